Context: an optimization exercise on an open-source flow, tuned for small area, a short achievable clock period and few clock cycles. The choices shown serve that exercise and are no tape-out recipe.
At most, simulation tests tie the RTL to the original design; equivalence was not proved.
Order is by start time. A run may have started before the one above it ended, and the first run may already hold edits.
The series may have gaps, and a smaller design here may also do less where the tests do not look.
The RTL of runs 2 to 5, 9, 10, 15 and 21 was laid out without a check of its function.
Power is estimated from default activity; no workload was simulated.

**flow/run.sh**
```bash
#!/bin/bash
# synth_recipe.tcl (not shown) runs the flow's synth.tcl, then flattens the netlist and writes it again
# the make line also repeats each setting of config.mk as NAME=value (left out here)
make -C /OpenROAD-flow-scripts/flow DESIGN_CONFIG=/design/flow/config.mk WORK_HOME=/design/flow/orfs CLKGATE_MAP_FILE= SYNTH_SCRIPT=/design/flow/synth_recipe.tcl finish
```
**flow/config.mk**
```make
export PLATFORM = sky130hd
export DESIGN_NAME = pipeline_top
export DESIGN_NICKNAME = pipeline_top
export VERILOG_FILES = /design/flow/design.v
export SDC_FILE = /design/flow/constraint.sdc
export NUM_CORES = 8
export LEC_CHECK = 0
export CAP_MARGIN = 20
export CORE_MARGIN = 2
export CORE_UTILIZATION = 40
export SLEW_MARGIN = 20
```
**flow/constraint.sdc**
```tcl
create_clock -name core_clock -period 8.0 [get_ports {clk}]
set_input_delay 1.6000 -clock core_clock [delete_from_list [all_inputs] [get_ports {clk}]]
set_output_delay 1.6000 -clock core_clock [all_outputs]
set_load 0.01 [all_outputs]
```
**flow/design.v**
```verilog
module alu (
    A, B, aluControl, result, Z, V, N, C
);
    input [31:0] A, B;
    input [2:0] aluControl;
    output [31:0] result;
    output Z, V, N, C;
    wire [31:0] a_and_b, a_or_b, not_b, mux_1, sum, mux_2, slt;
    wire carry_out;
    assign a_and_b = A & B;           
    assign a_or_b = A | B;            
    assign not_b = ~B;                
    assign mux_1 = (aluControl[0] == 1'b0) ? B : not_b;
    assign {carry_out, sum} = A + mux_1 + aluControl[0];           
    assign slt = {{31{1'b0}}, sum[31]};   
    assign mux_2 = (aluControl[2:0] == 3'b000) ? sum :
                   (aluControl[2:0] == 3'b001) ? sum :
                   (aluControl[2:0] == 3'b010) ? a_and_b :
                   (aluControl[2:0] == 3'b011) ? a_or_b :
                   (aluControl[2:0] == 3'b101) ? slt : 32'h00000000;
    assign result = mux_2;
    assign Z = &(~result);                
    assign N = result[31];                
    assign C = carry_out & ~aluControl[1]; 
    assign V = (~aluControl[1]) & (A[31] ^ sum[31]) & (~(aluControl[0] ^ A[31] ^ B[31]));  
endmodule
module alu_decoder(ALUOp, op5, funct7_5, funct3, aluControl);
    input [1:0] ALUOp;
    input op5;                
    input funct7_5;          
    input [2:0] funct3;      
    output [2:0] aluControl;
    wire [1:0] op5_funct7_5;
    assign op5_funct7_5 = {op5, funct7_5};
    assign aluControl = (ALUOp == 2'b00) ? 3'b000 :                      
                        (ALUOp == 2'b01) ? 3'b001 :                      
                        (ALUOp == 2'b10 && funct3 == 3'b010) ? 3'b101 :  
                        (ALUOp == 2'b10 && funct3 == 3'b110) ? 3'b011 :  
                        (ALUOp == 2'b10 && funct3 == 3'b111) ? 3'b010 :  
                        (ALUOp == 2'b10 && funct3 == 3'b000 && op5_funct7_5 == 2'b11) ? 3'b001 :  
                        (ALUOp == 2'b10 && funct3 == 3'b000 && op5_funct7_5 != 2'b11) ? 3'b000 :  
                        3'b000;  
endmodule                            
module main_decoder(op, RegWrite, MemWrite, ResultSrc, ALUSrc, ImmSrc, ALUOp, Branch);
    input  [6:0] op;
    output       RegWrite, MemWrite, ResultSrc, ALUSrc, Branch;
    output [1:0] ImmSrc, ALUOp;
    wire is_r   = (op == 7'b0110011);
    wire is_lw  = (op == 7'b0000011);
    wire is_sw  = (op == 7'b0100011);
    wire is_beq = (op == 7'b1100011);
    assign RegWrite  = is_r | is_lw;
    assign MemWrite  = is_sw;
    assign ResultSrc = is_lw;
    assign ALUSrc    = is_lw | is_sw;
    assign Branch    = is_beq;
    assign ImmSrc = is_sw ? 2'b01 :
                    is_beq ? 2'b10 :
                             2'b00;
    assign ALUOp = is_beq ? 2'b01 :
                   is_r   ? 2'b10 :
                            2'b00;
endmodule
module Control_Unit_Top (
    input  [6:0] opcode, funct7,
    input  [2:0] funct3,
    output       RegWrite, MemWrite, Branch, ALUSrc, ResultSrc,
    output [1:0] ImmSrc,
    output [2:0] ALUControl
);
    wire [1:0] ALUOp;
    wire       op5      = opcode[5];
    wire       funct7_5 = funct7[5];
    main_decoder u_main_decoder (
        .op(opcode),
        .RegWrite(RegWrite),
        .MemWrite(MemWrite),
        .ResultSrc(ResultSrc),
        .ALUSrc(ALUSrc),
        .ImmSrc(ImmSrc),
        .ALUOp(ALUOp),
        .Branch(Branch)
    );
    alu_decoder u_alu_decoder (
        .ALUOp(ALUOp),
        .op5(op5),
        .funct7_5(funct7_5),
        .funct3(funct3),
        .aluControl(ALUControl)
    );
endmodule
module Mux (a,b,s,c);
    input [31:0] a, b;
    input s;
    output [31:0] c;
    assign c = (~s) ? a : b;
endmodule
module PC_Adder(c, a, b);
    input [31:0] a, b;           
    output [31:0] c;             
    assign c = a + b;            
endmodule
module P_C(clk, rst, EN, PC, PC_NEXT);
    input clk, rst, EN;
    input [31:0] PC_NEXT;
    output reg [31:0] PC;
    always @(posedge clk or negedge rst) begin
        if (!rst) begin
            PC <= 32'h00000000;  
        end else if (!EN) begin  
            PC <= PC_NEXT;       
        end
    end
endmodule
module register_file(clk, rst, WE3, A1, A2, A3, WD3, RD1, RD2);
    input clk, rst;                
    input WE3;                     
    input [4:0] A1, A2, A3;       
    input [31:0] WD3;             
    output [31:0] RD1, RD2;       
    reg [31:0] reg_file [31:0];
    assign RD1 = (!rst) ? 32'b0 :
                 (WE3 && (A1 == A3) && (A3 != 5'd0)) ? WD3 : reg_file[A1];
    assign RD2 = (!rst) ? 32'b0 :
                 (WE3 && (A2 == A3) && (A3 != 5'd0)) ? WD3 : reg_file[A2];
    always @(posedge clk or negedge rst) begin
        if (!rst) begin
            integer i;
            for (i = 0; i < 32; i = i + 1) begin
                reg_file[i] <= 32'b0;
            end
        end else if (WE3 && A3 != 5'd0) begin
            reg_file[A3] <= WD3;  
        end
    end
endmodule
module sign_extend(In, ImmExt, ImmSrc);
    input [31:0] In;
    input [1:0] ImmSrc;
    output reg [31:0] ImmExt;
    always @(*) begin
        case (ImmSrc)
            2'b00: ImmExt = {{20{In[31]}}, In[31:20]};                
            2'b01: ImmExt = {{20{In[31]}}, In[31:25], In[11:7]};     
            2'b10: ImmExt = {{19{In[31]}}, In[31], In[7], In[30:25], In[11:8], 1'b0};  
            default: ImmExt = 32'b0;  
        endcase
    end
endmodule
module hazard_unit (
    output reg stallF, stallD, flushD, flushE,
    output reg [1:0] ForwardAE, ForwardBE,
    input [4:0] RS1D, RS2D, RS1E, RS2E, RDE, RDM, RDW,
    input PCSrcE, ResultSrcE,
    input RegWriteM, RegWriteW
);
    reg lwStall;
    always @(*) begin
        ForwardAE = 2'b00;
        ForwardBE = 2'b00;
        stallF    = 1'b0;
        stallD    = 1'b0;
        flushD    = 1'b0;
        flushE    = 1'b0;
        lwStall   = 1'b0;
        if ((RS1E == RDM) && RegWriteM && (RS1E != 5'b0))
            ForwardAE = 2'b10;
        else if ((RS1E == RDW) && RegWriteW && (RS1E != 5'b0))
            ForwardAE = 2'b01;
        if ((RS2E == RDM) && RegWriteM && (RS2E != 5'b0))
            ForwardBE = 2'b10;
        else if ((RS2E == RDW) && RegWriteW && (RS2E != 5'b0))
            ForwardBE = 2'b01;
        lwStall = ResultSrcE && ((RS1D == RDE) || (RS2D == RDE));
        stallF = lwStall;
        stallD = lwStall;
        flushD = PCSrcE;
        flushE = lwStall | PCSrcE;
    end
endmodule 
module fetch_cycle (clk, rst, stallF, EN, flushD, InstrD, PCPlus4D, PCD, PCSrcE, PCTargetE, PCF, InstrF);
    input clk, rst;
    input stallF, EN, flushD;
    input PCSrcE;
    input [31:0] PCTargetE;
    output [31:0] InstrD, PCPlus4D, PCD;
    output [31:0] PCF;            
    input  [31:0] InstrF;         
    wire [31:0] PCNextF, PCPlus4_F;
    reg  [31:0] InstrF_reg, PCF_reg, PCPlus4F_reg;
    Mux PC_Mux (
        .a(PCPlus4_F),
        .b(PCTargetE),
        .s(PCSrcE),
        .c(PCNextF)
    );
    P_C Program_Counter (
        .clk(clk),
        .rst(rst),
        .EN(stallF),
        .PC(PCF),
        .PC_NEXT(PCNextF)
    );
    PC_Adder PCadder_F (
        .c(PCPlus4_F),
        .a(PCF),
        .b(32'd4)
    );
    always @(posedge clk or negedge rst) begin
        if(!rst) begin
            InstrF_reg    <= 32'b0;
            PCF_reg       <= 32'b0;
            PCPlus4F_reg  <= 32'b0;
        end else if (flushD) begin
            InstrF_reg    <= 32'b0;
            PCF_reg       <= 32'b0;
            PCPlus4F_reg  <= 32'b0;
        end else if (!EN) begin
            InstrF_reg    <= InstrF;
            PCF_reg       <= PCF;
            PCPlus4F_reg  <= PCPlus4_F;
        end
    end
    assign InstrD    = InstrF_reg;
    assign PCD       = PCF_reg;
    assign PCPlus4D  = PCPlus4F_reg;
endmodule
module decode_cycle(clk, rst, flushE,
                    InstrD, PCD, PCPlus4D, RS1D, RS2D,
                    RegWriteW, RDW, ResultW, RS1E, RS2E, RD1E, RD2E, ImmExtE, PCPlus4E, RDE, PCE,
                    RegWriteE, ResultSrcE, MemWriteE, BranchE, ALUControlE, ALUSrcE);
    input clk, rst;
    input [31:0] InstrD, PCD, PCPlus4D;
    input RegWriteW;
    input [4:0] RDW;
    input [31:0] ResultW;
    input flushE;
    output [4:0] RS1D, RS2D;
    output [4:0] RS1E, RS2E;
    output [31:0] RD1E, RD2E, ImmExtE, PCPlus4E;
    output [4:0] RDE;
    output [31:0] PCE;
    output RegWriteE, ResultSrcE, MemWriteE, BranchE;
    output [2:0] ALUControlE;
    output ALUSrcE;
    wire RegWriteD, ResultSrcD, MemWriteD, BranchD, ALUSrcD;
    wire [2:0] ALUControlD;
    wire [31:0] RD1D, RD2D, ImmExtD;
    wire [1:0]  ImmSrcD;
    assign RS1D = InstrD[19:15];
    assign RS2D = InstrD[24:20];
    reg RegWriteE_r, ResultSrcE_r, MemWriteE_r, BranchE_r, ALUSrcE_r;
    reg [2:0] ALUControlE_r;
    reg [31:0] RD1E_r, RD2E_r, ImmExtE_r, PCPlus4E_r, PCE_r;
    reg [4:0] RDE_r, RS1E_r, RS2E_r;
    register_file u_register_file (
        .clk(clk),
        .rst(rst),
        .WE3(RegWriteW),
        .A1(InstrD[19:15]),
        .A2(InstrD[24:20]),
        .A3(RDW),
        .WD3(ResultW),
        .RD1(RD1D),
        .RD2(RD2D)
    );
    sign_extend u_sign_extend (
        .In(InstrD),
        .ImmExt(ImmExtD),
        .ImmSrc(ImmSrcD)
    );
    Control_Unit_Top u_cut (
        .opcode(InstrD[6:0]),
        .funct7(InstrD[31:25]),
        .funct3(InstrD[14:12]),
        .RegWrite(RegWriteD),
        .MemWrite(MemWriteD),
        .Branch(BranchD),
        .ALUSrc(ALUSrcD),
        .ResultSrc(ResultSrcD),
        .ImmSrc(ImmSrcD),
        .ALUControl(ALUControlD)
    );
    always @(posedge clk or negedge rst) begin
        if (!rst) begin
            RegWriteE_r   <= 1'b0;
            ResultSrcE_r  <= 1'b0;
            MemWriteE_r   <= 1'b0;
            BranchE_r     <= 1'b0;
            ALUSrcE_r     <= 1'b0;
            ALUControlE_r <= 3'b0;
            RD1E_r        <= 32'b0;
            RD2E_r        <= 32'b0;
            ImmExtE_r     <= 32'b0;
            PCPlus4E_r    <= 32'b0;
            PCE_r         <= 32'b0;
            RDE_r         <= 5'b0;
            RS1E_r        <= 5'b0;
            RS2E_r        <= 5'b0;
        end else if (flushE) begin
            RegWriteE_r   <= 1'b0;
            ResultSrcE_r  <= 1'b0;
            MemWriteE_r   <= 1'b0;
            BranchE_r     <= 1'b0;
            ALUSrcE_r     <= 1'b0;
            ALUControlE_r <= 3'b0;
            RD1E_r        <= 32'b0;
            RD2E_r        <= 32'b0;
            ImmExtE_r     <= 32'b0;
            PCPlus4E_r    <= 32'b0;
            PCE_r         <= 32'b0;
            RDE_r         <= 5'b0;
            RS1E_r        <= 5'b0;
            RS2E_r        <= 5'b0;
        end else begin
            RegWriteE_r   <= RegWriteD;
            ResultSrcE_r  <= ResultSrcD;
            MemWriteE_r   <= MemWriteD;
            BranchE_r     <= BranchD;
            ALUSrcE_r     <= ALUSrcD;
            ALUControlE_r <= ALUControlD;
            RD1E_r        <= RD1D;
            RD2E_r        <= RD2D;
            ImmExtE_r     <= ImmExtD;
            PCPlus4E_r    <= PCPlus4D;
            PCE_r         <= PCD;
            RDE_r         <= InstrD[11:7];
            RS1E_r        <= RS1D;
            RS2E_r        <= RS2D;
        end
    end
    assign RS1E       = RS1E_r;
    assign RS2E       = RS2E_r;
    assign RD1E       = RD1E_r;
    assign RD2E       = RD2E_r;
    assign ImmExtE    = ImmExtE_r;
    assign PCPlus4E   = PCPlus4E_r;
    assign PCE        = PCE_r;
    assign RDE        = RDE_r;
    assign RegWriteE  = RegWriteE_r;
    assign ResultSrcE = ResultSrcE_r;
    assign MemWriteE  = MemWriteE_r;
    assign BranchE    = BranchE_r;
    assign ALUControlE= ALUControlE_r;
    assign ALUSrcE    = ALUSrcE_r;
endmodule
module execute_cycle(clk, rst,
                    RD1E, RD2E, ImmExtE, PCPlus4E, RDE, PCE, ForwardAE, ForwardBE, ResultW,
                    RegWriteE, ResultSrcE, MemWriteE, BranchE, ALUControlE, ALUSrcE,
                    RegWriteM, ResultSrcM, MemWriteM, ALUResultM, WriteDataM, RDM, PCPlus4M, PCTargetE, PCSrcE);
        input clk, rst;
        input [31:0] RD1E, RD2E, ImmExtE, PCPlus4E, PCE, ResultW;
        input [4:0] RDE;
        input RegWriteE, ResultSrcE, MemWriteE, BranchE;
        input [1:0] ForwardAE, ForwardBE;
        input [2:0] ALUControlE;
        input ALUSrcE;
        output RegWriteM, ResultSrcM, MemWriteM;
        output [31:0] ALUResultM, WriteDataM, PCPlus4M;
        output [4:0] RDM;
        output [31:0] PCTargetE;
        output PCSrcE;
        wire [31:0] SrcBE, SrcAE, ALUResultE, SrcB_mux;
        wire zeroE;
        reg RegWriteE_r, ResultSrcE_r, MemWriteE_r;
        reg [31:0] ALUResultE_r, WriteDataE_r, PCPlus4E_r;
        reg [4:0] RDE_r;
        assign SrcAE = (ForwardAE == 2'b00) ? RD1E :
                        (ForwardAE == 2'b01) ? ResultW :
                        (ForwardAE == 2'b10) ? ALUResultM : 32'b0;
        assign SrcB_mux = (ForwardBE == 2'b00) ? RD2E :
                            (ForwardBE == 2'b01) ? ResultW :
                            (ForwardBE == 2'b10) ? ALUResultM : 32'b0;
        Mux u_alu_src_mux (
            .a(SrcB_mux),
            .b(ImmExtE),
            .s(ALUSrcE),
            .c(SrcBE)
        );
        alu u_alu (
            .A(SrcAE), .B(SrcBE), .aluControl(ALUControlE), .result(ALUResultE), .Z(zeroE), .V(), .N(), .C()
        );
        PC_Adder u_pc_adder (
            .c(PCTargetE), .a(PCE), .b(ImmExtE)
        );
        always @(posedge clk or negedge rst) begin
            if(!rst) begin
                RegWriteE_r   <= 1'b0;
                ResultSrcE_r  <= 1'b0;
                MemWriteE_r   <= 1'b0;
                ALUResultE_r  <= 32'b0;
                WriteDataE_r  <= 32'b0;
                PCPlus4E_r    <= 32'b0;
                RDE_r         <= 5'b0;
            end else begin
                RegWriteE_r   <= RegWriteE;
                ResultSrcE_r  <= ResultSrcE;
                MemWriteE_r   <= MemWriteE;
                ALUResultE_r  <= ALUResultE;
                WriteDataE_r  <= SrcB_mux;    
                PCPlus4E_r    <= PCPlus4E;
                RDE_r         <= RDE;
            end
        end
        assign PCSrcE = BranchE & zeroE;
        assign RegWriteM = RegWriteE_r;
        assign ResultSrcM = ResultSrcE_r;
        assign MemWriteM = MemWriteE_r;
        assign ALUResultM = ALUResultE_r;
        assign WriteDataM = WriteDataE_r;
        assign PCPlus4M = PCPlus4E_r;
        assign RDM = RDE_r;
endmodule
module writeback_cycle(clk, rst, ResultSrcW, ReadDataW, ALUResultW, ResultW);
    input clk, rst;
    input ResultSrcW;
    input [31:0] ReadDataW, ALUResultW;
    output [31:0] ResultW;
    Mux result_mux (.a(ALUResultW), .b(ReadDataW), .s(ResultSrcW), .c(ResultW));
endmodule
module datamem_cycle (clk, rst, RegWriteM, ResultSrcM, MemWriteM, ALUResultM, WriteDataM, RDM, PCPlus4M, ReadDataM,
                    RegWriteW, ResultSrcW, ReadDataW, RDW, PCPlus4W, ALUResultW);
    input clk, rst;
    input RegWriteM, ResultSrcM, MemWriteM;
    input [31:0] ALUResultM, WriteDataM, PCPlus4M;
    input [4:0] RDM;
    output RegWriteW, ResultSrcW;
    output [31:0] ReadDataW, PCPlus4W, ALUResultW;
    output [4:0] RDW;
    input [31:0] ReadDataM;       
    reg RegWriteM_r, ResultSrcM_r;
    reg [31:0] ALUResultM_r, ReadDataM_r, PCPlus4M_r;
    reg [4:0] RDM_r;
    always @(posedge clk or negedge rst) begin
        if(!rst) begin
            RegWriteM_r    <= 1'b0;
            ResultSrcM_r   <= 1'b0;
            ALUResultM_r   <= 32'b0;
            ReadDataM_r    <= 32'b0;
            PCPlus4M_r     <= 32'b0;
            RDM_r          <= 5'b0;
        end else begin
            RegWriteM_r    <= RegWriteM;
            ResultSrcM_r   <= ResultSrcM;
            ALUResultM_r   <= ALUResultM;
            ReadDataM_r    <= ReadDataM;
            PCPlus4M_r     <= PCPlus4M;
            RDM_r          <= RDM;
        end
    end
    assign RegWriteW = RegWriteM_r;
    assign ResultSrcW = ResultSrcM_r;
    assign ReadDataW = ReadDataM_r;
    assign PCPlus4W = PCPlus4M_r;
    assign RDW = RDM_r;
    assign ALUResultW = ALUResultM_r;
endmodule
module pipeline_top (clk, rst, imem_addr, imem_rdata, dmem_addr, dmem_wdata, dmem_we, dmem_rdata);
    input clk, rst;
    output [31:0] imem_addr;
    input  [31:0] imem_rdata;
    output [31:0] dmem_addr;
    output [31:0] dmem_wdata;
    output        dmem_we;
    input  [31:0] dmem_rdata;
    wire stallF, stallD, flushD, PCSrcE, flushE, RegWriteW, RegWriteE, ResultSrcE, MemWriteE, BranchE, ALUSrcE, RegWriteM, ResultSrcM, MemWriteM, ResultSrcW;
    wire [31:0] PCTargetE, InstrD, PCPlus4D, PCD, RD1E, RD2E, ImmExtE, PCPlus4E, ResultW, PCE, ALUResultM, WriteDataM, PCPlus4M, ReadDataW, PCPlus4W, ALUResultW;
    wire [4:0] RDW, RS1E, RS2E, RDE, RS1D, RS2D, RDM;
    wire [2:0] ALUControlE;
    wire [1:0] ForwardAE, ForwardBE;
    fetch_cycle FETCH (
        .clk(clk),
        .rst(rst),
        .EN(stallD),
        .flushD(flushD),
        .stallF(stallF),
        .InstrD(InstrD),
        .PCPlus4D(PCPlus4D),
        .PCD(PCD),
        .PCSrcE(PCSrcE),
        .PCTargetE(PCTargetE),
        .PCF(imem_addr),
        .InstrF(imem_rdata)
    );
    decode_cycle DECODE (
        .clk(clk), .rst(rst), .flushE(flushE),
        .InstrD(InstrD), .PCD(PCD), .PCPlus4D(PCPlus4D), .RS1D(RS1D), .RS2D(RS2D),
        .RegWriteW(RegWriteW), .RDW(RDW), .ResultW(ResultW), .RS1E(RS1E), .RS2E(RS2E), .RD1E(RD1E), .RD2E(RD2E), .ImmExtE(ImmExtE), .PCPlus4E(PCPlus4E), .RDE(RDE), .PCE(PCE),
        .RegWriteE(RegWriteE), .ResultSrcE(ResultSrcE), .MemWriteE(MemWriteE), .BranchE(BranchE), .ALUControlE(ALUControlE), .ALUSrcE(ALUSrcE)
    );
    execute_cycle EXECUTE (
        .clk(clk), .rst(rst),
        .RD1E(RD1E), .RD2E(RD2E), .ImmExtE(ImmExtE), .PCPlus4E(PCPlus4E), .RDE(RDE), .PCE(PCE), .ForwardAE(ForwardAE), .ForwardBE(ForwardBE), .ResultW(ResultW),
        .RegWriteE(RegWriteE), .ResultSrcE(ResultSrcE), .MemWriteE(MemWriteE), .BranchE(BranchE), .ALUControlE(ALUControlE), .ALUSrcE(ALUSrcE),
        .RegWriteM(RegWriteM), .ResultSrcM(ResultSrcM), .MemWriteM(MemWriteM), .ALUResultM(ALUResultM), .WriteDataM(WriteDataM), .RDM(RDM), .PCPlus4M(PCPlus4M), .PCTargetE(PCTargetE), .PCSrcE(PCSrcE)
    );
    datamem_cycle MEM (
        .clk(clk), .rst(rst), .RegWriteM(RegWriteM), .ResultSrcM(ResultSrcM), .MemWriteM(MemWriteM), .ALUResultM(ALUResultM), .WriteDataM(WriteDataM), .RDM(RDM), .PCPlus4M(PCPlus4M), .ReadDataM(dmem_rdata),
        .RegWriteW(RegWriteW), .ResultSrcW(ResultSrcW), .ReadDataW(ReadDataW), .RDW(RDW), .PCPlus4W(PCPlus4W), .ALUResultW(ALUResultW)
    );
    writeback_cycle WB(
        .clk(clk), .rst(rst), .ResultSrcW(ResultSrcW), .ReadDataW(ReadDataW), .ALUResultW(ALUResultW), .ResultW(ResultW)
    );
    assign dmem_addr  = ALUResultM;
    assign dmem_wdata = WriteDataM;
    assign dmem_we    = MemWriteM;
    hazard_unit HAZARD (
        .stallF(stallF), .stallD(stallD), .flushD(flushD), .flushE(flushE),
        .ForwardAE(ForwardAE), .ForwardBE(ForwardBE),
        .RS1D(RS1D), .RS2D(RS2D), .RS1E(RS1E), .RS2E(RS2E), .RDE(RDE), .RDM(RDM), .RDW(RDW),
        .PCSrcE(PCSrcE), .ResultSrcE(ResultSrcE),
        .RegWriteM(RegWriteM), .RegWriteW(RegWriteW)
    );
endmodule
```
==> impl_metrics.csv, run 1 <==
group,metric,value,unit
clock_tree,numCtsBuffers,154,
logic_synthesis,synthDistinctLibCells,87,
sta,setup_viol,0,
logic_synthesis,synthMostInstantiatedCell,"dfrtp_1",
clock_tree,post-cts-setup-buffer-count,0,
sta,drv_slew,0,
setup_path,end_kind,"flip-flop",
clock_tree,clkTransAtPathRegs,0.06,ns
sta,relSlewSlack,8.18,%
worst_hold_path,holdCritStartpoint,"DECODE.RegWriteE_r",
sta,tightestPinTransition,1.37,ns
setup_path,r2r.worst_path.cells,22,
clock_tree,insertion_delay,0.82,ns
global_route,antenna_found_initial,22,
placement,placed_cell_area,72200,um^2
setup_path,worst-endpoint-arrival,8.17,ns
final_layout,multiInputGateArea,30800,um^2
routing,drtAntennaViolNets,0,
sta,fin_crit_sh,93.6,%
final_layout,layout.nets,7221,
setup_path,worstReg2RegEnd,"FETCH.Program_Counter.PC[1]",
final_layout,fin_util,46.4,%
final_layout,fillers,15694,
sta,fmax,134,MHz
final_layout,syn2layout_area_growth,15.0,%
logic_synthesis,synthCells,7210,
logic_synthesis,yosysWarnings,9,
setup_path,start_kind,"flip-flop",
power_and_ir_drop,irDropWorstVdd,0.176,mV
global_route,grt_overflow,0,
setup_path,reg2reg_from,"DECODE.RS1E_r[1]",
logic_synthesis,ys_seq_elements,1395,
floorplanning,row_count,150,
placement,hpwl,194000,um
sta,fin_skew,0.0294,ns
floorplanning,num_io_pins,163,
placement,dp_cells,9131,
global_route,grt_pass1_vias,61362,
setup_path,r2r_slack,0.51,ns
logic_synthesis,synth_commonest_cells,"1395 x dfrtp_1, 862 x a21oi_1, 827 x nor2_1, 738 x nand2_1, 612 x clkbuf_1",
worst_hold_path,whs_endpoint,"EXECUTE.RegWriteE_r",
clock_tree,cts_tree,"yes",
placement,dp_slack,0.492,ns
final_layout,design_area,77700,um^2
power_and_ir_drop,p_leak,33.6,nW
floorplanning,core_area,167000,um^2
floorplanning,die_h,415,um
routing,drt-pass1-iter-count,12,
global_route,grt_max_degree,161,
floorplanning,dieArea,172000,um^2
clock_tree,cts.sinks,1395,
sta,post-route-min-period,7.49,ns
worst_hold_path,holdPathStages,0,
final_layout,layout-drive-gt1-share,9.87,%
final_layout,final_cells,9431,
clock_tree,cts_buffer_depth,3,
setup_path,path_max_fanout,84,
global_route,grt_usage,37.6,%
logic_synthesis,synth_edf_count,0,
placement,gp_congestion,0.967,
logic_synthesis,yosysTopAreaCellShare,51.7,%
logic_synthesis,async_flop_share,100,%
logic_synthesis,synth.top_cells.by_area,"dfrtp_1 52%, a21oi_1 6.4%, nor2_1 4.6%, a221oi_1 4.2%, a22o_1 4.2%",
floorplanning,initial_core_util,40.4,%
global_route,grt_pass1_wl,466000,um
logic_synthesis,syn_area,67600,um^2
logic_synthesis,synth-main-ff-cell,"dfrtp_1",
routing,vias_per_cell,6.85,
final_layout,regArea,34900,um^2
setup_path,required,8.68,ns
clock_tree,root_buffer,"clkbuf_16",
setup_path,crit_type,"flip-flop to flip-flop",
sta,hold_viol,0,
status,status,"timing/DRC/antenna clean",
routing,drtIter0Drc,11025,
floorplanning,fp.dieW,415,um
logic_synthesis,yosysSeqAreaShare,51.7,%
final_layout,regMostFlops,"DECODE.u_register_file.reg_file",
power_and_ir_drop,powerDensity,211,nW/um^2
routing,wl_per_cell,35.1,um
sta,tns,0,ns
flow_run,max-cap-violations,0,
routing,drc,0,
worst_hold_path,holdCritPathClass,"flip-flop to flip-flop",
routing,routed_wl,331000,um
sta,rsz0062_at_grt,"no",
clock_tree,htree_levels,4,
final_layout,largest_reg_flops,1024,
placement,port_buffers,162,
routing,routed-via-count,64638,
logic_synthesis,yosys.area.top_type,"dfrtp_1",
sta,fin_ws,0.510,ns
logic_synthesis,syn_avg_cell_area,9.37,um^2
## critical path, cell delays in order (launching register included)
cell,delay (ns)
dfrtp_1,0.41
or4_1,0.58
o211a_1,0.34
and2_2,0.24
o31ai_1,0.54
o21ba_4,0.26
or2_2,0.29
fa_1,0.44
nand2b_1,0.22
a21oi_1,0.31
o211ai_1,0.27
nand3_1,0.21
nand3_1,0.17
a211oi_2,0.45
o211ai_1,0.17
a211o_1,0.30
nand3b_1,0.17
nor4_1,0.43
nand4_4,0.32
nor2_4,0.26
buf_12,0.36
nand2_1,0.22
mux2_2,0.34
## routing by layer
| layer | global-route usage [%] | wire, um |
|---|---|---|
| met1 | 48.6 | 123000 |
| met3 | 15.5 | 48400 |
| met5 | 0.556 | 327 |
| met4 | 24.0 | 26600 |
| met2 | 51.6 | 132000 |
## logic make-up after synthesis
logic type                 share of synthesized area (%)
AOI/OAI and AO/OA                                   25.9
DFF                                                 51.7
xor gates and xnor gates                            1.46
buffers and inverters                               4.19
and+or+nand+nor                                     13.6
adders and majority gates                           1.47
muxes                                               1.68
## worst max path at each step
stage | start | to | slack (ns) | cells after the start
floorplan | DECODE.RS2E_r[1] | FETCH.Program_Counter.PC[15] | 1.92 | 27
finish | DECODE.RS1E_r[1] | FETCH.Program_Counter.PC[1] | 0.51 | 22
global route | DECODE.RS2E_r[1] | FETCH.Program_Counter.PC[0] | 0.01 | 22
global placement | DECODE.RS1E_r[1] | FETCH.Program_Counter.PC[1] | 0.57 | 22
CTS | DECODE.RS1E_r[1] | FETCH.Program_Counter.PC[0] | 0.45 | 22
detailed placement | DECODE.RS1E_r[1] | FETCH.Program_Counter.PC[0] | 0.49 | 22
## where the power goes
part	leakage (nW)	switching (W)	internal [W]
registers	19.1	0.000244	0.00729
clock network	2.57	0.00311	0.00433
logic	11.9	0.000909	0.000471
## cell type report
class / instances / share of cell area, %
Clock inverter: 44 / 0.673
Sequential cell: 1395 / 45.0
Tap cell: 2204 / 3.55
Inverter: 54 / 0.261
Clock buffer: 232 / 6.03
Timing Repair Buffer: 402 / 4.76
Multi-Input combinational cell: 5084 / 39.7
Antenna cell: 16 / 0.0516
## stage by stage
step,power (W),hold WS [ns]
floorplan,0.00824,0.331
global placement,0.00896,0.332
detailed placement,0.00898,0.339
CTS,0.0163,0.352
global route,0.0168,0.362
finish,0.0163,0.339
## placed cells by master, fill, tap and decap left out, types with 21 or more instances in the layout
cell	Yosys	routed
mux2i_1	57	25
nand4_1	147	147
a21o_1	29	29
dfrtp_1	1395	1393
mux2_2	50	50
buf_4	1	222
a221oi_1	325	325
clkbuf_1	612	32
nand3_1	126	126
and2_1	63	61
clkbuf_8	0	39
clkdlybuf4s50_1	0	161
a22o_1	323	323
inv_1	53	53
ha_1	62	62
nor3_1	65	59
a21oi_1	862	862
o21ai_0	550	549
o31ai_1	30	30
o21a_1	24	23
clkinv_2	0	23
xor2_1	32	32
clkbuf_16	0	161
nor2_4	1	76
or3_1	21	21
nor2_1	827	750
and3_1	39	39
o32ai_1	58	53
nand2_1	738	727
a22oi_1	337	337
xnor2_1	81	81
## what timing repair did
item                                   CTS  global route
hold buffers                             0             0
setup endpoints to repair                0             5
gates resized for setup                  0             2
endpoints found under the hold margin    0             0
Testbench counts, summed over its fixed seeds: cycles 17,570.
==> inputs of run 2 (changes only) <==
==> flow/design.v (replaced) <==
module register_file (clk, rst, we, wa, wd, ra1, ra2, rd1, rd2);
    input clk, rst;
    input we;                    
    input [4:0] wa, ra1, ra2;
    input [31:0] wd;
    output [31:0] rd1, rd2;
    reg  [31:1] vld;
    wire [32*32-1:0] q;          
    assign q[31:0] = 32'b0;
    genvar i;
    generate
        for (i = 1; i < 32; i = i + 1) begin : g_reg
            reg [31:0] r;
            wire wsel = we & (wa == i);
            always @(posedge clk or negedge rst) begin
                if (!rst)
                    vld[i] <= 1'b0;
                else if (wsel)
                    vld[i] <= 1'b1;
            end
            always @(posedge clk) begin
                if (wsel)
                    r <= wd;
            end
            assign q[32*i +: 32] = r;
        end
    endgenerate
    reg [31:0] o1, o2;
    integer k;
    always @(*) begin
        o1 = 32'b0;
        o2 = 32'b0;
        for (k = 1; k < 32; k = k + 1) begin
            o1 = o1 | ({32{vld[k] & (ra1 == k)}} & q[32*k +: 32]);
            o2 = o2 | ({32{vld[k] & (ra2 == k)}} & q[32*k +: 32]);
        end
    end
    assign rd1 = o1;
    assign rd2 = o2;
endmodule
module pipeline_top (clk, rst, imem_addr, imem_rdata, dmem_addr, dmem_wdata, dmem_we, dmem_rdata);
    input clk, rst;
    output [31:0] imem_addr;
    input  [31:0] imem_rdata;
    output [31:0] dmem_addr;
    output [31:0] dmem_wdata;
    output        dmem_we;
    input  [31:0] dmem_rdata;
    reg [31:0] pc;
    reg        e_wen, e_st, e_br;    
    reg        e_ld, e_sub;
    reg [1:0]  e_fn;                 
    reg [4:0]  e_rd;
    reg        e_fa, e_fb, e_ft;     
    reg [31:0] e_a, e_b, e_t;        
    reg        w_wen, w_st;          
    reg        w_ld;
    reg [4:0]  w_rd;
    reg [31:0] w_res, w_wd;          
    wire [31:0] res = w_ld ? dmem_rdata : w_res;
    assign dmem_addr  = w_res;
    assign dmem_wdata = w_wd;
    assign dmem_we    = w_st;
    wire [31:0] a = e_fa ? res : e_a;
    wire [31:0] b = e_fb ? (res ^ {32{e_sub}}) : e_b;
    wire [31:0] t = e_ft ? res : e_t;
    wire [32:0] sum_x = {a, e_sub} + {b, e_sub};
    wire [31:0] sum   = sum_x[32:1];
    reg  [31:0] alu;
    always @(*) begin
        case (e_fn)
            2'd0: alu = sum;
            2'd1: alu = {31'b0, sum[31]};
            2'd2: alu = a | b;
            default: alu = a & b;
        endcase
    end
    wire taken = e_br & (a == b);
    wire [31:0] ins = imem_rdata;
    wire [6:0]  op  = ins[6:0];
    wire [2:0]  f3  = ins[14:12];
    wire [4:0]  rs1 = ins[19:15];
    wire [4:0]  rs2 = ins[24:20];
    wire [4:0]  rd  = ins[11:7];
    wire is_r  = (op == 7'b0110011);
    wire is_lw = (op == 7'b0000011);
    wire is_sw = (op == 7'b0100011);
    wire is_br = (op == 7'b1100011);
    wire jmp   = is_br & (rs1 == rs2);      
    wire [31:0] immI = {{20{ins[31]}}, ins[31:20]};
    wire [31:0] immS = {{20{ins[31]}}, ins[31:25], ins[11:7]};
    wire [31:0] immB = {{20{ins[31]}}, ins[7], ins[30:25], ins[11:8], 1'b0};
    wire [31:0] pc_br = pc + immB;
    wire [31:0] pc_4  = pc + 32'd4;
    wire [31:0] rf1, rf2;
    register_file u_rf (
        .clk(clk), .rst(rst),
        .we(w_wen), .wa(w_rd), .wd(res),
        .ra1(rs1), .ra2(rs2), .rd1(rf1), .rd2(rf2)
    );
    wire [31:0] v1 = (w_wen && w_rd == rs1) ? res : rf1;
    wire [31:0] v2 = (w_wen && w_rd == rs2) ? res : rf2;
    wire m1 = e_wen && (e_rd == rs1);
    wire m2 = e_wen && (e_rd == rs2);
    wire sub = is_r & (((f3 == 3'b000) & ins[30]) | (f3 == 3'b010));
    wire [1:0] fn = !is_r          ? 2'd0 :
                    (f3 == 3'b010) ? 2'd1 :
                    (f3 == 3'b110) ? 2'd2 :
                    (f3 == 3'b111) ? 2'd3 : 2'd0;
    wire [31:0] b_next = is_lw ? immI :
                         is_sw ? immS :
                         sub   ? ~v2  : v2;
    wire [31:0] t_next = is_br ? pc_br : v2;
    always @(posedge clk or negedge rst) begin
        if (!rst) begin
            pc    <= 32'b0;
            e_wen <= 1'b0;
            e_st  <= 1'b0;
            e_br  <= 1'b0;
            w_wen <= 1'b0;
            w_st  <= 1'b0;
        end else begin
            pc    <= taken ? e_t : (jmp ? pc_br : pc_4);
            e_wen <= ~taken & (is_r | is_lw) & (rd != 5'd0);
            e_st  <= ~taken & is_sw;
            e_br  <= ~taken & is_br & ~jmp;
            w_wen <= e_wen;
            w_st  <= e_st;
        end
    end
    always @(posedge clk) begin
        e_ld  <= is_lw;
        e_sub <= sub;
        e_fn  <= fn;
        e_rd  <= rd;
        e_fa  <= m1;
        e_fb  <= m2 & ~(is_lw | is_sw);
        e_ft  <= m2 & is_sw;
        e_a   <= v1;
        e_b   <= b_next;
        e_t   <= t_next;
        w_ld  <= e_ld;
        w_rd  <= e_rd;
        w_res <= alu;
        w_wd  <= t;
    end
    assign imem_addr = pc;
endmodule
--- a/flow/config.mk
+++ b/flow/config.mk
@@ -8,4 +8,5 @@
 export CAP_MARGIN = 20
 export CORE_MARGIN = 2
 export CORE_UTILIZATION = 40
+export SETUP_SLACK_MARGIN = 4.5
 export SLEW_MARGIN = 20
==> impl_metrics.csv, run 2 <==
group,metric,value,unit
global_route,grt_pass1_vias,44972,
setup_path,path_max_fanout,3,
final_layout,regMostFlops,"u_rf.g.r",
sta,fmax,241,MHz
final_layout,largest_reg_flops,992,
final_layout,syn2layout_area_growth,22.7,%
routing,wl_met3,47300,um
sta,post-route-min-period,4.15,ns
floorplanning,die_h,378,um
logic_synthesis,synth_edf_count,992,
logic_synthesis,synthCells,4368,
global_route,grt_overflow,0,
logic_synthesis,synthMostInstantiatedCell,"edfxtp_1",
flow_run,max-cap-violations,0,
setup_path,worstReg2RegEnd,"w_res[0]",
worst_hold_path,holdCritPathClass,"flip-flop to flip-flop",
logic_synthesis,yosysTopAreaCellShare,53.3,%
final_layout,layout-drive-gt1-share,21.6,%
placement,dp_cells,6210,
routing,routed_wl,267000,um
logic_synthesis,yosysWarnings,2,
logic_synthesis,async_flop_share,5.49,%
setup_path,end_kind,"flip-flop",
logic_synthesis,yosysSeqAreaShare,62.7,%
setup_path,worst-endpoint-arrival,4.81,ns
clock_tree,htree_levels,4,
setup_path,required,8.66,ns
clock_tree,clkTransAtPathRegs,0.06,ns
final_layout,layout_common_cells,"992 x edfxtp_1, 338 x a22oi_1, 282 x a22o_1",
placement,gp_congestion,0.992,
setup_path,start_kind,"primary input",
setup_path,reg2reg_from,"e_sub",
logic_synthesis,syn_avg_cell_area,12.8,um^2
routing,routed-via-count,48262,
routing,drtIter0Drc,12111,
sta,relSlewSlack,17.2,%
setup_path,path_cells,"buf_6 > mux2i_4 > xnor2_1 > mux2_4 > inv_4 > fa_2 > nand2b_4 > a21o_1 > a21oi_4 > a31o_4 > a31oi_4 > or3_4 > a31oi_4 > xor2_2 > mux4_2",
clock_tree,cts.sinks,1238,
logic_synthesis,synth-main-ff-cell,"edfxtp_1",
setup_path,cp_slowest_stage_delay,0.45,ns
sta,drv_slew,0,
final_layout,layout.nets,4806,
routing,wl_met2,108000,um
sta,hold_viol,0,
worst_hold_path,holdCritStartpoint,"e_ld",
power_and_ir_drop,irDropWorstVdd,0.202,mV
final_layout,layout_commonest_cell,"edfxtp_1",
placement,port_buffers,162,
floorplanning,row_count,137,
routing,drtAntennaViolNets,0,
global_route,grt_max_degree,65,
setup_path,r2r.worst_path.cells,13,
clock_tree,ctsHoldBuffers,0,
global_route,antenna_found_initial,15,
floorplanning,fp.dieW,378,um
routing,wl_per_cell,40.3,um
clock_tree,numCtsBuffers,131,
sta,rsz0062_at_grt,"yes",
placement,hpwl,148000,um
routing,highest_layer,"met5",
sta,fin_skew,0.0301,ns
setup_path,critPathSlowestCell,"mux4_2",
floorplanning,dieArea,143000,um^2
sta,tns,0,ns
power_and_ir_drop,p_leak,24.3,nW
sta,hold_slack,0.338,ns
clock_tree,cts_buffer_depth,3,
sta,fin_crit_sh,51.9,%
clock_tree,insertion_delay,0.80,ns
floorplanning,num_io_pins,163,
floorplanning,initial_core_util,40.2,%
logic_synthesis,yosys.area.top_type,"edfxtp_1",
worst_hold_path,whs_endpoint,"w_ld",
global_route,grt_pass1_wl,358000,um
global_route,grt_usage,36.1,%
floorplanning,core_area,139000,um^2
setup_path,cpMostUsedCell,"a31oi_4",
logic_synthesis,synthDistinctLibCells,75,
setup_path,crit_type,"primary input to flip-flop",
logic_synthesis,ys_seq_elements,1238,
power_and_ir_drop,powerDensity,215,nW/um^2
routing,drc,0,
logic_synthesis,synth.top_cells.by_area,"edfxtp_1 53%, dfxtp_1 6.4%, a22oi_1 4.5%, a22o_1 4.4%, a221oi_1 4.4%",
routing,wl_met1,87100,um
routing,vias_per_cell,7.27,
worst_hold_path,holdPathStages,0,
logic_synthesis,synth_commonest_cells,"992 x edfxtp_1, 338 x a22oi_1, 283 x a22o_1, 282 x a221oi_1, 232 x nor2_1",
status,status,"timing/DRC/antenna clean",
routing,drt-pass1-iter-count,12,
clock_tree,root_buffer,"clkbuf_16",
sta,setup_viol,0,
logic_synthesis,syn_area,55900,um^2
clock_tree,cts_tree,"yes",
final_layout,final_cells,6637,
sta,tightestPinTransition,1.24,ns
setup_path,r2r_slack,4.03,ns
[run 2: final cells by class]
class / instances / area (um^2)
Fill cell: 11886 / 70400
Inverter: 124 / 474
Multi-Input combinational cell: 2664 / 21700
Clock buffer: 157 / 3500
Timing Repair Buffer: 484 / 4620
Tap cell: 1876 / 2350
Clock inverter: 81 / 856
Sequential cell: 1238 / 35100
Antenna cell: 13 / 32.5
[run 2: how the worst max path moves through the flow]
stage / from / to / slack (ns) / depth (start not counted)
final: dmem_rdata[0] / w_res[0] / 3.85 / 15
after global routing: dmem_rdata[9] / w_res[0] / 3.77 / 14
after CTS: dmem_rdata[0] / w_res[0] / 3.93 / 15
after detailed placement: dmem_rdata[23] / pc[16] / 1.86 / 11
after global placement: dmem_rdata[23] / pc[23] / 1.93 / 11
after floorplan: dmem_rdata[0] / w_res[0] / 3.63 / 14
[run 2: report_power, final]
group | internal, W | switching [W]
Clock | 0.00362 | 0.00268
Sequential | 0.00703 | 0.000133
Combinational | 0.000584 | 0.000727
[run 2: cell families (layout without fill, tap and decap cells)]
family | Yosys count | in the layout | share of synthesized area [%]
compound gates | 1400 | 1400 | 19.1
xor+xnor | 171 | 171 | 2.68
fa+ha+maj | 97 | 97 | 2.20
buf+inv | 472 | 846 | 3.55
flops | 1238 | 1238 | 62.7
mux | 95 | 95 | 1.83
other cells | 0 | 13 | 0
simple gates | 895 | 901 | 7.92
[run 2: critical path, delay by kind of cell]
kind / cells / cell delay [ns]
AO/OA/AOI/OAI: 5 / 1.06
adder cells (fa/ha/maj): 1 / 0.38
XOR/XNOR: 2 / 0.28
multiplexers: 3 / 0.84
buffers and inverters: 2 / 0.14
AND/OR/NAND/NOR: 2 / 0.51
[run 2: routing by layer]
layer | GRT usage [%] | up-vias
li1 | - | 18004
met1 | 43.4 | 22878
met4 | 23.3 | 18
met3 | 16.7 | 1795
met5 | 0.858 | -
met2 | 51.8 | 5567
[run 2: repair_timing]
action	4_1_cts	5_1_grt
setup endpoints to repair	172	161
pin swaps	75	89
buffers inserted	110	54
gates resized for setup	401	163
cloned	2	4
[run 2: per-stage QoR]
stage | utilization (%) | worst slack (ns) | power (W) | cell area (um^2)
floorplan | - | 3.63 | 0.00791 | 56700
global placement | 43.6 | 1.93 | 0.00834 | 60600
detailed placement | 43.6 | 1.86 | 0.00835 | 60600
CTS | 48.4 | 3.93 | 0.0146 | 67200
global route | 49.3 | 3.77 | 0.0151 | 68600
finish | 49.4 | 3.85 | 0.0148 | 68600
==> inputs of run 3 (changes only) <==
--- a/flow/design.v
+++ b/flow/design.v
@@ -1,3 +1,27 @@
+module alu (e_a, e_b, res, fa, fb, sub, fn, y, eq);
+    input  [31:0] e_a, e_b;      
+    input  [31:0] res;           
+    input         fa, fb;        
+    input         sub;           
+    input  [1:0]  fn;            
+    output [31:0] y;
+    output        eq;            
+    wire [31:0] a = fa ? res : e_a;
+    wire [31:0] b = fb ? (res ^ {32{sub}}) : e_b;
+    wire [32:0] sum_x = {a, sub} + {b, sub};
+    wire [31:0] sum   = sum_x[32:1];
+    reg [31:0] r;
+    always @(*) begin
+        case (fn)
+            2'd0: r = sum;
+            2'd1: r = {31'b0, sum[31]};
+            2'd2: r = a | b;
+            default: r = a & b;
+        endcase
+    end
+    assign y  = r;
+    assign eq = (a == b);
+endmodule
 module register_file (clk, rst, we, wa, wd, ra1, ra2, rd1, rd2);
     input clk, rst;
     input we;                    
@@ -25,18 +49,29 @@
             assign q[32*i +: 32] = r;
         end
     endgenerate
-    reg [31:0] o1, o2;
-    integer k;
-    always @(*) begin
-        o1 = 32'b0;
-        o2 = 32'b0;
-        for (k = 1; k < 32; k = k + 1) begin
-            o1 = o1 | ({32{vld[k] & (ra1 == k)}} & q[32*k +: 32]);
-            o2 = o2 | ({32{vld[k] & (ra2 == k)}} & q[32*k +: 32]);
+    wire [31:1] s1, s2;
+    generate
+        for (i = 1; i < 32; i = i + 1) begin : g_sel
+            assign s1[i] = vld[i] & (ra1 == i);
+            assign s2[i] = vld[i] & (ra2 == i);
         end
-    end
-    assign rd1 = o1;
-    assign rd2 = o2;
+    endgenerate
+    genvar b;
+    generate
+        for (b = 0; b < 32; b = b + 1) begin : g_rd
+            wire [31:1] d;
+            for (i = 1; i < 32; i = i + 1) begin : g_d
+                assign d[i] = q[32*i + b];
+            end
+            rf_read_bit u_rd1 (.s(s1), .d(d), .o(rd1[b]));
+            rf_read_bit u_rd2 (.s(s2), .d(d), .o(rd2[b]));
+        end
+    endgenerate
+endmodule
+module rf_read_bit (s, d, o);
+    input  [31:1] s, d;
+    output o;
+    assign o = |(s & d);
 endmodule
 module pipeline_top (clk, rst, imem_addr, imem_rdata, dmem_addr, dmem_wdata, dmem_we, dmem_rdata);
     input clk, rst;
@@ -61,21 +96,14 @@
     assign dmem_addr  = w_res;
     assign dmem_wdata = w_wd;
     assign dmem_we    = w_st;
-    wire [31:0] a = e_fa ? res : e_a;
-    wire [31:0] b = e_fb ? (res ^ {32{e_sub}}) : e_b;
+    wire [31:0] alu;
+    wire        eq;
+    alu u_alu (
+        .e_a(e_a), .e_b(e_b), .res(res), .fa(e_fa), .fb(e_fb),
+        .sub(e_sub), .fn(e_fn), .y(alu), .eq(eq)
+    );
     wire [31:0] t = e_ft ? res : e_t;
-    wire [32:0] sum_x = {a, e_sub} + {b, e_sub};
-    wire [31:0] sum   = sum_x[32:1];
-    reg  [31:0] alu;
-    always @(*) begin
-        case (e_fn)
-            2'd0: alu = sum;
-            2'd1: alu = {31'b0, sum[31]};
-            2'd2: alu = a | b;
-            default: alu = a & b;
-        endcase
-    end
-    wire taken = e_br & (a == b);
+    wire taken = e_br & eq;
     wire [31:0] ins = imem_rdata;
     wire [6:0]  op  = ins[6:0];
     wire [2:0]  f3  = ins[14:12];
==> flow/flow/run.sh (new file) <==
#!/bin/bash
# Layout flow: the standard flow, except that synthesis maps the ALU
# module with a delay-driven ABC script and without ORFS's full-adder
# extraction (see synth_custom.tcl). Everything after synthesis is
# standard.sh unchanged. Each step's output goes to a log file here.
set -euo pipefail
W=$PWD
export FAST_MODULES=alu
make -C "$FLOW_HOME" DESIGN_CONFIG="$FLOW_CONFIG" WORK_HOME="$W/orfs" CLKGATE_MAP_FILE= \
    SYNTH_SCRIPT="$W/flow/synth_custom.tcl" ADDER_MAP_FILE= FAST_MODULES=alu synth \
    > "$W/run_synth.log" 2>&1
bash "$W/standard.sh" finish > "$W/run_layout.log" 2>&1
==> flow/flow/abc_fast.script (new file) <==
strash
dch
map -D 500
topo
buffer -c
upsize -c -D 500
dnsize -c -D 500
==> flow/flow/synth_custom.tcl (new file) <==
set ::custom_synth_file [info script]
# The standard flow's synthesis (synth_recipe.tcl), except that ABC maps the modules named
# in FAST_MODULES with a delay-driven script (abc_fast.script beside this file).
proc synth {args} { yosys synth -nofsm -noshare {*}$args }

proc abc {args} {
  set here [file dirname $::custom_synth_file]
  set fast_script [file join $here abc_fast.script]
  set i [lsearch -exact $args -script]
  set fast_args [lreplace $args [expr {$i + 1}] [expr {$i + 1}] $fast_script]
  set sel "*"
  foreach m $::env(FAST_MODULES) {
    puts "custom abc: fast mapping of module $m"
    yosys abc {*}$fast_args $m
    append sel " $m %d"
  }
  yosys abc {*}$args {*}$sel
}
source $::env(SCRIPTS_DIR)/synth.tcl
# left out here: clear keep_hierarchy, flatten, clean up, hide names made inside functions, write 1_2_yosys.v
==> flow/standard.sh (new file) <==
#!/bin/bash
# synth_recipe.tcl (not shown) runs the flow's synth.tcl, then flattens the netlist and writes it again
# the make line also repeats each setting of config.mk as NAME=value (left out here)
make -C /OpenROAD-flow-scripts/flow DESIGN_CONFIG=/design/flow/config.mk WORK_HOME=/design/flow/orfs CLKGATE_MAP_FILE= SYNTH_SCRIPT=/design/flow/synth_recipe.tcl "${@:-finish}"
--- a/flow/config.mk
+++ b/flow/config.mk
@@ -10,3 +10,4 @@
 export CORE_UTILIZATION = 40
 export SETUP_SLACK_MARGIN = 4.5
 export SLEW_MARGIN = 20
+export SYNTH_HIERARCHICAL = 1
removed: flow/run.sh
==> impl_metrics.csv, run 3 <==
group,metric,value,unit
status,status,"timing/DRC/antenna clean",
clock_tree,numCtsBuffers,136,
placement,gp_congestion,1.02,
final_layout,layout_commonest_cell,"edfxtp_1",
clock_tree,root_buffer,"clkbuf_16",
final_layout,syn2layout_area_growth,31.8,%
global_route,grt_usage,36.3,%
sta,fmax,256,MHz
logic_synthesis,syn_avg_cell_area,12.3,um^2
logic_synthesis,yosys.area.top_type,"edfxtp_1",
routing,drt-pass1-iter-count,10,
sta,drv_slew,0,
setup_path,path_max_fanout,5,
sta,fin_crit_sh,48.8,%
final_layout,fillers,11885,
final_layout,regMostFlops,"u_rf.g.r",
clock_tree,cts_tree,"yes",
floorplanning,initial_core_util,40.3,%
final_layout,fin_util,53.1,%
final_layout,largest_reg_flops,992,
logic_synthesis,synth-main-ff-cell,"edfxtp_1",
clock_tree,cts.sinks,1238,
floorplanning,fp.dieW,382,um
power_and_ir_drop,p_comb_share,11.2,%
floorplanning,row_count,138,
sta,hold_viol,0,
sta,rsz0062_at_grt,"yes",
setup_path,cp_slowest_stage_delay,0.60,ns
logic_synthesis,synth_edf_count,992,
final_layout,regArea,35100,um^2
sta,tightestPinTransition,1.05,ns
floorplanning,die_h,382,um
setup_path,critPathTopFamily,"simple AND/OR/NAND/NOR gates",
global_route,grt_pass1_wl,372000,um
power_and_ir_drop,switching_power,0.00382,W
final_layout,multiInputGateArea,25200,um^2
floorplanning,core_area,142000,um^2
sta,post-route-min-period,3.90,ns
setup_path,start_kind,"primary input",
routing,wl_per_cell,37.3,um
setup_path,required,8.68,ns
routing,drtAntennaViolNets,0,
setup_path,path_cells,"buf_6 > mux2i_4 > buf_12 > inv_16 > and2_4 > o21ai_4 > nand3_4 > nand2_4 > nand4_1 > or4_4 > nor4_4 > buf_6 > and2_4 > buf_12 > buf_4 > nor3b_1 > or3_1",
routing,drc,0,
setup_path,critPathSlowestCell,"or4_4",
sta,relSlewSlack,30.3,%
logic_synthesis,synthDistinctLibCells,118,
clock_tree,htree_levels,4,
global_route,grt_overflow,0,
routing,routed-via-count,51553,
final_layout,layout-drive-gt1-share,30.4,%
worst_hold_path,holdCritPathClass,"flip-flop to flip-flop",
final_layout,layout_common_cells,"992 x edfxtp_1, 752 x a22oi_1, 438 x buf_4",
logic_synthesis,yosysTopAreaCellShare,52.1,%
sta,setup_viol,0,
logic_synthesis,syn_area,57200,um^2
power_and_ir_drop,clkPwrFrac,40.8,%
clock_tree,cts_buffer_depth,3,
clock_tree,insertion_delay,0.83,ns
power_and_ir_drop,p_sw_share,25.7,%
logic_synthesis,yosysSeqAreaShare,61.3,%
global_route,grt_max_degree,69,
setup_path,end_kind,"flip-flop",
logic_synthesis,synth_commonest_cells,"992 x edfxtp_1, 773 x a22oi_1, 321 x nand2_1, 284 x nor2_1, 242 x nand3_1",
routing,vias_per_cell,6.91,
global_route,antenna_found_initial,16,
power_and_ir_drop,p_total,0.0149,W
logic_synthesis,ys_seq_elements,1238,
routing,drtIter0Drc,9254,
sta,tns,0,ns
power_and_ir_drop,powerDensity,197,nW/um^2
setup_path,worst-endpoint-arrival,4.58,ns
power_and_ir_drop,irDropWorstVdd,0.248,mV
sta,hold_slack,0.324,ns
power_and_ir_drop,cell_internal_pwr,0.0110,W
setup_path,critPathBufInv,6,
power_and_ir_drop,p_leak,26.5,nW
placement,hpwl,157000,um
clock_tree,clkTransAtPathRegs,0.06,ns
logic_synthesis,async_flop_share,5.49,%
final_layout,layout.nets,5526,
setup_path,crit_type,"primary input to flip-flop",
global_route,grt_pass1_vias,47594,
logic_synthesis,synthCells,4659,
floorplanning,num_io_pins,163,
sta,fin_skew,0.0365,ns
flow_run,max-cap-violations,0,
logic_synthesis,synth.top_cells.by_area,"edfxtp_1 52%, a22oi_1 10%, dfxtp_1 6.2%, dfrtp_1 3.0%, nand4_1 2.2%",
routing,routed_wl,278000,um
placement,port_buffers,162,
floorplanning,dieArea,146000,um^2
power_and_ir_drop,power.share.sequential,48.0,%
logic_synthesis,synthMostInstantiatedCell,"edfxtp_1",
logic_synthesis,yosysWarnings,9,
-- run 3: cell count changes after synthesis, moves of 64 or more --
cell      before  now
a22oi_1      338  773
a221oi_1     282    6
a22o_1       283   64
nand2_1      146  321
clkbuf_1     227   74
nand4_1       86  200
ha_1          95    0
nand3_1      161  242
or4_1          3   75
a221oi_2       0   64
-- run 3: logic make-up (layout without fill, tap and decap cells) --
group,count (synthesis),in the layout,share of synthesized area (%)
buffers and inverters,241,1125,1.99
muxes,55,55,0.969
other,0,2,0
xor gates and xnor gates,112,112,1.73
AOI/OAI and AO/OA,1564,1564,20.7
and+or+nand+nor,1445,1469,13.2
DFF,1238,1238,61.3
adders and majority gates,4,4,0.0766
-- run 3: layer usage --
metal  up-vias  GRT usage (%)  part of all wire, %
met5         -          0.827                0.025
met4        12           20.2                  7.0
met3       949           13.6                   14
met2      4169           54.5                   44
met1     25675           44.9                   35
li1      20748              -                    -
-- run 3: stage by stage --
step	worst slack [ns]	cell area [um^2]	std cells
2_1_floorplan	3.69	58100	4659
3_3_place_gp	1.47	62500	6701
3_5_place_dp	1.47	62500	6701
4_1_cts	4.11	72800	7328
5_1_grt	4.03	75300	7457
6_report	4.10	75300	7459
-- run 3: power groups by stage --
stage | sequential, W | clock, W | combinational, W
floorplan | 0.00723 | 0 | 0.000728
global placement | 0.00733 | 0 | 0.00108
detailed placement | 0.00733 | 0 | 0.00109
CTS | 0.00715 | 0.00607 | 0.00147
global route | 0.00714 | 0.00634 | 0.00173
finish | 0.00714 | 0.00607 | 0.00166
-- run 3: worst paths after layout --
path                           to  slack, ns  depth (start not counted)           start
max                        pc[29]       4.10                         17  dmem_rdata[10]
min                          w_ld       0.32                          0            e_ld
max reg2reg                pc[29]       4.20                         17            w_ld
min reg2reg                  w_ld       0.32                          0            e_ld
max in group asynchronous  pc[11]       6.24                          1             rst
min in group asynchronous  pc[29]       0.95                          1             rst
-- run 3: repair_timing --
action,4_1_cts,5_1_grt
setup endpoints to repair,193,133
setup buffers,328,115
hold buffers,0,0
resized for setup,775,310
cloned,54,14
pin swaps,205,227
-- run 3: Yosys stat by module (local to each module, per instance) --
module         cell area, um^2  cells
rf_read_bit                154     20
register_file            31700   1202
alu                       4980    925
pipeline_top             10700   1252
-- run 3: worst register-to-register path: stages, from the launching register on --
cell and delay (ns):
dfxtp_4 0.38, buf_12 0.25, mux2i_4 0.32, buf_12 0.17, inv_16 0.04, and2_4 0.15
o21bai_4 0.20, nand3_4 0.12, nand2_4 0.07, nand4_1 0.12, or4_4 0.60, nor4_4 0.18
buf_6 0.22, and2_4 0.25, buf_12 0.12, buf_4 0.10, nor3b_1 0.04, or3_1 0.34
-- run 3: layout make-up --
| class | instances | area share [%] |
|---|---|---|
| sequential | 1238 | 46.6 |
| multi-input combinational | 3204 | 33.4 |
| timing repair buffer | 750 | 9.96 |
| tap | 1890 | 3.14 |
| inverter | 100 | 1.03 |
| clock buffer | 181 | 4.93 |
| antenna | 2 | 0.00664 |
| clock inverter | 64 | 0.644 |
| timing repair inverter | 30 | 0.306 |
==> inputs of run 4 (changes only) <==
--- a/flow/design.v
+++ b/flow/design.v
@@ -1,14 +1,30 @@
-module alu (e_a, e_b, res, fa, fb, sub, fn, y, eq);
+module opsel (e_a, e_b, e_t, w_res, x_res, res,
+              a_w, a_x, a_e, b_w, b_wi, b_x, b_xi, b_e, b_ei, b_t, c_w, c_x, c_e,
+              a, b, c, sd);
     input  [31:0] e_a, e_b;      
+    input  [31:0] e_t;           
+    input  [31:0] w_res;         
+    input  [31:0] x_res;         
     input  [31:0] res;           
-    input         fa, fb;        
-    input         sub;           
+    input         a_w, a_x, a_e;                        
+    input         b_w, b_wi, b_x, b_xi, b_e, b_ei, b_t;  
+    input         c_w, c_x, c_e;                        
+    output [31:0] a, b;          
+    output [31:0] c;             
+    output [31:0] sd;            
+    assign a  = ({32{a_w}} & w_res) | ({32{a_x}} & x_res) | ({32{a_e}} & e_a);
+    assign b  = ({32{b_w}} & w_res) | ({32{b_wi}} & ~w_res) |
+                ({32{b_x}} & x_res) | ({32{b_xi}} & ~x_res) |
+                ({32{b_e}} & e_b)   | ({32{b_ei}} & ~e_b)   | ({32{b_t}} & e_t);
+    assign c  = ({32{c_w}} & w_res) | ({32{c_x}} & x_res) | ({32{c_e}} & e_b);
+    assign sd = ({32{c_w}} & res)   | ({32{c_x}} & x_res) | ({32{c_e}} & e_b);
+endmodule
+module alu (a, b, cin, fn, y);
+    input  [31:0] a, b;          
+    input         cin;           
     input  [1:0]  fn;            
     output [31:0] y;
-    output        eq;            
-    wire [31:0] a = fa ? res : e_a;
-    wire [31:0] b = fb ? (res ^ {32{sub}}) : e_b;
-    wire [32:0] sum_x = {a, sub} + {b, sub};
+    wire [32:0] sum_x = {a, cin} + {b, cin};
     wire [31:0] sum   = sum_x[32:1];
     reg [31:0] r;
     always @(*) begin
@@ -19,8 +35,26 @@
             default: r = a & b;
         endcase
     end
-    assign y  = r;
-    assign eq = (a == b);
+    assign y = r;
+endmodule
+module cmp (a, c, eq);
+    input  [31:0] a, c;
+    output        eq;
+    assign eq = (a == c);
+endmodule
+module PC_Adder (pc, imm, pc_br, pc_4);
+    input  [31:0] pc;
+    input  [12:0] imm;           
+    output [31:0] pc_br, pc_4;
+    wire [18:0] hi     = pc[31:13];
+    wire [18:0] hi_inc = hi + 19'd1;
+    wire [18:0] hi_dec = hi - 19'd1;
+    wire [13:0] lo = {1'b0, pc[12:0]} + {1'b0, imm};
+    wire        c  = lo[13];
+    wire        s  = imm[12];
+    assign pc_br = {(c & ~s) ? hi_inc : (~c & s) ? hi_dec : hi, lo[12:0]};
+    wire [11:0] lo4 = {1'b0, pc[12:2]} + 12'd1;
+    assign pc_4 = {lo4[11] ? hi_inc : hi, lo4[10:0], pc[1:0]};
 endmodule
 module register_file (clk, rst, we, wa, wd, ra1, ra2, rd1, rd2);
     input clk, rst;
@@ -83,27 +117,36 @@
     input  [31:0] dmem_rdata;
     reg [31:0] pc;
     reg        e_wen, e_st, e_br;    
+    reg        e_hz;                 
+    reg        a_w, a_x, a_e;        
+    reg        b_w, b_wi, b_x, b_xi, b_e, b_ei, b_t;
+    reg        c_w, c_x, c_e;
     reg        e_ld, e_sub;
     reg [1:0]  e_fn;                 
     reg [4:0]  e_rd;
-    reg        e_fa, e_fb, e_ft;     
-    reg [31:0] e_a, e_b, e_t;        
-    reg        w_wen, w_st;          
-    reg        w_ld;
+    reg [31:0] e_a, e_b;             
+    reg [31:0] e_t;                  
+    reg        w_wen, w_st, w_ld;    
     reg [4:0]  w_rd;
     reg [31:0] w_res, w_wd;          
+    reg [31:0] x_res;
     wire [31:0] res = w_ld ? dmem_rdata : w_res;
     assign dmem_addr  = w_res;
     assign dmem_wdata = w_wd;
     assign dmem_we    = w_st;
-    wire [31:0] alu;
+    wire stall = w_ld & e_hz;
+    wire [31:0] a, b, c, sd, alu;
     wire        eq;
-    alu u_alu (
-        .e_a(e_a), .e_b(e_b), .res(res), .fa(e_fa), .fb(e_fb),
-        .sub(e_sub), .fn(e_fn), .y(alu), .eq(eq)
+    opsel u_opsel (
+        .e_a(e_a), .e_b(e_b), .e_t(e_t), .w_res(w_res), .x_res(x_res), .res(res),
+        .a_w(a_w), .a_x(a_x), .a_e(a_e),
+        .b_w(b_w), .b_wi(b_wi), .b_x(b_x), .b_xi(b_xi), .b_e(b_e), .b_ei(b_ei), .b_t(b_t),
+        .c_w(c_w), .c_x(c_x), .c_e(c_e),
+        .a(a), .b(b), .c(c), .sd(sd)
     );
-    wire [31:0] t = e_ft ? res : e_t;
-    wire taken = e_br & eq;
+    alu u_alu (.a(a), .b(b), .cin(e_sub), .fn(e_fn), .y(alu));
+    cmp u_cmp (.a(a), .c(c), .eq(eq));
+    wire taken = e_br & eq & ~stall;
     wire [31:0] ins = imem_rdata;
     wire [6:0]  op  = ins[6:0];
     wire [2:0]  f3  = ins[14:12];
@@ -117,60 +160,83 @@
     wire jmp   = is_br & (rs1 == rs2);      
     wire [31:0] immI = {{20{ins[31]}}, ins[31:20]};
     wire [31:0] immS = {{20{ins[31]}}, ins[31:25], ins[11:7]};
-    wire [31:0] immB = {{20{ins[31]}}, ins[7], ins[30:25], ins[11:8], 1'b0};
-    wire [31:0] pc_br = pc + immB;
-    wire [31:0] pc_4  = pc + 32'd4;
+    wire [12:0] immB = {ins[31], ins[7], ins[30:25], ins[11:8], 1'b0};
+    wire [31:0] pc_br, pc_4;
+    PC_Adder u_pc_add (.pc(pc), .imm(immB), .pc_br(pc_br), .pc_4(pc_4));
     wire [31:0] rf1, rf2;
     register_file u_rf (
         .clk(clk), .rst(rst),
         .we(w_wen), .wa(w_rd), .wd(res),
         .ra1(rs1), .ra2(rs2), .rd1(rf1), .rd2(rf2)
     );
-    wire [31:0] v1 = (w_wen && w_rd == rs1) ? res : rf1;
-    wire [31:0] v2 = (w_wen && w_rd == rs2) ? res : rf2;
     wire m1 = e_wen && (e_rd == rs1);
     wire m2 = e_wen && (e_rd == rs2);
+    wire n1 = w_wen && (w_rd == rs1);
+    wire n2 = w_wen && (w_rd == rs2);
     wire sub = is_r & (((f3 == 3'b000) & ins[30]) | (f3 == 3'b010));
     wire [1:0] fn = !is_r          ? 2'd0 :
                     (f3 == 3'b010) ? 2'd1 :
                     (f3 == 3'b110) ? 2'd2 :
                     (f3 == 3'b111) ? 2'd3 : 2'd0;
-    wire [31:0] b_next = is_lw ? immI :
-                         is_sw ? immS :
-                         sub   ? ~v2  : v2;
-    wire [31:0] t_next = is_br ? pc_br : v2;
+    wire [31:0] t_next = is_br ? pc_br : is_sw ? immS : immI;
+    wire br   = is_br & ~jmp;               
+    wire use1 = is_r | is_lw | is_sw | br;
+    wire sa_w = m1;
+    wire sa_x = ~m1 & n1;
+    wire sa_e = ~m1 & ~n1;
+    wire sb_w = m2;
+    wire sb_x = ~m2 & n2;
+    wire sb_e = ~m2 & ~n2;
     always @(posedge clk or negedge rst) begin
         if (!rst) begin
             pc    <= 32'b0;
             e_wen <= 1'b0;
             e_st  <= 1'b0;
             e_br  <= 1'b0;
+            e_hz  <= 1'b0;
             w_wen <= 1'b0;
             w_st  <= 1'b0;
+            w_ld  <= 1'b0;
         end else begin
-            pc    <= taken ? e_t : (jmp ? pc_br : pc_4);
-            e_wen <= ~taken & (is_r | is_lw) & (rd != 5'd0);
-            e_st  <= ~taken & is_sw;
-            e_br  <= ~taken & is_br & ~jmp;
-            w_wen <= e_wen;
-            w_st  <= e_st;
+            if (!stall) begin
+                pc    <= taken ? e_t : (jmp ? pc_br : pc_4);
+                e_wen <= ~taken & (is_r | is_lw) & (rd != 5'd0);
+                e_st  <= ~taken & is_sw;
+                e_br  <= ~taken & br;
+                e_hz  <= ~taken & ((m1 & use1) | (m2 & (is_r | br)));
+            end
+            w_wen <= e_wen & ~stall;
+            w_st  <= e_st & ~stall;
+            w_ld  <= e_ld & ~stall;
         end
     end
     always @(posedge clk) begin
-        e_ld  <= is_lw;
-        e_sub <= sub;
-        e_fn  <= fn;
-        e_rd  <= rd;
-        e_fa  <= m1;
-        e_fb  <= m2 & ~(is_lw | is_sw);
-        e_ft  <= m2 & is_sw;
-        e_a   <= v1;
-        e_b   <= b_next;
-        e_t   <= t_next;
-        w_ld  <= e_ld;
+        if (!stall) begin
+            a_w   <= sa_w;
+            a_x   <= sa_x;
+            a_e   <= sa_e;
+            b_w   <= is_r & sb_w & ~sub;
+            b_wi  <= is_r & sb_w & sub;
+            b_x   <= is_r & sb_x & ~sub;
+            b_xi  <= is_r & sb_x & sub;
+            b_e   <= is_r & sb_e & ~sub;
+            b_ei  <= is_r & sb_e & sub;
+            b_t   <= ~is_r;
+            c_w   <= sb_w;
+            c_x   <= sb_x;
+            c_e   <= sb_e;
+            e_ld  <= is_lw;
+            e_sub <= sub;
+            e_fn  <= fn;
+            e_rd  <= rd;
+            e_a   <= rf1;
+            e_b   <= rf2;
+            e_t   <= t_next;
+            x_res <= res;
+        end
+        w_res <= stall ? dmem_rdata : alu;
         w_rd  <= e_rd;
-        w_res <= alu;
-        w_wd  <= t;
+        w_wd  <= sd;
     end
     assign imem_addr = pc;
 endmodule
==> flow/flow/run.sh (replaced) <==
#!/bin/bash
# Layout flow: the standard flow, except for synthesis, where ABC maps
# the operand selection, the ALU, the branch comparison, the register-file
# read slices and the fetch-address adders each
# on its own with a delay-driven script, and ORFS's full-adder extraction is
# off (see synth_custom.tcl). Everything after synthesis is standard.sh
# unchanged. Each step's output goes to a log file here.
set -euo pipefail
W=$PWD
export FAST_MODULES="opsel:400 alu:1200 cmp:500 rf_read_bit:600 PC_Adder:1000"
make -C "$FLOW_HOME" DESIGN_CONFIG="$FLOW_CONFIG" WORK_HOME="$W/orfs" CLKGATE_MAP_FILE= \
    SYNTH_SCRIPT="$W/flow/synth_custom.tcl" ADDER_MAP_FILE= synth \
    > "$W/run_synth.log" 2>&1
bash "$W/standard.sh" finish > "$W/run_layout.log" 2>&1
==> flow/flow/synth_custom.tcl (replaced) <==
set ::custom_synth_file [info script]
# The standard flow's synthesis (synth_recipe.tcl), except that ABC maps each module named
# in FAST_MODULES (entries NAME:DELAY_PS) with a delay-driven script aiming at
# that delay; the rest of the design is mapped as ORFS does.
proc synth {args} { yosys synth -nofsm -noshare {*}$args }

proc abc {args} {
  set i [lsearch -exact $args -script]
  set sel "*"
  foreach entry $::env(FAST_MODULES) {
    lassign [split $entry :] m d
    set script [file join $::env(OBJECTS_DIR) abc_fast_$m.script]
    set fp [open $script w]
    puts $fp "strash\ndch\nmap -D $d\ntopo\nbuffer -c\nupsize -c -D $d\ndnsize -c -D $d"
    close $fp
    puts "custom abc: module $m mapped for a delay of $d ps"
    yosys abc {*}[lreplace $args [expr {$i + 1}] [expr {$i + 1}] $script] $m
    append sel " $m %d"
  }
  yosys abc {*}$args {*}$sel
}
source $::env(SCRIPTS_DIR)/synth.tcl
# left out here: clear keep_hierarchy, flatten, clean up, hide names made inside functions, write 1_2_yosys.v
--- a/flow/config.mk
+++ b/flow/config.mk
@@ -8,6 +8,6 @@
 export CAP_MARGIN = 20
 export CORE_MARGIN = 2
 export CORE_UTILIZATION = 40
-export SETUP_SLACK_MARGIN = 4.5
+export SETUP_SLACK_MARGIN = 4.8
 export SLEW_MARGIN = 20
 export SYNTH_HIERARCHICAL = 1
removed: flow/flow/abc_fast.script
==> impl_metrics.csv, run 4 <==
group,metric,value,unit
status,status,"timing/DRC/antenna clean",
clock_tree,insertion_delay,0.79,ns
logic_synthesis,syn_avg_cell_area,12.2,um^2
floorplanning,die_h,389,um
power_and_ir_drop,power.share.sequential,48.2,%
placement,port_buffers,162,
power_and_ir_drop,switching_power,0.00397,W
logic_synthesis,synth_top_family_by_area,"compound AO/OA/AOI/OAI gates",
setup_path,start_kind,"primary input",
logic_synthesis,synth-compound-area-share,19.4,%
logic_synthesis,async_flop_share,5.46,%
final_layout,syn2layout_area_growth,18.0,%
floorplanning,core_area,147000,um^2
power_and_ir_drop,p_sw_share,25.1,%
setup_path,critPathSlowestCell,"nand4_1",
logic_synthesis,synthDistinctLibCells,93,
logic_synthesis,synth-main-ff-cell,"edfxtp_1",
final_layout,design_area,70000,um^2
sta,drv_slew,0,
sta,fmax,308,MHz
global_route,grt_pass1_wl,327000,um
final_layout,regMostFlops,"u_rf.g.r",
sta,hold_viol,0,
logic_synthesis,syn_area,59300,um^2
clock_tree,numCtsBuffers,142,
sta,relSlewSlack,23.9,%
floorplanning,initial_core_util,40.2,%
placement,placed_cell_area,63900,um^2
setup_path,end_kind,"flip-flop",
logic_synthesis,ys_seq_elements,1281,
logic_synthesis,yosysTopAreaCellShare,57.8,%
clock_tree,cts_buffer_depth,3,
global_route,antenna_found_initial,6,
setup_path,crit_type,"primary input to flip-flop",
floorplanning,dieArea,151000,um^2
clock_tree,root_buffer,"clkbuf_16",
placement,dp_cells,6962,
logic_synthesis,synth-xor-area-share,0.909,%
sta,setup_viol,0,
floorplanning,num_io_pins,163,
logic_synthesis,synthAdderAreaFrac,0,%
logic_synthesis,synthMostInstantiatedCell,"edfxtp_1",
setup_path,path_max_fanout,32,
routing,wl_per_cell,32.3,um
logic_synthesis,synth_edf_count,1142,
logic_synthesis,yosysWarnings,9,
power_and_ir_drop,cell_internal_pwr,0.0118,W
final_layout,layout.nets,5291,
final_layout,layout-drive-gt1-share,14.7,%
global_route,grt_pass1_vias,45171,
setup_path,path_cells,"clkdlybuf4s18_2 > nor3b_1 > and3_1 > buf_4 > a22o_1 > a211oi_1 > nand4_1",
logic_synthesis,yosys.area.top_type,"edfxtp_1",
sta,fin_crit_sh,40.6,%
power_and_ir_drop,irDropWorstVdd,0.235,mV
global_route,grt_max_degree,76,
power_and_ir_drop,powerDensity,226,nW/um^2
power_and_ir_drop,p_comb_share,9.8,%
floorplanning,fp.dieW,389,um
routing,drtAntennaViolNets,0,
clock_tree,clkTransAtPathRegs,0.06,ns
clock_tree,ctsHoldBuffers,0,
sta,rsz0062_at_grt,"yes",
clock_tree,cts_tree,"yes",
routing,routed_wl,235000,um
power_and_ir_drop,p_leak,24.8,nW
routing,drtIter0Drc,7440,
final_layout,final_cells,7277,
flow_run,max-cap-violations,0,
final_layout,largest_reg_flops,992,
logic_synthesis,yosysSeqAreaShare,63.1,%
routing,routed-via-count,48560,
power_and_ir_drop,clkPwrFrac,41.9,%
final_layout,fin_util,47.4,%
floorplanning,row_count,141,
sta,tns,0,ns
logic_synthesis,muxShareOfSynthArea,1.35,%
routing,drt-pass1-iter-count,6,
final_layout,layout_commonest_cell,"edfxtp_1",
routing,vias_per_cell,6.67,
placement,gp_congestion,0.949,
global_route,grt_usage,29.8,%
placement,hpwl,143000,um
setup_path,worst-endpoint-arrival,3.65,ns
clock_tree,cts.sinks,1281,
sta,fin_skew,0.0294,ns
logic_synthesis,synth-simple-area-share,12.7,%
clock_tree,htree_levels,4,
global_route,grt_overflow,0,
routing,drc,0,
logic_synthesis,synth.top_cells.by_area,"edfxtp_1 58%, a22oi_1 9.0%, nand2_1 4.2%, dfrtp_1 3.0%, a22o_1 2.8%",
worst_hold_path,holdCritPathClass,"flip-flop to flip-flop",
logic_synthesis,synth_commonest_cells,"1142 x edfxtp_1, 711 x a22oi_1, 668 x nand2_1, 299 x nor2_1, 259 x nand4_1",
sta,tightestPinTransition,1.14,ns
sta,post-route-min-period,3.25,ns
logic_synthesis,synthCells,4864,
final_layout,layout_common_cells,"1142 x edfxtp_1, 708 x a22oi_1, 655 x nand2_1",
setup_path,cp_slowest_stage_delay,0.36,ns
setup_path,required,8.40,ns
run 4: cell count changes in the layout (fill, tap and decap cells not counted), moves of 59 or more:
cell and change:
nand3_2 -62, edfxtp_1 +150, buf_4 -317, a221oi_1 +118
a222oi_1 -64, nand2_1 +369, a22o_1 +128, buf_12 -72
dfxtp_1 -129, clkdlybuf4s50_1 -60, nand4_1 +59, dlygate4sd2_1 +78
inv_1 +145
run 4: path summary, 6_finish.rpt:
| kind | endpoint | slack [ns] | cells after the start | startpoint |
|---|---|---|---|---|
| min in group asynchronous | w_st | 0.71 | 1 | rst |
| worst max-delay path | e_a[30] | 4.75 | 7 | imem_rdata[15] |
| worst max register to register | w_res[0] | 4.84 | 16 | b_ei |
| worst min-delay path | w_ld | 0.45 | 1 | e_ld |
| worst min register to register | w_ld | 0.45 | 1 | e_ld |
| max in group asynchronous | pc[27] | 6.13 | 2 | rst |
run 4: critical path, delay by kind of cell:
| family | cells | cell delay (ns) |
|---|---|---|
| simple gates | 3 | 0.82 |
| compound gates | 2 | 0.57 |
| buf+inv | 2 | 0.64 |
run 4: power groups by stage:
stage / sequential [W] / combinational, W / clock, W
after CTS: 0.00762 / 0.00145 / 0.00669
final: 0.00763 / 0.00156 / 0.00663
after global routing: 0.00763 / 0.00166 / 0.00696
after global placement: 0.00779 / 0.00132 / 0
after detailed placement: 0.00779 / 0.00133 / 0
after floorplan: 0.00773 / 0.000820 / 0
run 4: cell type report:
class | instances | area, um^2
antenna | 5 | 12.5
inverter | 215 | 875
timing repair inverter | 2 | 32.5
multi-input combinational | 3260 | 21500
clock inverter | 77 | 863
clock buffer | 184 | 3820
fill | 13119 | 77500
timing repair buffer | 323 | 2920
sequential | 1281 | 37500
tap | 1930 | 2410
run 4: metal layers:
layer  up-vias  share of wire [%]  global-route usage, %
li1      20194                  -                      -
met1     24143                 38                   40.6
met2      3615                 43                   44.4
met3       604                 13                   7.42
met4         4                5.4                   14.7
met5         -              0.011                      0
run 4: cell families after synthesis:
family,Yosys count
flops,1281
mux,75
other cells,1
xor+xnor,60
compound gates,1539
simple gates,1578
buf+inv,330
run 4: metrics by stage:
stage / hold slack (ns) / worst slack, ns / power, W
6_report: 0.452 / 4.75 / 0.0158
5_1_grt: 0.472 / 4.71 / 0.0163
4_1_cts: 0.453 / 4.79 / 0.0158
3_5_place_dp: 0.435 / 3.01 / 0.00912
3_3_place_gp: 0.433 / 3.05 / 0.00910
2_1_floorplan: 0.407 / 4.77 / 0.00855
run 4: repair_timing:
item	in CTS	in global routing
setup endpoints to repair	331	170
setup buffers	25	16
pin swaps	12	26
resized for setup	336	147
cloned	4	4
run 4: modules after synthesis (local to each module, per instance):
module,cells inside,area (um^2),flip-flops and latches
register_file,1202,31700,1023
pipeline_top,676,9490,258
alu,545,2920,0
opsel,589,2790,0
PC_Adder,368,2050,0
cmp,140,614,0
rf_read_bit,21,153,0
==> inputs of run 5 (changes only) <==
==> flow/flow/run.sh (replaced) <==
#!/bin/bash
# Layout flow: the standard flow, except for synthesis, where ABC maps
# the operand selection, the ALU, the branch comparison, the register-file
# read slices and the fetch-address adders each
# on its own with a delay-driven script, and ORFS's full-adder extraction is
# off (see synth_custom.tcl); and the ports are buffered with buf_2 cells
# (the standard flow picks a delay cell). Everything else is standard.sh
# unchanged. Each step's output goes to a log file here.
set -euo pipefail
W=$PWD
export FAST_MODULES="opsel:400 alu:1200 cmp:500 rf_read_bit:600 PC_Adder:1000"
make -C "$FLOW_HOME" DESIGN_CONFIG="$FLOW_CONFIG" WORK_HOME="$W/orfs" CLKGATE_MAP_FILE= \
    SYNTH_SCRIPT="$W/flow/synth_custom.tcl" ADDER_MAP_FILE= synth \
    > "$W/run_synth.log" 2>&1
bash "$W/standard.sh" BUFFER_PORTS_ARGS="-buffer_cell sky130_fd_sc_hd__buf_2" finish > "$W/run_layout.log" 2>&1
--- a/flow/config.mk
+++ b/flow/config.mk
@@ -8,6 +8,8 @@
 export CAP_MARGIN = 20
 export CORE_MARGIN = 2
 export CORE_UTILIZATION = 40
+export CTS_CLUSTER_DIAMETER = 80
+export CTS_CLUSTER_SIZE = 30
 export SETUP_SLACK_MARGIN = 4.8
 export SLEW_MARGIN = 20
 export SYNTH_HIERARCHICAL = 1
==> impl_metrics.csv, run 5 <==
group,metric,value,unit
power_and_ir_drop,clkPwrFrac,32.9,%
power_and_ir_drop,irDropWorstVdd,0.149,mV
setup_path,crit_type,"primary input to flip-flop",
logic_synthesis,synth_commonest_cells,"1142 x edfxtp_1, 711 x a22oi_1, 668 x nand2_1, 299 x nor2_1, 259 x nand4_1",
setup_path,start_kind,"primary input",
final_layout,layout.nets,5202,
logic_synthesis,yosysTopAreaCellShare,57.8,%
logic_synthesis,synthCells,4864,
floorplanning,dieArea,151000,um^2
setup_path,required,8.46,ns
logic_synthesis,synthMostInstantiatedCell,"edfxtp_1",
global_route,antenna_found_initial,15,
power_and_ir_drop,p_sw_share,27.1,%
worst_hold_path,holdCritPathClass,"flip-flop to flip-flop",
clock_tree,root_buffer,"clkbuf_16",
routing,routed-via-count,48138,
power_and_ir_drop,power.share.sequential,56.9,%
power_and_ir_drop,powerDensity,201,nW/um^2
routing,drtIter0Drc,7360,
logic_synthesis,syn_area,59300,um^2
routing,wl_per_cell,33.3,um
final_layout,layout_commonest_cell,"edfxtp_1",
final_layout,layout_common_cells,"1142 x edfxtp_1, 711 x a22oi_1, 641 x nand2_1",
final_layout,largest_reg_flops,992,
final_layout,regMostFlops,"u_rf.g.r",
placement,port_buffers,162,
sta,fin_crit_sh,40.5,%
clock_tree,cts_buffer_depth,3,
sta,relSlewSlack,19.9,%
placement,dp_cells,6958,
final_layout,layout-drive-gt1-share,15.0,%
floorplanning,core_area,147000,um^2
floorplanning,row_count,141,
global_route,grt_usage,30.1,%
floorplanning,num_io_pins,163,
setup_path,path_max_fanout,32,
logic_synthesis,synth_edf_count,1142,
logic_synthesis,async_flop_share,5.46,%
floorplanning,fp.dieW,389,um
global_route,grt_pass1_vias,44981,
sta,fin_skew,0.0686,ns
placement,gp_congestion,0.936,
logic_synthesis,yosysSeqAreaShare,63.1,%
logic_synthesis,yosys.area.top_type,"edfxtp_1",
logic_synthesis,synthDistinctLibCells,93,
placement,placed_cell_area,63000,um^2
power_and_ir_drop,p_comb_share,10.1,%
logic_synthesis,synth.top_cells.by_area,"edfxtp_1 58%, a22oi_1 9.0%, nand2_1 4.2%, dfrtp_1 3.0%, a22o_1 2.8%",
logic_synthesis,yosysWarnings,9,
clock_tree,insertion_delay,0.75,ns
logic_synthesis,ys_seq_elements,1281,
floorplanning,initial_core_util,40.2,%
routing,routed_wl,237000,um
sta,rsz0062_at_grt,"yes",
final_layout,syn2layout_area_growth,12.5,%
routing,vias_per_cell,6.76,
final_layout,design_area,66700,um^2
final_layout,fin_util,45.3,%
routing,drc,0,
routing,drt-pass1-iter-count,8,
power_and_ir_drop,cell_internal_pwr,0.00979,W
routing,drtAntennaViolNets,0,
final_layout,final_cells,7123,
status,status,"timing/DRC/antenna clean",
power_and_ir_drop,p_leak,23.4,nW
sta,hold_viol,0,
logic_synthesis,syn_avg_cell_area,12.2,um^2
sta,post-route-min-period,3.24,ns
clock_tree,cts.sinks,1281,
setup_path,end_kind,"flip-flop",
clock_tree,htree_levels,3,
clock_tree,clkTransAtPathRegs,0.10,ns
power_and_ir_drop,switching_power,0.00364,W
sta,tns,0,ns
sta,tightestPinTransition,1.20,ns
clock_tree,cts_tree,"yes",
global_route,grt_max_degree,99,
sta,drv_slew,0,
power_and_ir_drop,p_total,0.0134,W
clock_tree,numCtsBuffers,71,
floorplanning,die_h,389,um
global_route,grt_overflow,0,
global_route,grt_pass1_wl,329000,um
logic_synthesis,synth-main-ff-cell,"edfxtp_1",
sta,setup_viol,0,
setup_path,worst-endpoint-arrival,3.71,ns
placement,hpwl,143000,um
flow_run,max-cap-violations,0,
sta,fmax,308,MHz
[run 5: final cells by class]
type | count | area [um^2]
diodes | 5 | 12.5
clock buffers | 77 | 1840
clock inverters | 48 | 683
fillers | 13309 | 80700
inverters | 215 | 870
multi-input cells | 3259 | 21400
flip-flops and latches | 1281 | 37400
well taps | 1930 | 2410
repair buffers | 305 | 2040
repair inverters | 3 | 41.3
[run 5: logic make-up after synthesis]
| kind of cell | after synthesis | share of synthesized area [%] |
|---|---|---|
| buffers and inverters | 330 | 2.45 |
| flip-flops | 1281 | 63.1 |
| multiplexers | 75 | 1.35 |
| AO/OA/AOI/OAI | 1539 | 19.4 |
| XOR/XNOR | 60 | 0.909 |
| AND/OR/NAND/NOR | 1578 | 12.7 |
| other | 1 | 0.00632 |
[run 5: power groups by stage]
stage / Clock (W) / Combinational (W) / Sequential [W]
floorplan: 0 / 0.000820 / 0.00773
global placement: 0 / 0.00123 / 0.00779
detailed placement: 0 / 0.00124 / 0.00779
CTS: 0.00446 / 0.00126 / 0.00764
global route: 0.00468 / 0.00147 / 0.00766
finish: 0.00442 / 0.00136 / 0.00765
[run 5: metal layers]
layer | part of all wire, % | wire, um | global-route usage [%] | vias to the layer above
li1 | - | - | - | 19932
met1 | 38 | 89700 | 40.5 | 24037
met2 | 45 | 106000 | 46.4 | 3576
met3 | 12 | 28700 | 6.67 | 589
met4 | 5.5 | 13000 | 14.2 | 4
met5 | 0.011 | 27 | 0 | -
[run 5: metrics by stage]
step,worst slack (ns),hold slack [ns]
global route,4.66,0.507
finish,4.76,0.466
floorplan,4.77,0.407
detailed placement,3.59,0.448
CTS,4.81,0.472
global placement,3.65,0.442
[run 5: timing repair]
| action | CTS | global route |
|---|---|---|
| pin swaps | 4 | 32 |
| gates resized for setup | 55 | 162 |
| buffers inserted | 4 | 23 |
| gates cloned | 2 | 6 |
| hold buffers | 0 | 0 |
| setup endpoints to repair | 133 | 122 |
| hold endpoints to repair | 0 | 0 |
[run 5: worst max-delay path: stages]
cell and delay (ns):
buf_2 0.27, and3b_1 0.27, and3_1 0.20, buf_4 0.31
a22o_1 0.29, a221oi_1 0.53, nand4_1 0.19
[run 5: worst paths after layout]
path                                     start   endpoint  slack (ns)  cells past startpoint
worst max-delay path            imem_rdata[23]     e_b[0]        4.76                      7
worst min-delay path                      e_ld       w_ld        0.47                      1
worst max register to register            b_xi  w_res[21]        4.78                     18
worst min register to register            e_ld       w_ld        0.47                      1
max in group asynchronous                  rst     pc[23]        6.51                      1
min in group asynchronous                  rst       e_st        0.95                      1
[run 5: modules after synthesis, one instance, submodules excluded]
module,copies in the design,cells inside
cmp,1,140
rf_read_bit,64,21
register_file,1,1202
pipeline_top,1,676
opsel,1,589
PC_Adder,1,368
alu,1,545
==> inputs of run 6 (changes only) <==
--- a/flow/design.v
+++ b/flow/design.v
@@ -117,7 +117,6 @@
     input  [31:0] dmem_rdata;
     reg [31:0] pc;
     reg        e_wen, e_st, e_br;    
-    reg        e_hz;                 
     reg        a_w, a_x, a_e;        
     reg        b_w, b_wi, b_x, b_xi, b_e, b_ei, b_t;
     reg        c_w, c_x, c_e;
@@ -126,7 +125,8 @@
     reg [4:0]  e_rd;
     reg [31:0] e_a, e_b;             
     reg [31:0] e_t;                  
-    reg        w_wen, w_st, w_ld;    
+    reg        w_wen, w_st;          
+    reg        w_ld;
     reg [4:0]  w_rd;
     reg [31:0] w_res, w_wd;          
     reg [31:0] x_res;
@@ -134,7 +134,6 @@
     assign dmem_addr  = w_res;
     assign dmem_wdata = w_wd;
     assign dmem_we    = w_st;
-    wire stall = w_ld & e_hz;
     wire [31:0] a, b, c, sd, alu;
     wire        eq;
     opsel u_opsel (
@@ -146,7 +145,7 @@
     );
     alu u_alu (.a(a), .b(b), .cin(e_sub), .fn(e_fn), .y(alu));
     cmp u_cmp (.a(a), .c(c), .eq(eq));
-    wire taken = e_br & eq & ~stall;
+    wire taken = e_br & eq;
     wire [31:0] ins = imem_rdata;
     wire [6:0]  op  = ins[6:0];
     wire [2:0]  f3  = ins[14:12];
@@ -187,54 +186,49 @@
     wire sb_w = m2;
     wire sb_x = ~m2 & n2;
     wire sb_e = ~m2 & ~n2;
+    wire stall = e_ld & ((m1 & use1) | (m2 & (is_r | br)));
     always @(posedge clk or negedge rst) begin
         if (!rst) begin
             pc    <= 32'b0;
             e_wen <= 1'b0;
             e_st  <= 1'b0;
             e_br  <= 1'b0;
-            e_hz  <= 1'b0;
             w_wen <= 1'b0;
             w_st  <= 1'b0;
-            w_ld  <= 1'b0;
         end else begin
-            if (!stall) begin
-                pc    <= taken ? e_t : (jmp ? pc_br : pc_4);
-                e_wen <= ~taken & (is_r | is_lw) & (rd != 5'd0);
-                e_st  <= ~taken & is_sw;
-                e_br  <= ~taken & br;
-                e_hz  <= ~taken & ((m1 & use1) | (m2 & (is_r | br)));
-            end
-            w_wen <= e_wen & ~stall;
-            w_st  <= e_st & ~stall;
-            w_ld  <= e_ld & ~stall;
+            if (!stall)
+                pc <= taken ? e_t : (jmp ? pc_br : pc_4);
+            e_wen <= ~taken & ~stall & (is_r | is_lw) & (rd != 5'd0);
+            e_st  <= ~taken & ~stall & is_sw;
+            e_br  <= ~taken & ~stall & br;
+            w_wen <= e_wen;
+            w_st  <= e_st;
         end
     end
     always @(posedge clk) begin
-        if (!stall) begin
-            a_w   <= sa_w;
-            a_x   <= sa_x;
-            a_e   <= sa_e;
-            b_w   <= is_r & sb_w & ~sub;
-            b_wi  <= is_r & sb_w & sub;
-            b_x   <= is_r & sb_x & ~sub;
-            b_xi  <= is_r & sb_x & sub;
-            b_e   <= is_r & sb_e & ~sub;
-            b_ei  <= is_r & sb_e & sub;
-            b_t   <= ~is_r;
-            c_w   <= sb_w;
-            c_x   <= sb_x;
-            c_e   <= sb_e;
-            e_ld  <= is_lw;
-            e_sub <= sub;
-            e_fn  <= fn;
-            e_rd  <= rd;
-            e_a   <= rf1;
-            e_b   <= rf2;
-            e_t   <= t_next;
-            x_res <= res;
-        end
-        w_res <= stall ? dmem_rdata : alu;
+        a_w   <= sa_w;
+        a_x   <= sa_x;
+        a_e   <= sa_e;
+        b_w   <= is_r & sb_w & ~sub;
+        b_wi  <= is_r & sb_w & sub;
+        b_x   <= is_r & sb_x & ~sub;
+        b_xi  <= is_r & sb_x & sub;
+        b_e   <= is_r & sb_e & ~sub;
+        b_ei  <= is_r & sb_e & sub;
+        b_t   <= ~is_r;
+        c_w   <= sb_w;
+        c_x   <= sb_x;
+        c_e   <= sb_e;
+        e_ld  <= is_lw & ~stall;
+        e_sub <= sub;
+        e_fn  <= fn;
+        e_rd  <= rd;
+        e_a   <= rf1;
+        e_b   <= rf2;
+        e_t   <= t_next;
+        x_res <= res;
+        w_ld  <= e_ld;
+        w_res <= alu;
         w_rd  <= e_rd;
         w_wd  <= sd;
     end
==> impl_metrics.csv, run 6 <==
group,metric,value,unit
clock_tree,cts_buffer_depth,3,
logic_synthesis,ys_seq_elements,1280,
setup_path,startpoint,"w_res[27]",
logic_synthesis,yosysWarnings,9,
final_layout,largest_reg_flops,992,
routing,drtAntennaViolNets,0,
power_and_ir_drop,irDropWorstVdd,0.199,mV
routing,drc,0,
final_layout,layout.nets,5099,
logic_synthesis,synthMostInstantiatedCell,"edfxtp_1",
power_and_ir_drop,p_sw_share,26.8,%
routing,routed_wl,218000,um
routing,wl_per_cell,31.1,um
setup_path,crit_type,"flip-flop to output port",
logic_synthesis,synth.top_cells.by_area,"edfxtp_1 52%, a22oi_1 9.2%, dfxtp_1 7.7%, nand2_1 3.7%, dfrtp_1 3.0%",
sta,fin_skew,0.0482,ns
setup_path,critPathBufInv,1,
final_layout,layout_common_cells,"992 x edfxtp_1, 705 x a22oi_1, 559 x nand2_1",
final_layout,layout_commonest_cell,"edfxtp_1",
setup_path,critPathSlowestCell,"dfxtp_1",
clock_tree,htree_levels,3,
setup_path,cp_slowest_stage_delay,0.67,ns
power_and_ir_drop,p_comb_share,10.2,%
sta,hold_slack,0.366,ns
logic_synthesis,yosysSeqAreaShare,62.4,%
worst_hold_path,holdCritStartpoint,"e_st",
placement,hpwl,136000,um
final_layout,multiInputGateArea,20900,um^2
final_layout,syn2layout_area_growth,12.1,%
clock_tree,insertion_delay,0.73,ns
routing,drtIter0Drc,6977,
global_route,grt_overflow,0,
logic_synthesis,syn_area,57500,um^2
floorplanning,die_h,383,um
sta,relSlewSlack,29.4,%
logic_synthesis,yosys.area.top_type,"edfxtp_1",
power_and_ir_drop,powerDensity,202,nW/um^2
setup_path,path_max_fanout,6,
setup_path,end_kind,"output port",
floorplanning,num_io_pins,163,
setup_path,path_cells,"buf_2",
final_layout,regArea,35900,um^2
sta,fin_crit_sh,40.3,%
setup_path,r2r.worst_path.cells,13,
floorplanning,fp.dieW,383,um
power_and_ir_drop,switching_power,0.00348,W
logic_synthesis,yosysTopAreaCellShare,51.8,%
placement,gp_congestion,0.985,
logic_synthesis,synthCells,4755,
power_and_ir_drop,clkPwrFrac,32.5,%
sta,hold_viol,0,
sta,post-route-min-period,3.22,ns
worst_hold_path,holdPathStages,0,
routing,routed-via-count,45552,
global_route,grt_max_degree,69,
sta,tns,0,ns
setup_path,reg2reg_from,"b_x",
floorplanning,core_area,143000,um^2
power_and_ir_drop,cell_internal_pwr,0.00954,W
logic_synthesis,synth_edf_count,992,
clock_tree,numCtsBuffers,67,
floorplanning,initial_core_util,40.2,%
clock_tree,root_buffer,"clkbuf_16",
logic_synthesis,synth_commonest_cells,"992 x edfxtp_1, 705 x a22oi_1, 569 x nand2_1, 332 x nor2_1, 259 x nand4_1",
logic_synthesis,async_flop_share,5.31,%
status,status,"timing/DRC/antenna clean",
flow_run,max-cap-violations,0,
setup_path,worst-endpoint-arrival,1.62,ns
final_layout,layout-drive-gt1-share,14.8,%
setup_path,start_kind,"flip-flop",
sta,fmax,310,MHz
global_route,antenna_found_initial,6,
logic_synthesis,synthDistinctLibCells,93,
floorplanning,row_count,139,
clock_tree,cts_tree,"yes",
logic_synthesis,synth-main-ff-cell,"edfxtp_1",
routing,vias_per_cell,6.52,
power_and_ir_drop,power.share.sequential,57.3,%
worst_hold_path,holdCritPathClass,"flip-flop to flip-flop",
setup_path,critPathTopFamily,"flip-flops",
sta,tightestPinTransition,1.06,ns
placement,port_buffers,162,
floorplanning,dieArea,147000,um^2
final_layout,fillers,12866,
power_and_ir_drop,p_leak,22.6,nW
clock_tree,cts.sinks,1280,
setup_path,cp.depth,1,
sta,drv_slew,0,
setup_path,required,6.40,ns
sta,setup_viol,0,
sta,rsz0062_at_grt,"yes",
logic_synthesis,syn_avg_cell_area,12.1,um^2
global_route,grt_pass1_wl,306000,um
final_layout,regMostFlops,"u_rf.g.r",
global_route,grt_usage,28.7,%
routing,drt-pass1-iter-count,8,
clock_tree,clkTransAtPathRegs,0.09,ns
global_route,grt_pass1_vias,42985,
## run 6: cell count changes after synthesis, sizes merged, moves of 8 or more
cell	delta
dfxtp	+151
edfxtp	-150
nand2	-99
mux2	+32
nor2	+32
o22ai	-26
a21oi	-20
clkbuf	-8
## run 6: timing repair
action,CTS,global route
endpoints found under the setup margin,101,94
endpoints found under the hold margin,0,0
gates resized for setup,47,71
cloned,1,1
hold buffers,0,0
setup buffers,2,21
pin swaps,2,14
## run 6: metal layers
layer	global-route usage [%]	wire length, um	share of wire [%]
met1	37.7	82700	38
met2	44.4	96600	44
met3	5.49	24600	11
met4	16.5	13800	6.4
met5	0	13	0.0060
## run 6: cell families (layout without fill, tap and decap cells)
logic type	count (synthesis)	after routing	synth area share (%)
AO/OA/AOI/OAI	1480	1480	19.5
XOR/XNOR	57	57	0.892
buffers and inverters	319	648	2.47
flip-flops	1280	1280	62.4
multiplexers	107	107	2.02
other	1	4	0.00652
AND/OR/NAND/NOR	1511	1512	12.7
## run 6: power groups by stage
stage | clock network [W] | logic, W | registers (W)
2_1_floorplan | 0 | 0.000808 | 0.00755
4_1_cts | 0.00427 | 0.00123 | 0.00746
3_3_place_gp | 0 | 0.00117 | 0.00760
6_report | 0.00423 | 0.00132 | 0.00747
3_5_place_dp | 0 | 0.00118 | 0.00761
5_1_grt | 0.00450 | 0.00143 | 0.00748
## run 6: per-stage QoR
stage	util [%]	instance area (um^2)	total power [W]	cells	setup WS, ns
floorplan	-	57700	0.00836	4756	4.60
global placement	42.9	61400	0.00877	6841	3.53
detailed placement	42.9	61400	0.00878	6841	3.53
CTS	44.7	64000	0.0130	6966	4.79
global route	45.0	64400	0.0134	6989	4.72
finish	45.0	64400	0.0130	6991	4.78
## run 6: path summary, 6_finish.rpt
path	endpoint	slack, ns
worst max-delay path	dmem_addr[27]	4.78
worst min-delay path	w_st	0.37
worst max register to register	w_res[21]	4.94
worst min register to register	w_st	0.37
max in group asynchronous	pc[31]	6.51
min in group asynchronous	w_st	0.87
## run 6: modules after synthesis (local to each module, per instance)
| module | cells inside | area (um^2) |
|---|---|---|
| register_file | 1202 | 31700 |
| pipeline_top | 567 | 7680 |
| alu | 545 | 2920 |
| opsel | 589 | 2790 |
| PC_Adder | 368 | 2050 |
| cmp | 140 | 614 |
| rf_read_bit | 21 | 153 |
## run 6: cell type report
| cell class | instances | area share, % |
|---|---|---|
| flip-flops and latches | 1280 | 55.7 |
| multi-input cells | 3158 | 32.4 |
| well taps | 1903 | 3.69 |
| repair buffers | 311 | 3.24 |
| clock buffers | 80 | 2.78 |
| inverters | 215 | 1.28 |
| clock inverters | 42 | 0.918 |
| diodes | 2 | 0.00777 |
Testbench counts for the RTL of run 6, summed over its fixed seeds: cycles 15,181.
==> inputs of run 7 (changes only) <==
==> flow/flow/run.sh (replaced) <==
#!/bin/bash
# Layout flow: the standard flow, except for synthesis, where ABC maps
# the operand selection, the ALU, the branch comparison, the register-file
# read slices and the fetch-address adders each
# on its own with a delay-driven script, ORFS's full-adder extraction is off,
# and the register-file read slice is the gate-level netlist in
# rf_read_bit_cells.v (see synth_custom.tcl); and the ports are buffered with buf_2 cells
# (the standard flow picks a delay cell). Everything else is standard.sh
# unchanged. Each step's output goes to a log file here.
set -euo pipefail
W=$PWD
export FAST_MODULES="opsel:400 alu:1200 cmp:500 rf_read_bit:600 PC_Adder:1000"
export GATE_MODULES="rf_read_bit:rf_read_bit_cells.v"
make -C "$FLOW_HOME" DESIGN_CONFIG="$FLOW_CONFIG" WORK_HOME="$W/orfs" CLKGATE_MAP_FILE= \
    SYNTH_SCRIPT="$W/flow/synth_custom.tcl" ADDER_MAP_FILE= synth \
    > "$W/run_synth.log" 2>&1
bash "$W/standard.sh" BUFFER_PORTS_ARGS="-buffer_cell sky130_fd_sc_hd__buf_2" finish > "$W/run_layout.log" 2>&1
==> flow/flow/rf_read_bit_cells.v (new file) <==
// Gate-level rf_read_bit (o = |(s & d)) used by the layout flow in place of
// ABC's mapping: ten a222oi and a nand2 for the 31 select/data pairs, then
// a nand4-nand4-nand3 / nor3 / inverter tree.
module rf_read_bit (s, d, o);
    input  [31:1] s, d;
    output o;
    wire [10:0] t;
    wire [2:0] u;
    wire on;
    sky130_fd_sc_hd__a222oi_1 g_t0 (.A1(s[1]), .A2(d[1]), .B1(s[2]), .B2(d[2]), .C1(s[3]), .C2(d[3]), .Y(t[0]));
    sky130_fd_sc_hd__a222oi_1 g_t1 (.A1(s[4]), .A2(d[4]), .B1(s[5]), .B2(d[5]), .C1(s[6]), .C2(d[6]), .Y(t[1]));
    sky130_fd_sc_hd__a222oi_1 g_t2 (.A1(s[7]), .A2(d[7]), .B1(s[8]), .B2(d[8]), .C1(s[9]), .C2(d[9]), .Y(t[2]));
    sky130_fd_sc_hd__a222oi_1 g_t3 (.A1(s[10]), .A2(d[10]), .B1(s[11]), .B2(d[11]), .C1(s[12]), .C2(d[12]), .Y(t[3]));
    sky130_fd_sc_hd__a222oi_1 g_t4 (.A1(s[13]), .A2(d[13]), .B1(s[14]), .B2(d[14]), .C1(s[15]), .C2(d[15]), .Y(t[4]));
    sky130_fd_sc_hd__a222oi_1 g_t5 (.A1(s[16]), .A2(d[16]), .B1(s[17]), .B2(d[17]), .C1(s[18]), .C2(d[18]), .Y(t[5]));
    sky130_fd_sc_hd__a222oi_1 g_t6 (.A1(s[19]), .A2(d[19]), .B1(s[20]), .B2(d[20]), .C1(s[21]), .C2(d[21]), .Y(t[6]));
    sky130_fd_sc_hd__a222oi_1 g_t7 (.A1(s[22]), .A2(d[22]), .B1(s[23]), .B2(d[23]), .C1(s[24]), .C2(d[24]), .Y(t[7]));
    sky130_fd_sc_hd__a222oi_1 g_t8 (.A1(s[25]), .A2(d[25]), .B1(s[26]), .B2(d[26]), .C1(s[27]), .C2(d[27]), .Y(t[8]));
    sky130_fd_sc_hd__a222oi_1 g_t9 (.A1(s[28]), .A2(d[28]), .B1(s[29]), .B2(d[29]), .C1(s[30]), .C2(d[30]), .Y(t[9]));
    sky130_fd_sc_hd__nand2_1 g_t10 (.A(s[31]), .B(d[31]), .Y(t[10]));
    sky130_fd_sc_hd__nand4_1 g_u0 (.A(t[0]), .B(t[1]), .C(t[2]), .D(t[3]), .Y(u[0]));
    sky130_fd_sc_hd__nand4_1 g_u1 (.A(t[4]), .B(t[5]), .C(t[6]), .D(t[7]), .Y(u[1]));
    sky130_fd_sc_hd__nand3_1 g_u2 (.A(t[8]), .B(t[9]), .C(t[10]), .Y(u[2]));
    sky130_fd_sc_hd__nor3_1 g_on (.A(u[0]), .B(u[1]), .C(u[2]), .Y(on));
    sky130_fd_sc_hd__inv_1 g_o (.A(on), .Y(o));
endmodule
--- a/flow/flow/synth_custom.tcl
+++ b/flow/flow/synth_custom.tcl
@@ -1,7 +1,9 @@
 set ::custom_synth_file [info script]
 # The standard flow's synthesis (synth_recipe.tcl), except that ABC maps each module named
 # in FAST_MODULES (entries NAME:DELAY_PS) with a delay-driven script aiming at
-# that delay; the rest of the design is mapped as ORFS does.
+# that delay, the rest of the design is mapped as ORFS does, and each module
+# named in GATE_MODULES (entries NAME:FILE, FILE beside this script) is then
+# replaced by the gate-level netlist in FILE.
 proc synth {args} { yosys synth -nofsm -noshare {*}$args }
 
 proc abc {args} {
@@ -20,4 +22,13 @@
   yosys abc {*}$args {*}$sel
 }
 source $::env(SCRIPTS_DIR)/synth.tcl
+if { [info exists ::env(GATE_MODULES)] } {
+  foreach entry $::env(GATE_MODULES) {
+    lassign [split $entry :] m f
+    puts "custom synthesis: module $m from $f"
+    yosys read_verilog -overwrite [file join [file dirname $::custom_synth_file] $f]
+  }
+  yosys hierarchy -check -top $::env(DESIGN_NAME)
+  yosys tee -o $::env(REPORTS_DIR)/synth_stat_gates.txt stat {*}$lib_args
+}
 # left out here: clear keep_hierarchy, flatten, clean up, hide names made inside functions, write 1_2_yosys.v
==> impl_metrics.csv, run 7 <==
group,metric,value,unit
setup_path,r2r_slack,4.95,ns
clock_tree,insertion_delay,0.78,ns
sta,fmax,300,MHz
power_and_ir_drop,powerDensity,205,nW/um^2
logic_synthesis,syn_avg_cell_area,12.6,um^2
sta,fin_crit_sh,41.7,%
clock_tree,root_buffer,"clkbuf_16",
flow_run,max-cap-violations,0,
setup_path,required,8.65,ns
routing,routed_wl,207000,um
setup_path,cp_slowest_stage_delay,0.50,ns
sta,tns,0,ns
placement,dp_cells,6487,
floorplanning,core_area,139000,um^2
clock_tree,numCtsBuffers,61,
final_layout,layout_common_cells,"992 x edfxtp_1, 640 x a222oi_1, 563 x nand2_1",
sta,drv_slew,0,
routing,drtIter0Drc,9702,
global_route,grt_usage,27.7,%
final_layout,final_cells,6636,
floorplanning,die_h,378,um
power_and_ir_drop,power.share.sequential,57.6,%
final_layout,largest_reg_flops,992,
floorplanning,row_count,137,
final_layout,layout_commonest_cell,"edfxtp_1",
final_layout,layout.nets,4768,
setup_path,start_kind,"primary input",
clock_tree,clkTransAtPathRegs,0.12,ns
final_layout,layout-drive-gt1-share,15.2,%
routing,wl_per_cell,31.2,um
worst_hold_path,holdCritPathClass,"flip-flop to flip-flop",
setup_path,path_cells,"buf_4 > and3b_2 > and3_1 > buf_12 > a222oi_1 > nand4_1 > nor3_2 > inv_1",
power_and_ir_drop,clkPwrFrac,32.0,%
sta,setup_viol,0,
power_and_ir_drop,p_comb_share,10.4,%
setup_path,worst-endpoint-arrival,3.99,ns
placement,placed_cell_area,59900,um^2
clock_tree,cts.sinks,1280,
setup_path,crit_type,"primary input to flip-flop",
final_layout,syn2layout_area_growth,12.6,%
logic_synthesis,yosysWarnings,9,
global_route,grt_pass1_vias,41631,
global_route,grt_pass1_wl,290000,um
power_and_ir_drop,switching_power,0.00341,W
power_and_ir_drop,p_sw_share,26.3,%
power_and_ir_drop,p_total,0.0130,W
routing,drt-pass1-iter-count,17,
setup_path,end_kind,"flip-flop",
sta,relSlewSlack,31.8,%
final_layout,fillers,12563,
placement,hpwl,128000,um
clock_tree,htree_levels,2,
final_layout,fin_util,45.3,%
floorplanning,dieArea,143000,um^2
sta,hold_viol,0,
placement,port_buffers,162,
power_and_ir_drop,p_leak,22.8,nW
routing,drtAntennaViolNets,0,
routing,drc,0,
logic_synthesis,synthCells,4435,
final_layout,regMostFlops,"u_rf.g.r",
routing,routed-via-count,44299,
setup_path,critPathSlowestCell,"a222oi_1",
floorplanning,num_io_pins,163,
clock_tree,ctsHoldBuffers,0,
clock_tree,cts_buffer_depth,3,
power_and_ir_drop,cell_internal_pwr,0.00954,W
status,status,"timing/DRC/antenna clean",
sta,fin_skew,0.0589,ns
placement,gp_congestion,0.991,
final_layout,design_area,63100,um^2
power_and_ir_drop,irDropWorstVdd,0.219,mV
global_route,antenna_found_initial,8,
global_route,grt_max_degree,65,
sta,rsz0062_at_grt,"yes",
sta,tightestPinTransition,1.02,ns
setup_path,path_max_fanout,32,
global_route,grt_overflow,0,
floorplanning,initial_core_util,40.2,%
routing,vias_per_cell,6.68,
floorplanning,fp.dieW,378,um
sta,post-route-min-period,3.34,ns
clock_tree,cts_tree,"yes",
logic_synthesis,syn_area,56100,um^2
run 7: layout make-up:
class / count / area, um^2 / share of cell area (%)
diodes: 5 / 12.5 / 0.0198
clock buffers: 81 / 1610 / 2.55
clock inverters: 35 / 684 / 1.08
inverters: 279 / 1070 / 1.69
multi-input cells: 2775 / 19300 / 30.6
flip-flops and latches: 1280 / 35900 / 56.9
well taps: 1876 / 2350 / 3.72
repair buffers: 305 / 2200 / 3.48
run 7: power groups by stage:
stage | Clock (W) | Combinational [W] | Sequential, W
global placement | 0 | 0.00116 | 0.00759
global route | 0.00440 | 0.00147 | 0.00747
floorplan | 0 | 0.000808 | 0.00755
detailed placement | 0 | 0.00117 | 0.00760
CTS | 0.00419 | 0.00122 | 0.00745
finish | 0.00414 | 0.00135 | 0.00746
run 7: critical path: cells and delay by family:
family	cells	cell delay, ns
and+or+nand+nor	4	1.37
AOI/OAI and AO/OA	1	0.50
buffers and inverters	3	0.45
run 7: stage by stage:
stage	setup WS, ns	hold slack [ns]
finish	4.66	0.367
detailed placement	3.53	0.350
global placement	3.55	0.349
CTS	4.80	0.365
global route	4.65	0.371
floorplan	4.60	0.331
run 7: what timing repair did:
action / 4_1_cts / 5_1_grt
endpoints found under the setup margin: 71 / 92
gates resized for setup: 41 / 115
setup buffers: 3 / 21
cloned: 1 / 3
pin swaps: 9 / 56
run 7: final timing paths:
| path | cells past startpoint | end | startpoint |
|---|---|---|---|
| setup / recovery | 8 | e_b[18] | imem_rdata[24] |
| hold / removal | 0 | w_ld | e_ld |
| setup reg to reg | 13 | pc[15] | e_b[21] |
| hold reg to reg | 0 | w_ld | e_ld |
| max in group asynchronous | 2 | u_rf.vld[20] | rst |
| min in group asynchronous | 1 | pc[30] | rst |
run 7: layer usage:
| layer | up-vias | routed length (um) | GRT usage, % | share of wire [%] |
|---|---|---|---|---|
| met4 | 10 | 7640 | 10.1 | 3.7 |
| met3 | 473 | 26700 | 7.15 | 13 |
| met2 | 3120 | 95300 | 44.6 | 46 |
| li1 | 18732 | - | - | - |
| met1 | 21964 | 77400 | 35.9 | 37 |
| met5 | - | 51 | 0 | 0.025 |
==> inputs of run 8 (changes only) <==
--- a/flow/config.mk
+++ b/flow/config.mk
@@ -7,7 +7,7 @@
 export LEC_CHECK = 0
 export CAP_MARGIN = 20
 export CORE_MARGIN = 2
-export CORE_UTILIZATION = 40
+export CORE_UTILIZATION = 55
 export CTS_CLUSTER_DIAMETER = 80
 export CTS_CLUSTER_SIZE = 30
 export SETUP_SLACK_MARGIN = 4.8
==> impl_metrics.csv, run 8 <==
group,metric,value,unit
status,status,"timing/DRC/antenna clean",
global_route,grt_usage,39.9,%
floorplanning,core_area,101000,um^2
global_route,grt_pass1_wl,297000,um
routing,vias_per_cell,7.40,
routing,drc,0,
floorplanning,row_count,117,
sta,setup_viol,0,
placement,hpwl,136000,um
setup_path,critPathSlowestCell,"nand4_1",
routing,drtAntennaViolNets,0,
clock_tree,cts_tree,"yes",
final_layout,layout_commonest_cell,"edfxtp_1",
setup_path,reg2reg_from,"a_x",
floorplanning,die_h,323,um
global_route,grt_pass1_vias,41326,
routing,drt-pass1-iter-count,15,
floorplanning,initial_core_util,55.3,%
final_layout,regMostFlops,"u_rf.g.r",
sta,hold_viol,0,
sta,tightestPinTransition,1.09,ns
sta,rsz0062_at_grt,"yes",
routing,drtIter0Drc,10234,
sta,relSlewSlack,26.8,%
power_and_ir_drop,irDropWorstVdd,0.243,mV
clock_tree,root_buffer,"clkbuf_16",
logic_synthesis,syn_area,56100,um^2
clock_tree,htree_levels,2,
final_layout,syn2layout_area_growth,11.0,%
worst_hold_path,holdCritPathClass,"flip-flop to flip-flop",
worst_hold_path,whs_endpoint,"w_ld",
setup_path,worst-endpoint-arrival,3.94,ns
setup_path,crit_type,"primary input to flip-flop",
routing,routed_wl,217000,um
setup_path,worstReg2RegEnd,"pc[10]",
final_layout,layout-drive-gt1-share,15.3,%
final_layout,multiInputGateArea,19300,um^2
logic_synthesis,yosysWarnings,9,
sta,tns,0,ns
final_layout,fillers,8070,
setup_path,r2r_slack,4.91,ns
clock_tree,numCtsBuffers,57,
sta,fin_crit_sh,41.1,%
final_layout,final_cells,6126,
floorplanning,fp.dieW,323,um
global_route,grt_max_degree,65,
placement,dp_cells,5970,
clock_tree,cts_buffer_depth,3,
power_and_ir_drop,powerDensity,201,nW/um^2
routing,wl_per_cell,35.5,um
global_route,grt_overflow,0,
placement,port_buffers,162,
floorplanning,dieArea,104000,um^2
setup_path,path_cells,"buf_6 > and3b_2 > buf_6 > and3_4 > buf_12 > buf_12 > a222oi_1 > nand4_1 > nor3_1 > inv_1",
sta,fin_skew,0.0442,ns
power_and_ir_drop,p_leak,22.6,nW
floorplanning,num_io_pins,163,
clock_tree,cts.sinks,1280,
setup_path,required,8.65,ns
worst_hold_path,holdCritStartpoint,"e_ld",
final_layout,layout.nets,4772,
flow_run,max-cap-violations,0,
final_layout,regArea,35900,um^2
clock_tree,ctsHoldBuffers,0,
placement,gp_congestion,0.957,
routing,routed-via-count,45358,
sta,drv_slew,0,
setup_path,path_max_fanout,13,
final_layout,largest_reg_flops,992,
sta,fmax,304,MHz
setup_path,cp_slowest_stage_delay,0.44,ns
clock_tree,clkTransAtPathRegs,0.11,ns
logic_synthesis,synthCells,4435,
setup_path,start_kind,"primary input",
setup_path,r2r.worst_path.cells,14,
final_layout,layout_common_cells,"992 x edfxtp_1, 640 x a222oi_1, 563 x nand2_1",
global_route,antenna_found_initial,12,
sta,post-route-min-period,3.29,ns
setup_path,end_kind,"flip-flop",
worst_hold_path,holdPathStages,0,
logic_synthesis,syn_avg_cell_area,12.6,um^2
clock_tree,insertion_delay,0.75,ns
==> run 8: layer usage <==
layer  part of all wire [%]  track usage [%]  vias up
met1                     35             52.1    22149
met2                     44             60.9     3731
met5                  0.046                0        -
met3                     15             11.5      713
met4                    6.0             20.5       14
li1                       -                -    18751
==> run 8: per-stage QoR <==
step / util (%) / hold WS [ns] / total power [W] / area [um^2] / setup WS [ns]
floorplan: - / 0.331 / 0.00836 / 56200 / 4.60
global placement: 58.3 / 0.348 / 0.00879 / 59200 / 3.50
detailed placement: 58.3 / 0.345 / 0.00880 / 59200 / 3.45
CTS: 60.6 / 0.368 / 0.0124 / 61500 / 4.69
global route: 61.3 / 0.375 / 0.0128 / 62200 / 4.79
finish: 61.3 / 0.370 / 0.0125 / 62200 / 4.71
==> run 8: final cells by class <==
type                    instances  area share [%]
clock inverters                25           0.601
repair buffers                311            3.72
inverters                     279            1.71
diodes                          5          0.0201
flip-flops and latches       1280            57.7
multi-input cells            2777            31.0
well taps                    1368            2.75
clock buffers                  81            2.45
==> run 8: how the worst max path moves through the flow <==
stage | start | endpoint | cells after the start
floorplan | imem_rdata[27] | pc[20] | 14
global placement | imem_rdata[22] | e_b[22] | 7
detailed placement | imem_rdata[22] | e_b[22] | 7
CTS | imem_rdata[22] | e_b[22] | 8
global route | imem_rdata[27] | pc[31] | 15
finish | imem_rdata[23] | e_b[5] | 10
==> run 8: where the power goes <==
part	internal [W]	switching, W
registers	0.00727	0.000214
clock network	0.00145	0.00225
logic	0.000464	0.000827
==> run 8: critical path, delay by kind of cell <==
family | cells | cell delay (ns)
buffers and inverters | 5 | 0.63
and+or+nand+nor | 4 | 1.26
AOI/OAI and AO/OA | 1 | 0.40
==> run 8: repair_timing <==
item                                    4_1_cts  5_1_grt
pin swaps                                    25       49
gates resized for setup                      68      118
hold endpoints to repair                      0        0
setup buffers                                 7       28
endpoints found under the setup margin      108      100
gates cloned                                  1        9
==> inputs of run 9 (changes only) <==
--- a/flow/design.v
+++ b/flow/design.v
@@ -42,10 +42,13 @@
     output        eq;
     assign eq = (a == c);
 endmodule
-module PC_Adder (pc, imm, pc_br, pc_4);
+module PC_Adder (pc, imm, e_t, taken, stall, jmp, pc_br, pc_next);
     input  [31:0] pc;
     input  [12:0] imm;           
-    output [31:0] pc_br, pc_4;
+    input  [31:0] e_t;
+    input         taken, stall, jmp;
+    output [31:0] pc_br, pc_next;
+    wire   [31:0] pc_4;
     wire [18:0] hi     = pc[31:13];
     wire [18:0] hi_inc = hi + 19'd1;
     wire [18:0] hi_dec = hi - 19'd1;
@@ -55,6 +58,11 @@
     assign pc_br = {(c & ~s) ? hi_inc : (~c & s) ? hi_dec : hi, lo[12:0]};
     wire [11:0] lo4 = {1'b0, pc[12:2]} + 12'd1;
     assign pc_4 = {lo4[11] ? hi_inc : hi, lo4[10:0], pc[1:0]};
+    wire s_t  = taken;
+    wire s_h  = ~taken & stall;
+    wire s_br = ~taken & ~stall & jmp;
+    wire s_4  = ~taken & ~stall & ~jmp;
+    assign pc_next = ({32{s_t}} & e_t) | ({32{s_h}} & pc) | ({32{s_br}} & pc_br) | ({32{s_4}} & pc_4);
 endmodule
 module register_file (clk, rst, we, wa, wd, ra1, ra2, rd1, rd2);
     input clk, rst;
@@ -84,12 +92,8 @@
         end
     endgenerate
     wire [31:1] s1, s2;
-    generate
-        for (i = 1; i < 32; i = i + 1) begin : g_sel
-            assign s1[i] = vld[i] & (ra1 == i);
-            assign s2[i] = vld[i] & (ra2 == i);
-        end
-    endgenerate
+    rf_dec u_dec1 (.vld(vld), .ra(ra1), .s(s1));
+    rf_dec u_dec2 (.vld(vld), .ra(ra2), .s(s2));
     genvar b;
     generate
         for (b = 0; b < 32; b = b + 1) begin : g_rd
@@ -106,6 +110,32 @@
     input  [31:1] s, d;
     output o;
     assign o = |(s & d);
+endmodule
+module rf_dec (vld, ra, s);
+    input  [31:1] vld;
+    input  [4:0]  ra;
+    output [31:1] s;
+    genvar i;
+    generate
+        for (i = 1; i < 32; i = i + 1) begin : g_s
+            assign s[i] = vld[i] & (ra == i);
+        end
+    endgenerate
+endmodule
+module hazard_unit (ins, e_rd, e_ldw, stall);
+    input  [31:0] ins;           
+    input  [4:0]  e_rd;          
+    input         e_ldw;         
+    output        stall;
+    wire [6:0] op   = ins[6:0];
+    wire is_r  = (op == 7'b0110011);
+    wire is_lw = (op == 7'b0000011);
+    wire is_sw = (op == 7'b0100011);
+    wire is_br = (op == 7'b1100011);
+    wire br    = is_br & (ins[19:15] != ins[24:20]);    
+    wire use1  = is_r | is_lw | is_sw | br;
+    wire use2  = is_r | br;
+    assign stall = e_ldw & (((ins[19:15] == e_rd) & use1) | ((ins[24:20] == e_rd) & use2));
 endmodule
 module pipeline_top (clk, rst, imem_addr, imem_rdata, dmem_addr, dmem_wdata, dmem_we, dmem_rdata);
     input clk, rst;
@@ -117,6 +147,7 @@
     input  [31:0] dmem_rdata;
     reg [31:0] pc;
     reg        e_wen, e_st, e_br;    
+    reg        e_ldw;                
     reg        a_w, a_x, a_e;        
     reg        b_w, b_wi, b_x, b_xi, b_e, b_ei, b_t;
     reg        c_w, c_x, c_e;
@@ -160,8 +191,7 @@
     wire [31:0] immI = {{20{ins[31]}}, ins[31:20]};
     wire [31:0] immS = {{20{ins[31]}}, ins[31:25], ins[11:7]};
     wire [12:0] immB = {ins[31], ins[7], ins[30:25], ins[11:8], 1'b0};
-    wire [31:0] pc_br, pc_4;
-    PC_Adder u_pc_add (.pc(pc), .imm(immB), .pc_br(pc_br), .pc_4(pc_4));
+    wire [31:0] pc_br, pc_next;
     wire [31:0] rf1, rf2;
     register_file u_rf (
         .clk(clk), .rst(rst),
@@ -186,21 +216,29 @@
     wire sb_w = m2;
     wire sb_x = ~m2 & n2;
     wire sb_e = ~m2 & ~n2;
-    wire stall = e_ld & ((m1 & use1) | (m2 & (is_r | br)));
+    wire stall;
+    hazard_unit u_hz (
+        .ins(ins), .e_rd(e_rd), .e_ldw(e_ldw), .stall(stall)
+    );
+    PC_Adder u_pc_add (
+        .pc(pc), .imm(immB), .e_t(e_t), .taken(taken), .stall(stall), .jmp(jmp),
+        .pc_br(pc_br), .pc_next(pc_next)
+    );
     always @(posedge clk or negedge rst) begin
         if (!rst) begin
             pc    <= 32'b0;
             e_wen <= 1'b0;
             e_st  <= 1'b0;
             e_br  <= 1'b0;
+            e_ldw <= 1'b0;
             w_wen <= 1'b0;
             w_st  <= 1'b0;
         end else begin
-            if (!stall)
-                pc <= taken ? e_t : (jmp ? pc_br : pc_4);
+            pc    <= pc_next;
             e_wen <= ~taken & ~stall & (is_r | is_lw) & (rd != 5'd0);
             e_st  <= ~taken & ~stall & is_sw;
             e_br  <= ~taken & ~stall & br;
+            e_ldw <= ~taken & ~stall & is_lw & (rd != 5'd0);
             w_wen <= e_wen;
             w_st  <= e_st;
         end
--- a/flow/flow/run.sh
+++ b/flow/flow/run.sh
@@ -1,6 +1,7 @@
 #!/bin/bash
 # Layout flow: the standard flow, except for synthesis, where ABC maps
 # the operand selection, the ALU, the branch comparison, the register-file
+# read decoders, the load-use hazard check,
 # read slices and the fetch-address adders each
 # on its own with a delay-driven script, ORFS's full-adder extraction is off,
 # and the register-file read slice is the gate-level netlist in
@@ -9,7 +10,7 @@
 # unchanged. Each step's output goes to a log file here.
 set -euo pipefail
 W=$PWD
-export FAST_MODULES="opsel:400 alu:1200 cmp:500 rf_read_bit:600 PC_Adder:1000"
+export FAST_MODULES="opsel:400 alu:1200 cmp:500 rf_read_bit:600 PC_Adder:1000 rf_dec:300 hazard_unit:400"
 export GATE_MODULES="rf_read_bit:rf_read_bit_cells.v"
 make -C "$FLOW_HOME" DESIGN_CONFIG="$FLOW_CONFIG" WORK_HOME="$W/orfs" CLKGATE_MAP_FILE= \
     SYNTH_SCRIPT="$W/flow/synth_custom.tcl" ADDER_MAP_FILE= synth \
--- a/flow/config.mk
+++ b/flow/config.mk
@@ -7,9 +7,9 @@
 export LEC_CHECK = 0
 export CAP_MARGIN = 20
 export CORE_MARGIN = 2
-export CORE_UTILIZATION = 55
+export CORE_UTILIZATION = 40
 export CTS_CLUSTER_DIAMETER = 80
 export CTS_CLUSTER_SIZE = 30
-export SETUP_SLACK_MARGIN = 4.8
+export SETUP_SLACK_MARGIN = 4.95
 export SLEW_MARGIN = 20
 export SYNTH_HIERARCHICAL = 1
==> impl_metrics.csv, run 9 <==
group,metric,value,unit
final_layout,layout.nets,4943,
final_layout,layout-drive-gt1-share,19.0,%
setup_path,path_max_fanout,8,
final_layout,syn2layout_area_growth,15.1,%
global_route,grt_max_degree,70,
setup_path,worst-endpoint-arrival,3.79,ns
logic_synthesis,syn_area,56300,um^2
routing,wl_per_cell,32.8,um
clock_tree,cts_tree,"yes",
routing,vias_per_cell,6.78,
sta,rsz0062_at_grt,"yes",
floorplanning,core_area,140000,um^2
power_and_ir_drop,powerDensity,193,nW/um^2
placement,port_buffers,162,
final_layout,fin_util,46.4,%
routing,drc,0,
power_and_ir_drop,p_leak,22.7,nW
global_route,grt_usage,29.7,%
placement,gp_congestion,0.920,
setup_path,cp_slowest_stage_delay,0.38,ns
global_route,antenna_found_initial,13,
clock_tree,numCtsBuffers,58,
power_and_ir_drop,p_total,0.0125,W
setup_path,critPathTopFamily,"simple AND/OR/NAND/NOR gates",
logic_synthesis,syn_avg_cell_area,12.4,um^2
final_layout,layout_common_cells,"992 x edfxtp_1, 640 x a222oi_1, 629 x nand2_1",
routing,drt-pass1-iter-count,14,
clock_tree,insertion_delay,0.74,ns
sta,setup_viol,0,
routing,routed-via-count,46083,
sta,drv_slew,0,
setup_path,end_kind,"flip-flop",
clock_tree,ctsHoldBuffers,0,
final_layout,largest_reg_flops,992,
setup_path,critPathBufInv,5,
setup_path,start_kind,"flip-flop",
final_layout,regMostFlops,"u_rf.g.r",
routing,drtIter0Drc,10273,
sta,hold_viol,0,
clock_tree,cts_buffer_depth,3,
floorplanning,initial_core_util,40.3,%
placement,dp_cells,6605,
placement,hpwl,132000,um
floorplanning,die_h,379,um
setup_path,required,8.61,ns
floorplanning,row_count,137,
final_layout,layout_commonest_cell,"edfxtp_1",
floorplanning,fp.dieW,379,um
floorplanning,dieArea,144000,um^2
global_route,grt_overflow,0,
sta,fin_crit_sh,39.8,%
global_route,grt_pass1_vias,43382,
sta,tightestPinTransition,1.05,ns
flow_run,max-cap-violations,0,
sta,fmax,314,MHz
setup_path,critPathSlowestCell,"dfxtp_4",
routing,drtAntennaViolNets,0,
sta,fin_ws,4.82,ns
placement,dp_slack,3.12,ns
logic_synthesis,synthCells,4558,
clock_tree,clkTransAtPathRegs,0.10,ns
sta,post-route-min-period,3.18,ns
setup_path,crit_type,"flip-flop to flip-flop",
logic_synthesis,yosysWarnings,9,
sta,relSlewSlack,30.1,%
global_route,grt_pass1_wl,309000,um
sta,tns,0,ns
status,status,"timing/DRC/antenna clean",
worst_hold_path,holdCritPathClass,"flip-flop to flip-flop",
clock_tree,cts.sinks,1281,
setup_path,path_cells,"buf_12 > buf_16 > a22oi_2 > nand2_2 > xor2_2 > nor3_4 > nand4_1 > nor2_2 > and2_4 > buf_12 > nor2_4 > nand2_4 > inv_6 > a21oi_4 > buf_12 > nor2_4 > a221oi_2 > nand2_1",
power_and_ir_drop,irDropWorstVdd,0.218,mV
sta,fin_skew,0.0407,ns
final_layout,final_cells,6799,
clock_tree,root_buffer,"clkbuf_16",
routing,routed_wl,223000,um
floorplanning,num_io_pins,163,
setup_path,cpMostUsedCell,"buf_12",
clock_tree,htree_levels,2,
## run 9: metrics by stage
stage	hold WS, ns	cell area (um^2)
final	0.332	64800
after global placement	0.314	60400
after floorplan	0.310	56600
after detailed placement	0.315	60400
after global routing	0.347	64800
after CTS	0.334	63500
## run 9: area by class of cell
| type | instances | area, um^2 |
|---|---|---|
| clock buffer | 76 | 1560 |
| antenna | 2 | 5.00 |
| inverter | 300 | 1170 |
| multi-input combinational | 2865 | 20100 |
| clock inverter | 28 | 434 |
| tap | 1876 | 2350 |
| fill | 12616 | 74700 |
| timing repair buffer | 371 | 3210 |
| sequential | 1281 | 36000 |
## run 9: path summary, 6_finish.rpt
kind / start / to / slack, ns / cells past startpoint
worst max register to register: a_w / pc[22] / 4.82 / 18
min in group asynchronous: rst / pc[2] / 0.91 / 1
worst min register to register: e_ld / w_ld / 0.33 / 0
worst max-delay path: a_w / pc[22] / 4.82 / 18
max in group asynchronous: rst / pc[30] / 6.52 / 1
worst min-delay path: e_ld / w_ld / 0.33 / 0
## run 9: worst register-to-register path: cells and delay by family (launching register included)
family          cells  cell delay, ns
xor+xnor            1            0.20
buf+inv             5            0.67
flops               1            0.38
simple gates        9            1.20
compound gates      3            0.64
## run 9: metal layers
metal / wire length, um / vias to the layer above / GRT usage [%] / share of wire (%)
met5: 13 / - / 0 / 0.0058
met4: 12000 / 2 / 14.6 / 5.4
met3: 29400 / 615 / 7.88 / 13
met2: 101000 / 3382 / 47.2 / 45
met1: 80700 / 22870 / 37.6 / 36
li1: - / 19214 / - / -
## run 9: report_power, final
group          internal, W  switching (W)  leakage [nW]
Sequential         0.00728       0.000181          11.6
Clock              0.00152        0.00231         0.953
Combinational     0.000405       0.000828          10.2
Total              0.00920        0.00332          22.7
## run 9: timing repair
action	CTS	global route
endpoints found under the setup margin	149	111
buffers inserted	31	43
pin swaps	67	122
cloned	5	9
gates resized for setup	190	197
==> inputs of run 10 (changes only) <==
--- a/flow/design.v
+++ b/flow/design.v
@@ -42,12 +42,11 @@
     output        eq;
     assign eq = (a == c);
 endmodule
-module PC_Adder (pc, imm, e_t, taken, stall, jmp, pc_br, pc_next);
+module PC_Adder (pc, imm, stall, jmp, pc_br, pc_seq);
     input  [31:0] pc;
     input  [12:0] imm;           
-    input  [31:0] e_t;
-    input         taken, stall, jmp;
-    output [31:0] pc_br, pc_next;
+    input         stall, jmp;
+    output [31:0] pc_br, pc_seq;
     wire   [31:0] pc_4;
     wire [18:0] hi     = pc[31:13];
     wire [18:0] hi_inc = hi + 19'd1;
@@ -58,11 +57,10 @@
     assign pc_br = {(c & ~s) ? hi_inc : (~c & s) ? hi_dec : hi, lo[12:0]};
     wire [11:0] lo4 = {1'b0, pc[12:2]} + 12'd1;
     assign pc_4 = {lo4[11] ? hi_inc : hi, lo4[10:0], pc[1:0]};
-    wire s_t  = taken;
-    wire s_h  = ~taken & stall;
-    wire s_br = ~taken & ~stall & jmp;
-    wire s_4  = ~taken & ~stall & ~jmp;
-    assign pc_next = ({32{s_t}} & e_t) | ({32{s_h}} & pc) | ({32{s_br}} & pc_br) | ({32{s_4}} & pc_4);
+    wire s_h  = stall;
+    wire s_br = ~stall & jmp;
+    wire s_4  = ~stall & ~jmp;
+    assign pc_seq = ({32{s_h}} & pc) | ({32{s_br}} & pc_br) | ({32{s_4}} & pc_4);
 endmodule
 module register_file (clk, rst, we, wa, wd, ra1, ra2, rd1, rd2);
     input clk, rst;
@@ -191,7 +189,7 @@
     wire [31:0] immI = {{20{ins[31]}}, ins[31:20]};
     wire [31:0] immS = {{20{ins[31]}}, ins[31:25], ins[11:7]};
     wire [12:0] immB = {ins[31], ins[7], ins[30:25], ins[11:8], 1'b0};
-    wire [31:0] pc_br, pc_next;
+    wire [31:0] pc_br, pc_seq;
     wire [31:0] rf1, rf2;
     register_file u_rf (
         .clk(clk), .rst(rst),
@@ -221,8 +219,8 @@
         .ins(ins), .e_rd(e_rd), .e_ldw(e_ldw), .stall(stall)
     );
     PC_Adder u_pc_add (
-        .pc(pc), .imm(immB), .e_t(e_t), .taken(taken), .stall(stall), .jmp(jmp),
-        .pc_br(pc_br), .pc_next(pc_next)
+        .pc(pc), .imm(immB), .stall(stall), .jmp(jmp),
+        .pc_br(pc_br), .pc_seq(pc_seq)
     );
     always @(posedge clk or negedge rst) begin
         if (!rst) begin
@@ -234,7 +232,7 @@
             w_wen <= 1'b0;
             w_st  <= 1'b0;
         end else begin
-            pc    <= pc_next;
+            pc    <= taken ? e_t : pc_seq;
             e_wen <= ~taken & ~stall & (is_r | is_lw) & (rd != 5'd0);
             e_st  <= ~taken & ~stall & is_sw;
             e_br  <= ~taken & ~stall & br;
==> impl_metrics.csv, run 10 <==
group,metric,value,unit
global_route,grt_pass1_vias,43937,
routing,drtAntennaViolNets,0,
final_layout,regMostFlops,"u_rf.g.r",
setup_path,required,8.60,ns
sta,hold_slack,0.330,ns
clock_tree,clkTransAtPathRegs,0.11,ns
logic_synthesis,yosysWarnings,9,
setup_path,critPathTopFamily,"simple AND/OR/NAND/NOR gates",
final_layout,syn2layout_area_growth,13.7,%
sta,rsz0062_at_grt,"yes",
global_route,grt_usage,29.1,%
setup_path,end_kind,"flip-flop",
routing,vias_per_cell,6.86,
sta,relSlewSlack,23.6,%
clock_tree,numCtsBuffers,57,
setup_path,crit_type,"primary input to flip-flop",
placement,port_buffers,162,
final_layout,layout.nets,4926,
placement,placed_cell_area,61000,um^2
global_route,grt_overflow,0,
setup_path,critPathBufInv,5,
floorplanning,core_area,141000,um^2
logic_synthesis,synthCells,4594,
sta,fin_skew,0.0539,ns
worst_hold_path,holdCritPathClass,"flip-flop to flip-flop",
setup_path,path_max_fanout,32,
final_layout,layout-drive-gt1-share,19.0,%
power_and_ir_drop,p_leak,22.7,nW
final_layout,largest_reg_flops,992,
power_and_ir_drop,powerDensity,195,nW/um^2
clock_tree,cts_tree,"yes",
floorplanning,fp.dieW,381,um
placement,hpwl,133000,um
final_layout,layout_common_cells,"992 x edfxtp_1, 640 x a222oi_1, 622 x nand2_1",
logic_synthesis,syn_avg_cell_area,12.4,um^2
clock_tree,cts_buffer_depth,3,
sta,post-route-min-period,3.16,ns
setup_path,reg2reg_from,"a_x",
global_route,grt_max_degree,70,
sta,drv_slew,0,
sta,tns,0,ns
routing,drt-pass1-iter-count,11,
status,status,"timing/DRC/antenna clean",
final_layout,final_cells,6800,
power_and_ir_drop,irDropWorstVdd,0.185,mV
final_layout,layout_commonest_cell,"edfxtp_1",
logic_synthesis,syn_area,57000,um^2
floorplanning,die_h,381,um
sta,fmax,316,MHz
setup_path,startpoint,"imem_rdata[21]",
routing,routed-via-count,46674,
placement,gp_congestion,0.969,
routing,drtIter0Drc,10495,
setup_path,cp_slowest_stage_delay,0.43,ns
global_route,antenna_found_initial,7,
clock_tree,insertion_delay,0.74,ns
setup_path,worst-endpoint-arrival,3.76,ns
setup_path,critPathSlowestCell,"nand4_1",
clock_tree,ctsHoldBuffers,0,
routing,drc,0,
sta,hold_viol,0,
floorplanning,initial_core_util,40.3,%
sta,tightestPinTransition,1.14,ns
placement,dp_cells,6642,
sta,fin_crit_sh,39.5,%
clock_tree,root_buffer,"clkbuf_16",
worst_hold_path,holdCritStartpoint,"e_ld",
sta,setup_viol,0,
final_layout,design_area,64800,um^2
floorplanning,dieArea,145000,um^2
setup_path,start_kind,"primary input",
setup_path,path_cells,"buf_8 > inv_1 > nand4_1 > buf_4 > nor2_4 > buf_12 > a222oi_1 > nand4_1 > nor3_4 > inv_1",
floorplanning,num_io_pins,163,
routing,wl_per_cell,32.9,um
clock_tree,htree_levels,2,
global_route,grt_pass1_wl,310000,um
routing,routed_wl,224000,um
clock_tree,cts.sinks,1281,
flow_run,max-cap-violations,0,
power_and_ir_drop,p_total,0.0126,W
floorplanning,row_count,138,
## run 10: timing repair
action	4_1_cts	5_1_grt
gates cloned	5	5
buffers inserted	17	22
resized for setup	161	166
pin swaps	40	90
setup endpoints to repair	151	117
## run 10: layout make-up
class	count	area [um^2]
Clock buffer	82	1550
Tap cell	1890	2360
Fill cell	12651	76600
Timing Repair Buffer	327	2720
Timing Repair inverter	1	11.3
Sequential cell	1281	36000
Antenna cell	2	5.00
Multi-Input combinational cell	2888	20500
Inverter	304	1190
Clock inverter	25	440
## run 10: power by group
| part | internal (W) | switching, W | leakage (nW) |
|---|---|---|---|
| combinational | 0.000460 | 0.000854 | 10.2 |
| sequential | 0.00728 | 0.000174 | 11.6 |
| clock | 0.00156 | 0.00230 | 0.942 |
## run 10: per-layer routing
metal / part of all wire [%] / up-vias / GRT usage, %
met1: 36 / 23046 / 37.9
li1: - / 19273 / -
met4: 5.5 / 4 / 14.7
met2: 45 / 3700 / 45.3
met5: 0.013 / - / 0
met3: 14 / 651 / 7.12
## run 10: final timing paths
check,end,slack (ns),cells past startpoint
worst max-delay path,e_b[6],4.84,10
worst min-delay path,w_ld,0.33,0
worst max register to register,pc[11],5.04,11
worst min register to register,w_ld,0.33,0
max in group asynchronous,pc[11],6.49,1
min in group asynchronous,w_st,0.95,1
## run 10: through the flow
step	setup WS, ns	utilization (%)
final	4.84	45.8
after global routing	4.77	45.8
after CTS	4.88	45.2
after detailed placement	3.31	43.2
after global placement	3.27	43.2
after floorplan	4.43	-
==> inputs of run 11 (changes only) <==
==> flow/design.v: back to that of run 6 <==
--- a/flow/flow/run.sh
+++ b/flow/flow/run.sh
@@ -1,7 +1,6 @@
 #!/bin/bash
 # Layout flow: the standard flow, except for synthesis, where ABC maps
 # the operand selection, the ALU, the branch comparison, the register-file
-# read decoders, the load-use hazard check,
 # read slices and the fetch-address adders each
 # on its own with a delay-driven script, ORFS's full-adder extraction is off,
 # and the register-file read slice is the gate-level netlist in
@@ -10,7 +9,7 @@
 # unchanged. Each step's output goes to a log file here.
 set -euo pipefail
 W=$PWD
-export FAST_MODULES="opsel:400 alu:1200 cmp:500 rf_read_bit:600 PC_Adder:1000 rf_dec:300 hazard_unit:400"
+export FAST_MODULES="opsel:400 alu:1200 cmp:500 rf_read_bit:600 PC_Adder:1000"
 export GATE_MODULES="rf_read_bit:rf_read_bit_cells.v"
 make -C "$FLOW_HOME" DESIGN_CONFIG="$FLOW_CONFIG" WORK_HOME="$W/orfs" CLKGATE_MAP_FILE= \
     SYNTH_SCRIPT="$W/flow/synth_custom.tcl" ADDER_MAP_FILE= synth \
==> impl_metrics.csv, run 11 <==
group,metric,value,unit
status,status,"timing/DRC/antenna clean",
routing,drt-pass1-iter-count,11,
floorplanning,dieArea,143000,um^2
floorplanning,fp.dieW,378,um
routing,vias_per_cell,6.74,
setup_path,required,8.64,ns
setup_path,cp_slowest_stage_delay,0.47,ns
final_layout,syn2layout_area_growth,15.2,%
sta,drv_slew,0,
sta,hold_viol,0,
clock_tree,htree_levels,2,
final_layout,layout.nets,4831,
logic_synthesis,syn_area,56100,um^2
floorplanning,num_io_pins,163,
setup_path,path_max_fanout,16,
setup_path,r2r.worst_path.cells,15,
logic_synthesis,synthCells,4435,
setup_path,cpMostUsedCell,"buf_12",
clock_tree,cts_buffer_depth,3,
clock_tree,root_buffer,"clkbuf_16",
power_and_ir_drop,powerDensity,196,nW/um^2
setup_path,worst-endpoint-arrival,3.78,ns
setup_path,crit_type,"primary input to flip-flop",
final_layout,layout_commonest_cell,"edfxtp_1",
sta,fin_skew,0.0414,ns
routing,drc,0,
routing,highest_layer,"met5",
power_and_ir_drop,irDropWorstVdd,0.170,mV
final_layout,largest_reg_flops,992,
sta,tns,0,ns
routing,routed-via-count,45104,
power_and_ir_drop,p_leak,23.3,nW
routing,wl_met3,27400,um
global_route,antenna_found_initial,4,
final_layout,regMostFlops,"u_rf.g.r",
logic_synthesis,syn_avg_cell_area,12.6,um^2
sta,tightestPinTransition,1.10,ns
setup_path,start_kind,"primary input",
global_route,grt_pass1_wl,293000,um
sta,fin_crit_sh,39.3,%
clock_tree,clkTransAtPathRegs,0.12,ns
sta,fmax,318,MHz
clock_tree,ctsHoldBuffers,0,
routing,drtAntennaViolNets,0,
global_route,grt_usage,28.0,%
clock_tree,cts.sinks,1280,
setup_path,critPathTopFamily,"simple AND/OR/NAND/NOR gates",
placement,port_buffers,162,
global_route,grt_overflow,0,
setup_path,critPathBufInv,3,
sta,post-route-min-period,3.14,ns
routing,wl_met1,78900,um
sta,setup_viol,0,
placement,gp_congestion,0.994,
setup_path,critPathSlowestCell,"nand4_1",
floorplanning,initial_core_util,40.2,%
routing,routed_wl,218000,um
routing,wl_met2,101000,um
sta,hold_slack,0.363,ns
sta,relSlewSlack,26.9,%
global_route,grt_pass1_vias,42102,
worst_hold_path,holdPathStages,0,
floorplanning,row_count,137,
floorplanning,core_area,139000,um^2
flow_run,max-cap-violations,0,
final_layout,layout_common_cells,"992 x edfxtp_1, 640 x a222oi_1, 555 x nand2_1",
clock_tree,cts_tree,"yes",
routing,wl_per_cell,32.5,um
placement,hpwl,127000,um
worst_hold_path,holdCritPathClass,"flip-flop to flip-flop",
setup_path,cp.depth,8,
setup_path,end_kind,"flip-flop",
clock_tree,numCtsBuffers,56,
global_route,grt_max_degree,69,
setup_path,path_cells,"buf_12 > and3b_2 > and3_4 > buf_12 > a222oi_1 > nand4_1 > nor3_4 > inv_1",
sta,rsz0062_at_grt,"yes",
final_layout,layout-drive-gt1-share,18.1,%
logic_synthesis,yosysWarnings,9,
floorplanning,die_h,378,um
clock_tree,insertion_delay,0.74,ns
routing,drtIter0Drc,8890,
run 11: cell type report:
class                           instances  area (um^2)
Antenna cell                            4         10.0
Clock buffer                           86         1620
Clock inverter                         20          317
Fill cell                           12390        74800
Inverter                              279         1080
Multi-Input combinational cell       2779        19700
Sequential cell                      1280        35900
Tap cell                             1876         2350
Timing Repair Buffer                  369         3560
run 11: where the power goes:
group / total (W) / internal (W) / switching [W]
registers: 0.00746 / 0.00728 / 0.000185
logic: 0.00145 / 0.000568 / 0.000887
clock network: 0.00376 / 0.00152 / 0.00224
total: 0.0127 / 0.00937 / 0.00331
run 11: worst register-to-register path: stages (launching register included):
cell	delay, ns
dfxtp_1	0.33
inv_2	0.05
buf_8	0.24
nor2_1	0.09
a21oi_1	0.14
nand4_1	0.15
nand2_2	0.14
inv_2	0.05
nor2_2	0.17
nand2_2	0.14
nor3_2	0.29
a21oi_1	0.19
nor2_1	0.31
nand4_1	0.23
a21oi_1	0.19
o221ai_1	0.13
run 11: per-stage QoR:
stage          utilization, %  setup slack (ns)  total power (W)  cell area, um^2  cells
3_5_place_dp             43.0              3.57          0.00876            59900   6486
3_3_place_gp             43.0              3.57          0.00874            59900   6486
4_1_cts                  45.0              4.92           0.0125            62700   6615
5_1_grt                  46.3              4.84           0.0130            64600   6689
6_report                 46.4              4.86           0.0127            64600   6693
2_1_floorplan               -              4.60          0.00836            56300   4436
run 11: what timing repair did:
| item | 4_1_cts | 5_1_grt |
|---|---|---|
| buffers inserted | 20 | 48 |
| gates cloned | 3 | 25 |
| endpoints found under the setup margin | 138 | 120 |
| gates resized for setup | 139 | 267 |
| pin swaps | 59 | 92 |
run 11: worst paths after layout:
check	end	slack [ns]	startpoint
max	e_a[18]	4.86	imem_rdata[18]
min	w_st	0.36	e_st
max reg2reg	w_res[25]	5.04	b_xi
min reg2reg	w_st	0.36	e_st
max in group asynchronous	u_rf.vld[18]	6.50	rst
min in group asynchronous	pc[4]	0.84	rst
run 11: per-layer routing:
| metal | global-route usage, % | vias up |
|---|---|---|
| li1 | - | 18865 |
| met1 | 35.8 | 22433 |
| met2 | 45.6 | 3259 |
| met3 | 6.82 | 543 |
| met4 | 11.2 | 4 |
| met5 | 0 | - |
Testbench counts for the RTL of run 11, summed over its fixed seeds: cycles 15,181.
==> inputs of run 12 (changes only) <==
--- a/flow/config.mk
+++ b/flow/config.mk
@@ -8,8 +8,8 @@
 export CAP_MARGIN = 20
 export CORE_MARGIN = 2
 export CORE_UTILIZATION = 40
-export CTS_CLUSTER_DIAMETER = 80
-export CTS_CLUSTER_SIZE = 30
+export CTS_CLUSTER_DIAMETER = 60
+export CTS_CLUSTER_SIZE = 20
 export SETUP_SLACK_MARGIN = 4.95
 export SLEW_MARGIN = 20
 export SYNTH_HIERARCHICAL = 1
==> impl_metrics.csv, run 12 <==
group,metric,value,unit
status,status,"timing/DRC/antenna clean",
power_and_ir_drop,powerDensity,218,nW/um^2
setup_path,critPathSlowestCell,"a222oi_1",
floorplanning,fp.dieW,378,um
routing,drtIter0Drc,9279,
sta,hold_viol,0,
placement,port_buffers,162,
worst_hold_path,holdPathStages,0,
final_layout,syn2layout_area_growth,18.0,%
setup_path,r2r_slack,5.05,ns
clock_tree,cts_buffer_depth,3,
setup_path,worstReg2RegEnd,"w_res[21]",
setup_path,r2r.worst_path.cells,16,
logic_synthesis,syn_area,56100,um^2
sta,fin_crit_sh,38.9,%
setup_path,start_kind,"primary input",
placement,gp_congestion,0.994,
logic_synthesis,syn_avg_cell_area,12.6,um^2
global_route,grt_pass1_vias,42789,
global_route,grt_usage,28.3,%
clock_tree,numCtsBuffers,101,
sta,relSlewSlack,28.5,%
routing,vias_per_cell,6.72,
sta,fin_ws,4.89,ns
sta,setup_viol,0,
flow_run,max-cap-violations,0,
final_layout,layout_commonest_cell,"edfxtp_1",
setup_path,path_max_fanout,32,
final_layout,layout-drive-gt1-share,19.9,%
worst_hold_path,whs_endpoint,"w_st",
logic_synthesis,yosysWarnings,9,
floorplanning,initial_core_util,40.2,%
sta,tightestPinTransition,1.07,ns
power_and_ir_drop,irDropWorstVdd,0.166,mV
clock_tree,insertion_delay,0.74,ns
routing,wl_per_cell,32.2,um
setup_path,end_kind,"flip-flop",
setup_path,crit_type,"primary input to flip-flop",
routing,drt-pass1-iter-count,14,
clock_tree,clkTransAtPathRegs,0.08,ns
global_route,antenna_found_initial,4,
final_layout,design_area,66100,um^2
clock_tree,cts_tree,"yes",
worst_hold_path,holdCritPathClass,"flip-flop to flip-flop",
routing,routed_wl,218000,um
worst_hold_path,holdCritStartpoint,"e_st",
sta,post-route-min-period,3.11,ns
final_layout,layout.nets,4871,
logic_synthesis,synthCells,4435,
placement,placed_cell_area,59900,um^2
setup_path,reg2reg_from,"e_b[18]",
routing,routed-via-count,45497,
sta,rsz0062_at_grt,"yes",
sta,drv_slew,0,
sta,tns,0,ns
final_layout,fillers,12221,
clock_tree,htree_levels,3,
routing,drc,0,
clock_tree,cts.sinks,1280,
final_layout,largest_reg_flops,992,
setup_path,cp_slowest_stage_delay,0.48,ns
global_route,grt_max_degree,69,
setup_path,required,8.62,ns
routing,drtAntennaViolNets,0,
global_route,grt_pass1_wl,296000,um
floorplanning,dieArea,143000,um^2
final_layout,layout_common_cells,"992 x edfxtp_1, 640 x a222oi_1, 557 x nand2_1",
floorplanning,core_area,139000,um^2
placement,hpwl,127000,um
final_layout,regMostFlops,"u_rf.g.r",
setup_path,worst-endpoint-arrival,3.73,ns
power_and_ir_drop,p_leak,24.1,nW
floorplanning,row_count,137,
clock_tree,root_buffer,"clkbuf_16",
global_route,grt_overflow,0,
sta,fmax,322,MHz
clock_tree,ctsHoldBuffers,0,
setup_path,path_cells,"buf_6 > and2_4 > and3_4 > buf_12 > a222oi_1 > nand4_1 > nor3_2 > inv_1",
placement,dp_slack,3.57,ns
floorplanning,die_h,378,um
floorplanning,num_io_pins,163,
sta,fin_skew,0.0409,ns
run 12: worst max path at each step:
stage,from,endpoint,slack [ns],depth (start not counted)
floorplan,imem_rdata[27],pc[20],4.60,14
global placement,imem_rdata[31],pc[29],3.57,13
detailed placement,imem_rdata[31],pc[29],3.57,13
CTS,imem_rdata[27],pc[29],4.91,15
global route,imem_rdata[27],pc[29],4.85,15
finish,imem_rdata[15],e_a[19],4.89,8
run 12: final cells by class:
type	count	area (um^2)	share of cell area, %
flip-flops and latches	1280	36000	54.4
multi-input cells	2778	19800	29.9
repair buffers	365	3410	5.15
clock buffers	107	2580	3.90
well taps	1876	2350	3.55
inverters	279	1060	1.60
clock inverters	83	1010	1.53
diodes	3	7.51	0.0113
run 12: stage by stage:
stage	util (%)	power (W)	instances	hold WS, ns
6_report	47.5	0.0144	6771	0.357
5_1_grt	47.5	0.0149	6768	0.370
4_1_cts	46.2	0.0143	6698	0.359
3_5_place_dp	43.0	0.00876	6486	0.340
3_3_place_gp	43.0	0.00874	6486	0.340
2_1_floorplan	-	0.00836	4436	0.331
run 12: power by group:
group | internal, W | leakage [nW] | switching, W
Sequential | 0.00728 | 11.6 | 0.000180
Clock | 0.00274 | 1.74 | 0.00273
Combinational | 0.000594 | 10.7 | 0.000903
run 12: per-layer routing:
layer / vias up / wire (um) / track usage, %
met5: - / 32 / 0
li1: 19024 / - / -
met2: 3456 / 101000 / 45.5
met4: 4 / 9430 / 12.2
met1: 22489 / 79300 / 36.2
met3: 524 / 28300 / 6.95
run 12: what timing repair did:
item / in CTS / in global routing
pin swaps: 57 / 99
setup buffers: 19 / 47
endpoints found under the setup margin: 141 / 123
hold endpoints to repair: 0 / 0
gates resized for setup: 145 / 264
gates cloned: 3 / 22
run 12: critical path: cells and delay by family:
kind,cells,cell delay [ns]
simple gates,4,1.20
compound gates,1,0.48
buf+inv,3,0.36
==> inputs of run 13 (changes only) <==
--- a/flow/config.mk
+++ b/flow/config.mk
@@ -7,9 +7,9 @@
 export LEC_CHECK = 0
 export CAP_MARGIN = 20
 export CORE_MARGIN = 2
-export CORE_UTILIZATION = 40
-export CTS_CLUSTER_DIAMETER = 60
-export CTS_CLUSTER_SIZE = 20
+export CORE_UTILIZATION = 55
+export CTS_CLUSTER_DIAMETER = 80
+export CTS_CLUSTER_SIZE = 30
 export SETUP_SLACK_MARGIN = 4.95
 export SLEW_MARGIN = 20
 export SYNTH_HIERARCHICAL = 1
==> impl_metrics.csv, run 13 <==
group,metric,value,unit
status,status,"timing/DRC/antenna clean",
placement,dp_slack,3.54,ns
power_and_ir_drop,powerDensity,199,nW/um^2
sta,relSlewSlack,30.9,%
sta,rsz0062_at_grt,"yes",
routing,routed-via-count,45152,
sta,tns,0,ns
clock_tree,insertion_delay,0.73,ns
setup_path,crit_type,"primary input to flip-flop",
setup_path,cp_slowest_stage_delay,0.45,ns
sta,hold_viol,0,
sta,tightestPinTransition,1.03,ns
final_layout,layout-drive-gt1-share,17.5,%
clock_tree,htree_levels,2,
placement,port_buffers,162,
clock_tree,cts.sinks,1280,
worst_hold_path,holdCritStartpoint,"e_st",
routing,drc,0,
global_route,grt_pass1_wl,290000,um
setup_path,end_kind,"flip-flop",
sta,fin_ws,4.75,ns
floorplanning,row_count,117,
floorplanning,die_h,323,um
setup_path,start_kind,"primary input",
floorplanning,dieArea,104000,um^2
setup_path,path_cells,"buf_12 > and3b_2 > and3_4 > buf_12 > a222oi_1 > nand4_1 > nor3_2 > inv_1",
clock_tree,clkTransAtPathRegs,0.11,ns
sta,drv_slew,0,
global_route,grt_usage,38.7,%
power_and_ir_drop,switching_power,0.00333,W
power_and_ir_drop,irDropWorstVdd,0.221,mV
logic_synthesis,yosysWarnings,9,
final_layout,regMostFlops,"u_rf.g.r",
sta,setup_viol,0,
setup_path,worst-endpoint-arrival,3.84,ns
setup_path,critPathTopFamily,"simple AND/OR/NAND/NOR gates",
power_and_ir_drop,p_sw_share,26.3,%
routing,vias_per_cell,7.33,
global_route,grt_max_degree,69,
setup_path,required,8.59,ns
routing,wl_per_cell,34.6,um
clock_tree,root_buffer,"clkbuf_16",
sta,fin_skew,0.0432,ns
floorplanning,fp.dieW,323,um
routing,drtIter0Drc,9718,
final_layout,layout_common_cells,"992 x edfxtp_1, 640 x a222oi_1, 559 x nand2_1",
worst_hold_path,whs_endpoint,"w_st",
setup_path,r2r_slack,5.11,ns
clock_tree,cts_buffer_depth,3,
global_route,grt_overflow,0,
floorplanning,num_io_pins,163,
power_and_ir_drop,p_comb_share,10.9,%
clock_tree,numCtsBuffers,58,
routing,routed_wl,213000,um
logic_synthesis,syn_avg_cell_area,12.6,um^2
clock_tree,cts_tree,"yes",
power_and_ir_drop,clkPwrFrac,29.9,%
placement,hpwl,126000,um
flow_run,max-cap-violations,0,
worst_hold_path,holdCritPathClass,"flip-flop to flip-flop",
final_layout,syn2layout_area_growth,13.3,%
setup_path,path_max_fanout,8,
final_layout,layout.nets,4811,
logic_synthesis,synthCells,4435,
setup_path,reg2reg_from,"a_e",
sta,post-route-min-period,3.25,ns
routing,drtAntennaViolNets,0,
clock_tree,ctsHoldBuffers,0,
worst_hold_path,holdPathStages,0,
final_layout,largest_reg_flops,992,
setup_path,r2r.worst_path.cells,13,
sta,hold_slack,0.372,ns
final_layout,layout_commonest_cell,"edfxtp_1",
floorplanning,core_area,101000,um^2
setup_path,cpMostUsedCell,"buf_12",
power_and_ir_drop,p_leak,23.1,nW
power_and_ir_drop,power.share.sequential,59.1,%
power_and_ir_drop,cell_internal_pwr,0.00932,W
global_route,antenna_found_initial,5,
floorplanning,initial_core_util,55.3,%
sta,fmax,308,MHz
setup_path,critPathBufInv,3,
logic_synthesis,syn_area,56100,um^2
setup_path,worstReg2RegEnd,"pc[16]",
final_layout,fin_util,62.6,%
global_route,grt_pass1_vias,41251,
setup_path,critPathSlowestCell,"nand4_1",
sta,fin_crit_sh,40.6,%
placement,gp_congestion,0.966,
routing,drt-pass1-iter-count,12,
-- run 13: per-stage QoR --
stage / area [um^2] / total power, W / instances
after floorplan: 56300 / 0.00836 / 4436
after global placement: 59200 / 0.00876 / 5974
after detailed placement: 59200 / 0.00877 / 5974
after global routing: 63500 / 0.0130 / 6156
final: 63500 / 0.0126 / 6159
after CTS: 62100 / 0.0125 / 6092
-- run 13: how the worst max path moves through the flow --
stage,from,endpoint,slack [ns],depth (start not counted)
2_1_floorplan,imem_rdata[27],pc[20],4.60,14
3_3_place_gp,imem_rdata[31],pc[29],3.52,13
3_5_place_dp,imem_rdata[31],pc[29],3.54,13
4_1_cts,imem_rdata[19],e_a[11],4.95,8
5_1_grt,imem_rdata[21],e_b[7],4.83,8
6_report,imem_rdata[21],e_b[7],4.75,8
-- run 13: final cells by class --
cell class	instances	area (um^2)
fillers	7897	37900
flip-flops and latches	1280	35900
multi-input cells	2778	19700
repair buffers	348	3150
well taps	1368	1710
clock buffers	79	1560
inverters	279	1070
clock inverters	24	408
diodes	3	7.51
-- run 13: what timing repair did --
action | 4_1_cts | 5_1_grt
buffers inserted | 8 | 47
resized for setup | 154 | 201
pin swaps | 44 | 111
gates cloned | 7 | 17
endpoints found under the setup margin | 135 | 105
-- run 13: layer usage --
layer / track usage, % / vias up / share of wire (%)
met5: 0 / - / 0.011
met4: 20.0 / 4 / 5.5
met3: 9.03 / 594 / 13
met2: 60.8 / 3540 / 45
met1: 50.3 / 22190 / 36
li1: - / 18824 / -
-- run 13: power groups by stage --
stage          registers (W)  logic [W]  clock network [W]
4_1_cts              0.00747    0.00123            0.00381
2_1_floorplan        0.00755   0.000810                  0
5_1_grt              0.00749    0.00148            0.00401
6_report             0.00748    0.00138            0.00379
3_5_place_dp         0.00761    0.00116                  0
3_3_place_gp         0.00761    0.00115                  0
-- run 13: worst reg2reg max path, cell delays in order (launching register included) --
cell	delay [ns]
dfxtp_1	0.36
buf_8	0.22
nand2_1	0.20
nand2_1	0.17
nand2b_1	0.12
nand4_1	0.26
nor2_2	0.26
nand4_1	0.18
nor2_4	0.20
nand2_2	0.09
buf_12	0.21
nor2_1	0.15
a21oi_1	0.05
mux2_1	0.29
==> inputs of run 14 (changes only) <==
--- a/flow/config.mk
+++ b/flow/config.mk
@@ -7,9 +7,9 @@
 export LEC_CHECK = 0
 export CAP_MARGIN = 20
 export CORE_MARGIN = 2
-export CORE_UTILIZATION = 55
+export CORE_UTILIZATION = 40
 export CTS_CLUSTER_DIAMETER = 80
 export CTS_CLUSTER_SIZE = 30
-export SETUP_SLACK_MARGIN = 4.95
+export SETUP_SLACK_MARGIN = 5
 export SLEW_MARGIN = 20
 export SYNTH_HIERARCHICAL = 1
==> impl_metrics.csv, run 14 <==
group,metric,value,unit
setup_path,end_kind,"flip-flop",
worst_hold_path,holdCritPathClass,"flip-flop to flip-flop",
setup_path,critPathBufInv,4,
final_layout,final_cells,6704,
sta,fin_crit_sh,39.9,%
floorplanning,initial_core_util,40.2,%
logic_synthesis,syn_avg_cell_area,12.6,um^2
power_and_ir_drop,irDropWorstVdd,0.182,mV
final_layout,regMostFlops,"u_rf.g.r",
setup_path,worst-endpoint-arrival,3.81,ns
floorplanning,num_io_pins,163,
power_and_ir_drop,clkPwrFrac,29.7,%
final_layout,largest_reg_flops,992,
power_and_ir_drop,p_leak,23.3,nW
global_route,antenna_found_initial,8,
global_route,grt_max_degree,65,
setup_path,path_cells,"buf_6 > or2_4 > nand2_4 > nor2_4 > nand2_2 > nand2_4 > a21oi_4 > buf_12 > nand3_4 > buf_6 > buf_12 > o211ai_1 > o311ai_2 > mux2i_1 > a21oi_1 > mux2_4",
routing,drtIter0Drc,11122,
setup_path,reg2reg_from,"a_x",
global_route,grt_pass1_vias,42711,
placement,dp_cells,6481,
sta,rsz0062_at_grt,"yes",
worst_hold_path,holdPathStages,0,
setup_path,r2r_slack,5.07,ns
final_layout,fillers,12328,
setup_path,crit_type,"primary input to flip-flop",
routing,routed_wl,225000,um
floorplanning,dieArea,143000,um^2
global_route,grt_overflow,0,
setup_path,path_max_fanout,8,
final_layout,layout.nets,4845,
sta,tns,0,ns
floorplanning,row_count,137,
power_and_ir_drop,power.share.sequential,57.6,%
placement,port_buffers,162,
sta,hold_viol,0,
setup_path,startpoint,"imem_rdata[27]",
routing,drc,0,
clock_tree,cts.sinks,1280,
clock_tree,cts_buffer_depth,3,
final_layout,syn2layout_area_growth,15.4,%
sta,fin_skew,0.0642,ns
sta,fmax,314,MHz
power_and_ir_drop,switching_power,0.00347,W
status,status,"timing/DRC/antenna clean",
routing,drt-pass1-iter-count,12,
power_and_ir_drop,powerDensity,200,nW/um^2
clock_tree,root_buffer,"clkbuf_16",
routing,routed-via-count,45806,
floorplanning,core_area,139000,um^2
logic_synthesis,synthCells,4435,
clock_tree,htree_levels,2,
setup_path,r2r.worst_path.cells,14,
placement,gp_congestion,0.958,
setup_path,start_kind,"primary input",
placement,hpwl,131000,um
power_and_ir_drop,cell_internal_pwr,0.00945,W
clock_tree,insertion_delay,0.78,ns
setup_path,critPathSlowestCell,"mux2_4",
clock_tree,cts_tree,"yes",
setup_path,cp.depth,16,
clock_tree,ctsHoldBuffers,0,
final_layout,layout_commonest_cell,"edfxtp_1",
setup_path,required,8.62,ns
floorplanning,fp.dieW,378,um
routing,vias_per_cell,6.83,
worst_hold_path,holdCritStartpoint,"e_st",
global_route,grt_usage,29.1,%
final_layout,layout-drive-gt1-share,19.1,%
logic_synthesis,syn_area,56100,um^2
power_and_ir_drop,p_sw_share,26.9,%
final_layout,layout_common_cells,"992 x edfxtp_1, 640 x a222oi_1, 551 x nand2_1",
global_route,grt_pass1_wl,301000,um
power_and_ir_drop,p_comb_share,12.8,%
routing,drtAntennaViolNets,0,
setup_path,critPathTopFamily,"simple AND/OR/NAND/NOR gates",
clock_tree,numCtsBuffers,59,
flow_run,max-cap-violations,0,
sta,drv_slew,0,
sta,tightestPinTransition,1.07,ns
setup_path,cp_slowest_stage_delay,0.28,ns
floorplanning,die_h,378,um
sta,post-route-min-period,3.19,ns
routing,wl_per_cell,33.6,um
sta,relSlewSlack,28.5,%
clock_tree,clkTransAtPathRegs,0.10,ns
sta,setup_viol,0,
logic_synthesis,yosysWarnings,9,
-- run 14: path summary, 6_finish.rpt --
| path | to |
|---|---|
| worst max-delay path | pc[27] |
| worst min-delay path | w_st |
| worst max register to register | pc[16] |
| worst min register to register | w_st |
| max in group asynchronous | u_rf.vld[23] |
| min in group asynchronous | pc[12] |
-- run 14: power by group through the flow --
stage | logic, W | registers [W] | clock network, W
finish | 0.00165 | 0.00744 | 0.00383
global route | 0.00177 | 0.00745 | 0.00408
CTS | 0.00138 | 0.00742 | 0.00387
detailed placement | 0.00117 | 0.00760 | 0
global placement | 0.00116 | 0.00760 | 0
floorplan | 0.000810 | 0.00755 | 0
-- run 14: layout make-up --
class                      count  area (um^2)  share of cell area, %
tap                         1876         2350                   3.63
multi-input combinational   2786        19800                   30.6
clock inverter                29          460                  0.712
timing repair buffer         373         3380                   5.23
clock buffer                  80         1580                   2.44
inverter                     279         1080                   1.67
antenna                        1         2.50                0.00387
sequential                  1280        36000                   55.7
-- run 14: stage by stage --
step	hold slack [ns]	area (um^2)	util [%]	total power (W)	setup WS, ns
floorplan	0.331	56300	-	0.00836	4.60
global placement	0.346	59900	43.0	0.00876	3.60
detailed placement	0.349	59900	43.0	0.00877	3.57
CTS	0.369	62900	45.1	0.0127	4.92
global route	0.379	64700	46.4	0.0133	4.73
finish	0.367	64700	46.4	0.0129	4.81
-- run 14: worst reg2reg max path: stages, from the launching register on --
cell     delay [ns]
dfxtp_1        0.35
buf_8          0.26
a22oi_1        0.18
nand2_1        0.22
inv_1          0.07
nand2_1        0.06
nand4_1        0.20
nor2_4         0.22
nand4_1        0.18
nor2_4         0.23
nand2_2        0.10
buf_12         0.19
nor2_1         0.22
a21oi_1        0.05
mux2_1         0.29
-- run 14: per-layer routing --
metal	routed length [um]	up-vias	global-route usage (%)
li1	-	18911	-
met1	81300	22617	37.6
met2	101000	3666	45.4
met3	32100	604	8.16
met4	11000	8	13.0
met5	35	-	0
-- run 14: repair_timing --
| item | in CTS | in global routing |
|---|---|---|
| gates resized for setup | 170 | 260 |
| pin swaps | 39 | 99 |
| setup endpoints to repair | 179 | 103 |
| hold endpoints to repair | 0 | 0 |
| cloned | 3 | 26 |
| buffers inserted | 38 | 46 |
==> inputs of run 15 (changes only) <==
==> flow/design.v: back to that of run 10 <==
--- a/flow/flow/run.sh
+++ b/flow/flow/run.sh
@@ -1,6 +1,7 @@
 #!/bin/bash
 # Layout flow: the standard flow, except for synthesis, where ABC maps
 # the operand selection, the ALU, the branch comparison, the register-file
+# read decoders, the load-use hazard check,
 # read slices and the fetch-address adders each
 # on its own with a delay-driven script, ORFS's full-adder extraction is off,
 # and the register-file read slice is the gate-level netlist in
@@ -9,7 +10,7 @@
 # unchanged. Each step's output goes to a log file here.
 set -euo pipefail
 W=$PWD
-export FAST_MODULES="opsel:400 alu:1200 cmp:500 rf_read_bit:600 PC_Adder:1000"
+export FAST_MODULES="opsel:300 alu:1000 cmp:400 rf_read_bit:600 PC_Adder:800 rf_dec:300 hazard_unit:400"
 export GATE_MODULES="rf_read_bit:rf_read_bit_cells.v"
 make -C "$FLOW_HOME" DESIGN_CONFIG="$FLOW_CONFIG" WORK_HOME="$W/orfs" CLKGATE_MAP_FILE= \
     SYNTH_SCRIPT="$W/flow/synth_custom.tcl" ADDER_MAP_FILE= synth \
--- a/flow/config.mk
+++ b/flow/config.mk
@@ -10,6 +10,6 @@
 export CORE_UTILIZATION = 40
 export CTS_CLUSTER_DIAMETER = 80
 export CTS_CLUSTER_SIZE = 30
-export SETUP_SLACK_MARGIN = 5
+export SETUP_SLACK_MARGIN = 4.95
 export SLEW_MARGIN = 20
 export SYNTH_HIERARCHICAL = 1
==> impl_metrics.csv, run 15 <==
group,metric,value,unit
power_and_ir_drop,powerDensity,192,nW/um^2
sta,fmax,314,MHz
placement,gp_congestion,0.955,
clock_tree,cts_tree,"yes",
setup_path,critPathBufInv,6,
floorplanning,num_io_pins,163,
setup_path,end_kind,"flip-flop",
final_layout,multiInputGateArea,20800,um^2
floorplanning,fp.dieW,383,um
worst_hold_path,holdCritStartpoint,"e_ld",
floorplanning,core_area,143000,um^2
sta,post-route-min-period,3.18,ns
global_route,grt_pass1_wl,316000,um
worst_hold_path,holdPathStages,0,
sta,tightestPinTransition,1.00,ns
placement,port_buffers,162,
power_and_ir_drop,p_total,0.0125,W
setup_path,crit_type,"primary input to flip-flop",
global_route,grt_pass1_vias,44933,
floorplanning,die_h,383,um
routing,routed-via-count,47379,
final_layout,layout_commonest_cell,"edfxtp_1",
routing,drt-pass1-iter-count,13,
final_layout,syn2layout_area_growth,13.7,%
floorplanning,initial_core_util,40.1,%
clock_tree,numCtsBuffers,57,
global_route,grt_max_degree,70,
setup_path,path_max_fanout,8,
setup_path,cp_slowest_stage_delay,0.39,ns
power_and_ir_drop,p_leak,22.5,nW
setup_path,startpoint,"imem_rdata[16]",
worst_hold_path,holdCritPathClass,"flip-flop to flip-flop",
setup_path,critPathTopFamily,"simple AND/OR/NAND/NOR gates",
sta,hold_viol,0,
sta,rsz0062_at_grt,"yes",
setup_path,worst-endpoint-arrival,3.81,ns
final_layout,regMostFlops,"u_rf.g.r",
setup_path,r2r.worst_path.cells,10,
worst_hold_path,whs_endpoint,"w_ld",
power_and_ir_drop,irDropWorstVdd,0.230,mV
logic_synthesis,synthCells,4699,
sta,tns,0,ns
global_route,antenna_found_initial,4,
final_layout,fin_util,45.6,%
sta,fin_crit_sh,39.8,%
sta,relSlewSlack,32.8,%
routing,drtIter0Drc,9515,
sta,setup_viol,0,
flow_run,max-cap-violations,0,
clock_tree,clkTransAtPathRegs,0.11,ns
global_route,grt_overflow,0,
final_layout,regArea,36000,um^2
setup_path,worstReg2RegEnd,"pc[18]",
setup_path,reg2reg_from,"a_x",
routing,routed_wl,228000,um
global_route,grt_usage,29.5,%
routing,vias_per_cell,6.83,
setup_path,critPathSlowestCell,"nand4_1",
clock_tree,htree_levels,2,
sta,drv_slew,0,
final_layout,largest_reg_flops,992,
status,status,"timing/DRC/antenna clean",
clock_tree,cts_buffer_depth,3,
final_layout,layout_common_cells,"992 x edfxtp_1, 642 x nand2_1, 640 x a222oi_1",
clock_tree,root_buffer,"clkbuf_16",
routing,drtAntennaViolNets,0,
setup_path,required,8.62,ns
floorplanning,dieArea,147000,um^2
logic_synthesis,syn_avg_cell_area,12.2,um^2
final_layout,fillers,12838,
placement,hpwl,137000,um
routing,wl_per_cell,32.9,um
routing,drc,0,
final_layout,layout-drive-gt1-share,17.9,%
logic_synthesis,syn_area,57500,um^2
final_layout,layout.nets,5046,
sta,fin_skew,0.0506,ns
clock_tree,cts.sinks,1281,
floorplanning,row_count,139,
clock_tree,insertion_delay,0.74,ns
setup_path,r2r_slack,4.87,ns
logic_synthesis,yosysWarnings,9,
setup_path,start_kind,"primary input",
setup_path,path_cells,"buf_16 > buf_12 > buf_6 > nand4_1 > nor2_4 > buf_12 > clkbuf_16 > a222oi_1 > nand4_1 > nor3_4 > inv_1",
==> run 15: what timing repair did <==
action | CTS | global route
setup endpoints to repair | 159 | 117
setup buffers | 20 | 42
pin swaps | 59 | 87
gates cloned | 5 | 5
hold buffers | 0 | 0
resized for setup | 168 | 147
==> run 15: power breakdown <==
| part | switching [W] | internal, W | total, W |
|---|---|---|---|
| Sequential | 0.000179 | 0.00728 | 0.00746 |
| Combinational | 0.000885 | 0.000442 | 0.00133 |
| Clock | 0.00229 | 0.00146 | 0.00375 |
==> run 15: how the worst max path moves through the flow <==
| stage | cells after the start | end |
|---|---|---|
| floorplan | 11 | pc[27] |
| global placement | 16 | pc[26] |
| detailed placement | 16 | pc[26] |
| CTS | 15 | pc[26] |
| global route | 15 | pc[19] |
| finish | 11 | e_a[10] |
==> run 15: area by class of cell <==
| type | count | share of cell area, % |
|---|---|---|
| sequential | 1281 | 55.1 |
| multi-input combinational | 2947 | 31.9 |
| timing repair buffer | 339 | 4.22 |
| tap | 1903 | 3.65 |
| clock buffer | 86 | 2.38 |
| inverter | 354 | 2.15 |
| clock inverter | 22 | 0.563 |
| antenna | 2 | 0.00766 |
==> run 15: stage by stage <==
stage               cell area, um^2  hold slack, ns  worst slack, ns  instances
finish                        65300           0.334             4.82       6934
global route                  65300           0.337             4.76       6932
CTS                           64200           0.334             4.84       6884
detailed placement            61400           0.312             2.98       6751
global placement              61400           0.313             2.88       6751
floorplan                     57800           0.310             4.40       4700
==> run 15: metal layers <==
| metal | GRT usage, % | up-vias | share of wire [%] |
|---|---|---|---|
| li1 | - | 19746 | - |
| met1 | 37.6 | 23326 | 36 |
| met2 | 47.4 | 3654 | 46 |
| met3 | 7.24 | 651 | 13 |
| met4 | 13.3 | 2 | 5.3 |
| met5 | 0 | - | 0.0031 |
==> inputs of run 16 (changes only) <==
==> flow/design.v: back to that of run 6 <==
==> flow/flow/run.sh (replaced) <==
#!/bin/bash
# Layout flow: the standard flow, except for synthesis, where ABC maps
# the operand selection, the ALU, the branch comparison, the register-file
# read slices and the fetch-address adders each
# on its own with a delay-driven script, and ORFS's full-adder extraction is
# off (see synth_custom.tcl); and the ports are buffered with buf_2 cells
# (the standard flow picks a delay cell). Everything else is standard.sh
# unchanged. Each step's output goes to a log file here.
set -euo pipefail
W=$PWD
export FAST_MODULES="opsel:400 alu:1200 cmp:500 rf_read_bit:600 PC_Adder:1000"
make -C "$FLOW_HOME" DESIGN_CONFIG="$FLOW_CONFIG" WORK_HOME="$W/orfs" CLKGATE_MAP_FILE= \
    SYNTH_SCRIPT="$W/flow/synth_custom.tcl" ADDER_MAP_FILE= synth \
    > "$W/run_synth.log" 2>&1
bash "$W/standard.sh" BUFFER_PORTS_ARGS="-buffer_cell sky130_fd_sc_hd__buf_2" finish > "$W/run_layout.log" 2>&1
==> flow/flow/synth_custom.tcl (replaced) <==
set ::custom_synth_file [info script]
# The standard flow's synthesis (synth_recipe.tcl), except that ABC maps each module named
# in FAST_MODULES (entries NAME:DELAY_PS) with a delay-driven script aiming at
# that delay; the rest of the design is mapped as ORFS does.
proc synth {args} { yosys synth -nofsm -noshare {*}$args }

proc abc {args} {
  set i [lsearch -exact $args -script]
  set sel "*"
  foreach entry $::env(FAST_MODULES) {
    lassign [split $entry :] m d
    set script [file join $::env(OBJECTS_DIR) abc_fast_$m.script]
    set fp [open $script w]
    puts $fp "strash\ndch\nmap -D $d\ntopo\nbuffer -c\nupsize -c -D $d\ndnsize -c -D $d"
    close $fp
    puts "custom abc: module $m mapped for a delay of $d ps"
    yosys abc {*}[lreplace $args [expr {$i + 1}] [expr {$i + 1}] $script] $m
    append sel " $m %d"
  }
  yosys abc {*}$args {*}$sel
}
source $::env(SCRIPTS_DIR)/synth.tcl
# left out here: clear keep_hierarchy, flatten, clean up, hide names made inside functions, write 1_2_yosys.v
removed: flow/flow/rf_read_bit_cells.v
==> impl_metrics.csv, run 16 <==
group,metric,value,unit
placement,dp_cells,6835,
final_layout,largest_reg_flops,992,
power_and_ir_drop,cell_internal_pwr,0.00960,W
power_and_ir_drop,irDropWorstVdd,0.235,mV
clock_tree,root_buffer,"clkbuf_16",
global_route,grt_max_degree,69,
clock_tree,clkTransAtPathRegs,0.10,ns
clock_tree,insertion_delay,0.73,ns
logic_synthesis,synthAdderAreaFrac,0,%
setup_path,path_max_fanout,7,
setup_path,critPathSlowestCell,"mux2_4",
logic_synthesis,synthDistinctLibCells,93,
clock_tree,cts_tree,"yes",
logic_synthesis,synth-main-ff-cell,"edfxtp_1",
power_and_ir_drop,powerDensity,201,nW/um^2
routing,vias_per_cell,6.57,
sta,tightestPinTransition,0.991,ns
routing,wl_per_cell,31.7,um
power_and_ir_drop,p_comb_share,11.2,%
logic_synthesis,synth_edf_count,992,
logic_synthesis,yosys.area.top_type,"edfxtp_1",
routing,routed_wl,222000,um
power_and_ir_drop,power.share.sequential,56.9,%
final_layout,final_cells,7003,
routing,drc,0,
logic_synthesis,syn_avg_cell_area,12.1,um^2
clock_tree,htree_levels,3,
logic_synthesis,synth-compound-area-share,19.5,%
sta,post-route-min-period,3.12,ns
logic_synthesis,synth.top_cells.by_area,"edfxtp_1 52%, a22oi_1 9.2%, dfxtp_1 7.7%, nand2_1 3.7%, dfrtp_1 3.0%",
global_route,grt_usage,29.2,%
placement,hpwl,135000,um
logic_synthesis,synth_commonest_cells,"992 x edfxtp_1, 705 x a22oi_1, 569 x nand2_1, 332 x nor2_1, 259 x nand4_1",
power_and_ir_drop,p_sw_share,26.8,%
floorplanning,die_h,383,um
sta,relSlewSlack,33.9,%
flow_run,max-cap-violations,0,
logic_synthesis,yosysWarnings,9,
setup_path,start_kind,"primary input",
clock_tree,cts.sinks,1280,
final_layout,syn2layout_area_growth,13.6,%
logic_synthesis,synth-simple-area-share,12.7,%
final_layout,layout.nets,5112,
final_layout,layout-drive-gt1-share,16.6,%
global_route,grt_pass1_vias,43486,
worst_hold_path,holdCritPathClass,"flip-flop to flip-flop",
floorplanning,fp.dieW,383,um
setup_path,required,8.59,ns
logic_synthesis,synth_top_family_by_area,"compound AO/OA/AOI/OAI gates",
global_route,antenna_found_initial,5,
sta,tns,0,ns
final_layout,regMostFlops,"u_rf.g.r",
logic_synthesis,yosysSeqAreaShare,62.4,%
sta,fmax,320,MHz
setup_path,critPathBufInv,3,
setup_path,critPathTopFamily,"compound AO/OA/AOI/OAI gates",
sta,hold_viol,0,
sta,hold_slack,0.358,ns
global_route,grt_pass1_wl,311000,um
status,status,"timing/DRC/antenna clean",
logic_synthesis,muxShareOfSynthArea,2.02,%
placement,gp_congestion,0.953,
logic_synthesis,synthCells,4755,
power_and_ir_drop,clkPwrFrac,31.9,%
sta,fin_crit_sh,39.1,%
floorplanning,initial_core_util,40.2,%
power_and_ir_drop,switching_power,0.00351,W
setup_path,path_cells,"buf_6 > or2_4 > nand2_4 > nor2_4 > nand2_2 > nand2_2 > a21oi_4 > buf_12 > nand3_4 > buf_12 > o211ai_1 > o311ai_2 > mux2i_1 > a21oi_1 > mux2_4",
setup_path,end_kind,"flip-flop",
routing,routed-via-count,46034,
sta,fin_ws,4.88,ns
logic_synthesis,yosysTopAreaCellShare,51.8,%
setup_path,crit_type,"primary input to flip-flop",
sta,drv_slew,0,
setup_path,cp_slowest_stage_delay,0.28,ns
logic_synthesis,ys_seq_elements,1280,
final_layout,layout_commonest_cell,"edfxtp_1",
placement,port_buffers,162,
sta,setup_viol,0,
floorplanning,dieArea,147000,um^2
logic_synthesis,async_flop_share,5.31,%
floorplanning,core_area,143000,um^2
sta,rsz0062_at_grt,"yes",
floorplanning,num_io_pins,163,
setup_path,worst-endpoint-arrival,3.71,ns
logic_synthesis,synth-xor-area-share,0.892,%
floorplanning,row_count,139,
global_route,grt_overflow,0,
clock_tree,cts_buffer_depth,3,
sta,fin_skew,0.0425,ns
logic_synthesis,synthMostInstantiatedCell,"edfxtp_1",
final_layout,layout_common_cells,"992 x edfxtp_1, 702 x a22oi_1, 554 x nand2_1",
power_and_ir_drop,p_leak,22.9,nW
placement,dp_slack,3.53,ns
routing,drtAntennaViolNets,0,
routing,drtIter0Drc,7219,
logic_synthesis,syn_area,57500,um^2
routing,drt-pass1-iter-count,8,
clock_tree,ctsHoldBuffers,0,
clock_tree,numCtsBuffers,66,
run 16: changes by cell type in the layout (fill, tap and decap cells not counted), sizes merged, moves of 126 or more:
| cell | delta |
|---|---|
| a22o | +192 |
| a22oi | +570 |
| a222oi | -640 |
| a221oi | +126 |
| nand3 | -139 |
| inv | -130 |
run 16: metal layers:
metal	share of wire (%)	wire, um	vias up	global-route usage (%)
li1	-	-	19436	-
met4	6.4	14300	2	16.8
met1	38	83900	22813	38.2
met5	0.0059	13	-	0
met3	11	24900	538	5.72
met2	45	98900	3245	45.2
run 16: cell type report:
type | count | area (um^2)
Fill cell | 12813 | 77800
Sequential cell | 1280 | 36000
Multi-Input combinational cell | 3161 | 21300
Inverter | 215 | 850
Clock buffer | 78 | 1730
Antenna cell | 4 | 10.0
Timing Repair Buffer | 322 | 2460
Clock inverter | 40 | 584
Tap cell | 1903 | 2380
run 16: logic make-up after synthesis:
group                  after synthesis
buffers and inverters              319
flip-flops                        1280
AND/OR/NAND/NOR                   1511
other                                1
multiplexers                       107
XOR/XNOR                            57
AO/OA/AOI/OAI                     1480
run 16: per-stage QoR:
stage / power, W / instance area [um^2] / utilization [%]
floorplan: 0.00836 / 57700 / -
global route: 0.0135 / 65300 / 45.6
detailed placement: 0.00879 / 61400 / 42.9
finish: 0.0131 / 65300 / 45.6
global placement: 0.00877 / 61400 / 42.9
CTS: 0.0130 / 64300 / 44.9
run 16: worst reg2reg max path, cell delays in order, from the launching register on:
cell and delay, ns:
dfxtp_1 0.45, clkinv_8 0.21, nor2_1 0.20, a21oi_1 0.06, nand4_1 0.20, nor2_1 0.12, nor2_2 0.23, nand2_1 0.18
nor2_4 0.18, inv_2 0.07, nor2_2 0.13, nand4_1 0.16, o311ai_4 0.14, a21boi_1 0.11, o21ai_1 0.12, o221ai_1 0.16
run 16: timing repair:
| item | 4_1_cts | 5_1_grt |
|---|---|---|
| setup buffers | 15 | 26 |
| gates resized for setup | 133 | 159 |
| pin swaps | 15 | 52 |
| endpoints found under the setup margin | 148 | 108 |
| gates cloned | 2 | 2 |
run 16: per-module statistics from Yosys (local to each module, per instance):
module	cells	cell area (um^2)
register_file	1202	31700
pipeline_top	567	7680
alu	545	2920
opsel	589	2790
PC_Adder	368	2050
cmp	140	614
rf_read_bit	21	153
run 16: final timing paths:
check                               startpoint   endpoint  slack [ns]  depth (start not counted)
worst max register to register            b_ei  w_res[21]        5.07                         15
worst min register to register            e_st       w_st        0.36                          0
max in group asynchronous                  rst     pc[15]        6.50                          2
worst max-delay path            imem_rdata[27]     pc[27]        4.88                         15
worst min-delay path                      e_st       w_st        0.36                          0
min in group asynchronous                  rst       w_st        0.84                          1
run 16: power groups by stage:
| stage | sequential, W | clock, W | combinational [W] |
|---|---|---|---|
| after floorplan | 0.00755 | 0 | 0.000809 |
| after global placement | 0.00760 | 0 | 0.00117 |
| after detailed placement | 0.00761 | 0 | 0.00118 |
| after CTS | 0.00745 | 0.00423 | 0.00128 |
| after global routing | 0.00748 | 0.00444 | 0.00158 |
| final | 0.00747 | 0.00418 | 0.00147 |
Testbench counts for the RTL of run 16, summed over its fixed seeds: cycles 15,181.
==> inputs of run 17 (changes only) <==
--- a/flow/design.v
+++ b/flow/design.v
@@ -1,7 +1,7 @@
-module opsel (e_a, e_b, e_t, w_res, x_res, res,
+module opsel (e_an, e_bn, e_t, w_res, x_res, res,
               a_w, a_x, a_e, b_w, b_wi, b_x, b_xi, b_e, b_ei, b_t, c_w, c_x, c_e,
               a, b, c, sd);
-    input  [31:0] e_a, e_b;      
+    input  [31:0] e_an, e_bn;    
     input  [31:0] e_t;           
     input  [31:0] w_res;         
     input  [31:0] x_res;         
@@ -12,6 +12,8 @@
     output [31:0] a, b;          
     output [31:0] c;             
     output [31:0] sd;            
+    wire [31:0] e_a = ~e_an;
+    wire [31:0] e_b = ~e_bn;
     assign a  = ({32{a_w}} & w_res) | ({32{a_x}} & x_res) | ({32{a_e}} & e_a);
     assign b  = ({32{b_w}} & w_res) | ({32{b_wi}} & ~w_res) |
                 ({32{b_x}} & x_res) | ({32{b_xi}} & ~x_res) |
@@ -56,12 +58,12 @@
     wire [11:0] lo4 = {1'b0, pc[12:2]} + 12'd1;
     assign pc_4 = {lo4[11] ? hi_inc : hi, lo4[10:0], pc[1:0]};
 endmodule
-module register_file (clk, rst, we, wa, wd, ra1, ra2, rd1, rd2);
+module register_file (clk, rst, we, wa, wd, ra1, ra2, rd1n, rd2n);
     input clk, rst;
     input we;                    
     input [4:0] wa, ra1, ra2;
     input [31:0] wd;
-    output [31:0] rd1, rd2;
+    output [31:0] rd1n, rd2n;    
     reg  [31:1] vld;
     wire [32*32-1:0] q;          
     assign q[31:0] = 32'b0;
@@ -97,15 +99,15 @@
             for (i = 1; i < 32; i = i + 1) begin : g_d
                 assign d[i] = q[32*i + b];
             end
-            rf_read_bit u_rd1 (.s(s1), .d(d), .o(rd1[b]));
-            rf_read_bit u_rd2 (.s(s2), .d(d), .o(rd2[b]));
+            rf_read_bit u_rd1 (.s(s1), .d(d), .on(rd1n[b]));
+            rf_read_bit u_rd2 (.s(s2), .d(d), .on(rd2n[b]));
         end
     endgenerate
 endmodule
-module rf_read_bit (s, d, o);
+module rf_read_bit (s, d, on);
     input  [31:1] s, d;
-    output o;
-    assign o = |(s & d);
+    output on;                   
+    assign on = ~|(s & d);
 endmodule
 module pipeline_top (clk, rst, imem_addr, imem_rdata, dmem_addr, dmem_wdata, dmem_we, dmem_rdata);
     input clk, rst;
@@ -123,7 +125,7 @@
     reg        e_ld, e_sub;
     reg [1:0]  e_fn;                 
     reg [4:0]  e_rd;
-    reg [31:0] e_a, e_b;             
+    reg [31:0] e_an, e_bn;           
     reg [31:0] e_t;                  
     reg        w_wen, w_st;          
     reg        w_ld;
@@ -137,7 +139,7 @@
     wire [31:0] a, b, c, sd, alu;
     wire        eq;
     opsel u_opsel (
-        .e_a(e_a), .e_b(e_b), .e_t(e_t), .w_res(w_res), .x_res(x_res), .res(res),
+        .e_an(e_an), .e_bn(e_bn), .e_t(e_t), .w_res(w_res), .x_res(x_res), .res(res),
         .a_w(a_w), .a_x(a_x), .a_e(a_e),
         .b_w(b_w), .b_wi(b_wi), .b_x(b_x), .b_xi(b_xi), .b_e(b_e), .b_ei(b_ei), .b_t(b_t),
         .c_w(c_w), .c_x(c_x), .c_e(c_e),
@@ -162,11 +164,11 @@
     wire [12:0] immB = {ins[31], ins[7], ins[30:25], ins[11:8], 1'b0};
     wire [31:0] pc_br, pc_4;
     PC_Adder u_pc_add (.pc(pc), .imm(immB), .pc_br(pc_br), .pc_4(pc_4));
-    wire [31:0] rf1, rf2;
+    wire [31:0] rf1n, rf2n;
     register_file u_rf (
         .clk(clk), .rst(rst),
         .we(w_wen), .wa(w_rd), .wd(res),
-        .ra1(rs1), .ra2(rs2), .rd1(rf1), .rd2(rf2)
+        .ra1(rs1), .ra2(rs2), .rd1n(rf1n), .rd2n(rf2n)
     );
     wire m1 = e_wen && (e_rd == rs1);
     wire m2 = e_wen && (e_rd == rs2);
@@ -223,8 +225,8 @@
         e_sub <= sub;
         e_fn  <= fn;
         e_rd  <= rd;
-        e_a   <= rf1;
-        e_b   <= rf2;
+        e_an  <= rf1n;
+        e_bn  <= rf2n;
         e_t   <= t_next;
         x_res <= res;
         w_ld  <= e_ld;
==> flow/flow/run.sh (replaced) <==
#!/bin/bash
# Layout flow: the standard flow, except for synthesis, where ABC maps
# the operand selection, the ALU, the branch comparison, the register-file
# read slices and the fetch-address adders each
# on its own with a delay-driven script, ORFS's full-adder extraction is off,
# and the register-file read slice is the gate-level netlist in
# rf_read_bit_cells.v (see synth_custom.tcl); and the ports are buffered with buf_2 cells
# (the standard flow picks a delay cell). Everything else is standard.sh
# unchanged. Each step's output goes to a log file here.
set -euo pipefail
W=$PWD
export FAST_MODULES="opsel:400 alu:1200 cmp:500 rf_read_bit:600 PC_Adder:1000"
export GATE_MODULES="rf_read_bit:rf_read_bit_cells.v"
make -C "$FLOW_HOME" DESIGN_CONFIG="$FLOW_CONFIG" WORK_HOME="$W/orfs" CLKGATE_MAP_FILE= \
    SYNTH_SCRIPT="$W/flow/synth_custom.tcl" ADDER_MAP_FILE= synth \
    > "$W/run_synth.log" 2>&1
bash "$W/standard.sh" BUFFER_PORTS_ARGS="-buffer_cell sky130_fd_sc_hd__buf_2" finish > "$W/run_layout.log" 2>&1
==> flow/flow/rf_read_bit_cells.v (new file) <==
// Gate-level rf_read_bit (on = ~|(s & d)) used by the layout flow in place of
// ABC's mapping: ten a222oi and a nand2 for the 31 select/data pairs, then
// a nand4-nand4-nand3 / nor3 tree.
module rf_read_bit (s, d, on);
    input  [31:1] s, d;
    output on;
    wire [10:0] t;
    wire [2:0] u;
    sky130_fd_sc_hd__a222oi_1 g_t0 (.A1(s[1]), .A2(d[1]), .B1(s[2]), .B2(d[2]), .C1(s[3]), .C2(d[3]), .Y(t[0]));
    sky130_fd_sc_hd__a222oi_1 g_t1 (.A1(s[4]), .A2(d[4]), .B1(s[5]), .B2(d[5]), .C1(s[6]), .C2(d[6]), .Y(t[1]));
    sky130_fd_sc_hd__a222oi_1 g_t2 (.A1(s[7]), .A2(d[7]), .B1(s[8]), .B2(d[8]), .C1(s[9]), .C2(d[9]), .Y(t[2]));
    sky130_fd_sc_hd__a222oi_1 g_t3 (.A1(s[10]), .A2(d[10]), .B1(s[11]), .B2(d[11]), .C1(s[12]), .C2(d[12]), .Y(t[3]));
    sky130_fd_sc_hd__a222oi_1 g_t4 (.A1(s[13]), .A2(d[13]), .B1(s[14]), .B2(d[14]), .C1(s[15]), .C2(d[15]), .Y(t[4]));
    sky130_fd_sc_hd__a222oi_1 g_t5 (.A1(s[16]), .A2(d[16]), .B1(s[17]), .B2(d[17]), .C1(s[18]), .C2(d[18]), .Y(t[5]));
    sky130_fd_sc_hd__a222oi_1 g_t6 (.A1(s[19]), .A2(d[19]), .B1(s[20]), .B2(d[20]), .C1(s[21]), .C2(d[21]), .Y(t[6]));
    sky130_fd_sc_hd__a222oi_1 g_t7 (.A1(s[22]), .A2(d[22]), .B1(s[23]), .B2(d[23]), .C1(s[24]), .C2(d[24]), .Y(t[7]));
    sky130_fd_sc_hd__a222oi_1 g_t8 (.A1(s[25]), .A2(d[25]), .B1(s[26]), .B2(d[26]), .C1(s[27]), .C2(d[27]), .Y(t[8]));
    sky130_fd_sc_hd__a222oi_1 g_t9 (.A1(s[28]), .A2(d[28]), .B1(s[29]), .B2(d[29]), .C1(s[30]), .C2(d[30]), .Y(t[9]));
    sky130_fd_sc_hd__nand2_1 g_t10 (.A(s[31]), .B(d[31]), .Y(t[10]));
    sky130_fd_sc_hd__nand4_1 g_u0 (.A(t[0]), .B(t[1]), .C(t[2]), .D(t[3]), .Y(u[0]));
    sky130_fd_sc_hd__nand4_1 g_u1 (.A(t[4]), .B(t[5]), .C(t[6]), .D(t[7]), .Y(u[1]));
    sky130_fd_sc_hd__nand3_1 g_u2 (.A(t[8]), .B(t[9]), .C(t[10]), .Y(u[2]));
    sky130_fd_sc_hd__nor3_1 g_on (.A(u[0]), .B(u[1]), .C(u[2]), .Y(on));
endmodule
--- a/flow/flow/synth_custom.tcl
+++ b/flow/flow/synth_custom.tcl
@@ -1,7 +1,9 @@
 set ::custom_synth_file [info script]
 # The standard flow's synthesis (synth_recipe.tcl), except that ABC maps each module named
 # in FAST_MODULES (entries NAME:DELAY_PS) with a delay-driven script aiming at
-# that delay; the rest of the design is mapped as ORFS does.
+# that delay, the rest of the design is mapped as ORFS does, and each module
+# named in GATE_MODULES (entries NAME:FILE, FILE beside this script) is then
+# replaced by the gate-level netlist in FILE.
 proc synth {args} { yosys synth -nofsm -noshare {*}$args }
 
 proc abc {args} {
@@ -20,4 +22,13 @@
   yosys abc {*}$args {*}$sel
 }
 source $::env(SCRIPTS_DIR)/synth.tcl
+if { [info exists ::env(GATE_MODULES)] } {
+  foreach entry $::env(GATE_MODULES) {
+    lassign [split $entry :] m f
+    puts "custom synthesis: module $m from $f"
+    yosys read_verilog -overwrite [file join [file dirname $::custom_synth_file] $f]
+  }
+  yosys hierarchy -check -top $::env(DESIGN_NAME)
+  yosys tee -o $::env(REPORTS_DIR)/synth_stat_gates.txt stat {*}$lib_args
+}
 # left out here: clear keep_hierarchy, flatten, clean up, hide names made inside functions, write 1_2_yosys.v
==> impl_metrics.csv, run 17 <==
group,metric,value,unit
final_layout,layout_common_cells,"992 x edfxtp_1, 640 x a222oi_1, 430 x nand2_1",
sta,post-route-min-period,3.14,ns
routing,drtAntennaViolNets,0,
clock_tree,cts.sinks,1280,
power_and_ir_drop,p_leak,22.1,nW
global_route,grt_max_degree,69,
routing,wl_per_cell,31.9,um
logic_synthesis,syn_avg_cell_area,13.0,um^2
routing,vias_per_cell,6.74,
sta,rsz0062_at_grt,"yes",
clock_tree,root_buffer,"clkbuf_16",
floorplanning,dieArea,143000,um^2
clock_tree,htree_levels,2,
setup_path,required,8.61,ns
status,status,"timing/DRC/antenna clean",
routing,routed_wl,208000,um
floorplanning,initial_core_util,40.2,%
sta,relSlewSlack,30.6,%
sta,hold_slack,0.367,ns
routing,drtIter0Drc,9244,
final_layout,regMostFlops,"u_rf.g.r",
setup_path,crit_type,"primary input to flip-flop",
placement,hpwl,130000,um
logic_synthesis,synthCells,4309,
routing,drc,0,
setup_path,worst-endpoint-arrival,3.75,ns
sta,tightestPinTransition,1.04,ns
logic_synthesis,yosysWarnings,9,
power_and_ir_drop,powerDensity,199,nW/um^2
routing,drt-pass1-iter-count,12,
placement,gp_congestion,0.943,
power_and_ir_drop,irDropWorstVdd,0.187,mV
sta,fmax,318,MHz
floorplanning,num_io_pins,163,
placement,port_buffers,162,
final_layout,layout_commonest_cell,"edfxtp_1",
floorplanning,row_count,137,
global_route,grt_usage,27.9,%
global_route,grt_pass1_vias,41505,
global_route,antenna_found_initial,14,
clock_tree,numCtsBuffers,55,
global_route,grt_overflow,0,
final_layout,fin_util,45.4,%
flow_run,max-cap-violations,0,
floorplanning,fp.dieW,378,um
sta,setup_viol,0,
sta,fin_crit_sh,39.3,%
final_layout,layout-drive-gt1-share,18.2,%
sta,hold_viol,0,
sta,fin_skew,0.0468,ns
clock_tree,ctsHoldBuffers,0,
setup_path,path_max_fanout,32,
clock_tree,clkTransAtPathRegs,0.11,ns
floorplanning,die_h,378,um
worst_hold_path,holdCritPathClass,"flip-flop to flip-flop",
clock_tree,insertion_delay,0.74,ns
final_layout,layout.nets,4662,
floorplanning,core_area,139000,um^2
clock_tree,cts_tree,"yes",
global_route,grt_pass1_wl,291000,um
setup_path,end_kind,"flip-flop",
sta,tns,0,ns
final_layout,syn2layout_area_growth,13.0,%
logic_synthesis,syn_area,55800,um^2
setup_path,start_kind,"primary input",
sta,drv_slew,0,
final_layout,largest_reg_flops,992,
clock_tree,cts_buffer_depth,3,
routing,routed-via-count,43981,
-- run 17: cell types whose count changed in the layout (fill, tap and decap cells not counted), sizes merged, moves of 64 or more --
cell    delta
a211oi    -64
a221oi   -128
a222oi   +640
a22o     -192
a22oi    -608
nand2    -128
nand4     -64
nor2      -64
nor3      +64
o21ai     +64
-- run 17: per-stage QoR --
step,cell area [um^2],setup slack (ns),cells,power [W]
floorplan,56100,4.60,4310,0.00837
global placement,59700,3.45,6361,0.00876
detailed placement,59700,3.45,6361,0.00878
CTS,62300,4.93,6490,0.0124
global route,63100,4.82,6517,0.0129
finish,63100,4.86,6521,0.0125
-- run 17: report_power, final --
part / switching [W] / internal [W] / total (W) / leakage [nW]
sequential: 0.000171 / 0.00728 / 0.00745 / 11.6
clock: 0.00222 / 0.00142 / 0.00365 / 0.867
combinational: 0.000890 / 0.000550 / 0.00144 / 9.58
total: 0.00328 / 0.00925 / 0.0125 / 22.1
-- run 17: final timing paths --
check / start / to / slack, ns / cells after the start
max in group asynchronous: rst / u_rf.vld[17] / 6.52 / 1
max: imem_rdata[15] / e_an[2] / 4.86 / 7
min reg2reg: e_ld / w_ld / 0.37 / 0
min in group asynchronous: rst / pc[4] / 0.92 / 1
min: e_ld / w_ld / 0.37 / 0
max reg2reg: a_e / w_res[27] / 4.98 / 13
-- run 17: worst max-delay path, stage by stage --
cell	delay [ns]
buf_4	0.18
and2_1	0.24
and3_1	0.20
buf_6	0.21
a222oi_1	0.44
nand4_1	0.46
nor3_4	0.38
-- run 17: metal layers --
layer	wire, um	global-route usage (%)	vias to the layer above
met2	97300	45.6	3122
met4	8530	11.2	12
met1	77400	36.1	21886
met5	87	0	-
li1	-	-	18474
met3	25000	6.00	487
-- run 17: repair_timing --
item                                    in CTS  in global routing
setup buffers                               21                 22
resized for setup                          152                169
gates cloned                                 6                  5
pin swaps                                   35                 84
endpoints found under the setup margin     157                123
-- run 17: final cells by class --
class                           count  area (um^2)
Inverter                          249          976
Multi-Input combinational cell   2681        19500
Clock inverter                     22          330
Timing Repair inverter              1         7.51
Clock buffer                       80         1490
Timing Repair Buffer              328         2540
Tap cell                         1876         2350
Sequential cell                  1280        35900
Antenna cell                        4         10.0
Fill cell                       12448        75900
Testbench counts for the RTL of run 17, summed over its fixed seeds: cycles 15,181.
==> inputs of run 18 (changes only) <==
--- a/flow/config.mk
+++ b/flow/config.mk
@@ -10,6 +10,7 @@
 export CORE_UTILIZATION = 40
 export CTS_CLUSTER_DIAMETER = 80
 export CTS_CLUSTER_SIZE = 30
+export PLACE_DENSITY = 0.75
 export SETUP_SLACK_MARGIN = 4.95
 export SLEW_MARGIN = 20
 export SYNTH_HIERARCHICAL = 1
==> impl_metrics.csv, run 18 <==
group,metric,value,unit
floorplanning,dieArea,143000,um^2
setup_path,path_max_fanout,32,
clock_tree,insertion_delay,0.75,ns
flow_run,max-cap-violations,0,
power_and_ir_drop,irDropWorstVdd,0.211,mV
sta,fin_crit_sh,39.5,%
global_route,grt_pass1_wl,279000,um
global_route,grt_overflow,0,
placement,port_buffers,162,
routing,drtAntennaViolNets,0,
routing,highest_layer,"met5",
sta,drv_slew,0,
global_route,grt_max_degree,65,
clock_tree,numCtsBuffers,56,
clock_tree,cts_buffer_depth,3,
placement,hpwl,123000,um
logic_synthesis,synthCells,4309,
global_route,grt_pass1_vias,41916,
global_route,antenna_found_initial,6,
logic_synthesis,syn_area,55800,um^2
power_and_ir_drop,p_total,0.0125,W
placement,dp_cells,6351,
floorplanning,die_h,378,um
sta,setup_viol,0,
setup_path,worst-endpoint-arrival,3.73,ns
final_layout,layout.nets,4655,
setup_path,critPathSlowestCell,"nor3_2",
final_layout,final_cells,6515,
routing,vias_per_cell,6.88,
routing,wl_met1,68800,um
setup_path,path_cells,"buf_6 > and3b_1 > and3_1 > buf_4 > a222oi_1 > nand4_1 > nor3_2",
setup_path,reg2reg_from,"c_e",
routing,routed_wl,200000,um
routing,routed-via-count,44841,
routing,wl_met3,31000,um
clock_tree,cts_tree,"yes",
floorplanning,core_area,139000,um^2
setup_path,crit_type,"primary input to flip-flop",
setup_path,critPathTopFamily,"simple AND/OR/NAND/NOR gates",
floorplanning,num_io_pins,163,
floorplanning,initial_core_util,40.2,%
clock_tree,htree_levels,2,
sta,tightestPinTransition,1.08,ns
power_and_ir_drop,p_leak,22.0,nW
final_layout,layout-drive-gt1-share,17.9,%
floorplanning,row_count,137,
final_layout,syn2layout_area_growth,13.2,%
clock_tree,clkTransAtPathRegs,0.11,ns
logic_synthesis,yosysWarnings,9,
setup_path,cp.depth,7,
setup_path,r2r.worst_path.cells,14,
sta,hold_viol,0,
setup_path,startpoint,"imem_rdata[19]",
sta,tns,0,ns
global_route,grt_usage,26.2,%
final_layout,layout_common_cells,"992 x edfxtp_1, 640 x a222oi_1, 430 x nand2_1",
sta,hold_slack,0.360,ns
setup_path,crit_path_end,"e_an[12]",
setup_path,critPathBufInv,2,
placement,gp_congestion,0.973,
logic_synthesis,syn_avg_cell_area,13.0,um^2
routing,drc,0,
sta,post-route-min-period,3.16,ns
routing,wl_met2,90500,um
power_and_ir_drop,powerDensity,198,nW/um^2
clock_tree,cts.sinks,1280,
setup_path,worstReg2RegEnd,"pc[26]",
floorplanning,fp.dieW,378,um
setup_path,required,8.57,ns
final_layout,regMostFlops,"u_rf.g.r",
sta,rsz0062_at_grt,"yes",
sta,fin_skew,0.0573,ns
setup_path,start_kind,"primary input",
routing,wl_per_cell,30.7,um
routing,drt-pass1-iter-count,12,
setup_path,r2r_slack,4.94,ns
setup_path,end_kind,"flip-flop",
clock_tree,root_buffer,"clkbuf_16",
sta,fmax,316,MHz
final_layout,largest_reg_flops,992,
routing,drtIter0Drc,10852,
sta,relSlewSlack,27.7,%
worst_hold_path,holdCritPathClass,"flip-flop to flip-flop",
setup_path,cp_slowest_stage_delay,0.53,ns
status,status,"timing/DRC/antenna clean",
final_layout,layout_commonest_cell,"edfxtp_1",
[run 18: worst min path at each step]
stage / start / end / slack (ns) / cells after the start
global placement: e_st / w_st / 0.34 / 0
CTS: e_st / w_st / 0.36 / 0
global route: e_st / w_st / 0.36 / 0
detailed placement: e_st / w_st / 0.34 / 0
floorplan: e_st / w_st / 0.33 / 0
finish: e_st / w_st / 0.36 / 0
[run 18: cell type report]
cell class	instances	area [um^2]
Clock buffer	86	1520
Multi-Input combinational cell	2680	19500
Clock inverter	20	352
Sequential cell	1280	35900
Timing Repair inverter	1	7.51
Fill cell	12152	75800
Inverter	249	990
Tap cell	1876	2350
Timing Repair Buffer	321	2610
Antenna cell	2	5.00
[run 18: repair_timing]
action,CTS,global route
resized for setup,136,200
endpoints found under the setup margin,154,121
hold buffers,0,0
gates cloned,3,8
pin swaps,27,69
buffers inserted,16,28
[run 18: power by group]
group / internal (W) / switching (W) / leakage, nW
Sequential: 0.00728 / 0.000178 / 11.6
Clock: 0.00141 / 0.00222 / 0.867
Combinational: 0.000545 / 0.000896 / 9.53
Total: 0.00924 / 0.00330 / 22.0
[run 18: per-layer routing]
layer	GRT usage, %	vias up
met4	11.9	10
met2	41.2	4011
met5	0	-
met1	33.3	21695
li1	-	18472
met3	7.80	653
[run 18: stage by stage]
step	setup slack (ns)	instance area [um^2]	util, %
CTS	4.95	62100	44.7
finish	4.84	63200	45.5
global placement	3.48	59600	42.9
global route	4.83	63200	45.5
floorplan	4.60	56100	-
detailed placement	3.50	59600	42.9
[run 18: worst reg2reg max path: stages (launching register included)]
cell,delay [ns]
dfxtp_1,0.32
bufinv_8,0.33
nor2_1,0.13
a21oi_2,0.22
o21ai_0,0.16
nand2_1,0.11
nand4_1,0.16
nor2_2,0.28
nand4_1,0.19
nor2_4,0.22
nand2_2,0.09
buf_8,0.22
nor2_1,0.19
a21oi_1,0.06
mux2_4,0.28
==> inputs of run 19 (changes only) <==
--- a/flow/config.mk
+++ b/flow/config.mk
@@ -10,7 +10,7 @@
 export CORE_UTILIZATION = 40
 export CTS_CLUSTER_DIAMETER = 80
 export CTS_CLUSTER_SIZE = 30
-export PLACE_DENSITY = 0.75
 export SETUP_SLACK_MARGIN = 4.95
 export SLEW_MARGIN = 20
 export SYNTH_HIERARCHICAL = 1
+export TNS_END_PERCENT = 20
==> impl_metrics.csv, run 19 <==
group,metric,value,unit
power_and_ir_drop,irDropWorstVdd,0.189,mV
final_layout,antenna_cells,0,
sta,tightestPinTransition,1.09,ns
global_route,grt_usage,27.6,%
sta,hold_slack,0.354,ns
setup_path,worstReg2RegEnd,"pc[23]",
setup_path,r2r.worst_path.cells,11,
global_route,grt_pass1_wl,289000,um
routing,routed-via-count,43744,
final_layout,fin_util,45.5,%
sta,hold_viol,0,
clock_tree,ctsHoldBuffers,0,
setup_path,reg2reg_from,"pc[14]",
routing,vias_per_cell,6.71,
placement,gp_congestion,0.944,
setup_path,start_kind,"primary input",
floorplanning,num_io_pins,163,
sta,drv_slew,0,
final_layout,layout.nets,4660,
global_route,grt_max_degree,69,
routing,drtIter0Drc,9665,
logic_synthesis,syn_area,55800,um^2
flow_run,max-cap-violations,0,
clock_tree,insertion_delay,0.75,ns
sta,fmax,315,MHz
clock_tree,numCtsBuffers,57,
status,status,"timing/DRC/antenna clean",
floorplanning,initial_core_util,40.2,%
logic_synthesis,syn_avg_cell_area,13.0,um^2
placement,hpwl,130000,um
clock_tree,cts_buffer_depth,3,
sta,setup_viol,0,
routing,drt-pass1-iter-count,17,
routing,wl_per_cell,31.7,um
worst_hold_path,holdPathStages,0,
floorplanning,die_h,378,um
worst_hold_path,holdCritStartpoint,"e_ld",
setup_path,crit_type,"primary input to flip-flop",
final_layout,largest_reg_flops,992,
logic_synthesis,synthCells,4309,
logic_synthesis,yosysWarnings,9,
sta,tns,0,ns
power_and_ir_drop,powerDensity,199,nW/um^2
global_route,grt_pass1_vias,41632,
final_layout,layout_common_cells,"992 x edfxtp_1, 640 x a222oi_1, 429 x nand2_1",
global_route,grt_overflow,0,
floorplanning,core_area,139000,um^2
floorplanning,fp.dieW,378,um
placement,dp_cells,6368,
final_layout,regMostFlops,"u_rf.g.r",
sta,relSlewSlack,27.1,%
setup_path,required,8.59,ns
worst_hold_path,holdCritPathClass,"flip-flop to flip-flop",
clock_tree,clkTransAtPathRegs,0.12,ns
clock_tree,htree_levels,2,
setup_path,path_max_fanout,15,
sta,post-route-min-period,3.17,ns
final_layout,layout-drive-gt1-share,17.9,%
clock_tree,cts_tree,"yes",
setup_path,r2r_slack,5.06,ns
global_route,antenna_found_initial,10,
setup_path,worst-endpoint-arrival,3.76,ns
final_layout,layout_commonest_cell,"edfxtp_1",
final_layout,syn2layout_area_growth,13.2,%
sta,fin_crit_sh,39.6,%
floorplanning,dieArea,143000,um^2
placement,port_buffers,162,
sta,fin_skew,0.0538,ns
routing,drtAntennaViolNets,0,
clock_tree,cts.sinks,1280,
routing,drc,0,
setup_path,end_kind,"flip-flop",
final_layout,final_cells,6518,
worst_hold_path,whs_endpoint,"w_ld",
floorplanning,row_count,137,
power_and_ir_drop,p_leak,22.1,nW
clock_tree,root_buffer,"clkbuf_16",
sta,rsz0062_at_grt,"yes",
routing,routed_wl,207000,um
## run 19: how the worst max path moves through the flow
stage,startpoint,end,slack [ns],depth (start not counted)
floorplan,imem_rdata[27],pc[20],4.60,14
global placement,imem_rdata[31],pc[29],3.44,13
detailed placement,imem_rdata[31],pc[29],3.56,13
CTS,imem_rdata[24],e_bn[9],4.85,7
global route,imem_rdata[27],pc[20],4.80,15
finish,imem_rdata[16],e_an[12],4.83,7
## run 19: critical path: stages
cell and delay (ns):
buf_2 0.22, nor3_1 0.14, and3_2 0.40, buf_4 0.31, a222oi_1 0.38, nand4_1 0.22
nor3_2 0.47
## run 19: timing repair
item,in CTS,in global routing
gates cloned,4,7
resized for setup,125,220
setup buffers,13,19
endpoints found under the setup margin,159,139
pin swaps,17,73
## run 19: area by class of cell
| type | instances | area (um^2) |
|---|---|---|
| multi-input combinational | 2681 | 19500 |
| inverter | 249 | 970 |
| timing repair buffer | 324 | 2530 |
| tap | 1876 | 2350 |
| fill | 12441 | 75800 |
| sequential | 1280 | 35900 |
| timing repair inverter | 1 | 7.51 |
| clock buffer | 84 | 1550 |
| clock inverter | 23 | 398 |
## run 19: metal layers
metal	share of wire, %	track usage, %
met1	37	35.6
met2	47	45.6
met3	11	5.21
met4	4.1	11.4
met5	0.030	0
## run 19: power breakdown
group	total, W	switching [W]	internal (W)
Clock	0.00375	0.00226	0.00148
Sequential	0.00745	0.000172	0.00728
Combinational	0.00140	0.000889	0.000513
Total	0.0126	0.00332	0.00927
## run 19: through the flow
step | cell area (um^2) | setup slack (ns) | total power, W
after detailed placement | 59600 | 3.56 | 0.00876
after global routing | 63200 | 4.80 | 0.0130
after global placement | 59600 | 3.44 | 0.00875
after CTS | 62200 | 4.85 | 0.0125
final | 63200 | 4.83 | 0.0126
after floorplan | 56000 | 4.60 | 0.00835
==> inputs of run 20 (changes only) <==
--- a/flow/config.mk
+++ b/flow/config.mk
@@ -8,9 +8,9 @@
 export CAP_MARGIN = 20
 export CORE_MARGIN = 2
 export CORE_UTILIZATION = 40
+export CTS_BUF_LIST = sky130_fd_sc_hd__clkbuf_8 sky130_fd_sc_hd__clkbuf_16
 export CTS_CLUSTER_DIAMETER = 80
 export CTS_CLUSTER_SIZE = 30
 export SETUP_SLACK_MARGIN = 4.95
 export SLEW_MARGIN = 20
 export SYNTH_HIERARCHICAL = 1
-export TNS_END_PERCENT = 20
==> impl_metrics.csv, run 20 <==
group,metric,value,unit
floorplanning,initial_core_util,40.2,%
power_and_ir_drop,powerDensity,198,nW/um^2
logic_synthesis,syn_avg_cell_area,13.0,um^2
power_and_ir_drop,irDropWorstVdd,0.184,mV
status,status,"timing/DRC/antenna clean",
routing,drtAntennaViolNets,0,
sta,rsz0062_at_grt,"yes",
final_layout,final_cells,6520,
floorplanning,num_io_pins,163,
setup_path,path_max_fanout,32,
power_and_ir_drop,p_leak,22.1,nW
sta,drv_slew,0,
global_route,grt_usage,27.9,%
logic_synthesis,yosysWarnings,9,
floorplanning,die_h,378,um
floorplanning,fp.dieW,378,um
final_layout,fin_util,45.4,%
final_layout,layout_common_cells,"992 x edfxtp_1, 640 x a222oi_1, 430 x nand2_1",
setup_path,reg2reg_from,"a_e",
sta,hold_viol,0,
final_layout,layout-drive-gt1-share,18.2,%
routing,drtIter0Drc,9085,
placement,placed_cell_area,59700,um^2
setup_path,crit_type,"primary input to flip-flop",
sta,fin_skew,0.0441,ns
final_layout,largest_reg_flops,992,
routing,vias_per_cell,6.74,
worst_hold_path,holdCritPathClass,"flip-flop to flip-flop",
clock_tree,insertion_delay,0.74,ns
placement,gp_congestion,0.943,
sta,tns,0,ns
sta,tightestPinTransition,1.04,ns
setup_path,worst-endpoint-arrival,3.78,ns
placement,port_buffers,162,
power_and_ir_drop,p_total,0.0125,W
final_layout,syn2layout_area_growth,13.0,%
clock_tree,numCtsBuffers,55,
worst_hold_path,whs_endpoint,"w_ld",
clock_tree,root_buffer,"clkbuf_16",
routing,routed_wl,209000,um
floorplanning,dieArea,143000,um^2
floorplanning,row_count,137,
global_route,grt_overflow,0,
setup_path,start_kind,"primary input",
setup_path,worstReg2RegEnd,"w_res[27]",
clock_tree,cts.sinks,1280,
setup_path,r2r_slack,4.97,ns
sta,post-route-min-period,3.18,ns
routing,drc,0,
clock_tree,ctsHoldBuffers,0,
clock_tree,cts_buffer_depth,3,
clock_tree,htree_levels,2,
routing,drt-pass1-iter-count,12,
global_route,grt_pass1_wl,291000,um
routing,wl_per_cell,32.0,um
clock_tree,clkTransAtPathRegs,0.11,ns
final_layout,regMostFlops,"u_rf.g.r",
global_route,antenna_found_initial,14,
final_layout,layout_commonest_cell,"edfxtp_1",
sta,fin_crit_sh,39.8,%
global_route,grt_pass1_vias,41470,
global_route,grt_max_degree,69,
routing,routed-via-count,43943,
worst_hold_path,holdPathStages,0,
final_layout,design_area,63100,um^2
sta,setup_viol,0,
final_layout,layout.nets,4662,
worst_hold_path,holdCritStartpoint,"e_ld",
setup_path,required,8.60,ns
clock_tree,cts_tree,"yes",
floorplanning,core_area,139000,um^2
placement,hpwl,130000,um
sta,relSlewSlack,30.4,%
sta,fmax,314,MHz
flow_run,max-cap-violations,0,
logic_synthesis,synthCells,4309,
setup_path,r2r.worst_path.cells,13,
setup_path,end_kind,"flip-flop",
logic_synthesis,syn_area,55800,um^2
final_layout,fillers,12455,
placement,dp_cells,6361,
run 20: layer usage:
metal | track usage [%] | share of wire [%] | wire [um] | vias up
met2 | 45.5 | 47 | 97500 | 3084
met1 | 36.0 | 37 | 77500 | 21854
met4 | 11.2 | 4.2 | 8700 | 14
met3 | 6.04 | 12 | 24700 | 504
met5 | 0 | 0.049 | 103 | -
li1 | - | - | - | 18487
run 20: area by class of cell:
class	count	area, um^2	area share [%]
Sequential cell	1280	35900	56.9
Multi-Input combinational cell	2681	19500	30.8
Timing Repair Buffer	328	2550	4.04
Tap cell	1876	2350	3.72
Clock buffer	56	1400	2.22
Inverter	249	976	1.55
Clock inverter	46	420	0.666
Timing Repair inverter	1	7.51	0.0119
Antenna cell	3	7.51	0.0119
run 20: how the worst max path moves through the flow:
stage | startpoint | endpoint | slack (ns) | depth (start not counted)
floorplan | imem_rdata[27] | pc[20] | 4.60 | 14
global placement | imem_rdata[31] | pc[29] | 3.45 | 13
detailed placement | imem_rdata[31] | pc[29] | 3.45 | 13
CTS | imem_rdata[27] | pc[24] | 4.93 | 16
global route | imem_rdata[9] | pc[27] | 4.82 | 15
finish | imem_rdata[17] | e_an[16] | 4.82 | 7
run 20: worst max-delay path, cell delays in order:
cell and delay, ns:
buf_4 0.17, and3b_2 0.27, and3_1 0.20, buf_6 0.22, a222oi_1 0.46, nand4_1 0.36
nor3_1 0.42
run 20: stage by stage:
step / hold WS (ns) / worst slack [ns]
4_1_cts: 0.367 / 4.93
5_1_grt: 0.370 / 4.82
2_1_floorplan: 0.331 / 4.60
6_report: 0.368 / 4.82
3_5_place_dp: 0.342 / 3.45
3_3_place_gp: 0.352 / 3.45
run 20: report_power, final:
group	total [W]	internal, W	switching (W)
Combinational	0.00144	0.000551	0.000890
Clock	0.00362	0.00139	0.00223
Sequential	0.00745	0.00728	0.000171
run 20: repair_timing:
action                     in CTS  in global routing
cloned                          6                  5
pin swaps                      35                 87
gates resized for setup       152                174
setup endpoints to repair     157                123
buffers inserted               21                 22
==> inputs of run 21 (changes only) <==
--- a/flow/design.v
+++ b/flow/design.v
@@ -44,10 +44,12 @@
     output        eq;
     assign eq = (a == c);
 endmodule
-module PC_Adder (pc, imm, pc_br, pc_4);
+module PC_Adder (pc, imm, stall, jmp, pc_br, pc_seq);
     input  [31:0] pc;
     input  [12:0] imm;           
-    output [31:0] pc_br, pc_4;
+    input         stall, jmp;
+    output [31:0] pc_br, pc_seq;
+    wire   [31:0] pc_4;
     wire [18:0] hi     = pc[31:13];
     wire [18:0] hi_inc = hi + 19'd1;
     wire [18:0] hi_dec = hi - 19'd1;
@@ -57,6 +59,10 @@
     assign pc_br = {(c & ~s) ? hi_inc : (~c & s) ? hi_dec : hi, lo[12:0]};
     wire [11:0] lo4 = {1'b0, pc[12:2]} + 12'd1;
     assign pc_4 = {lo4[11] ? hi_inc : hi, lo4[10:0], pc[1:0]};
+    wire s_h  = stall;
+    wire s_br = ~stall & jmp;
+    wire s_4  = ~stall & ~jmp;
+    assign pc_seq = ({32{s_h}} & pc) | ({32{s_br}} & pc_br) | ({32{s_4}} & pc_4);
 endmodule
 module register_file (clk, rst, we, wa, wd, ra1, ra2, rd1n, rd2n);
     input clk, rst;
@@ -86,12 +92,8 @@
         end
     endgenerate
     wire [31:1] s1, s2;
-    generate
-        for (i = 1; i < 32; i = i + 1) begin : g_sel
-            assign s1[i] = vld[i] & (ra1 == i);
-            assign s2[i] = vld[i] & (ra2 == i);
-        end
-    endgenerate
+    rf_dec u_dec1 (.vld(vld), .ra(ra1), .s(s1));
+    rf_dec u_dec2 (.vld(vld), .ra(ra2), .s(s2));
     genvar b;
     generate
         for (b = 0; b < 32; b = b + 1) begin : g_rd
@@ -108,6 +110,32 @@
     input  [31:1] s, d;
     output on;                   
     assign on = ~|(s & d);
+endmodule
+module rf_dec (vld, ra, s);
+    input  [31:1] vld;
+    input  [4:0]  ra;
+    output [31:1] s;
+    genvar i;
+    generate
+        for (i = 1; i < 32; i = i + 1) begin : g_s
+            assign s[i] = vld[i] & (ra == i);
+        end
+    endgenerate
+endmodule
+module hazard_unit (ins, e_rd, e_ldw, stall);
+    input  [31:0] ins;           
+    input  [4:0]  e_rd;          
+    input         e_ldw;         
+    output        stall;
+    wire [6:0] op   = ins[6:0];
+    wire is_r  = (op == 7'b0110011);
+    wire is_lw = (op == 7'b0000011);
+    wire is_sw = (op == 7'b0100011);
+    wire is_br = (op == 7'b1100011);
+    wire br    = is_br & (ins[19:15] != ins[24:20]);    
+    wire use1  = is_r | is_lw | is_sw | br;
+    wire use2  = is_r | br;
+    assign stall = e_ldw & (((ins[19:15] == e_rd) & use1) | ((ins[24:20] == e_rd) & use2));
 endmodule
 module pipeline_top (clk, rst, imem_addr, imem_rdata, dmem_addr, dmem_wdata, dmem_we, dmem_rdata);
     input clk, rst;
@@ -119,6 +147,7 @@
     input  [31:0] dmem_rdata;
     reg [31:0] pc;
     reg        e_wen, e_st, e_br;    
+    reg        e_ldw;                
     reg        a_w, a_x, a_e;        
     reg        b_w, b_wi, b_x, b_xi, b_e, b_ei, b_t;
     reg        c_w, c_x, c_e;
@@ -162,8 +191,7 @@
     wire [31:0] immI = {{20{ins[31]}}, ins[31:20]};
     wire [31:0] immS = {{20{ins[31]}}, ins[31:25], ins[11:7]};
     wire [12:0] immB = {ins[31], ins[7], ins[30:25], ins[11:8], 1'b0};
-    wire [31:0] pc_br, pc_4;
-    PC_Adder u_pc_add (.pc(pc), .imm(immB), .pc_br(pc_br), .pc_4(pc_4));
+    wire [31:0] pc_br, pc_seq;
     wire [31:0] rf1n, rf2n;
     register_file u_rf (
         .clk(clk), .rst(rst),
@@ -188,21 +216,29 @@
     wire sb_w = m2;
     wire sb_x = ~m2 & n2;
     wire sb_e = ~m2 & ~n2;
-    wire stall = e_ld & ((m1 & use1) | (m2 & (is_r | br)));
+    wire stall;
+    hazard_unit u_hz (
+        .ins(ins), .e_rd(e_rd), .e_ldw(e_ldw), .stall(stall)
+    );
+    PC_Adder u_pc_add (
+        .pc(pc), .imm(immB), .stall(stall), .jmp(jmp),
+        .pc_br(pc_br), .pc_seq(pc_seq)
+    );
     always @(posedge clk or negedge rst) begin
         if (!rst) begin
             pc    <= 32'b0;
             e_wen <= 1'b0;
             e_st  <= 1'b0;
             e_br  <= 1'b0;
+            e_ldw <= 1'b0;
             w_wen <= 1'b0;
             w_st  <= 1'b0;
         end else begin
-            if (!stall)
-                pc <= taken ? e_t : (jmp ? pc_br : pc_4);
+            pc    <= taken ? e_t : pc_seq;
             e_wen <= ~taken & ~stall & (is_r | is_lw) & (rd != 5'd0);
             e_st  <= ~taken & ~stall & is_sw;
             e_br  <= ~taken & ~stall & br;
+            e_ldw <= ~taken & ~stall & is_lw & (rd != 5'd0);
             w_wen <= e_wen;
             w_st  <= e_st;
         end
--- a/flow/flow/run.sh
+++ b/flow/flow/run.sh
@@ -1,6 +1,7 @@
 #!/bin/bash
 # Layout flow: the standard flow, except for synthesis, where ABC maps
 # the operand selection, the ALU, the branch comparison, the register-file
+# read decoders, the load-use hazard check,
 # read slices and the fetch-address adders each
 # on its own with a delay-driven script, ORFS's full-adder extraction is off,
 # and the register-file read slice is the gate-level netlist in
@@ -9,7 +10,7 @@
 # unchanged. Each step's output goes to a log file here.
 set -euo pipefail
 W=$PWD
-export FAST_MODULES="opsel:400 alu:1200 cmp:500 rf_read_bit:600 PC_Adder:1000"
+export FAST_MODULES="opsel:400 alu:1200 cmp:500 rf_read_bit:600 PC_Adder:1000 rf_dec:300 hazard_unit:400"
 export GATE_MODULES="rf_read_bit:rf_read_bit_cells.v"
 make -C "$FLOW_HOME" DESIGN_CONFIG="$FLOW_CONFIG" WORK_HOME="$W/orfs" CLKGATE_MAP_FILE= \
     SYNTH_SCRIPT="$W/flow/synth_custom.tcl" ADDER_MAP_FILE= synth \
--- a/flow/config.mk
+++ b/flow/config.mk
@@ -8,7 +8,6 @@
 export CAP_MARGIN = 20
 export CORE_MARGIN = 2
 export CORE_UTILIZATION = 40
-export CTS_BUF_LIST = sky130_fd_sc_hd__clkbuf_8 sky130_fd_sc_hd__clkbuf_16
 export CTS_CLUSTER_DIAMETER = 80
 export CTS_CLUSTER_SIZE = 30
 export SETUP_SLACK_MARGIN = 4.95
==> impl_metrics.csv, run 21 <==
group,metric,value,unit
status,status,"timing/DRC/antenna clean",
global_route,grt_usage,29.4,%
placement,port_buffers,162,
setup_path,worst-endpoint-arrival,3.74,ns
clock_tree,cts_buffer_depth,3,
power_and_ir_drop,clkPwrFrac,31.4,%
setup_path,critPathSlowestCell,"nand4_1",
sta,fin_crit_sh,39.1,%
floorplanning,fp.dieW,381,um
sta,hold_slack,0.342,ns
sta,setup_viol,0,
setup_path,path_max_fanout,32,
power_and_ir_drop,powerDensity,198,nW/um^2
floorplanning,initial_core_util,40.2,%
power_and_ir_drop,cell_internal_pwr,0.00934,W
clock_tree,ctsHoldBuffers,0,
final_layout,fillers,12716,
setup_path,crit_type,"primary input to flip-flop",
worst_hold_path,holdCritStartpoint,"e_ld",
setup_path,r2r_slack,5.08,ns
final_layout,layout-drive-gt1-share,20.4,%
floorplanning,row_count,138,
clock_tree,insertion_delay,0.77,ns
routing,routed-via-count,46087,
power_and_ir_drop,irDropWorstVdd,0.207,mV
clock_tree,clkTransAtPathRegs,0.10,ns
global_route,grt_pass1_wl,312000,um
final_layout,regMostFlops,"u_rf.g.r",
setup_path,reg2reg_from,"a_e",
final_layout,regArea,36000,um^2
final_layout,largest_reg_flops,992,
power_and_ir_drop,power.share.sequential,58.3,%
floorplanning,die_h,381,um
logic_synthesis,synthCells,4468,
placement,dp_cells,6511,
setup_path,critPathBufInv,3,
sta,tns,0,ns
setup_path,required,8.62,ns
placement,placed_cell_area,60800,um^2
clock_tree,root_buffer,"clkbuf_16",
worst_hold_path,whs_endpoint,"w_ld",
placement,gp_congestion,0.938,
power_and_ir_drop,switching_power,0.00344,W
flow_run,max-cap-violations,0,
logic_synthesis,syn_area,56800,um^2
setup_path,worstReg2RegEnd,"w_res[22]",
sta,post-route-min-period,3.13,ns
setup_path,end_kind,"flip-flop",
logic_synthesis,yosysWarnings,9,
sta,relSlewSlack,27.9,%
clock_tree,numCtsBuffers,61,
final_layout,design_area,64700,um^2
worst_hold_path,holdCritPathClass,"flip-flop to flip-flop",
routing,wl_per_cell,33.5,um
floorplanning,num_io_pins,163,
global_route,grt_pass1_vias,43576,
sta,rsz0062_at_grt,"yes",
clock_tree,cts.sinks,1281,
final_layout,final_cells,6682,
sta,fin_skew,0.0558,ns
global_route,grt_max_degree,54,
power_and_ir_drop,p_sw_share,27.0,%
clock_tree,cts_tree,"yes",
placement,hpwl,134000,um
global_route,antenna_found_initial,11,
setup_path,cp_slowest_stage_delay,0.43,ns
worst_hold_path,holdPathStages,0,
sta,tightestPinTransition,1.08,ns
routing,routed_wl,224000,um
sta,fmax,320,MHz
routing,drc,0,
setup_path,critPathTopFamily,"simple AND/OR/NAND/NOR gates",
final_layout,fin_util,45.8,%
floorplanning,dieArea,145000,um^2
global_route,grt_overflow,0,
final_layout,syn2layout_area_growth,13.9,%
setup_path,start_kind,"primary input",
sta,hold_viol,0,
final_layout,layout.nets,4804,
routing,drtIter0Drc,10183,
final_layout,layout_common_cells,"992 x edfxtp_1, 640 x a222oi_1, 497 x nand2_1",
logic_synthesis,syn_avg_cell_area,12.7,um^2
power_and_ir_drop,p_leak,22.1,nW
sta,drv_slew,0,
final_layout,multiInputGateArea,20400,um^2
setup_path,path_cells,"buf_12 > buf_4 > nand4_1 > nor2_4 > buf_4 > a222oi_1 > nand4_1 > nor3_4",
clock_tree,htree_levels,2,
floorplanning,core_area,141000,um^2
routing,drt-pass1-iter-count,14,
setup_path,r2r.worst_path.cells,12,
routing,vias_per_cell,6.90,
power_and_ir_drop,p_comb_share,10.3,%
final_layout,layout_commonest_cell,"edfxtp_1",
routing,drtAntennaViolNets,0,
run 21: power by group through the flow:
stage / clock [W] / combinational, W / sequential (W)
final: 0.00402 / 0.00132 / 0.00745
after CTS: 0.00405 / 0.00126 / 0.00743
after detailed placement: 0 / 0.00117 / 0.00758
after global placement: 0 / 0.00116 / 0.00758
after global routing: 0.00427 / 0.00142 / 0.00746
after floorplan: 0 / 0.000829 / 0.00754
run 21: area by class of cell:
type                       instances  area share (%)
timing repair inverter             2          0.0271
tap                             1890            3.66
sequential                      1281            55.7
multi-input combinational       2794            31.6
clock buffer                      84            2.61
inverter                         274            1.70
clock inverter                    32           0.751
timing repair buffer             324            3.99
antenna                            1         0.00387
run 21: stage by stage:
stage	power, W	worst slack (ns)
5_1_grt	0.0131	4.78
3_5_place_dp	0.00876	3.34
4_1_cts	0.0127	4.93
3_3_place_gp	0.00875	3.31
2_1_floorplan	0.00836	4.43
6_report	0.0128	4.87
run 21: repair_timing:
action	4_1_cts	5_1_grt
pin swaps	31	56
gates cloned	8	2
endpoints found under the setup margin	157	120
setup buffers	19	25
endpoints found under the hold margin	0	0
gates resized for setup	183	149
run 21: layer usage:
layer	wire [um]	up-vias	track usage [%]	part of all wire (%)
met5	142	-	0	0.063
met3	30200	595	7.87	13
met1	81900	22912	38.3	37
met2	101000	3567	46.1	45
met4	10700	6	12.9	4.8
li1	-	19007	-	-
run 21: worst max-delay path by stage:
stage / start / to / depth (start not counted)
floorplan: imem_rdata[2] / pc[18] / 11
global placement: imem_rdata[31] / pc[28] / 10
detailed placement: imem_rdata[31] / pc[28] / 10
CTS: imem_rdata[1] / pc[18] / 14
global route: imem_rdata[3] / pc[30] / 16
finish: imem_rdata[16] / e_an[6] / 8

==> port drivers added, routing unchanged <==
How much do the figures lean on ideal ports? The routed layouts below were timed once more, with nothing changed but the port constraints. Step 1 sets driving cells, clkbuf_16 on the clock port and buf_2 on the other inputs (assumed; they add their load-dependent delay and slew). Step 2 adds t to the input delays and takes it off the output delays; t is the mean of the earliest and latest rising clock arrival at the registers after step 1. Input paths then give back, and output paths get back, about the clock's delay inside the block. a / b / c = no drivers / after step 1 / after step 2; a / b = the first two.
run | shift t [ns] | setup slack, ns | worst setup path after step 2 | clock arrival spread, ns | worst register clock-pin slew, ns
run 1 | 0.885 | 0.510 / 0.510 / 0.510 | register to register | 0.043 / 0.043 | 0.07 / 0.07
run 2 | 0.869 | 3.850 / 3.900 / 3.032 | input to register | 0.037 / 0.037 | 0.07 / 0.07
run 3 | 0.883 | 4.099 / 4.143 / 3.260 | input to register | 0.038 / 0.038 | 0.07 / 0.07
run 4 | 0.858 | 4.754 / 4.752 / 3.949 | input to register | 0.032 / 0.032 | 0.07 / 0.07
run 5 | 0.784 | 4.756 / 4.782 / 4.023 | input to register | 0.070 / 0.071 | 0.12 / 0.12
run 6 | 0.778 | 4.778 / 4.702 / 4.071 | input to register | 0.053 / 0.053 | 0.12 / 0.12
run 7 | 0.824 | 4.662 / 4.681 / 3.858 | input to register | 0.071 / 0.071 | 0.12 / 0.12
run 8 | 0.801 | 4.713 / 4.658 / 3.857 | input to register | 0.048 / 0.047 | 0.12 / 0.12
run 9 | 0.803 | 4.815 / 4.781 / 3.977 | input to register | 0.043 / 0.043 | 0.12 / 0.12
run 10 | 0.794 | 4.836 / 4.847 / 4.053 | input to register | 0.056 / 0.056 | 0.12 / 0.12
run 11 | 0.802 | 4.860 / 4.850 / 4.048 | input to register | 0.049 / 0.048 | 0.12 / 0.12
run 12 | 0.809 | 4.891 / 4.824 / 4.015 | input to register | 0.042 / 0.043 | 0.09 / 0.09
run 13 | 0.782 | 4.754 / 4.641 / 3.860 | input to register | 0.049 / 0.049 | 0.12 / 0.12
run 14 | 0.819 | 4.811 / 4.737 / 3.919 | input to register | 0.065 / 0.065 | 0.12 / 0.12
run 15 | 0.799 | 4.817 / 4.825 / 4.026 | input to register | 0.063 / 0.062 | 0.12 / 0.12
run 16 | 0.791 | 4.875 / 4.882 / 4.111 | input to register | 0.046 / 0.046 | 0.12 / 0.12
run 17 | 0.795 | 4.859 / 4.881 / 4.088 | input to register | 0.050 / 0.050 | 0.12 / 0.12
run 18 | 0.794 | 4.840 / 4.796 / 4.002 | input to register | 0.064 / 0.064 | 0.12 / 0.12
run 19 | 0.798 | 4.829 / 4.784 / 4.011 | input to register | 0.057 / 0.058 | 0.12 / 0.12
run 20 | 0.791 | 4.818 / 4.862 / 4.071 | input to register | 0.044 / 0.045 | 0.12 / 0.12
run 21 | 0.823 | 4.875 / 4.876 / 4.053 | input to register | 0.059 / 0.059 | 0.12 / 0.12
After both steps setup and hold are still met in every run listed. The setup slack of run 13, which loses most, moves by -0.113 ns with the drivers and by -0.894 ns with both steps.
